This is an optimization exercise on Yosys and OpenROAD, whose aim is small area and a short achievable clock period, not a production implementation.
RTL that was checked went through simulation tests only; none was proved equivalent to the original.
Order is by start time. A run may have started before the one above it ended, and the first run may already hold edits.
Not every run is shown, and edits may drop behaviour that the tests do not exercise.
No functional check of the RTL was part of runs 2, 8, 12, 21 and 22.
Power and IR drop assume default switching activity.

`design/flow/run.sh`:
```
#!/bin/bash
# synth_recipe.tcl (not shown) runs the flow's synth.tcl, then flattens the netlist and writes it again
# the make line also repeats each setting of config.mk as NAME=value (left out here)
make -C /OpenROAD-flow-scripts/flow DESIGN_CONFIG=/design/flow/config.mk WORK_HOME=/design/flow/orfs CLKGATE_MAP_FILE= SYNTH_SCRIPT=/design/flow/synth_recipe.tcl finish
```
`design/flow/config.mk`:
```
export PLATFORM = sky130hd
export DESIGN_NAME = adress_checker
export DESIGN_NICKNAME = adress_checker
export VERILOG_FILES = /design/flow/design.v
export SDC_FILE = /design/flow/constraint.sdc
export NUM_CORES = 4
export LEC_CHECK = 0
export CAP_MARGIN = 20
export CORE_MARGIN = 2
export CORE_UTILIZATION = 40
export SETUP_SLACK_MARGIN = 0.1
export SLEW_MARGIN = 20
```
`design/flow/constraint.sdc`:
```
create_clock -name core_clock -period 7.5 [get_ports {clk}]
set_input_delay 1.5000 -clock core_clock [delete_from_list [all_inputs] [get_ports {clk}]]
set_output_delay 1.5000 -clock core_clock [all_outputs]
set_load 0.01 [all_outputs]
```
`design/flow/design.v`:
```
`timescale 1ns / 1ps
module adress_checker(
    input clk,
    input rst,
    input [63:0] address,          
    input [63:0] size,             
    input valid,                   
    input [3:0] start,             
    input [3:0] complete,          
    output reg [1:0] dependency    
    );
reg [63:0] address_buffer [0:3];
reg [63:0] end_address_buffer [0:3];
reg [3:0] busy;
reg [3:0] clash;
reg full;
reg [1:0] free_slot;
wire [63:0] end_address;
assign end_address = address + size - 1'b1;
integer i;
always @(*) begin
    full = &busy;
    for (i = 0; i < 4; i = i + 1)
        clash[i] = busy[i] & (address <= end_address_buffer[i]) & (end_address >= address_buffer[i]);
    if (~busy[0])      free_slot = 2'd0;
    else if (~busy[1]) free_slot = 2'd1;
    else if (~busy[2]) free_slot = 2'd2;
    else               free_slot = 2'd3;
end
always @(posedge clk) begin
    if (~rst) begin
        for (i = 0; i < 4; i = i + 1) begin
            address_buffer[i] <= 0;
            end_address_buffer[i] <= 0;
        end
        busy <= 0;
        dependency <= 0;
    end
    else begin
        busy <= busy & ~complete;
        if (valid) begin
            if (full) begin
                dependency <= 2'b11;
            end
            else if (|clash) begin
                dependency <= 2'b01;
            end
            else begin
                dependency <= 2'b00;
                address_buffer[free_slot] <= address;
                end_address_buffer[free_slot] <= end_address;
                busy[free_slot] <= 1'b1;
            end
        end
    end
end
endmodule
```
==> notes.md, run 1 <==
Maxcap violations: 0
Starting Density: 40.5%
Clock transition at path regs: 0.06 ns
Reg2Reg Setup Slack: 3.21 ns
Die Area: 0.0973 mm^2
Hold Path Cell Cnt: 1
Depth of the worst register-to-register path: 15
HPWL reported at the end of detailed placement: 92,200 um
Final wirelength: 121,000 um
Crit-path most repeated cell: o21ai_4
RSZ-0062 raised after global routing: no
Max Root-Sink Buffers: 3
Leak pwr: 21.5 nW
Hold Path Origin: dependency[0]
Worst R2R Start: end_address_buffer[0][29]
Largest net degree at the start of global routing: 163
Initial antenna violation count: 2
DP Area: 0.0461 mm^2
Die Ht: 312 um
Post-synth EDFFs: 512
Kind of critical path: in -> reg
Total CTS buffers: 60
Main combinational cell family by area after synthesis: adder cells
Synth-to-Final Area Change: 28.7%
TritonCTS Sinks: 518
Via count: 32,500
Slowest CP cell: clkdlybuf4s50_1
Max VDD drop: 0.202 mV
Hold Crit Class: reg -> reg
DR WL/cell: 20.3 um
Slowest stage delay, CP: 0.48 ns
GRT Overall Usage: 24.1%
Synth area leaders: edfxtp_1 (41%), ha_1 (21%), inv_1 (8.4%), nor4_1 (6.6%), a21oi_1 (3.3%)
Post-Synthesis Cell Area: 0.0379 mm^2
Clock Latency Late Sink: 0.66 ns
Slew @ Worst Pin: 1.17 ns
Hold bufs inserted after CTS: 0
Syn_nets: 4,750
Clock Tree Root: clkbuf_16
Pre-antenna DRT Iters: 6
Vias in the first global route: 31,600
Port Buf Inserts: 136
Status: complete, no violations
Unique masters post-synth: 73
Design area: 0.0488 mm^2
Syn Area/Cell: 9.55 um^2
Reg2reg end: end_address_buffer[0][27]
DRT iter0 DRCs: 2,486
Synth Area in XOR/XNOR: 1.32%
Avg Vias per Cell: 5.46
Number of I/O pins: 141
TritonCTS clock tree: built
CTS H-tree lvls: 2
CP endpoint kind: flip-flop
Post-synthesis sequential area ratio: 40.8%
Yosys top cell by area: edfxtp_1
Synth top area share: 40.5%
Final hold violation count: 0
Critical path startpoint category: primary input
Nets: 5,424
YS warnings: 1
Post-synthesis adder-cell area fraction: 21.1%
Total gr overflow: 0
Worst hold slack: 0.485 ns
Rel. slew slack: 21.6%
DIE WIDTH: 312 um
Slew Limit Fails: 0
Remaining DRCs: 0
Yosys reg bits: 518
Crit path DAT: 7.68 ns
Post-synthesis async set-or-reset flop share: 0%
Power Density: 230 mW/mm^2
Antenna Nets Post-Route: 0
CP Max Fanout: 8
Most frequent cell after synthesis: inv_1
Simple-gate share of the synthesized area: 15.6%
Synth Instances: 3,973
Global-route wire length before repair: 183,000 um
Global placer's final weighted congestion: 0.931
Clock skew: 0.0448 ns
Setup violations, final: 0
# rows: 112
Compound-Gate Fraction of Synth Area: 10.9%
Mux cell area share after synthesis: 0.0264%
Share of cells above drive strength 1: 18.9%
Crit path time final: 7.33 ns
Required time at the worst-slack endpoint: 7.85 ns
Core Footprint: 0.0936 mm^2
Tcrit/Tclk final: 97.7%
Main flop type after synthesis: edfxtp_1
Commonest cells post-synth: inv_1 (846), ha_1 (637), edfxtp_1 (512)
Fmax: 136 MHz
WHS Endpoint: dependency[0]
==> state kept, by name, indices dropped and copies added, names as in the netlist <==
register	flops
dependency	2
address_buffer	256
end_address_buffer	256
busy	4
==> power by group <==
group	internal, mW	switching (mW)	leakage [nW]	total [mW]
logic	2.10	2.62	15.2	4.71
clock network	1.71	1.26	0.945	2.97
registers	3.46	0.0699	5.42	3.53
==> worst max-delay path by stage <==
stage / from / end
after floorplan: address[1] / address_buffer[0][0]
after global placement: address[19] / end_address_buffer[1][3]
after detailed placement: address[19] / address_buffer[1][44]
after CTS: address[16] / address_buffer[0][42]
after global routing: address[1] / end_address_buffer[0][26]
final: address[2] / end_address_buffer[0][27]
==> metal layers <==
| layer | wire (um) | vias to the layer above | GRT usage [%] | share of wire [%] |
|---|---|---|---|---|
| li1 | - | 15800 | - | - |
| met1 | 52400 | 15700 | 32.4 | 43 |
| met2 | 57700 | 849 | 41.1 | 48 |
| met3 | 7030 | 187 | 2.58 | 5.8 |
| met4 | 3640 | 2 | 7.18 | 3.0 |
| met5 | 13 | - | 0 | 0.011 |
==> layout by cell type (no fill, tap or decap), types with 8 or more instances in the layout <==
master,synthesis,final
inv_1,846,823
ha_1,637,611
buf_4,0,597
edfxtp_1,512,512
nor4_1,401,395
a21oi_1,252,235
nand2_1,166,162
nor3_1,166,162
clkdlybuf4s50_1,0,128
o21ai_0,119,102
nand4_1,100,100
a21o_1,88,87
clkbuf_16,0,69
nor2_1,71,66
nand3_1,64,60
buf_12,0,46
xnor2_1,32,27
xor2_1,25,22
o211ai_1,22,22
ha_4,0,22
clkbuf_1,146,20
o21a_1,19,19
and4_1,18,18
nand2b_1,19,18
nor2b_1,17,17
inv_2,0,17
a211oi_1,20,17
a21oi_2,1,16
a31oi_1,15,13
o21ai_1,2,12
o21bai_1,13,12
clkinv_1,0,12
a221oi_1,14,11
or3_1,10,9
or4_1,9,9
and3_1,10,9
clkinv_2,0,9
a21boi_0,9,8
and2_1,8,8
==> cell type report <==
| type | count | area, um^2 |
|---|---|---|
| fill | 8569 | 44800 |
| multi-input combinational | 2429 | 19500 |
| sequential | 518 | 15500 |
| timing repair buffer | 792 | 7060 |
| inverter | 846 | 3210 |
| clock buffer | 82 | 1620 |
| tap | 1254 | 1570 |
| clock inverter | 31 | 317 |
| antenna | 2 | 5.00 |
==> worst max-delay path, delay by kind of cell <==
family	cells	cell delay, ns
simple gates	4	0.82
fa+ha+maj	3	0.82
buf+inv	10	1.71
compound gates	13	2.80
==> logic make-up after synthesis <==
group / count (synthesis)
xor gates and xnor gates: 57
and+or+nand+nor: 1074
muxes: 1
AOI/OAI and AO/OA: 659
buffers and inverters: 1026
DFF: 518
adders and majority gates: 638
==> per-stage QoR <==
stage | setup TNS, ns | worst slack, ns | std cells | util [%] | power (mW)
2_1_floorplan | -432.29 | -0.856 | 3973 | - | 6.01
5_1_grt | 0 | 0.0297 | 5952 | 52.1 | 11.9
3_3_place_gp | -645.83 | -0.694 | 5817 | 49.3 | 7.98
6_report | 0 | 0.173 | 5954 | 52.2 | 11.2
3_5_place_dp | -698.09 | -0.747 | 5817 | 49.3 | 8.08
4_1_cts | 0 | 0.101 | 5933 | 51.4 | 11.1
==> timing repair <==
item,in CTS,in global routing
buffers inserted,3,10
setup endpoints to repair,1000,1027
gates cloned,0,9
gates resized for setup,12,88
pin swaps,5,34
==> run 2, diff against run 1 <==
==> design/flow/design.v (replaced) <==
`timescale 1ns / 1ps
module adress_checker(
    input clk,
    input rst,
    input [63:0] address,          
    input [63:0] size,             
    input valid,                   
    input [3:0] start,             
    input [3:0] complete,          
    output reg [1:0] dependency    
    );
reg [63:0] address_buffer [0:3];
reg [63:0] end_address_buffer [0:3];
reg [3:0] busy;
reg [3:0] clash;
reg full;
reg [3:0] take;
wire [63:0] end_address = address + size - 1'b1;
integer i;
always @(*) begin
    full = &busy;
    for (i = 0; i < 4; i = i + 1)
        clash[i] = busy[i] & (address <= end_address_buffer[i]) & (end_address >= address_buffer[i]);
    take[0] = ~busy[0];
    take[1] = busy[0] & ~busy[1];
    take[2] = busy[0] & busy[1] & ~busy[2];
    take[3] = busy[0] & busy[1] & busy[2] & ~busy[3];
end
always @(posedge clk) begin
    for (i = 0; i < 4; i = i + 1)
        if (~busy[i]) begin
            address_buffer[i] <= address;
            end_address_buffer[i] <= end_address;
        end
end
always @(posedge clk) begin
    if (~rst) begin
        busy <= 0;
        dependency <= 0;
    end
    else begin
        if (valid)
            dependency <= full ? 2'b11 : (|clash) ? 2'b01 : 2'b00;
        busy <= (busy & ~complete) | (take & {4{valid & ~|clash}});
    end
end
endmodule
==> run 2 against run 1 <==
Still clean on timing, DRC and antenna. Sequential power grew 24%. Clock-buffer cell count shrank 12. Non-clock buffer count shrank 419. Flip-flop and latch count is the same. Critical endpoint is now busy[2]. Largest power group unchanged.
==> notes.md, run 2 <==
Status: complete, no violations
Most common cell after layout, fill and taps aside: inv_1
Commonest cells post-synth: inv_1 (780), ha_1 (637), edfxtp_1 (512)
Total CTS buffers: 58 (-3.3%)
Psw: 4.13 mW (+4.5%)
CTS H-tree lvls: 2 (unchanged)
Commonest cells after routing, fill and taps aside: inv_1 (776), ha_1 (637), edfxtp_1 (512)
Post-synthesis sequential area ratio: 46.1% (+5.3 points)
Die Area: 0.0863 mm^2 (-11%)
Setup violations, final: 0 (unchanged)
Pint: 7.77 mW (+6.8%)
Clock transition at path regs: 0.06 ns (about the same)
Dpl ws: -0.773 ns (-0.0254 ns)
Power Density: 298 mW/mm^2 (+29%)
Critical path startpoint category: primary input
Logic pwr share: 40.1% (-1.9 points)
Yosys top cell by area: edfxtp_1
Crit path time final: 7.14 ns (-0.189 ns)
# rows: 106 (-5.4%)
Vias in the first global route: 22,700 (-28%)
Core Footprint: 0.0834 mm^2 (-11%)
Worst setup margin: 0.362 ns (+0.189 ns)
Kind of critical path: in -> reg
Synth top area share: 45.8% (+5.2 points)
Slew Limit Fails: 0 (unchanged)
Pre-antenna DRT Iters: 7 (+1)
Clock skew: 0.0252 ns (-0.0196 ns)
Biggest regs: address_buffer: 256 flops, end_address_buffer: 256 flops, busy: 4 flops
Clock Latency Late Sink: 0.64 ns (-0.02 ns)
Die Ht: 294 um (-5.8%)
Yosys reg bits: 518 (unchanged)
Number of I/O pins: 141 (unchanged)
Hold Crit Class: reg -> reg
Synth area leaders: edfxtp_1 (46%), ha_1 (24%), inv_1 (8.7%), a21o_1 (5.3%), a21oi_1 (2.8%)
Worst hold slack: 0.611 ns (+0.126 ns)
Unique masters post-synth: 66 (-9.6%)
Post-layout total power: 11.9 mW (+6.0%)
Leak pwr: 20.2 nW (-6.3%)
YS warnings: 3 (+2)
# fillers: 7,612 (-11%)
CP bufs+invs: 5 (-5)
Global placer's final weighted congestion: 0.882 (-5.2%)
Share of cells above drive strength 1: 9.84% (-9.1 points)
Largest net degree at the start of global routing: 85 (-48%)
Sequential power share: 36.9% (+5.4 points)
Rel. slew slack: 29.1% (+7.5 points)
Starting Density: 40.3% (-0.25 points)
HPWL reported at the end of detailed placement: 67,200 um (-27%)
Post-Synthesis Cell Area: 0.0336 mm^2 (-11%)
Slowest stage delay, CP: 0.48 ns (about the same)
Syn Area/Cell: 10.9 um^2 (+14%)
Net Sw Frac: 34.7% (-0.51 points)
Clock Tree Root: clkbuf_16
CP Max Fanout: 4 (-4)
Maxcap violations: 0 (unchanged)
Antenna Nets Post-Route: 0 (unchanged)
TritonCTS Sinks: 518 (unchanged)
Most frequent cell after synthesis: inv_1
Synth Instances: 3,088 (-22%)
Required time at the worst-slack endpoint: 8.05 ns (+0.20 ns)
Max Root-Sink Buffers: 3 (unchanged)
CP endpoint kind: flip-flop
Final wirelength: 88,300 um (-27%)
# diodes: 0 (-2)
DIE WIDTH: 294 um (-5.8%)
Remaining DRCs: 0 (unchanged)
DR WL/cell: 19.1 um (-5.9%)
Total gr overflow: 0 (unchanged)
Max VDD drop: 0.194 mV (-4.0%)
Nets: 4,279 (-21%)
Avg Vias per Cell: 5.10 (-6.7%)
Synth-to-Final Area Change: 19.0%
GRT Overall Usage: 20.6% (-3.5 points)
Post-synthesis async set-or-reset flop share: 0% (unchanged)
Initial antenna violation count: 3 (+1)
Crit path DAT: 7.69 ns (about the same)
Final hold violation count: 0 (unchanged)
Via count: 23,600 (-27%)
Slowest CP cell: clkdlybuf4s50_1
Syn_nets: 3,865 (-19%)
Global-route wire length before repair: 135,000 um (-26%)
Port Buf Inserts: 136 (unchanged)
RSZ-0062 raised after global routing: no
DRT iter0 DRCs: 1,652 (-34%)
Slew @ Worst Pin: 1.05 ns (-0.112 ns)
TritonCTS clock tree: built
Main flop type after synthesis: edfxtp_1
Clock power frac: 23.0% (-3.5 points)
Post-synth EDFFs: 512 (unchanged)
Fmax: 140 MHz (+2.6%)
Crit-path most repeated cell: ha_1
Tcrit/Tclk final: 95.2% (-2.5 points)
CP delay by family, top: compound AO/OA/AOI/OAI gates
run 2: cell count changes in the layout (fill, tap and decap cells not counted), sizes merged, moves of 36 or more:
cell / delta
nand2: -90
nor3: -143
o21ai: -36
buf: -411
a21o: +149
inv: -69
a21oi: -64
nor4: -388
run 2: repair_timing:
action	CTS	global route
resized for setup	2	22
setup buffers	0	5
endpoints found under the setup margin	5	5
pin swaps	0	6
hold buffers	0	0
run 2: cell families after synthesis:
| logic type | synth area share, % |
|---|---|
| adders and majority gates | 23.8 |
| AOI/OAI and AO/OA | 13.0 |
| DFF | 46.1 |
| and+or+nand+nor | 6.48 |
| muxes | 0.0298 |
| buffers and inverters | 8.96 |
| xor gates and xnor gates | 1.62 |
run 2: metal layers:
| metal | track usage (%) | vias to the layer above | share of wire, % |
|---|---|---|---|
| li1 | - | 11800 | - |
| met1 | 30.1 | 11200 | 48 |
| met2 | 32.6 | 556 | 44 |
| met3 | 2.21 | 106 | 5.5 |
| met4 | 5.16 | 0 | 2.4 |
| met5 | 0 | - | 0 |
run 2: worst reg2reg max path: stages (launching register included):
cell	delay, ns
edfxtp_1	0.36
inv_1	0.06
ha_1	0.23
a21o_1	0.16
a21o_1	0.16
a21oi_1	0.24
o21ai_0	0.31
a211oi_1	0.90
nand3_1	0.38
a2111oi_0	0.74
nor2b_1	0.21
o211ai_1	0.39
buf_4	0.18
o41ai_2	0.05
run 2: final timing paths:
path / slack [ns] / end / depth (start not counted) / startpoint
worst max-delay path: 0.36 / busy[2] / 28 / address[1]
worst min-delay path: 0.61 / busy[3] / 2 / busy[2]
worst max register to register: 3.01 / busy[0] / 13 / end_address_buffer[0][41]
worst min register to register: 0.61 / busy[3] / 2 / busy[2]
run 2: area by class of cell:
| class | instances | area (um^2) | share of cell area [%] |
|---|---|---|---|
| sequential | 518 | 15500 | 38.8 |
| multi-input combinational | 1771 | 15200 | 38.1 |
| timing repair buffer | 373 | 3150 | 7.89 |
| inverter | 780 | 2950 | 7.37 |
| clock buffer | 70 | 1520 | 3.80 |
| tap | 1080 | 1350 | 3.38 |
| clock inverter | 34 | 272 | 0.679 |
run 2: power by group through the flow:
stage	registers, mW	clock network [mW]	logic [mW]
floorplan	4.43	0	2.90
CTS	4.39	2.78	4.75
global route	4.46	2.90	5.42
detailed placement	4.45	0	4.70
finish	4.39	2.73	4.77
global placement	4.43	0	4.60
run 2: stage by stage:
stage	cells	util, %	cell area (um^2)	TNS [ns]
after floorplan	3088	-	33600	0
after global placement	4517	45.6	38000	-3.71
after detailed placement	4517	45.6	38000	-3.73
after CTS	4621	47.7	39800	0
after global routing	4626	47.9	40000	0
final	4626	47.9	40000	0
==> run 3, diff against run 2 <==
==> design/flow/design.v (replaced) <==
`timescale 1ns / 1ps
module adress_checker(
    input clk,
    input rst,
    input [63:0] address,          
    input [63:0] size,             
    input valid,                   
    input [3:0] start,             
    input [3:0] complete,          
    output reg [1:0] dependency    
    );
reg [63:0] address_buffer [0:3];
reg [63:0] end_address_buffer [0:3];
reg [3:0] busy;
reg [3:0] free;      
function le64;
    input [63:0] x;
    input [63:0] y;
    reg [63:0] g, p;
    integer k, w;
    begin
        g = y & ~x;
        p = y | ~x;
        g[0] = p[0];                       
        for (w = 32; w >= 1; w = w / 2)
            for (k = 0; k < w; k = k + 1) begin
                g[k] = g[2*k+1] | (p[2*k+1] & g[2*k]);
                p[k] = p[2*k+1] & p[2*k];
            end
        le64 = g[0];
    end
endfunction
function [63:0] addm1;
    input [63:0] x;
    input [63:0] y;
    reg [63:0] u, v, g, p;
    integer k, l, s;
    begin
        u = ~(x ^ y);
        v = {(x[62:0] | y[62:0]), 1'b0};
        g = u & v;
        p = u ^ v;
        for (l = 0; l < 6; l = l + 1) begin
            s = 1 << l;
            for (k = 63; k >= 0; k = k - 1)
                if ((k & s) != 0) begin
                    g[k] = g[k] | (p[k] & g[(k & ~(2*s-1)) + s - 1]);
                    p[k] = p[k] & p[(k & ~(2*s-1)) + s - 1];
                end
        end
        addm1 = (u ^ v) ^ {g[62:0], 1'b0};
    end
endfunction
wire [63:0] end_address = addm1(address, size);
reg [3:0] clash;
reg [3:0] take;
integer i;
always @(*) begin
    for (i = 0; i < 4; i = i + 1)
        clash[i] = busy[i] & le64(address, end_address_buffer[i]) & le64(address_buffer[i], end_address);
    take[0] = ~busy[0];
    take[1] = busy[0] & ~busy[1];
    take[2] = busy[0] & busy[1] & ~busy[2];
    take[3] = busy[0] & busy[1] & busy[2] & ~busy[3];
end
always @(posedge clk) begin
    for (i = 0; i < 4; i = i + 1) begin
        address_buffer[i] <= (address_buffer[i] & {64{busy[i]}}) | (address & {64{free[i]}});
        end_address_buffer[i] <= (end_address_buffer[i] & {64{busy[i]}}) | (end_address & {64{free[i]}});
    end
end
always @(posedge clk) begin
    if (~rst) begin
        busy <= 0;
        free <= 4'b1111;
        dependency <= 0;
    end
    else begin
        if (valid)
            dependency <= (&busy) ? 2'b11 : (|clash) ? 2'b01 : 2'b00;
        busy <= (busy & ~complete) | (take & {4{valid & ~|clash}});
        free <= ~((busy & ~complete) | (take & {4{valid & ~|clash}}));
    end
end
endmodule
--- a/design/flow/config.mk
+++ b/design/flow/config.mk
@@ -7,2 +7,3 @@
 export LEC_CHECK = 0
+export ABC_AREA = 1
 export CAP_MARGIN = 20
==> run 3 against run 2 <==
Sequential share of layout area fell by 7.9 points. Maximum frequency rose by 17%. Area after synthesis fell by 11%. Largest cell class is now multi-input combinational cells. Final area down 15%.
==> notes.md, run 3 <==
Status: complete, no violations
Required time at the worst-slack endpoint: 8.03 ns (-0.02 ns)
Postcts setup bufs: 0 (unchanged)
Nets: 4,840 (+13%)
Rel. slew slack: 23.8% (-5.3 points)
Most frequent cell after synthesis: nand2_1
PostCTS Resize Cnt: 0 (-2)
Slew Limit Fails: 0 (unchanged)
Tcrit/Tclk final: 81.3% (-14 points)
Port Buf Inserts: 136 (unchanged)
Final wirelength: 93,400 um (+5.7%)
DR WL/cell: 16.7 um (-13%)
Utilization after layout: 45.6% (-2.4 points)
Main flop type after synthesis: dfxtp_1
Kind of critical path: in -> reg
HPWL reported at the end of detailed placement: 65,100 um (-3.1%)
Global placer's final weighted congestion: 0.869 (-1.4%)
Crit path DAT: 6.63 ns (-1.06 ns)
Post-synthesis adder-cell area fraction: 5.54% (-18 points)
CTS H-tree lvls: 2 (unchanged)
Compound-Gate Fraction of Synth Area: 20.9% (+7.9 points)
Synth area leaders: dfxtp_1 (35%), nand2_1 (13%), inv_1 (9.7%), o22ai_1 (8.6%), o21ai_0 (6.1%)
# rows: 100 (-5.7%)
Share of cells above drive strength 1: 5.73% (-4.1 points)
Post-synthesis async set-or-reset flop share: 0% (unchanged)
Die Ht: 278 um (-5.4%)
Die Area: 0.0773 mm^2 (-10%)
CP delay by family, top: simple AND/OR/NAND/NOR gates
Main combinational cell family by area after synthesis: simple AND/OR/NAND/NOR gates
Antenna Nets Post-Route: 0 (unchanged)
Number of I/O pins: 141 (unchanged)
Initial antenna violation count: 1 (-2)
Critical path depth in cells: 30 (+7.1%)
Global-route wire length before repair: 147,000 um (+8.9%)
TritonCTS Sinks: 522 (+0.77%)
Post-Synthesis Cell Area: 0.0300 mm^2 (-11%)
Clock Latency Late Sink: 0.64 ns (about the same)
Mux cell area share after synthesis: 0% (-0.030 points)
Commonest cells post-synth: nand2_1 (1,045), inv_1 (775), dfxtp_1 (522)
Post-synthesis sequential area ratio: 34.8% (-11 points)
CP endpoint kind: flip-flop
Syn_nets: 4,810 (+24%)
Unique masters post-synth: 56 (-15%)
Fmax: 164 MHz (+17%)
Largest net degree at the start of global routing: 91 (+7.1%)
Slowest CP cell: clkdlybuf4s50_1
Slowest stage delay, CP: 0.68 ns (+0.20 ns)
Total gr overflow: 0 (unchanged)
Vias in the first global route: 27,300 (+21%)
RSZ-0062 raised after global routing: no
DIE WIDTH: 278 um (-5.4%)
Setup Total Neg Slack: 0 ns (unchanged)
Depth of the worst register-to-register path: 18 (+5)
GRT Overall Usage: 23.7% (+3.1 points)
Syn Area/Cell: 6.61 um^2 (-39%)
Core Footprint: 0.0744 mm^2 (-11%)
Avg Vias per Cell: 5.28 (+3.4%)
Max Root-Sink Buffers: 3 (unchanged)
Synth top area share: 34.8% (-11 points)
Critical path startpoint category: primary input
Hold bufs inserted after CTS: 0 (unchanged)
Via count: 29,500 (+25%)
Hold Path Cell Cnt: 2 (unchanged)
Final hold violation count: 0 (unchanged)
Remaining DRCs: 0 (unchanged)
DRT iter0 DRCs: 1,918 (+16%)
Starting Density: 40.3% (+0.062 points)
Power Density: 293 mW/mm^2 (-1.5%)
CP Max Fanout: 11 (+7)
Total CTS buffers: 58 (unchanged)
Commonest cells after routing, fill and taps aside: nand2_1 (1,045), inv_1 (767), dfxtp_1 (518)
Most common cell after layout, fill and taps aside: nand2_1
Post-synth EDFFs: 0 (-100%)
Slew @ Worst Pin: 1.14 ns (+0.0889 ns)
Clock transition at path regs: 0.06 ns (about the same)
Post-layout total power: 9.94 mW (-16%)
Synth Instances: 4,541 (+47%)
Leak pwr: 16.4 nW (-19%)
Synth-to-Final Area Change: 12.9%
Crit-path most repeated cell: nand2_1
Max VDD drop: 0.165 mV (-15%)
Clock Tree Root: clkbuf_16
Simple-gate share of the synthesized area: 25.7% (+19 points)
# diodes: 0 (unchanged)
Yosys reg bits: 522 (+0.77%)
YS warnings: 3 (unchanged)
Yosys top cell by area: dfxtp_1
Clock skew: 0.0303 ns (+0.00509 ns)
Hold Crit Class: reg -> reg
Maxcap violations: 0 (unchanged)
CP bufs+invs: 9 (+4)
Setup violations, final: 0 (unchanged)
Pre-antenna DRT Iters: 6 (-1)
Biggest regs: address_buffer: 256 flops, end_address_buffer: 256 flops
Synth Area in XOR/XNOR: 0.0875% (-1.5 points)
Crit path time final: 6.10 ns (-1.04 ns)
TritonCTS clock tree: built
[run 3: cell count changes in the layout (fill, tap and decap cells not counted), sizes merged, moves of 100 or more]
cell / delta
dfxtp: +516
edfxtp: -512
nand2: +1027
nand3: +293
o21ai: +295
nand4: -100
o22ai: +406
nor2: +223
buf: -214
a21o: -236
ha: -512
[run 3: final timing paths]
| check | endpoint | start | slack [ns] |
|---|---|---|---|
| setup / recovery | dependency[0] | address[32] | 1.40 |
| hold / removal | end_address_buffer[2][0] | end_address_buffer[2][0] | 0.46 |
| setup reg to reg | dependency[0] | end_address_buffer[2][35] | 4.76 |
| hold reg to reg | end_address_buffer[2][0] | end_address_buffer[2][0] | 0.46 |
[run 3: tightest hold or removal path, stage by stage (launching register included)]
cell and delay, ns:
dfxtp_1 0.33, nand2_1 0.05, o21ai_0 0.05
[run 3: cell type report]
| type | instances | area (um^2) |
|---|---|---|
| clock buffers | 84 | 1670 |
| clock inverters | 26 | 272 |
| fillers | 7775 | 40500 |
| inverters | 820 | 3100 |
| multi-input cells | 3010 | 15700 |
| flip-flops and latches | 522 | 10500 |
| well taps | 969 | 1210 |
| repair buffers | 159 | 1530 |
[run 3: power by group]
part	total (mW)	switching, mW	internal (mW)
registers	3.65	0.292	3.36
logic	3.38	2.25	1.13
clock network	2.91	1.22	1.69
total	9.94	3.76	6.18
[run 3: layer usage]
layer  vias up  GRT usage, %  share of wire, %
met5         -             0                 0
met4         0          8.04               3.1
met3       146          2.64               4.7
met2       674          40.5                47
met1     13600          31.0                45
li1      15000             -                 -
[run 3: per-stage QoR]
stage	instance area, um^2	std cells	worst slack (ns)	hold WS (ns)
after floorplan	30000	4541	2.29	0.426
after global placement	32000	5480	0.810	0.441
after detailed placement	32000	5480	0.758	0.446
final	33900	5590	1.40	0.462
after global routing	33900	5590	0.800	0.488
after CTS	33900	5590	1.41	0.465
[run 3: cell families after synthesis]
| logic type | count (synthesis) |
|---|---|
| XOR/XNOR | 3 |
| adder cells (fa/ha/maj) | 130 |
| AND/OR/NAND/NOR | 1808 |
| flip-flops | 522 |
| buffers and inverters | 1009 |
| AO/OA/AOI/OAI | 1069 |
==> run 4, diff against run 3 <==
--- a/design/flow/config.mk
+++ b/design/flow/config.mk
@@ -10,4 +10,4 @@
 export CORE_MARGIN = 2
-export CORE_UTILIZATION = 40
-export SETUP_SLACK_MARGIN = 0.1
+export CORE_UTILIZATION = 60
+export CTS_BUF_LIST = sky130_fd_sc_hd__clkbuf_4 sky130_fd_sc_hd__clkbuf_8
 export SLEW_MARGIN = 20
==> run 4 against run 3 <==
Final area is 1.1% lower. Non-clock buffer count is 1 lower. Core utilization is 23 points higher. Combinational power hardly changed. Via count is 2.8% higher. Largest cell class unchanged. Clock-buffer cell count is 63 higher. Still clean. Hold slack worse by 0.0029 ns.
==> notes.md, run 4 <==
Leak pwr: 16.5 nW (+0.52%)
Design area: 0.0335 mm^2 (-1.1%)
Met1 GRT Util: 44.6% (+14 points)
Hold Crit Class: reg -> reg
Max Root-Sink Buffers: 3 (unchanged)
Required time at the worst-slack endpoint: 8.07 ns (+0.04 ns)
Post-layout total power: 9.82 mW (-1.2%)
Placed insts: 5,173 (-5.6%)
Post-synthesis async set-or-reset flop share: 0% (unchanged)
Slowest stage delay, CP: 0.69 ns (about the same)
Clock Tree Root: clkbuf_8
CP endpoint kind: flip-flop
Port Buf Inserts: 136 (unchanged)
Die Ht: 228 um (-18%)
GRT Overall Usage: 34.2% (+10 points)
Fmax: 165 MHz (+0.87%)
TritonCTS clock tree: built
Initial antenna violation count: 1 (unchanged)
Post-synth EDFFs: 0 (unchanged)
Crit path DAT: 6.62 ns (about the same)
# fillers: 4,548 (-42%)
HPWL reported at the end of detailed placement: 62,300 um (-4.2%)
CP Max Fanout: 11 (unchanged)
YS warnings: 3 (unchanged)
Starting Density: 61.1% (+21 points)
Synth Instances: 4,541 (unchanged)
Mux cell area share after synthesis: 0% (unchanged)
Syn_nets: 4,810 (unchanged)
Total CTS buffers: 88 (+52%)
Worst setup margin: 1.45 ns (+0.0529 ns)
Largest net degree at the start of global routing: 92 (+1.1%)
Slowest CP cell: clkdlybuf4s50_1
Depth of the worst register-to-register path: 10 (-8)
Vias in the first global route: 27,900 (+2.3%)
Clock skew: 0.0168 ns (-0.0135 ns)
Unique masters post-synth: 56 (unchanged)
TritonCTS Sinks: 522 (unchanged)
Kind of critical path: in -> reg
Reg2Reg Setup Slack: 4.47 ns (-0.29 ns)
Yosys reg bits: 522 (unchanged)
Post-synthesis adder-cell area fraction: 5.54% (unchanged)
Worst Setup SP: address[32]
WHS Endpoint: end_address_buffer[1][0]
Postcts setup bufs: 0 (unchanged)
Compound-Gate Fraction of Synth Area: 20.9% (unchanged)
Nets: 4,869 (+0.60%)
Global-route wire length before repair: 145,000 um (-1.8%)
Crit path time final: 6.05 ns (-0.0529 ns)
GR Util met3: 4.63% (+2.0 points)
Dpl ws: 0.843 ns (+0.0844 ns)
Slew Limit Fails: 0 (unchanged)
Maxcap violations: 0 (unchanged)
Total gr overflow: 0 (unchanged)
Worst R2R Start: busy[3]
Commonest cells after routing, fill and taps aside: nand2_1 (1,045), inv_1 (767), dfxtp_1 (518)
Core Footprint: 0.0492 mm^2 (-34%)
Syn Area/Cell: 6.61 um^2 (unchanged)
Clock Latency Late Sink: 0.67 ns (+0.03 ns)
Critical path startpoint category: primary input
Biggest regs: address_buffer: 256 flops, end_address_buffer: 256 flops
Crit-path most repeated cell: nand2_1
Share of cells above drive strength 1: 7.06% (+1.3 points)
PostCTS Resize Cnt: 0 (unchanged)
Synth-to-Final Area Change: 11.7%
Final wirelength: 90,900 um (-2.7%)
Main flop type after synthesis: dfxtp_1
Number of I/O pins: 141 (unchanged)
Post-Synthesis Cell Area: 0.0300 mm^2 (unchanged)
Remaining DRCs: 0 (unchanged)
Most frequent cell after synthesis: nand2_1
Setup Total Neg Slack: 0 ns (unchanged)
Post-route insts no fill: 5,337 (-4.5%)
Synth top area share: 34.8% (unchanged)
Hold Path Cell Cnt: 2 (unchanged)
Synth Area in XOR/XNOR: 0.0875% (unchanged)
Slew @ Worst Pin: 1.04 ns (-0.103 ns)
Main combinational cell family by area after synthesis: simple AND/OR/NAND/NOR gates
Antenna Nets Post-Route: 0 (unchanged)
DIE WIDTH: 228 um (-18%)
CTS H-tree lvls: 3 (+1)
Power Density: 293 mW/mm^2 (-0.17%)
Commonest cells post-synth: nand2_1 (1,045), inv_1 (775), dfxtp_1 (522)
Via count: 30,300 (+2.8%)
DP Area: 0.0316 mm^2 (-1.2%)
Hold Path Origin: end_address_buffer[1][0]
Setup violations, final: 0 (unchanged)
Final hold violation count: 0 (unchanged)
Clock transition at path regs: 0.06 ns (about the same)
Pre-antenna DRT Iters: 6 (unchanged)
Global placer's final weighted congestion: 0.901 (+3.7%)
Synth area leaders: dfxtp_1 (35%), nand2_1 (13%), inv_1 (9.7%), o22ai_1 (8.6%), o21ai_0 (6.1%)
Hold bufs inserted after CTS: 0 (unchanged)
Tcrit/Tclk final: 80.6% (-0.71 points)
Simple-gate share of the synthesized area: 25.7% (unchanged)
DRT iter0 DRCs: 2,565 (+34%)
Reg2reg end: busy[0]
Most common cell after layout, fill and taps aside: nand2_1
Max VDD drop: 0.179 mV (+8.4%)
DR WL/cell: 17.0 um (+1.9%)
Post-synthesis sequential area ratio: 34.8% (unchanged)
Most Crowded Layer GR: met2
Rel. slew slack: 30.7% (+6.9 points)
RSZ-0062 raised after global routing: no
Status: complete, no violations
Yosys top cell by area: dfxtp_1
# rows: 81 (-19%)
Die Area: 0.0519 mm^2 (-33%)
M2 GR Usage: 57.2% (+17 points)
Avg Vias per Cell: 5.68 (+7.6%)
[run 4: cell counts after synthesis]
No cell type changed its count.
[run 4: cell families after synthesis]
| group | count (synthesis) |
|---|---|
| AOI/OAI and AO/OA | 1069 |
| xor gates and xnor gates | 3 |
| adders and majority gates | 130 |
| buffers and inverters | 1009 |
| DFF | 522 |
| and+or+nand+nor | 1808 |
[run 4: worst max-delay path, delay by kind of cell]
kind,cells,cell delay [ns]
simple gates,16,2.11
compound gates,3,0.53
fa+ha+maj,2,0.69
buf+inv,9,1.75
[run 4: area by class of cell]
cell class	instances	area, um^2	area share, %
clock buffers	147	1840	5.47
flip-flops and latches	522	10500	31.2
multi-input cells	3010	15700	46.7
well taps	664	831	2.48
inverters	820	3100	9.23
diodes	1	2.50	0.00746
repair buffers	158	1550	4.61
clock inverters	15	108	0.321
[run 4: how the worst max path moves through the flow]
stage                    end  cells after the start
2_1_floorplan  dependency[0]                     34
6_report       dependency[0]                     30
5_1_grt              busy[0]                     34
4_1_cts        dependency[0]                     33
3_5_place_dp   dependency[0]                     33
3_3_place_gp   dependency[0]                     33
[run 4: metrics by stage]
stage,util [%],hold slack (ns)
global placement,64.2,0.439
CTS,68.2,0.461
global route,68.3,0.479
finish,68.3,0.459
detailed placement,64.2,0.447
floorplan,-,0.426
[run 4: routing by layer]
metal  wire length (um)  vias to the layer above
li1                   -                    15100
met1              39300                    13900
met2              41800                     1078
met3               6380                      198
met4               3380                        0
met5                  0                        -
[run 4: power breakdown]
group | switching (mW) | leakage, nW | internal [mW]
clock network | 1.21 | 1.04 | 1.58
registers | 0.299 | 4.40 | 3.36
logic | 2.24 | 11.0 | 1.13
==> run 5, diff against run 4 <==
--- a/design/flow/config.mk
+++ b/design/flow/config.mk
@@ -11,3 +11,6 @@
 export CORE_UTILIZATION = 60
-export CTS_BUF_LIST = sky130_fd_sc_hd__clkbuf_4 sky130_fd_sc_hd__clkbuf_8
+export CTS_CLUSTER_DIAMETER = 100
+export CTS_CLUSTER_SIZE = 30
+export SETUP_SLACK_MARGIN = 1.5
 export SLEW_MARGIN = 20
+export TNS_END_PERCENT = 10
==> run 5 against run 4 <==
Still clean on timing, DRC and antenna. Sequential power is essentially flat. Final area is 3.0% lower. Sequential share of layout area grew 0.96 points. Hold slack gained 0.011 ns. Cell count shrank 2.0%. Setup slack improved by 0.27 ns. Wire length is 0.85% lower. Critical path type unchanged. Critical endpoint is now busy[0].
==> notes.md, run 5 <==
Status: complete, no violations
DIE WIDTH: 228 um (unchanged)
Yosys reg bits: 522 (unchanged)
Power Density: 261 mW/mm^2 (-11%)
Post-layout total power: 8.51 mW (-13%)
Hold bufs inserted after CTS: 0 (unchanged)
Rel. slew slack: 30.1% (-0.59 points)
Biggest regs: address_buffer: 256 flops, end_address_buffer: 256 flops
CP Max Fanout: 9 (-2)
TritonCTS clock tree: built
Main flop type after synthesis: dfxtp_1
Clock Latency Late Sink: 0.58 ns (-0.09 ns)
Post-synthesis async set-or-reset flop share: 0% (unchanged)
Synth-to-Final Area Change: 8.38%
Leak pwr: 16.0 nW (-3.1%)
Register area: 0.0105 mm^2 (unchanged)
Pre-antenna DRT Iters: 6 (unchanged)
Post-synthesis sequential area ratio: 34.8% (unchanged)
Via count: 29,900 (-1.3%)
Commonest cells after routing, fill and taps aside: nand2_1 (1,042), inv_1 (762), dfxtp_1 (518)
Multi-input gate area: 0.0157 mm^2 (+0.38%)
Unique masters post-synth: 56 (unchanged)
Synth top area share: 34.8% (unchanged)
Starting Density: 61.1% (unchanged)
Largest net degree at the start of global routing: 92 (unchanged)
# rows: 81 (unchanged)
Critical path startpoint category: primary input
Final wirelength: 90,100 um (-0.85%)
Syn_nets: 4,810 (unchanged)
Avg Vias per Cell: 5.72 (+0.72%)
Kind of critical path: in -> reg
Nets: 4,830 (-0.80%)
Clock skew: 0.0194 ns (+0.00260 ns)
CP delay by family, top: simple AND/OR/NAND/NOR gates
Global-route wire length before repair: 142,000 um (-2.1%)
Utilization after layout: 66.2% (-2.0 points)
CTS H-tree lvls: 1 (-2)
Synth Instances: 4,541 (unchanged)
Total gr overflow: 0 (unchanged)
Slowest CP cell: clkdlybuf4s50_1
TritonCTS Sinks: 522 (unchanged)
Clock transition at path regs: 0.12 ns (+0.06 ns)
CP bufs+invs: 7 (-2)
Share of cells above drive strength 1: 5.26% (-1.8 points)
CP endpoint kind: flip-flop
RSZ-0062 raised after global routing: no
Setup violations, final: 0 (unchanged)
Total CTS buffers: 21 (-76%)
Crit-path most repeated cell: nand2_1
Post-Synthesis Cell Area: 0.0300 mm^2 (unchanged)
Fmax: 173 MHz (+4.6%)
Tcrit/Tclk final: 77.1% (-3.6 points)
Most frequent cell after synthesis: nand2_1
Hold Crit Class: reg -> reg
Die Area: 0.0519 mm^2 (unchanged)
Number of I/O pins: 141 (unchanged)
DRT iter0 DRCs: 2,547 (-0.70%)
Global placer's final weighted congestion: 0.901 (unchanged)
Crit path time final: 5.78 ns (-0.267 ns)
Slowest stage delay, CP: 0.62 ns (-0.07 ns)
Final hold violation count: 0 (unchanged)
Required time at the worst-slack endpoint: 7.99 ns (-0.08 ns)
Die Ht: 228 um (unchanged)
# fillers: 4,634 (+1.9%)
Antenna Nets Post-Route: 0 (unchanged)
Core Footprint: 0.0492 mm^2 (unchanged)
Crit path DAT: 6.27 ns (-0.35 ns)
Initial antenna violation count: 2 (+1)
DR WL/cell: 17.2 um (+1.2%)
Synth area leaders: dfxtp_1 (35%), nand2_1 (13%), inv_1 (9.7%), o22ai_1 (8.6%), o21ai_0 (6.1%)
Maxcap violations: 0 (unchanged)
Max VDD drop: 0.199 mV (+11%)
Syn Area/Cell: 6.61 um^2 (unchanged)
GRT Overall Usage: 33.2% (-0.95 points)
Slew Limit Fails: 0 (unchanged)
Most common cell after layout, fill and taps aside: nand2_1
Vias in the first global route: 27,100 (-2.9%)
Setup Total Neg Slack: 0 ns (unchanged)
Post-synth EDFFs: 0 (unchanged)
Max Root-Sink Buffers: 3 (unchanged)
Remaining DRCs: 0 (unchanged)
Commonest cells post-synth: nand2_1 (1,045), inv_1 (775), dfxtp_1 (522)
DP Area: 0.0316 mm^2 (unchanged)
Design area: 0.0325 mm^2 (-3.0%)
Slew @ Worst Pin: 1.05 ns (+0.00890 ns)
Port Buf Inserts: 136 (unchanged)
HPWL reported at the end of detailed placement: 62,300 um (unchanged)
Clock Tree Root: clkbuf_16
Yosys top cell by area: dfxtp_1
YS warnings: 3 (unchanged)
[run 5: changes by cell type in the layout (fill, tap and decap cells not counted), sizes merged]
| cell | delta |
|---|---|
| clkdlybuf4s50 | -14 |
| dlymetal6s2s | +14 |
| inv | -3 |
| clkinv | -17 |
| buf | +26 |
| clkinvlp | +7 |
| clkbuf | -124 |
| nand2 | +1 |
| diode | +1 |
[run 5: layout make-up]
type                    instances  area share (%)
clock inverters                 2           0.142
inverters                     820            9.65
diodes                          2          0.0154
multi-input cells            3011            48.3
flip-flops and latches        522            32.1
clock buffers                  22            1.63
well taps                     664            2.55
repair buffers                185            5.55
[run 5: worst register-to-register path: stages, from the launching register on]
cell and delay (ns):
dfxtp_2 0.76, clkinv_2 0.79, buf_4 0.60, a21oi_1 0.21
nand2_1 0.08, nand2_1 0.12, inv_2 0.09, nand2_2 0.11
nand2_2 0.05, nand2_2 0.10, inv_2 0.03
[run 5: worst paths after layout]
check / startpoint / end / slack (ns) / cells past startpoint
setup / recovery: address[21] / busy[0] / 1.72 / 33
hold / removal: address_buffer[1][0] / address_buffer[1][0] / 0.47 / 2
setup reg to reg: busy[3] / busy[0] / 4.48 / 10
hold reg to reg: address_buffer[1][0] / address_buffer[1][0] / 0.47 / 2
[run 5: logic make-up after synthesis]
group | Yosys count | share of synthesized area, %
compound gates | 1069 | 20.9
xor+xnor | 3 | 0.0875
fa+ha+maj | 130 | 5.54
buf+inv | 1009 | 13.0
flops | 522 | 34.8
simple gates | 1808 | 25.7
[run 5: repair_timing]
item / in CTS / in global routing
resized for setup: 3 / 39
endpoints found under the setup margin: 6 / 9
pin swaps: 0 / 3
cloned: 0 / 1
setup buffers: 0 / 27
[run 5: per-layer routing]
layer	GRT usage, %	vias to the layer above	share of wire [%]
met5	0	-	0
met4	11.2	0	3.7
met3	2.63	167	6.7
met2	56.5	1060	46
met1	44.5	13700	44
li1	-	15000	-
[run 5: where the power goes]
| part | internal (mW) | leakage [nW] | total [mW] | switching, mW |
|---|---|---|---|---|
| logic | 1.16 | 11.3 | 3.42 | 2.26 |
| registers | 3.35 | 4.40 | 3.65 | 0.297 |
| clock network | 0.551 | 0.281 | 1.44 | 0.891 |
[run 5: metrics by stage]
step           instances  worst slack, ns  hold slack (ns)
4_1_cts             5197             1.50            0.472
3_3_place_gp        5173            0.844            0.439
2_1_floorplan       4541             2.29            0.426
6_report            5228             1.72            0.470
5_1_grt             5228             1.48            0.485
3_5_place_dp        5173            0.843            0.447
==> run 6, diff against run 5 <==
--- a/design/flow/config.mk
+++ b/design/flow/config.mk
@@ -13,3 +13,3 @@
 export CTS_CLUSTER_SIZE = 30
-export SETUP_SLACK_MARGIN = 1.5
+export SETUP_SLACK_MARGIN = 3.0
 export SLEW_MARGIN = 20
==> run 6 against run 5 <==
Still clean. Cell count up 2.9%. Setup slack better by 1.1 ns. Clock skew grew 0.0070 ns. Hold slack got worse by 0.0042 ns. Final area rose by 12%. Core utilization is 7.7 points higher.
==> notes.md, run 6 <==
Status: complete, no violations
Die Ht: 228 um (unchanged)
Global placer's final weighted congestion: 0.903 (+0.22%)
# rows: 81 (unchanged)
Vias in the first global route: 29,200 (+7.7%)
Post-Synthesis Cell Area: 0.0300 mm^2 (unchanged)
Core Footprint: 0.0492 mm^2 (unchanged)
Most common cell after layout, fill and taps aside: nand2_1
Max VDD drop: 0.176 mV (-12%)
Antenna Nets Post-Route: 0 (unchanged)
# fillers: 4,041 (-13%)
Design area: 0.0363 mm^2 (+12%)
Leak pwr: 17.1 nW (+7.3%)
Worst hold slack: 0.466 ns (-0.00417 ns)
Post-synthesis sequential area ratio: 34.8% (unchanged)
Reg2Reg Setup Slack: 4.38 ns (-0.10 ns)
Largest net degree at the start of global routing: 97 (+5.4%)
Clock skew: 0.0264 ns (+0.00704 ns)
Clock Latency Late Sink: 0.59 ns (about the same)
Clock Tree Root: clkbuf_16
Required time at the worst-slack endpoint: 8.00 ns (about the same)
Slew @ Worst Pin: 1.11 ns (+0.0658 ns)
Nets: 4,981 (+3.1%)
Hold Crit Class: reg -> reg
YS warnings: 3 (unchanged)
Pre-antenna DRT Iters: 6 (unchanged)
Rel. slew slack: 25.7% (-4.4 points)
Placed insts: 5,174 (+0.019%)
Crit path DAT: 5.22 ns (-1.05 ns)
Worst R2R Start: busy[2]
Worst setup margin: 2.78 ns (+1.06 ns)
Final hold violation count: 0 (unchanged)
Slew Limit Fails: 0 (unchanged)
Most frequent cell after synthesis: nand2_1
DIE WIDTH: 228 um (unchanged)
Initial antenna violation count: 5 (+3)
Dpl ws: 1.03 ns (+0.187 ns)
Maxcap violations: 0 (unchanged)
Starting Density: 61.1% (unchanged)
HPWL reported at the end of detailed placement: 61,300 um (-1.6%)
TritonCTS Sinks: 522 (unchanged)
Avg Vias per Cell: 5.87 (+2.6%)
Syn_nets: 4,810 (unchanged)
Depth of the worst register-to-register path: 6 (-4)
Number of I/O pins: 141 (unchanged)
Crit path time final: 4.72 ns (-1.06 ns)
Post-synthesis async set-or-reset flop share: 0% (unchanged)
Post-synth EDFFs: 0 (unchanged)
CP endpoint kind: flip-flop
Port Buf Inserts: 136 (unchanged)
Hold Path Origin: end_address_buffer[0][0]
Setup violations, final: 0 (unchanged)
CP Max Fanout: 13 (+4)
Total gr overflow: 0 (unchanged)
Synth-to-Final Area Change: 20.9%
Crit-path most repeated cell: nand2_2
Setup Total Neg Slack: 0 ns (unchanged)
Main flop type after synthesis: dfxtp_1
Yosys reg bits: 522 (unchanged)
Via count: 31,600 (+5.6%)
Unique masters post-synth: 56 (unchanged)
Clock transition at path regs: 0.11 ns (about the same)
Syn Area/Cell: 6.61 um^2 (unchanged)
Share of cells above drive strength 1: 19.5% (+14 points)
Synth Instances: 4,541 (unchanged)
GRT Overall Usage: 36.0% (+2.8 points)
Commonest cells post-synth: nand2_1 (1,045), inv_1 (775), dfxtp_1 (522)
Post-layout total power: 9.25 mW (+8.7%)
Reg2reg end: dependency[1]
Utilization after layout: 73.9% (+7.7 points)
Worst Setup SP: address[58]
Commonest cells after routing, fill and taps aside: nand2_1 (919), inv_1 (633), dfxtp_1 (518)
CTS H-tree lvls: 1 (unchanged)
Post-route insts no fill: 5,380 (+2.9%)
Critical path startpoint category: primary input
Global-route wire length before repair: 153,000 um (+8.1%)
Die Area: 0.0519 mm^2 (unchanged)
TritonCTS clock tree: built
Kind of critical path: in -> reg
Yosys top cell by area: dfxtp_1
Hold bufs inserted after CTS: 0 (unchanged)
RSZ-0062 raised after global routing: yes
DR WL/cell: 18.3 um (+6.0%)
CP Capture Point: busy[0]
Power Density: 255 mW/mm^2 (-2.6%)
Biggest regs: address_buffer: 256 flops, end_address_buffer: 256 flops
Slowest stage delay, CP: 0.45 ns (-0.17 ns)
Max Root-Sink Buffers: 3 (unchanged)
Total CTS buffers: 21 (unchanged)
Remaining DRCs: 0 (unchanged)
DP Area: 0.0322 mm^2 (+1.8%)
Tcrit/Tclk final: 62.9% (-14 points)
DRT iter0 DRCs: 3,204 (+26%)
Slowest CP cell: clkdlybuf4s50_1
Fmax: 212 MHz (+22%)
Final wirelength: 98,300 um (+9.1%)
Synth top area share: 34.8% (unchanged)
Synth area leaders: dfxtp_1 (35%), nand2_1 (13%), inv_1 (9.7%), o22ai_1 (8.6%), o21ai_0 (6.1%)
[run 6: cell counts after synthesis]
No cell type changed its count.
[run 6: worst min path at each step]
stage	end	cells after the start	slack [ns]
2_1_floorplan	end_address_buffer[0][0]	2	0.43
3_3_place_gp	end_address_buffer[1][0]	2	0.44
3_5_place_dp	end_address_buffer[0][0]	2	0.44
4_1_cts	address_buffer[0][0]	2	0.47
5_1_grt	end_address_buffer[1][0]	2	0.49
6_report	end_address_buffer[0][0]	2	0.47
[run 6: cell type report]
| type | count | area, um^2 | area share (%) |
|---|---|---|---|
| antenna | 2 | 5.00 | 0.0138 |
| clock buffer | 21 | 526 | 1.45 |
| clock inverter | 4 | 57.6 | 0.159 |
| inverter | 820 | 3310 | 9.12 |
| multi-input combinational | 3016 | 18300 | 50.4 |
| sequential | 522 | 10500 | 28.8 |
| tap | 664 | 831 | 2.29 |
| timing repair buffer | 331 | 2830 | 7.78 |
[run 6: cell families after synthesis]
| family | Yosys count | share of synthesized area, % |
|---|---|---|
| AO/OA/AOI/OAI | 1069 | 20.9 |
| XOR/XNOR | 3 | 0.0875 |
| adder cells (fa/ha/maj) | 130 | 5.54 |
| buffers and inverters | 1009 | 13.0 |
| flip-flops | 522 | 34.8 |
| AND/OR/NAND/NOR | 1808 | 25.7 |
[run 6: layer usage]
layer  track usage, %  up-vias  part of all wire [%]
met5                0        -                 0.036
met2             60.5     1281                    47
li1                 -    15300                     -
met1             46.4    14700                    41
met3             4.01      254                   6.9
met4             16.5        6                   4.8
[run 6: critical path, delay by kind of cell]
kind / cells / cell delay (ns)
buffers and inverters: 8 / 1.04
adder cells (fa/ha/maj): 2 / 0.57
AND/OR/NAND/NOR: 20 / 2.08
[run 6: what timing repair did]
action | CTS | global route
gates resized for setup | 788 | 168
setup endpoints to repair | 26 | 9
pin swaps | 217 | 103
setup buffers | 136 | 37
gates cloned | 6 | 0
[run 6: power breakdown]
group / switching [mW] / internal, mW
Clock: 0.908 / 0.554
Combinational: 2.61 / 1.53
Sequential: 0.298 / 3.35
Total: 3.82 / 5.43
==> run 7, diff against run 6 <==
==> design/flow/flow/run.sh (new file) <==
#!/bin/bash
# Standard ORFS layout, but with the half/full adder cells marked don't-use so
# that Yosys leaves adder and comparator logic to ABC.
set -e
cp standard.sh standard_sh.txt
cat >> config.mk <<'EOF'
export DONT_USE_CELLS += sky130_fd_sc_hd__ha_1 sky130_fd_sc_hd__ha_2 sky130_fd_sc_hd__ha_4 sky130_fd_sc_hd__fa_1 sky130_fd_sc_hd__fa_2 sky130_fd_sc_hd__fa_4 sky130_fd_sc_hd__fah_1 sky130_fd_sc_hd__fahcin_1 sky130_fd_sc_hd__fahcon_1
EOF
bash standard.sh > standard.log 2>&1
==> design/flow/standard.sh (new file) <==
#!/bin/bash
# synth_recipe.tcl (not shown) runs the flow's synth.tcl, then flattens the netlist and writes it again
# the make line also repeats each setting of config.mk as NAME=value (left out here)
make -C /OpenROAD-flow-scripts/flow DESIGN_CONFIG=/design/flow/config.mk WORK_HOME=/design/flow/orfs CLKGATE_MAP_FILE= SYNTH_SCRIPT=/design/flow/synth_recipe.tcl "${@:-finish}"
--- a/design/flow/config.mk
+++ b/design/flow/config.mk
@@ -16 +16,2 @@
 export TNS_END_PERCENT = 10
+export DONT_USE_CELLS += sky130_fd_sc_hd__ha_1 sky130_fd_sc_hd__ha_2 sky130_fd_sc_hd__ha_4 sky130_fd_sc_hd__fa_1 sky130_fd_sc_hd__fa_2 sky130_fd_sc_hd__fa_4 sky130_fd_sc_hd__fah_1 sky130_fd_sc_hd__fahcin_1 sky130_fd_sc_hd__fahcon_1
removed: design/flow/run.sh
==> run 7 against run 6 <==
Sequential power fell by 4%. Clock-buffer cell count grew 1. Critical path type unchanged. Via count grew 2.3%. Critical path depth is 2 higher. Flip-flop and latch count is the same. Still clean. Die area is 0.12% lower. Clock power is essentially flat. Register-to-register slack better by 0.02 ns. First-iteration DRC count shrank 7.9%.
==> notes.md, run 7 <==
Clock Tree Root: clkbuf_16
YS warnings: 3 (unchanged)
Post-synth EDFFs: 0 (unchanged)
Commonest cells after routing, fill and taps aside: nand2_1 (1,217), inv_1 (555), dfxtp_1 (518)
Synth area leaders: dfxtp_1 (35%), nand2_1 (17%), o22ai_1 (8.3%), inv_1 (7.3%), o21ai_0 (6.5%)
Power Density: 234 mW/mm^2 (-8.2%)
Synth Instances: 4,760 (+4.8%)
Crit-path most repeated cell: nand2_4
Post-Synthesis Cell Area: 0.0300 mm^2 (-0.12%)
Slowest stage delay, CP: 0.47 ns (+0.02 ns)
Worst Setup SP: size[0]
Final hold violation count: 0 (unchanged)
Kind of critical path: in -> reg
Total CTS buffers: 21 (unchanged)
Max Root-Sink Buffers: 3 (unchanged)
CP delay by family, top: simple AND/OR/NAND/NOR gates
Remaining DRCs: 0 (unchanged)
Register area: 0.0105 mm^2 (unchanged)
Reg2Reg Setup Slack: 4.40 ns (+0.02 ns)
Setup violations, final: 0 (unchanged)
Yosys reg bits: 522 (unchanged)
Post-synthesis async set-or-reset flop share: 0% (unchanged)
Worst setup margin: 2.94 ns (+0.159 ns)
Status: complete, no violations
Die Area: 0.0518 mm^2 (-0.12%)
Total gr overflow: 0 (unchanged)
CP bufs+invs: 5 (-3)
Crit path DAT: 5.03 ns (-0.19 ns)
Hold bufs inserted after CTS: 0 (unchanged)
Slew Limit Fails: 0 (unchanged)
Leak pwr: 16.6 nW (-3.2%)
Post-layout total power: 8.08 mW (-13%)
Yosys top cell by area: dfxtp_1
Share of cells above drive strength 1: 15.0% (-4.5 points)
Required time at the worst-slack endpoint: 7.97 ns (-0.03 ns)
Largest net degree at the start of global routing: 101 (+4.1%)
Main flop type after synthesis: dfxtp_1
Avg Vias per Cell: 5.81 (-1.0%)
Clock Latency Late Sink: 0.60 ns (about the same)
GRT Overall Usage: 36.1% (+0.12 points)
Most frequent cell after synthesis: nand2_1
CTS H-tree lvls: 1 (unchanged)
Final wirelength: 96,400 um (-1.9%)
Clock transition at path regs: 0.12 ns (about the same)
Global placer's final weighted congestion: 0.883 (-2.2%)
Post-synthesis sequential area ratio: 34.8% (+0.041 points)
Critical path startpoint category: primary input
Global-route wire length before repair: 150,000 um (-2.3%)
# rows: 81 (unchanged)
Slew @ Worst Pin: 1.05 ns (-0.0641 ns)
Worst hold slack: 0.478 ns (+0.0125 ns)
Max VDD drop: 0.138 mV (-21%)
Hold Crit Class: reg -> reg
Synth-to-Final Area Change: 15.2%
Crit path time final: 4.56 ns (-0.159 ns)
Tcrit/Tclk final: 60.8% (-2.1 points)
DIE WIDTH: 228 um (about the same)
Critical path depth in cells: 32 (+6.7%)
# fillers: 4,515 (+12%)
Setup Total Neg Slack: 0 ns (unchanged)
Worst R2R Start: end_address_buffer[0][3]
Port Buf Inserts: 136 (unchanged)
Syn_nets: 4,899 (+1.9%)
Biggest regs: address_buffer: 256 flops, end_address_buffer: 256 flops
Antenna Nets Post-Route: 0 (unchanged)
Fmax: 219 MHz (+3.5%)
CP Capture Point: free[1]
Commonest cells post-synth: nand2_1 (1,351), inv_1 (586), dfxtp_1 (522)
Clock skew: 0.0274 ns (+0.000927 ns)
Synth top area share: 34.8% (+0.041 points)
Dpl ws: 1.19 ns (+0.162 ns)
RSZ-0062 raised after global routing: yes
Multi-input gate area: 0.0176 mm^2 (-3.9%)
Via count: 32,300 (+2.3%)
HPWL reported at the end of detailed placement: 63,000 um (+2.8%)
Vias in the first global route: 28,700 (-1.8%)
Number of I/O pins: 141 (unchanged)
Slowest CP cell: clkdlybuf4s50_1
Rel. slew slack: 30.0% (+4.3 points)
Utilization after layout: 70.3% (-3.6 points)
Most common cell after layout, fill and taps aside: nand2_1
TritonCTS clock tree: built
Core Footprint: 0.0492 mm^2 (unchanged)
# diodes: 0 (-2)
Syn Area/Cell: 6.30 um^2 (-4.7%)
Design area: 0.0346 mm^2 (-4.8%)
Post-route insts no fill: 5,560 (+3.3%)
CP Max Fanout: 8 (-5)
Starting Density: 61.0% (-0.071 points)
Initial antenna violation count: 0 (-5)
CP endpoint kind: flip-flop
TritonCTS Sinks: 522 (unchanged)
Depth of the worst register-to-register path: 21 (+15)
Hold Path Cell Cnt: 2 (unchanged)
Nets: 5,034 (+1.1%)
DRT iter0 DRCs: 2,952 (-7.9%)
Maxcap violations: 0 (unchanged)
Pre-antenna DRT Iters: 6 (unchanged)
DP Area: 0.0314 mm^2 (-2.3%)
Unique masters post-synth: 61 (+8.9%)
DR WL/cell: 17.3 um (-5.1%)
Placed insts: 5,386 (+4.1%)
Die Ht: 228 um (about the same)
Reg2reg end: free[1]
[run 7: logic make-up after synthesis]
logic type,synth area share [%]
AND/OR/NAND/NOR,32.8
AO/OA/AOI/OAI,20.8
buffers and inverters,11.3
flip-flops,34.8
XOR/XNOR,0.259
[run 7: metal layers]
| metal | routed length [um] | track usage (%) |
|---|---|---|
| met3 | 6250 | 3.21 |
| met4 | 3180 | 13.1 |
| met5 | 0 | 0 |
| met2 | 46000 | 61.8 |
| met1 | 41000 | 47.5 |
[run 7: timing repair]
| action | CTS | global route |
|---|---|---|
| gates cloned | 7 | 2 |
| pin swaps | 110 | 84 |
| setup buffers | 98 | 43 |
| resized for setup | 398 | 192 |
| endpoints found under the setup margin | 29 | 9 |
[run 7: worst reg2reg max path, stage by stage (launching register included)]
cell,delay (ns)
dfxtp_1,0.34
nor2_1,0.14
nor3_1,0.06
a21oi_1,0.12
o31a_1,0.18
o21ai_0,0.08
o21ai_0,0.13
nand2_1,0.08
nand3b_1,0.09
nand2_1,0.10
a21oi_1,0.25
nor2_1,0.09
o21ai_0,0.41
nand2_1,0.21
nand2_1,0.12
a21oi_1,0.07
nand2_1,0.11
nand2_2,0.09
inv_4,0.09
nand3_2,0.09
nand2_1,0.07
nand2_1,0.04
[run 7: how the worst min path moves through the flow]
| stage | endpoint | start |
|---|---|---|
| 6_report | address_buffer[2][0] | address_buffer[2][0] |
| 5_1_grt | address_buffer[0][22] | address_buffer[0][22] |
| 2_1_floorplan | end_address_buffer[1][0] | end_address_buffer[1][0] |
| 3_5_place_dp | end_address_buffer[1][0] | end_address_buffer[1][0] |
| 4_1_cts | address_buffer[1][44] | address_buffer[1][44] |
| 3_3_place_gp | address_buffer[0][0] | address_buffer[0][0] |
[run 7: report_power, final]
| group | switching (mW) | internal (mW) |
|---|---|---|
| clock | 0.905 | 0.522 |
| combinational | 2.05 | 1.10 |
| sequential | 0.258 | 3.25 |
[run 7: cell type report]
cell class              instances  area share (%)
multi-input cells            3399            50.9
clock inverters                 2          0.0833
repair buffers                293            7.25
flip-flops and latches        522            30.3
inverters                     657            7.55
clock buffers                  22            1.53
repair inverters                1          0.0253
well taps                     664            2.40
==> run 8, diff against run 7 <==
--- a/design/flow/design.v
+++ b/design/flow/design.v
@@ -15,5 +15,5 @@
 reg [3:0] free;      
-function le64;
-    input [63:0] x;
-    input [63:0] y;
+function cout64;
+    input [63:0] g_in;
+    input [63:0] p_in;
     reg [63:0] g, p;
@@ -21,5 +21,4 @@
     begin
-        g = y & ~x;
-        p = y | ~x;
-        g[0] = p[0];                       
+        g = g_in;
+        p = p_in;
         for (w = 32; w >= 1; w = w / 2)
@@ -29,27 +28,64 @@
             end
-        le64 = g[0];
+        cout64 = g[0];
     end
 endfunction
-function [63:0] addm1;
+function le64;
     input [63:0] x;
     input [63:0] y;
-    reg [63:0] u, v, g, p;
-    integer k, l, s;
+    reg [63:0] g, p;
     begin
-        u = ~(x ^ y);
-        v = {(x[62:0] | y[62:0]), 1'b0};
-        g = u & v;
-        p = u ^ v;
-        for (l = 0; l < 6; l = l + 1) begin
-            s = 1 << l;
-            for (k = 63; k >= 0; k = k - 1)
-                if ((k & s) != 0) begin
-                    g[k] = g[k] | (p[k] & g[(k & ~(2*s-1)) + s - 1]);
-                    p[k] = p[k] & p[(k & ~(2*s-1)) + s - 1];
-                end
-        end
-        addm1 = (u ^ v) ^ {g[62:0], 1'b0};
+        g = y & ~x;
+        p = y | ~x;
+        g[0] = p[0];
+        le64 = cout64(g, p);
     end
 endfunction
-wire [63:0] end_address = addm1(address, size);
+wire [63:0] h = address ^ size;
+wire [63:0] u = ~h;
+wire [63:0] w = address | size;
+wire [63:0] n = address & size;
+reg [63:0] end_address;
+reg wrap;            
+always @(*) begin : adder
+    reg [63:0] v, g, p;
+    integer k, l, s;
+    v = {w[62:0], 1'b0};
+    g = u & v;
+    p = u ^ v;
+    for (l = 0; l < 6; l = l + 1) begin
+        s = 1 << l;
+        for (k = 0; k < 64; k = k + 1) if (k % (2*s) == 2*s-1) begin
+            g[k] = g[k] | (p[k] & g[k-s]);
+            p[k] = p[k] & p[k-s];
+        end
+    end
+    for (l = 4; l >= 0; l = l - 1) begin
+        s = 1 << l;
+        for (k = 0; k < 64; k = k + 1) if (k >= 3*s-1 && k % (2*s) == s-1) begin
+            g[k] = g[k] | (p[k] & g[k-s]);
+            p[k] = p[k] & p[k-s];
+        end
+    end
+    end_address = (u ^ v) ^ {g[62:0], 1'b0};
+    wrap = w[63] & g[63];
+end
+wire zero = ~|(address | size);
+function ge_end;
+    input [63:0] s;
+    input [63:0] h;
+    input [63:0] n;
+    input [63:0] w;
+    input zero;
+    input wrap;
+    reg [63:0] t, c, g, p;
+    reg co;
+    begin
+        t = ~(h ^ s);
+        c = (s & n) | (~s & w);           
+        g = {t[63:1] & c[62:0], 1'b0};
+        p = {t[63:1] | c[62:0], 1'b0};
+        co = cout64(g, p);
+        ge_end = zero | (wrap ? (co & c[63]) : (co | c[63]));
+    end
+endfunction
 reg [3:0] clash;
@@ -59,3 +95,3 @@
     for (i = 0; i < 4; i = i + 1)
-        clash[i] = busy[i] & le64(address, end_address_buffer[i]) & le64(address_buffer[i], end_address);
+        clash[i] = busy[i] & le64(address, end_address_buffer[i]) & ge_end(address_buffer[i], h, n, w, zero, wrap);
     take[0] = ~busy[0];
==> run 8 against run 7 <==
Final area up 7.4%. Largest cell class unchanged. Largest power group unchanged. Clock power up 25%. Core utilization down 4.2 points.
==> notes.md, run 8 <==
Status: complete, no violations
CTS H-tree lvls: 1 (unchanged)
TritonCTS clock tree: built
Most frequent cell after synthesis: nand2_1
Clock transition at path regs: 0.12 ns (about the same)
YS warnings: 3 (unchanged)
Rel. slew slack: 22.5% (-7.5 points)
Synth Instances: 5,641 (+19%)
Total CTS buffers: 25 (+19%)
Final hold violation count: 0 (unchanged)
Core Footprint: 0.0562 mm^2 (+14%)
Unique masters post-synth: 59 (-3.3%)
Commonest cells after routing, fill and taps aside: nand2_1 (1,642), inv_1 (781), dfxtp_1 (519)
Worst hold slack: 0.451 ns (-0.0276 ns)
Yosys reg bits: 522 (unchanged)
Clock skew: 0.0239 ns (-0.00343 ns)
Syn_nets: 5,780 (+18%)
Synth area leaders: dfxtp_1 (31%), nand2_1 (18%), inv_1 (8.9%), o22ai_1 (8.1%), nand3_1 (6.6%)
Share of cells above drive strength 1: 5.76% (-9.3 points)
RSZ-0062 raised after global routing: yes
Max VDD drop: 0.179 mV (+29%)
Sequential power share: 42.4% (-1.0 points)
Most common cell after layout, fill and taps aside: nand2_1
Clock power frac: 21.3% (+3.6 points)
Antenna Nets Post-Route: 0 (unchanged)
Via count: 37,300 (+16%)
TritonCTS Sinks: 522 (unchanged)
Pint: 5.03 mW (+3.4%)
Setup violations, final: 0 (unchanged)
Global placer's final weighted congestion: 0.925 (+4.8%)
Vias in the first global route: 34,200 (+19%)
Max Root-Sink Buffers: 3 (unchanged)
Avg Vias per Cell: 5.78 (-0.43%)
Critical path startpoint category: primary input
Slew @ Worst Pin: 1.16 ns (+0.111 ns)
Clock Latency Late Sink: 0.61 ns (about the same)
Psw: 3.34 mW (+4.0%)
Crit path DAT: 4.76 ns (-0.27 ns)
Crit path time final: 4.30 ns (-0.257 ns)
Post-synth EDFFs: 0 (unchanged)
Pre-antenna DRT Iters: 6 (unchanged)
Global-route wire length before repair: 177,000 um (+18%)
Post-Synthesis Cell Area: 0.0340 mm^2 (+13%)
Total gr overflow: 0 (unchanged)
CP Max Fanout: 6 (-2)
Commonest cells post-synth: nand2_1 (1,664), inv_1 (809), dfxtp_1 (522)
Clock Tree Root: clkbuf_16
Biggest regs: address_buffer: 256 flops, end_address_buffer: 256 flops
Net Sw Frac: 39.9% (+0.14 points)
Remaining DRCs: 0 (unchanged)
Fmax: 232 MHz (+6.0%)
Yosys top cell by area: dfxtp_1
Synth top area share: 30.7% (-4.1 points)
Number of I/O pins: 141 (unchanged)
Tcrit/Tclk final: 57.4% (-3.4 points)
DRT iter0 DRCs: 3,309 (+12%)
GRT Overall Usage: 36.8% (+0.66 points)
Final wirelength: 112,000 um (+16%)
Required time at the worst-slack endpoint: 7.96 ns (about the same)
Die Area: 0.0586 mm^2 (+13%)
HPWL reported at the end of detailed placement: 80,000 um (+27%)
Slew Limit Fails: 0 (unchanged)
Post-synthesis sequential area ratio: 30.7% (-4.1 points)
DIE WIDTH: 242 um (+6.4%)
Maxcap violations: 0 (unchanged)
CP endpoint kind: flip-flop
Kind of critical path: in -> reg
Leak pwr: 19.3 nW (+16%)
Starting Density: 60.6% (-0.47 points)
Die Ht: 242 um (+6.4%)
Initial antenna violation count: 0 (unchanged)
Main flop type after synthesis: dfxtp_1
Power Density: 226 mW/mm^2 (-3.5%)
Synth-to-Final Area Change: 9.09%
Logic pwr share: 36.2% (-2.7 points)
Setup Total Neg Slack: 0 ns (unchanged)
Hold Crit Class: reg -> reg
Port Buf Inserts: 136 (unchanged)
Largest net degree at the start of global routing: 72 (-29%)
DR WL/cell: 17.3 um (-0.25%)
Nets: 5,823 (+16%)
Post-synthesis async set-or-reset flop share: 0% (unchanged)
Syn Area/Cell: 6.03 um^2 (-4.3%)
# rows: 87 (+7.4%)
## run 8: cell count changes after synthesis, sizes merged, moves of 11 or more
cell and delta:
a21o +27, a21oi +137, buf -14, clkbuf -11, inv +194, nand2 +280
nand3 +105, nand3b +32, nor2 +17, nor4 +12, o21ai -23, o22ai +43
or2 +12, xor2 +60
## run 8: power by group through the flow
stage                     logic [mW]  registers (mW)  clock network (mW)
after global placement          2.87            3.59                   0
after global routing            3.40            3.61                1.88
after floorplan                 2.16            3.53                   0
after detailed placement        2.93            3.60                   0
final                           3.03            3.55                1.79
after CTS                       2.94            3.54                1.80
## run 8: final timing paths
kind	startpoint	end	slack (ns)	cells after the start
hold / removal	end_address_buffer[0][43]	end_address_buffer[0][43]	0.45	2
hold reg to reg	end_address_buffer[0][43]	end_address_buffer[0][43]	0.45	2
setup reg to reg	free[2]	end_address_buffer[2][34]	4.72	3
setup / recovery	address[30]	end_address_buffer[1][55]	3.20	24
## run 8: per-layer routing
layer | vias to the layer above | track usage [%] | share of wire [%]
met3 | 279 | 3.26 | 7.5
met2 | 1470 | 60.3 | 45
met1 | 16900 | 49.9 | 43
met5 | - | 0 | 0
met4 | 0 | 14.7 | 4.5
li1 | 18700 | - | -
## run 8: metrics by stage
| step | std cells | setup slack, ns | area, um^2 | total power, mW | utilization [%] |
|---|---|---|---|---|---|
| 5_1_grt | 6454 | 2.98 | 37100 | 8.89 | 66.1 |
| 2_1_floorplan | 5641 | 3.89 | 34000 | 5.69 | - |
| 6_report | 6455 | 3.20 | 37100 | 8.37 | 66.1 |
| 3_5_place_dp | 6379 | 1.88 | 35700 | 6.53 | 63.6 |
| 3_3_place_gp | 6379 | 1.99 | 35700 | 6.46 | 63.6 |
| 4_1_cts | 6421 | 3.02 | 36600 | 8.28 | 65.2 |
## run 8: cell families (layout without fill, tap and decap cells)
| kind of cell | after synthesis | count (layout) | synth area share (%) |
|---|---|---|---|
| other | 0 | 1 | 0 |
| AOI/OAI and AO/OA | 1265 | 1265 | 21.6 |
| buffers and inverters | 1011 | 1068 | 11.5 |
| xor gates and xnor gates | 72 | 72 | 1.90 |
| and+or+nand+nor | 2771 | 2771 | 34.3 |
| DFF | 522 | 522 | 30.7 |
## run 8: timing repair
action                                  in CTS  in global routing
pin swaps                                    1                  2
hold buffers                                 0                  0
gates resized for setup                     19                122
setup buffers                                1                 33
endpoints found under the hold margin        0                  0
endpoints found under the setup margin     120                127
## run 8: layout make-up
type	instances	area, um^2
Multi-Input combinational cell	4108	19800
Timing Repair Buffer	181	1730
Antenna cell	1	2.50
Inverter	846	3280
Tap cell	756	946
Clock buffer	26	639
Clock inverter	15	215
Fill cell	5499	19100
Sequential cell	522	10500
## run 8: worst max-delay path: stages
cell and delay (ns):
clkdlybuf4s50_1 0.59, clkinvlp_4 0.19, nand2_4 0.14, nand2_2 0.13, nand2_1 0.15, nand2_1 0.08
inv_1 0.08, nand2_1 0.09, nor2_1 0.18, nand4_1 0.11, nor2_1 0.15, nand2_2 0.13
nand2_4 0.17, nand2_2 0.08, nand2_2 0.11, nand2_1 0.10, nand2_1 0.08, nand2_2 0.07
o21bai_2 0.18, nand2_1 0.11, nand2_1 0.09, nand2_2 0.08, nand3_1 0.07, o21ai_0 0.08
==> run 9, diff against run 8 <==
==> design/flow/design.v: back to that of run 3 <==
--- a/design/flow/config.mk
+++ b/design/flow/config.mk
@@ -12,4 +12,4 @@
 export CTS_CLUSTER_DIAMETER = 100
-export CTS_CLUSTER_SIZE = 30
-export SETUP_SLACK_MARGIN = 3.0
+export CTS_CLUSTER_SIZE = 25
+export SETUP_SLACK_MARGIN = 4.0
 export SLEW_MARGIN = 20
==> run 9 against run 8 <==
Sequential power down 1%. Wire length fell by 9.0%. Setup slack better by 0.019 ns. Cell count down 12%. Critical path depth rose by 8. First-iteration DRC count down 9.5%. Die area down 12%. Synthesized cell count shrank 16%. Via count is 11% lower. Total power up 0.42%. Clock skew fell by 0.013 ns. Critical endpoint is now free[1].
==> notes.md, run 9 <==
Psw: 3.34 mW (+0.20%)
Global placer's final weighted congestion: 0.905 (-2.2%)
CP delay by family, top: simple AND/OR/NAND/NOR gates
Post-synth EDFFs: 0 (unchanged)
Max Root-Sink Buffers: 3 (unchanged)
DRT iter0 DRCs: 2,996 (-9.5%)
Unique masters post-synth: 61 (+3.4%)
Net Sw Frac: 39.8% (-0.089 points)
Synth area leaders: dfxtp_1 (35%), nand2_1 (17%), o22ai_1 (8.3%), inv_1 (7.3%), o21ai_0 (6.5%)
Post-synthesis sequential area ratio: 34.8% (+4.1 points)
# diodes: 0 (-1)
Via count: 33,200 (-11%)
Die Area: 0.0518 mm^2 (-12%)
Share of cells above drive strength 1: 22.4% (+17 points)
Crit-path most repeated cell: nand2_1
Commonest cells after routing, fill and taps aside: nand2_1 (1,099), inv_1 (523), dfxtp_1 (518)
Utilization after layout: 74.4% (+8.4 points)
TritonCTS Sinks: 522 (unchanged)
Max VDD drop: 0.148 mV (-17%)
Avg Vias per Cell: 5.87 (+1.5%)
CP endpoint kind: flip-flop
Crit path time final: 4.28 ns (-0.0194 ns)
Status: complete, no violations
Core Footprint: 0.0492 mm^2 (-12%)
Pre-antenna DRT Iters: 6 (unchanged)
Final wirelength: 102,000 um (-9.0%)
Commonest cells post-synth: nand2_1 (1,351), inv_1 (586), dfxtp_1 (522)
Slew Limit Fails: 0 (unchanged)
Number of I/O pins: 141 (unchanged)
Starting Density: 61.0% (+0.47 points)
Tcrit/Tclk final: 57.1% (-0.26 points)
Post-synthesis async set-or-reset flop share: 0% (unchanged)
Hold bufs inserted after CTS: 0 (unchanged)
Synth top area share: 34.8% (+4.1 points)
Power Density: 230 mW/mm^2 (+1.8%)
DIE WIDTH: 228 um (-6.0%)
Initial antenna violation count: 0 (unchanged)
CP Max Fanout: 8 (+2)
Remaining DRCs: 0 (unchanged)
Final hold violation count: 0 (unchanged)
Hold Crit Class: reg -> reg
Clock skew: 0.0111 ns (-0.0129 ns)
Vias in the first global route: 30,500 (-11%)
Port Buf Inserts: 136 (unchanged)
TritonCTS clock tree: built
Logic pwr share: 40.2% (+4.0 points)
Fmax: 233 MHz (+0.45%)
Worst hold slack: 0.465 ns (+0.0140 ns)
Total gr overflow: 0 (unchanged)
Kind of critical path: in -> reg
Biggest regs: address_buffer: 256 flops, end_address_buffer: 256 flops
Slew @ Worst Pin: 1.17 ns (+0.00963 ns)
# rows: 81 (-6.9%)
Clock transition at path regs: 0.10 ns (-0.02 ns)
Crit path DAT: 4.77 ns (about the same)
Largest net degree at the start of global routing: 96 (+33%)
YS warnings: 3 (unchanged)
Maxcap violations: 0 (unchanged)
Slowest CP cell: nand2_8
Required time at the worst-slack endpoint: 7.98 ns (+0.02 ns)
Syn Area/Cell: 6.30 um^2 (+4.5%)
GRT Overall Usage: 37.8% (+1.0 points)
Critical path startpoint category: primary input
HPWL reported at the end of detailed placement: 63,200 um (-21%)
DR WL/cell: 17.9 um (+3.7%)
Nets: 5,135 (-12%)
Global-route wire length before repair: 156,000 um (-11%)
CP bufs+invs: 4 (+1)
Slowest stage delay, CP: 0.25 ns (-0.34 ns)
Yosys reg bits: 522 (unchanged)
CTS H-tree lvls: 1 (unchanged)
Total CTS buffers: 24 (-4.0%)
Yosys top cell by area: dfxtp_1
Die Ht: 228 um (-6.0%)
Antenna Nets Post-Route: 0 (unchanged)
Syn_nets: 4,899 (-15%)
Synth Instances: 4,760 (-16%)
Setup violations, final: 0 (unchanged)
Sequential power share: 41.8% (-0.6 points)
Post-Synthesis Cell Area: 0.0300 mm^2 (-12%)
Clock Latency Late Sink: 0.60 ns (about the same)
Synth-to-Final Area Change: 22.0%
RSZ-0062 raised after global routing: yes
Rel. slew slack: 21.9% (-0.54 points)
Pint: 5.06 mW (+0.57%)
Most common cell after layout, fill and taps aside: nand2_1
Clock power frac: 18.0% (-3.3 points)
Most frequent cell after synthesis: nand2_1
Main flop type after synthesis: dfxtp_1
Clock Tree Root: clkbuf_16
Setup Total Neg Slack: 0 ns (unchanged)
Leak pwr: 17.4 nW (-9.9%)
==> run 9: logic make-up (layout without fill, tap and decap cells) <==
kind of cell,after synthesis,count (layout),share of synthesized area [%]
xor+xnor,8,8,0.259
buf+inv,847,1075,11.3
flops,522,522,34.8
simple gates,2313,2321,32.8
compound gates,1070,1070,20.8
==> run 9: area by class of cell <==
cell class                      count  area (um^2)
Timing Repair Buffer              391         3240
Clock buffer                       25          626
Sequential cell                   522        10500
Tap cell                          664          831
Multi-Input combinational cell   3399        18800
Inverter                          657         2660
Fill cell                        4007        12600
Timing Repair inverter              1         16.3
Clock inverter                      1         5.00
==> run 9: stage by stage <==
step / area [um^2] / std cells / worst slack (ns) / power (mW)
finish: 36600 / 5660 / 3.22 / 8.40
detailed placement: 31400 / 5385 / 1.31 / 6.24
global route: 36600 / 5660 / 3.01 / 8.86
global placement: 31400 / 5385 / 1.35 / 6.18
floorplan: 30000 / 4760 / 3.34 / 5.49
CTS: 35600 / 5623 / 3.29 / 8.15
==> run 9: layer usage <==
layer	up-vias	track usage, %	part of all wire, %
li1	16200	-	-
met3	252	4.16	7.0
met5	-	0	0
met4	0	18.1	4.5
met2	1345	64.8	48
met1	15500	47.4	41
==> run 9: tightest hold or removal path, stage by stage (launching register included) <==
cell and delay [ns]:
dfxtp_1 0.33, inv_1 0.05, o22ai_1 0.05
==> run 9: power groups by stage <==
stage               sequential [mW]  clock, mW  combinational [mW]
global route                   3.56       1.59                3.71
global placement               3.55          0                2.63
CTS                            3.50       1.52                3.13
finish                         3.51       1.51                3.38
floorplan                      3.50          0                2.00
detailed placement             3.56          0                2.67
==> run 9: repair_timing <==
item / 4_1_cts / 5_1_grt
pin swaps: 265 / 146
gates resized for setup: 962 / 252
setup buffers: 205 / 35
setup endpoints to repair: 213 / 34
cloned: 7 / 2
==> run 9: final timing paths <==
path                         from                   end  slack (ns)  depth (start not counted)
max                      size[23]               free[1]        3.22                         32
max reg2reg               busy[3]               busy[1]        4.38                          9
min reg2reg  address_buffer[1][5]  address_buffer[1][5]        0.46                          2
min          address_buffer[1][5]  address_buffer[1][5]        0.46                          2
==> run 10, diff against run 9 <==
==> design/flow/flow/run.sh (replaced) <==
#!/bin/bash
# Standard ORFS layout (standard.sh) with two changes:
# - the half/full adder cells are don't-use, so Yosys leaves adder and
#   comparator logic to ABC instead of extracting ha/fa cells;
# - the port buffers that buffer_ports inserts are buf_2 cells.
set -e
cat >> config.mk <<'EOF'
export DONT_USE_CELLS += sky130_fd_sc_hd__ha_1 sky130_fd_sc_hd__ha_2 sky130_fd_sc_hd__ha_4 sky130_fd_sc_hd__fa_1 sky130_fd_sc_hd__fa_2 sky130_fd_sc_hd__fa_4 sky130_fd_sc_hd__fah_1 sky130_fd_sc_hd__fahcin_1 sky130_fd_sc_hd__fahcon_1
export BUFFER_PORTS_ARGS = -buffer_cell sky130_fd_sc_hd__buf_2
EOF
bash standard.sh > standard.log 2>&1
--- a/design/flow/config.mk
+++ b/design/flow/config.mk
@@ -12,4 +12,4 @@
 export CTS_CLUSTER_DIAMETER = 100
-export CTS_CLUSTER_SIZE = 25
-export SETUP_SLACK_MARGIN = 4.0
+export CTS_CLUSTER_SIZE = 30
+export SETUP_SLACK_MARGIN = 3.0
 export SLEW_MARGIN = 20
@@ -17 +17,2 @@
 export DONT_USE_CELLS += sky130_fd_sc_hd__ha_1 sky130_fd_sc_hd__ha_2 sky130_fd_sc_hd__ha_4 sky130_fd_sc_hd__fa_1 sky130_fd_sc_hd__fa_2 sky130_fd_sc_hd__fa_4 sky130_fd_sc_hd__fah_1 sky130_fd_sc_hd__fahcin_1 sky130_fd_sc_hd__fahcon_1
+export BUFFER_PORTS_ARGS = -buffer_cell sky130_fd_sc_hd__buf_2
==> run 10 against run 9 <==
Core utilization fell by 6.2 points. Sequential share of layout area increased by 2.6 points. Die area is the same. Critical endpoint is now free[3]. Still clean. Clock skew up 0.0030 ns. Hold slack improved by 0.0028 ns.
==> notes.md, run 10 <==
Maxcap violations: 0 (unchanged)
Status: complete, no violations
Most common cell after layout, fill and taps aside: nand2_1
Synth top area share: 34.8% (unchanged)
CTS H-tree lvls: 1 (unchanged)
Clock Latency Late Sink: 0.57 ns (-0.03 ns)
Most frequent cell after synthesis: nand2_1
DR WL/cell: 17.0 um (-5.0%)
CP endpoint kind: flip-flop
Synth-to-Final Area Change: 11.8%
DRT iter0 DRCs: 2,653 (-11%)
# fillers: 4,604 (+15%)
Yosys reg bits: 522 (unchanged)
Pre-antenna DRT Iters: 5 (-1)
Post-route insts no fill: 5,509 (-2.7%)
Global placer's final weighted congestion: 0.903 (-0.22%)
Fmax: 227 MHz (-2.6%)
Clock skew: 0.0141 ns (+0.00298 ns)
Number of I/O pins: 141 (unchanged)
Total gr overflow: 0 (unchanged)
Commonest cells after routing, fill and taps aside: nand2_1 (1,246), inv_1 (561), dfxtp_1 (518)
Leak pwr: 16.2 nW (-7.0%)
Kind of critical path: in -> reg
Clock Tree Root: clkbuf_16
Synth area leaders: dfxtp_1 (35%), nand2_1 (17%), o22ai_1 (8.3%), inv_1 (7.3%), o21ai_0 (6.5%)
Vias in the first global route: 27,400 (-10%)
TritonCTS Sinks: 522 (unchanged)
Syn Area/Cell: 6.30 um^2 (unchanged)
Antenna Nets Post-Route: 0 (unchanged)
Commonest cells post-synth: nand2_1 (1,351), inv_1 (586), dfxtp_1 (522)
Placed insts: 5,383 (-0.037%)
Setup violations, final: 0 (unchanged)
Port Buf Inserts: 136 (unchanged)
YS warnings: 3 (unchanged)
Core Footprint: 0.0492 mm^2 (unchanged)
Unique masters post-synth: 61 (unchanged)
Post-synthesis async set-or-reset flop share: 0% (unchanged)
Die Area: 0.0518 mm^2 (unchanged)
Share of cells above drive strength 1: 15.2% (-7.2 points)
Clock transition at path regs: 0.11 ns (about the same)
Post-layout total power: 7.94 mW (-5.5%)
Main flop type after synthesis: dfxtp_1
Crit path time final: 4.40 ns (+0.114 ns)
Starting Density: 61.0% (unchanged)
Slew @ Worst Pin: 1.21 ns (+0.0348 ns)
Biggest regs: address_buffer: 256 flops, end_address_buffer: 256 flops
Via count: 31,700 (-4.5%)
Initial antenna violation count: 0 (unchanged)
Slew Limit Fails: 0 (unchanged)
# diodes: 0 (unchanged)
GRT Overall Usage: 34.5% (-3.3 points)
Nets: 4,983 (-3.0%)
Final wirelength: 93,900 um (-7.6%)
Critical path startpoint category: primary input
Total CTS buffers: 21 (-13%)
Hold Crit Class: reg -> reg
DIE WIDTH: 228 um (unchanged)
Tcrit/Tclk final: 58.6% (+1.5 points)
Max Root-Sink Buffers: 3 (unchanged)
Crit path DAT: 4.86 ns (+0.09 ns)
TritonCTS clock tree: built
Final hold violation count: 0 (unchanged)
Post-synthesis sequential area ratio: 34.8% (unchanged)
# rows: 81 (unchanged)
Max VDD drop: 0.134 mV (-9.8%)
Syn_nets: 4,899 (unchanged)
Synth Instances: 4,760 (unchanged)
CP Max Fanout: 12 (+4)
HPWL reported at the end of detailed placement: 62,000 um (-1.8%)
Largest net degree at the start of global routing: 91 (-5.2%)
Required time at the worst-slack endpoint: 7.96 ns (-0.02 ns)
Yosys top cell by area: dfxtp_1
Remaining DRCs: 0 (unchanged)
Setup Total Neg Slack: 0 ns (unchanged)
Rel. slew slack: 17.5% (-4.4 points)
Global-route wire length before repair: 142,000 um (-9.0%)
Die Ht: 228 um (unchanged)
Power Density: 237 mW/mm^2 (+3.1%)
RSZ-0062 raised after global routing: yes
Post-synth EDFFs: 0 (unchanged)
Post-Synthesis Cell Area: 0.0300 mm^2 (unchanged)
Avg Vias per Cell: 5.76 (-1.9%)
==> run 10: cell counts after synthesis <==
No cell type changed its count.
==> run 10: through the flow <==
| stage | instance area, um^2 | hold slack, ns | utilization (%) | setup WS [ns] |
|---|---|---|---|---|
| global route | 33500 | 0.501 | 68.2 | 2.90 |
| floorplan | 30000 | 0.426 | - | 3.33 |
| detailed placement | 30700 | 0.445 | 62.5 | 1.84 |
| CTS | 31700 | 0.471 | 64.5 | 3.00 |
| global placement | 30700 | 0.441 | 62.5 | 1.90 |
| finish | 33500 | 0.468 | 68.2 | 3.10 |
==> run 10: final cells by class <==
cell class	instances	area, um^2	share of cell area [%]
Sequential cell	522	10500	31.2
Clock buffer	21	526	1.57
Inverter	657	2660	7.94
Tap cell	664	831	2.48
Timing Repair Buffer	244	1650	4.91
Clock inverter	3	23.8	0.0709
Multi-Input combinational cell	3398	17400	51.9
==> run 10: where the power goes <==
group	leakage, nW	internal, mW	switching, mW	total [mW]
clock network	0.269	0.517	0.895	1.41
registers	4.40	3.25	0.252	3.50
logic	11.5	1.03	2.00	3.03
==> run 10: logic make-up (layout without fill, tap and decap cells) <==
family,Yosys count,count (layout),synth area share [%]
buffers and inverters,847,925,11.3
AND/OR/NAND/NOR,2313,2320,32.8
XOR/XNOR,8,8,0.259
flip-flops,522,522,34.8
AO/OA/AOI/OAI,1070,1070,20.8
==> run 10: worst paths after layout <==
path / slack (ns) / start / end / depth (start not counted)
min: 0.47 / end_address_buffer[3][0] / end_address_buffer[3][0] / 2
max: 3.10 / address[45] / free[3] / 28
min reg2reg: 0.47 / end_address_buffer[3][0] / end_address_buffer[3][0] / 2
max reg2reg: 4.41 / end_address_buffer[1][31] / busy[0] / 15
==> run 10: layer usage <==
layer	global-route usage [%]	vias to the layer above	wire [um]
met1	45.4	14700	39800
met5	0	-	0
met2	59.3	1012	44600
met3	2.89	186	5970
met4	12.1	0	3500
li1	-	15900	-
==> run 10: critical path, cell delays in order <==
cell and delay, ns:
buf_2 0.18, inv_4 0.16, nand2_1 0.11, nand2_1 0.09, nor2_1 0.05, nor2_1 0.26
nand2_2 0.14, nor3_4 0.20, buf_4 0.17, nand2_8 0.09, nand2_8 0.15, a21oi_1 0.11
nand2_1 0.08, nand2_1 0.16, nand2_4 0.16, nand2_1 0.11, nand3_1 0.11, nand2_2 0.08
nand2_1 0.07, nand2_1 0.10, a21oi_2 0.15, nand3_2 0.09, nand2_2 0.09, nand2_2 0.07
nor2_4 0.15, nand3_2 0.10, nand2_1 0.07, nand2_1 0.05
==> run 10: what timing repair did <==
item | 4_1_cts | 5_1_grt
cloned | 4 | 3
hold buffers | 0 | 0
pin swaps | 14 | 84
gates resized for setup | 67 | 347
setup endpoints to repair | 9 | 9
buffers inserted | 15 | 80
==> run 11, diff against run 10 <==
--- a/design/flow/design.v
+++ b/design/flow/design.v
@@ -44,7 +44,13 @@
             s = 1 << l;
-            for (k = 63; k >= 0; k = k - 1)
-                if ((k & s) != 0) begin
-                    g[k] = g[k] | (p[k] & g[(k & ~(2*s-1)) + s - 1]);
-                    p[k] = p[k] & p[(k & ~(2*s-1)) + s - 1];
-                end
+            for (k = 0; k < 64; k = k + 1) if (k % (2*s) == 2*s-1) begin
+                g[k] = g[k] | (p[k] & g[k-s]);
+                p[k] = p[k] & p[k-s];
+            end
+        end
+        for (l = 4; l >= 0; l = l - 1) begin
+            s = 1 << l;
+            for (k = 0; k < 64; k = k + 1) if (k >= 3*s-1 && k % (2*s) == s-1) begin
+                g[k] = g[k] | (p[k] & g[k-s]);
+                p[k] = p[k] & p[k-s];
+            end
         end
--- a/design/flow/config.mk
+++ b/design/flow/config.mk
@@ -12,3 +12,3 @@
 export CTS_CLUSTER_DIAMETER = 100
-export CTS_CLUSTER_SIZE = 30
+export CTS_CLUSTER_SIZE = 25
 export SETUP_SLACK_MARGIN = 3.0
==> run 11 against run 10 <==
Synthesized cell count is 6.4% lower. Combinational power is 2% lower. Non-clock buffer count decreased by 8. Still clean on timing, DRC and antenna. First-iteration DRC count fell by 1.2%. Global-route usage is 0.35 points lower. Area after synthesis is 5.0% lower. Sequential power hardly changed. Clock skew is essentially flat. Setup slack worse by 0.24 ns. Flip-flop and latch count did not move. Wire length is 4.7% lower.
==> notes.md, run 11 <==
Status: complete, no violations
Yosys reg bits: 522 (unchanged)
Depth of the worst register-to-register path: 20 (+5)
Post-route insts no fill: 5,144 (-6.6%)
Slew @ Worst Pin: 0.987 ns (-0.219 ns)
Vias in the first global route: 26,500 (-3.0%)
Met3 wire len: 7440 um (+25%)
Synth-to-Final Area Change: 14.3%
Final wirelength: 89,400 um (-4.7%)
Avg Vias per Cell: 5.87 (+2.0%)
Hold Crit Class: reg -> reg
Fmax: 216 MHz (-5.1%)
Reg2reg end: busy[2]
YS warnings: 3 (unchanged)
Tcrit/Tclk final: 61.8% (+3.2 points)
Biggest regs: address_buffer: 256 flops, end_address_buffer: 256 flops
Number of I/O pins: 141 (unchanged)
Hold Path Cell Cnt: 2 (unchanged)
Global placer's final weighted congestion: 0.897 (-0.69%)
Remaining DRCs: 0 (unchanged)
Main flop type after synthesis: dfxtp_1
WHS Endpoint: end_address_buffer[3][0]
DP Area: 0.0293 mm^2 (-4.8%)
DIE WIDTH: 222 um (-2.5%)
TritonCTS Sinks: 522 (unchanged)
Largest net degree at the start of global routing: 97 (+6.6%)
Syn_nets: 4,595 (-6.2%)
Pre-antenna DRT Iters: 5 (unchanged)
Rel. slew slack: 34.2% (+17 points)
Design area: 0.0326 mm^2 (-2.9%)
DR WL met2: 41,300 um (-7.4%)
Clock Tree Root: clkbuf_16
Unique masters post-synth: 52 (-15%)
Commonest cells post-synth: nand2_1 (1,262), inv_1 (590), dfxtp_1 (522)
Hold bufs inserted after CTS: 0 (unchanged)
M1 wire length: 38,400 um (-3.4%)
Initial antenna violation count: 2 (+2)
Slew Limit Fails: 0 (unchanged)
# fillers: 4,269 (-7.3%)
Core Footprint: 0.0468 mm^2 (-4.9%)
Setup violations, final: 0 (unchanged)
Worst R2R Start: end_address_buffer[0][1]
Placed insts: 5,028 (-6.6%)
Port Buf Inserts: 136 (unchanged)
Power Density: 244 mW/mm^2 (+3.2%)
Share of cells above drive strength 1: 16.7% (+1.5 points)
HPWL reported at the end of detailed placement: 58,800 um (-5.3%)
Maxcap violations: 0 (unchanged)
Crit-path most repeated cell: nand2_1
Crit path DAT: 5.15 ns (+0.29 ns)
CP Max Fanout: 10 (-2)
RSZ-0062 raised after global routing: yes
# rows: 79 (-2.5%)
Global-route wire length before repair: 137,000 um (-3.5%)
Synth Instances: 4,456 (-6.4%)
Slowest stage delay, CP: 0.30 ns (+0.04 ns)
Setup Total Neg Slack: 0 ns (unchanged)
Post-synth EDFFs: 0 (unchanged)
Nets: 4,675 (-6.2%)
Top layer in use: met5
Clock transition at path regs: 0.10 ns (about the same)
Die Ht: 222 um (-2.5%)
Starting Density: 61.0% (-0.076 points)
TritonCTS clock tree: built
Max Root-Sink Buffers: 3 (unchanged)
Post-Synthesis Cell Area: 0.0285 mm^2 (-5.0%)
Final hold violation count: 0 (unchanged)
Post-synthesis sequential area ratio: 36.7% (+1.8 points)
Crit path time final: 4.64 ns (+0.238 ns)
Clock skew: 0.0138 ns (-0.000236 ns)
Total gr overflow: 0 (unchanged)
Leak pwr: 15.6 nW (-3.7%)
Critical path startpoint category: primary input
Syn Area/Cell: 6.40 um^2 (+1.5%)
CTS H-tree lvls: 1 (unchanged)
Slowest CP cell: a21boi_0
Worst setup margin: 2.86 ns (-0.238 ns)
CP endpoint kind: flip-flop
Synth top area share: 36.7% (+1.8 points)
Synth area leaders: dfxtp_1 (37%), nand2_1 (17%), o22ai_1 (9.5%), inv_1 (7.8%), o21ai_0 (6.2%)
Antenna Nets Post-Route: 0 (unchanged)
Die Area: 0.0493 mm^2 (-4.9%)
Most common cell after layout, fill and taps aside: nand2_1
Clock Latency Late Sink: 0.59 ns (+0.02 ns)
Most frequent cell after synthesis: nand2_1
Reg2Reg Setup Slack: 3.91 ns (-0.50 ns)
Total CTS buffers: 24 (+14%)
Post-synthesis async set-or-reset flop share: 0% (unchanged)
Max VDD drop: 0.177 mV (+32%)
Commonest cells after routing, fill and taps aside: nand2_1 (1,066), inv_1 (569), dfxtp_1 (518)
Utilization after layout: 69.7% (+1.4 points)
Via count: 30,200 (-4.8%)
DRT iter0 DRCs: 2,621 (-1.2%)
Yosys top cell by area: dfxtp_1
GRT Overall Usage: 34.1% (-0.35 points)
Kind of critical path: in -> reg
Required time at the worst-slack endpoint: 8.01 ns (+0.05 ns)
Hold Path Origin: end_address_buffer[3][0]
DR WL/cell: 17.4 um (+2.0%)
Dpl ws: 1.53 ns (-0.316 ns)
run 11: changes by cell type after synthesis, moves of 20 or more:
| cell | change |
|---|---|
| nand2_1 | -89 |
| a21oi_1 | -63 |
| nor2_1 | -49 |
| nand2_2 | -47 |
| nand3_1 | -47 |
| o21ai_0 | -35 |
| o22ai_1 | +33 |
| nand4_1 | +20 |
run 11: kinds of logic after synthesis:
kind of cell           share of synthesized area, %
XOR/XNOR                                      0.364
buffers and inverters                          11.4
flip-flops                                     36.7
AO/OA/AOI/OAI                                  21.3
AND/OR/NAND/NOR                                30.3
run 11: worst max path at each step:
stage	from	end	slack, ns	cells past startpoint
6_report	address[9]	busy[2]	2.86	32
2_1_floorplan	address[15]	busy[0]	3.19	36
4_1_cts	size[18]	busy[0]	3.00	34
3_3_place_gp	address[1]	busy[0]	1.59	33
3_5_place_dp	address[1]	free[0]	1.53	33
5_1_grt	address[6]	free[3]	2.72	31
run 11: report_power, final:
group          leakage (nW)  switching [mW]  internal (mW)  total [mW]
clock network         0.312           0.901          0.598        1.50
registers              4.40           0.257           3.25        3.50
logic                  10.8            1.95           1.01        2.96
total                  15.6            3.11           4.85        7.96
run 11: area by class of cell:
| cell class | count | area (um^2) | share of cell area (%) |
|---|---|---|---|
| Clock inverter | 1 | 5.00 | 0.0154 |
| Sequential cell | 522 | 10500 | 32.1 |
| Clock buffer | 25 | 626 | 1.92 |
| Timing Repair Buffer | 236 | 1630 | 5.02 |
| Inverter | 648 | 2620 | 8.03 |
| Tap cell | 607 | 759 | 2.33 |
| Multi-Input combinational cell | 3104 | 16500 | 50.6 |
| Antenna cell | 1 | 2.50 | 0.00768 |
run 11: repair_timing:
action,CTS,global route
gates cloned,0,2
buffers inserted,35,52
gates resized for setup,173,417
pin swaps,46,158
endpoints found under the setup margin,9,9
run 11: worst max-delay path: cells and delay by family:
family / cells / cell delay (ns)
buffers and inverters: 2 / 0.20
and+or+nand+nor: 27 / 2.74
AOI/OAI and AO/OA: 3 / 0.69
run 11: per-layer routing:
| layer | GRT usage, % | up-vias |
|---|---|---|
| met5 | 0 | - |
| li1 | - | 14900 |
| met1 | 47.6 | 14000 |
| met2 | 56.4 | 1157 |
| met3 | 3.92 | 152 |
| met4 | 8.22 | 2 |
run 11: through the flow:
step                hold slack, ns  total power [mW]
detailed placement           0.445              6.07
CTS                          0.467              7.63
global placement             0.440              6.02
floorplan                    0.426              5.38
finish                       0.465              7.96
global route                 0.494              8.41
==> run 12, diff against run 11 <==
--- a/design/flow/design.v
+++ b/design/flow/design.v
@@ -15,5 +15,5 @@
 reg [3:0] free;      
-function le64;
-    input [63:0] x;
-    input [63:0] y;
+function cout64;
+    input [63:0] g_in;
+    input [63:0] p_in;
     reg [63:0] g, p;
@@ -21,5 +21,4 @@
     begin
-        g = y & ~x;
-        p = y | ~x;
-        g[0] = p[0];                       
+        g = g_in;
+        p = p_in;
         for (w = 32; w >= 1; w = w / 2)
@@ -29,33 +28,58 @@
             end
-        le64 = g[0];
+        cout64 = g[0];
     end
 endfunction
-function [63:0] addm1;
+function le64;
     input [63:0] x;
     input [63:0] y;
-    reg [63:0] u, v, g, p;
-    integer k, l, s;
+    reg [63:0] g, p;
     begin
-        u = ~(x ^ y);
-        v = {(x[62:0] | y[62:0]), 1'b0};
-        g = u & v;
-        p = u ^ v;
-        for (l = 0; l < 6; l = l + 1) begin
-            s = 1 << l;
-            for (k = 0; k < 64; k = k + 1) if (k % (2*s) == 2*s-1) begin
-                g[k] = g[k] | (p[k] & g[k-s]);
-                p[k] = p[k] & p[k-s];
-            end
-        end
-        for (l = 4; l >= 0; l = l - 1) begin
-            s = 1 << l;
-            for (k = 0; k < 64; k = k + 1) if (k >= 3*s-1 && k % (2*s) == s-1) begin
-                g[k] = g[k] | (p[k] & g[k-s]);
-                p[k] = p[k] & p[k-s];
-            end
-        end
-        addm1 = (u ^ v) ^ {g[62:0], 1'b0};
+        g = y & ~x;
+        p = y | ~x;
+        g[0] = p[0];
+        le64 = cout64(g, p);
     end
 endfunction
-wire [63:0] end_address = addm1(address, size);
+wire [63:0] h = address ^ size;
+wire [63:0] u = ~h;
+wire [63:0] w = address | size;
+wire [63:0] n = address & size;
+reg [63:0] end_address;
+reg wrap;            
+always @(*) begin : adder
+    reg [63:0] v, g, p;
+    integer k, l, s;
+    v = {w[62:0], 1'b0};
+    g = u & v;
+    p = u ^ v;
+    for (l = 0; l < 6; l = l + 1) begin
+        s = 1 << l;
+        for (k = 63; k >= 0; k = k - 1)
+            if ((k & s) != 0) begin
+                g[k] = g[k] | (p[k] & g[(k & ~(2*s-1)) + s - 1]);
+                p[k] = p[k] & p[(k & ~(2*s-1)) + s - 1];
+            end
+    end
+    end_address = (u ^ v) ^ {g[62:0], 1'b0};
+    wrap = w[63] & g[63];
+end
+wire zero = ~|(address | size);
+function ge_end;
+    input [63:0] s;
+    input [63:0] h;
+    input [63:0] n;
+    input [63:0] w;
+    input zero;
+    input wrap;
+    reg [63:0] t, c, g, p;
+    reg co;
+    begin
+        t = ~(h ^ s);
+        c = (s & n) | (~s & w);           
+        g = {t[63:1] & c[62:0], 1'b0};
+        p = {t[63:1] | c[62:0], 1'b0};
+        co = cout64(g, p);
+        ge_end = zero | (wrap ? (co & c[63]) : (co | c[63]));
+    end
+endfunction
 reg [3:0] clash;
@@ -65,3 +89,3 @@
     for (i = 0; i < 4; i = i + 1)
-        clash[i] = busy[i] & le64(address, end_address_buffer[i]) & le64(address_buffer[i], end_address);
+        clash[i] = busy[i] & le64(address, end_address_buffer[i]) & ge_end(address_buffer[i], h, n, w, zero, wrap);
     take[0] = ~busy[0];
==> run 12 against run 11 <==
Combinational power rose by 5%. Clock power rose by 28%. Synthesized cell count grew 25%. Final area grew 12%. Global-route usage increased by 2.8 points. Flip-flop and latch count stayed put. Area after synthesis up 21%. Largest cell class unchanged. Highest routed layer unchanged.
==> notes.md, run 12 <==
Status: complete, no violations
TritonCTS clock tree: built
Final wirelength: 113,000 um (+26%)
Slowest stage delay, CP: 0.31 ns (about the same)
Required time at the worst-slack endpoint: 8.02 ns (about the same)
Core Footprint: 0.0565 mm^2 (+21%)
DIE WIDTH: 243 um (+9.7%)
Max VDD drop: 0.199 mV (+13%)
Clock skew: 0.0215 ns (+0.00773 ns)
Post-Synthesis Cell Area: 0.0344 mm^2 (+21%)
Nets: 5,715 (+22%)
Critical path startpoint category: primary input
Setup violations, final: 0 (unchanged)
Die Area: 0.0592 mm^2 (+20%)
Hold bufs inserted after CTS: 0 (unchanged)
Initial antenna violation count: 4 (+2)
Vias in the first global route: 33,200 (+25%)
Crit-path most repeated cell: nand2_1
Clock Tree Root: clkbuf_16
Slew @ Worst Pin: 1.20 ns (+0.212 ns)
Die Ht: 243 um (+9.7%)
Clock Latency Late Sink: 0.63 ns (+0.04 ns)
DRT iter0 DRCs: 3,469 (+32%)
Biggest regs: address_buffer: 256 flops, end_address_buffer: 256 flops
Via count: 36,900 (+22%)
Global-route wire length before repair: 177,000 um (+29%)
Tcrit/Tclk final: 56.7% (-5.1 points)
Clock transition at path regs: 0.10 ns (about the same)
Global placer's final weighted congestion: 0.954 (+6.3%)
Synth-to-Final Area Change: 5.77%
Post-layout total power: 8.61 mW (+8.2%)
Unique masters post-synth: 66 (+27%)
Rel. slew slack: 20.1% (-14 points)
Crit path DAT: 4.77 ns (-0.38 ns)
Post-synth EDFFs: 0 (unchanged)
CP delay by family, top: simple AND/OR/NAND/NOR gates
GRT Overall Usage: 36.9% (+2.8 points)
Slowest CP cell: a21oi_1
Worst hold slack: 0.456 ns (-0.00907 ns)
Synth top area share: 30.4% (-6.3 points)
# rows: 87 (+10%)
Avg Vias per Cell: 5.81 (-1.0%)
CP bufs+invs: 2 (unchanged)
Yosys reg bits: 522 (unchanged)
Largest net degree at the start of global routing: 80 (-18%)
Cell Chain, Critical Path: buf_2 > inv_1 > nand2_2 > nand2_2 > xor2_1 > nand2_1 > nand3_1 > nor2_1 > nor2_1 > nand2_1 > a21oi_1 > nand2_1 > nand2_1 > nand2_1 > a21oi_1 > nand2_1 > nand2_2 > nand2_2 > nor2_4 > nand2_4 > nor2_1 > nor2_1
Total CTS buffers: 29 (+21%)
Commonest cells post-synth: nand2_1 (1,559), inv_1 (730), dfxtp_1 (522)
Kind of critical path: in -> reg
Starting Density: 60.9% (-0.086 points)
Utilization after layout: 64.4% (-5.3 points)
HPWL reported at the end of detailed placement: 81,700 um (+39%)
CP Max Fanout: 13 (+3)
Share of cells above drive strength 1: 9.12% (-7.6 points)
CTS H-tree lvls: 1 (unchanged)
YS warnings: 3 (unchanged)
Post-synthesis sequential area ratio: 30.4% (-6.3 points)
Power Density: 237 mW/mm^2 (-3.1%)
Slew Limit Fails: 0 (unchanged)
# fillers: 5,496 (+29%)
Synth Instances: 5,559 (+25%)
Antenna Nets Post-Route: 0 (unchanged)
Fmax: 235 MHz (+8.9%)
Main flop type after synthesis: dfxtp_1
Maxcap violations: 0 (unchanged)
Reg2Reg Setup Slack: 4.28 ns (+0.37 ns)
TritonCTS Sinks: 522 (unchanged)
Hold Crit Class: reg -> reg
Leak pwr: 18.7 nW (+20%)
RSZ-0062 raised after global routing: no
CP endpoint kind: flip-flop
Worst R2R Start: busy[3]
Commonest cells after routing, fill and taps aside: nand2_1 (1,557), inv_1 (726), dfxtp_1 (519)
Pre-antenna DRT Iters: 6 (+1)
Syn_nets: 5,698 (+24%)
Number of I/O pins: 141 (unchanged)
Final hold violation count: 0 (unchanged)
Total gr overflow: 0 (unchanged)
Setup Total Neg Slack: 0 ns (unchanged)
Most common cell after layout, fill and taps aside: nand2_1
Max Root-Sink Buffers: 3 (unchanged)
Worst setup margin: 3.25 ns (+0.381 ns)
Crit path time final: 4.25 ns (-0.381 ns)
Port Buf Inserts: 136 (unchanged)
Worst Setup SP: address[30]
Yosys top cell by area: dfxtp_1
DR WL/cell: 17.8 um (+2.3%)
Dpl ws: 2.68 ns (+1.15 ns)
Synth area leaders: dfxtp_1 (30%), nand2_1 (17%), o22ai_1 (8.3%), inv_1 (8.0%), o21ai_0 (5.3%)
Post-synthesis async set-or-reset flop share: 0% (unchanged)
Syn Area/Cell: 6.19 um^2 (-3.3%)
Remaining DRCs: 0 (unchanged)
Hold Path Origin: end_address_buffer[3][51]
Most frequent cell after synthesis: nand2_1
-- run 12: cell types whose count changed in the layout (fill, tap and decap cells not counted), sizes merged, moves of 37 or more --
cell,previous run,this run
xor2,5,100
nand2,1323,1676
nand3,281,359
inv,629,818
nor2,368,490
a21o,0,37
buf,229,145
a21oi,96,270
-- run 12: area by class of cell --
class                   instances  area (um^2)  share of cell area, %
inverters                     815         3090                   8.49
multi-input cells            4063        20200                   55.4
repair buffers                145          748                   2.06
diodes                          4         10.0                 0.0275
clock buffers                  38          800                   2.20
well taps                     756          946                   2.60
flip-flops and latches        522        10500                   28.7
clock inverters                12          173                  0.475
-- run 12: logic make-up (layout without fill, tap and decap cells) --
family,Yosys count,in the layout,synth area share [%]
AOI/OAI and AO/OA,1266,1266,21.6
buffers and inverters,974,1010,11.0
DFF,522,522,30.4
xor gates and xnor gates,111,111,2.89
and+or+nand+nor,2685,2685,34.1
other,0,4,0
adders and majority gates,1,1,0.0327
-- run 12: path summary, 6_finish.rpt --
| path | to | cells past startpoint |
|---|---|---|
| hold reg to reg | end_address_buffer[3][51] | 2 |
| setup reg to reg | dependency[0] | 9 |
| setup / recovery | dependency[0] | 22 |
| hold / removal | end_address_buffer[3][51] | 2 |
-- run 12: worst reg2reg max path, stage by stage (launching register included) --
cell	delay (ns)
dfxtp_2	0.62
inv_4	0.77
buf_4	0.83
a21oi_1	0.11
nand2_1	0.11
nand2_1	0.09
inv_2	0.14
nand2_4	0.07
nor2_1	0.31
nor2_1	0.07
-- run 12: through the flow --
stage | area (um^2) | instances
global route | 36400 | 6354
CTS | 36400 | 6351
global placement | 35400 | 6301
floorplan | 34400 | 5559
finish | 36400 | 6355
detailed placement | 35400 | 6301
-- run 12: timing repair --
action	CTS	global route
gates resized for setup	0	2
setup endpoints to repair	0	1
setup buffers	0	0
-- run 12: where the power goes --
part	total [mW]	switching [mW]	leakage [nW]	internal (mW)
clock network	1.92	1.09	0.474	0.825
logic	3.12	2.10	13.8	1.02
registers	3.57	0.279	4.40	3.29
-- run 12: per-layer routing --
metal | wire length [um] | vias to the layer above | part of all wire [%] | track usage, %
met5 | 13 | - | 0.012 | 0
met4 | 3750 | 2 | 3.3 | 12.1
met3 | 8730 | 220 | 7.7 | 3.37
met2 | 50500 | 1442 | 45 | 60.0
met1 | 50100 | 16900 | 44 | 51.6
li1 | - | 18400 | - | -
==> run 13, diff against run 12 <==
==> design/flow/design.v: back to that of run 11 <==
--- a/design/flow/config.mk
+++ b/design/flow/config.mk
@@ -13,3 +13,3 @@
 export CTS_CLUSTER_SIZE = 25
-export SETUP_SLACK_MARGIN = 3.0
+export SETUP_SLACK_MARGIN = 2.2
 export SLEW_MARGIN = 20
==> run 13 against run 12 <==
Setup slack worse by 0.79 ns. Combinational power is 16% lower. Non-clock buffer count is 8 higher. Synthesized cell count is 20% lower. Critical path type unchanged. Still clean. Critical path depth is 14 higher. Clock skew is 0.0095 ns lower. Clock-buffer cell count is 13 lower. Largest cell class unchanged. Sequential share of layout area is 6.0 points higher. Area after synthesis is 17% lower. Final area is 17% lower. Via count is 21% lower. Hold slack better by 0.011 ns.
==> notes.md, run 13 <==
Post-synthesis adder-cell area fraction: 0% (-0.033 points)
Post-synthesis async set-or-reset flop share: 0% (unchanged)
Maxcap violations: 0 (unchanged)
YS warnings: 3 (unchanged)
Main combinational cell family by area after synthesis: simple AND/OR/NAND/NOR gates
Rel. slew slack: 32.4% (+12 points)
Hold Crit Class: reg -> reg
Largest net degree at the start of global routing: 97 (+21%)
Critical path startpoint category: primary input
TritonCTS clock tree: built
Hold bufs inserted after CTS: 0 (unchanged)
Sequential power share: 46.0% (+4.5 points)
GRT Overall Usage: 33.6% (-3.3 points)
Commonest cells after routing, fill and taps aside: nand2_1 (1,251), inv_1 (581), dfxtp_1 (518)
Setup Total Neg Slack: 0 ns (unchanged)
Share of cells above drive strength 1: 8.00% (-1.1 points)
Kind of critical path: in -> reg
Clock Latency Late Sink: 0.59 ns (-0.04 ns)
Total CTS buffers: 24 (-17%)
CP Max Fanout: 13 (unchanged)
Post-synth EDFFs: 0 (unchanged)
HPWL reported at the end of detailed placement: 58,800 um (-28%)
Power Density: 253 mW/mm^2 (+6.9%)
Clock skew: 0.0121 ns (-0.00948 ns)
Post-Synthesis Cell Area: 0.0285 mm^2 (-17%)
Die Ht: 222 um (-8.8%)
CP endpoint kind: flip-flop
DR WL/cell: 16.8 um (-5.3%)
Pre-antenna DRT Iters: 6 (unchanged)
Met1 GRT Util: 47.1% (-4.5 points)
RSZ-0062 raised after global routing: yes
DRT iter0 DRCs: 2,635 (-24%)
Unique masters post-synth: 52 (-21%)
M2 GR Usage: 55.5% (-4.4 points)
Synth Instances: 4,456 (-20%)
Via count: 29,200 (-21%)
Core Footprint: 0.0468 mm^2 (-17%)
Worst setup margin: 2.45 ns (-0.795 ns)
Biggest regs: address_buffer: 256 flops, end_address_buffer: 256 flops
Crit-path most repeated cell: nand2_1
Yosys top cell by area: dfxtp_1
Slowest CP cell: nor2_2
Post-synthesis sequential area ratio: 36.7% (+6.3 points)
Initial antenna violation count: 2 (-2)
Clock power frac: 19.7% (-2.5 points)
Global placer's final weighted congestion: 0.897 (-6.0%)
Number of I/O pins: 141 (unchanged)
Syn Area/Cell: 6.40 um^2 (+3.4%)
Nets: 4,590 (-20%)
Slowest stage delay, CP: 0.20 ns (-0.11 ns)
Placed insts: 5,028 (-20%)
Net Sw Frac: 38.4% (-1.9 points)
Slew @ Worst Pin: 1.00 ns (-0.194 ns)
Yosys reg bits: 522 (unchanged)
Required time at the worst-slack endpoint: 8.03 ns (about the same)
Most Crowded Layer GR: met2
Most frequent cell after synthesis: nand2_1
Vias in the first global route: 26,000 (-22%)
Compound-Gate Fraction of Synth Area: 21.3% (-0.24 points)
Synth Area in XOR/XNOR: 0.364% (-2.5 points)
Antenna Nets Post-Route: 0 (unchanged)
CTS H-tree lvls: 1 (unchanged)
Port Buf Inserts: 136 (unchanged)
Mux cell area share after synthesis: 0% (unchanged)
Synth-to-Final Area Change: 5.47%
Synth top area share: 36.7% (+6.3 points)
Clock transition at path regs: 0.10 ns (about the same)
# rows: 79 (-9.2%)
DIE WIDTH: 222 um (-8.8%)
Slew Limit Fails: 0 (unchanged)
Commonest cells post-synth: nand2_1 (1,262), inv_1 (590), dfxtp_1 (522)
TritonCTS Sinks: 522 (unchanged)
Leak pwr: 14.8 nW (-21%)
Simple-gate share of the synthesized area: 30.3% (-3.8 points)
Max Root-Sink Buffers: 3 (unchanged)
Total gr overflow: 0 (unchanged)
Utilization after layout: 64.3% (-0.097 points)
GR Util met3: 3.82% (+0.45 points)
Crit path time final: 5.05 ns (+0.795 ns)
Psw: 2.92 mW (-16%)
Remaining DRCs: 0 (unchanged)
Status: complete, no violations
Starting Density: 61.0% (+0.086 points)
Tcrit/Tclk final: 67.3% (+11 points)
Main flop type after synthesis: dfxtp_1
Logic pwr share: 34.3% (-2.0 points)
Global-route wire length before repair: 135,000 um (-24%)
Fmax: 198 MHz (-16%)
Crit path DAT: 5.58 ns (+0.81 ns)
Setup violations, final: 0 (unchanged)
Post-route insts no fill: 5,059 (-20%)
Avg Vias per Cell: 5.78 (-0.61%)
Die Area: 0.0493 mm^2 (-17%)
Most common cell after layout, fill and taps aside: nand2_1
Max VDD drop: 0.172 mV (-14%)
Final wirelength: 85,200 um (-25%)
Dpl ws: 1.53 ns (-1.15 ns)
Syn_nets: 4,595 (-19%)
Pint: 4.68 mW (-8.9%)
Post-layout total power: 7.61 mW (-12%)
Final hold violation count: 0 (unchanged)
Clock Tree Root: clkbuf_16
Synth area leaders: dfxtp_1 (37%), nand2_1 (17%), o22ai_1 (9.5%), inv_1 (7.8%), o21ai_0 (6.2%)
## run 13: changes by cell type after synthesis, sizes merged, moves of 21 or more
| cell | delta |
|---|---|
| a21o | -37 |
| nand2 | -355 |
| xor2 | -95 |
| a21oi | -174 |
| nand3 | -78 |
| o22ai | -26 |
| nor4 | -21 |
| inv | -173 |
| nor2 | -122 |
| nand3b | -24 |
## run 13: per-stage QoR
step           hold WS (ns)  area, um^2
2_1_floorplan         0.426       28500
3_3_place_gp          0.440       29300
3_5_place_dp          0.445       29300
4_1_cts               0.467       29900
5_1_grt               0.494       30100
6_report              0.468       30100
## run 13: cell type report
class | count | area (um^2)
multi-input cells | 3102 | 14900
well taps | 607 | 759
repair buffers | 153 | 815
diodes | 1 | 2.50
flip-flops and latches | 522 | 10500
fillers | 4653 | 16700
inverters | 648 | 2470
clock inverters | 1 | 5.00
clock buffers | 25 | 626
## run 13: what timing repair did
action	4_1_cts	5_1_grt
gates resized for setup	3	33
endpoints found under the setup margin	8	9
setup buffers	0	4
pin swaps	0	4
## run 13: critical path: cells and delay by family
family / cells / cell delay, ns
buffers and inverters: 2 / 0.25
AND/OR/NAND/NOR: 34 / 3.81
## run 13: kinds of logic after synthesis
group,Yosys count
AOI/OAI and AO/OA,1026
buffers and inverters,832
DFF,522
and+or+nand+nor,2065
xor gates and xnor gates,11
## run 13: metal layers
| layer | wire (um) | vias to the layer above |
|---|---|---|
| met5 | 13 | - |
| met4 | 1930 | 2 |
| met3 | 6430 | 114 |
| met2 | 38500 | 962 |
| met1 | 38300 | 13400 |
| li1 | - | 14800 |
## run 13: power groups by stage
stage | Clock [mW] | Sequential (mW) | Combinational [mW]
after detailed placement | 0 | 3.55 | 2.52
after CTS | 1.50 | 3.49 | 2.53
after floorplan | 0 | 3.50 | 1.88
after global routing | 1.59 | 3.55 | 2.92
final | 1.50 | 3.50 | 2.61
after global placement | 0 | 3.54 | 2.48
## run 13: worst paths after layout
kind	from	endpoint	slack, ns	cells past startpoint
worst max-delay path	address[1]	busy[0]	2.45	36
worst min-delay path	end_address_buffer[3][0]	end_address_buffer[3][0]	0.47	2
worst max register to register	end_address_buffer[1][63]	busy[0]	3.63	15
worst min register to register	end_address_buffer[3][0]	end_address_buffer[3][0]	0.47	2
==> run 14, diff against run 13 <==
--- a/design/flow/design.v
+++ b/design/flow/design.v
@@ -44,13 +44,7 @@
             s = 1 << l;
-            for (k = 0; k < 64; k = k + 1) if (k % (2*s) == 2*s-1) begin
-                g[k] = g[k] | (p[k] & g[k-s]);
-                p[k] = p[k] & p[k-s];
-            end
-        end
-        for (l = 4; l >= 0; l = l - 1) begin
-            s = 1 << l;
-            for (k = 0; k < 64; k = k + 1) if (k >= 3*s-1 && k % (2*s) == s-1) begin
-                g[k] = g[k] | (p[k] & g[k-s]);
-                p[k] = p[k] & p[k-s];
-            end
+            for (k = 63; k >= 0; k = k - 1)
+                if ((k & s) != 0) begin
+                    g[k] = g[k] | (p[k] & g[(k & ~(2*s-1)) + s - 1]);
+                    p[k] = p[k] & p[(k & ~(2*s-1)) + s - 1];
+                end
         end
--- a/design/flow/config.mk
+++ b/design/flow/config.mk
@@ -13,3 +13,3 @@
 export CTS_CLUSTER_SIZE = 25
-export SETUP_SLACK_MARGIN = 2.2
+export SETUP_SLACK_MARGIN = 3.0
 export SLEW_MARGIN = 20
==> run 14 against run 13 <==
Critical path type unchanged. Clock power about the same. Setup slack better by 0.70 ns. Area after synthesis up 5.3%. Still clean. Core utilization up 3.7 points. Via count up 7.5%. Die area up 5.2%. Total power up 5.2%.
==> notes.md, run 14 <==
Initial antenna violation count: 0 (-2)
M2 GR Usage: 58.8% (+3.3 points)
Die Area: 0.0518 mm^2 (+5.2%)
Kind of critical path: in -> reg
Net Sw Frac: 39.2% (+0.84 points)
CP bufs+invs: 2 (unchanged)
Clock skew: 0.0243 ns (+0.0123 ns)
Synth Instances: 4,760 (+6.8%)
Commonest cells after routing, fill and taps aside: nand2_1 (1,253), inv_1 (563), dfxtp_1 (518)
CP endpoint kind: flip-flop
Global-route wire length before repair: 142,000 um (+4.9%)
Main combinational cell family by area after synthesis: simple AND/OR/NAND/NOR gates
Synth area leaders: dfxtp_1 (35%), nand2_1 (17%), o22ai_1 (8.3%), inv_1 (7.3%), o21ai_0 (6.5%)
Required time at the worst-slack endpoint: 7.98 ns (-0.05 ns)
RSZ-0062 raised after global routing: no
Vias in the first global route: 27,300 (+5.1%)
Crit path time final: 4.35 ns (-0.704 ns)
Met1 GRT Util: 45.2% (-1.9 points)
Unique masters post-synth: 61 (+17%)
Slew @ Worst Pin: 1.22 ns (+0.217 ns)
Leak pwr: 16.1 nW (+9.2%)
Die Ht: 228 um (+2.6%)
Commonest cells post-synth: nand2_1 (1,351), inv_1 (586), dfxtp_1 (522)
Post-Synthesis Cell Area: 0.0300 mm^2 (+5.3%)
Logic pwr share: 37.5% (+3.2 points)
Worst setup margin: 3.15 ns (+0.704 ns)
Crit path DAT: 4.83 ns (-0.75 ns)
Main flop type after synthesis: dfxtp_1
Sequential power share: 43.7% (-2.3 points)
Worst Setup SP: address[2]
Largest net degree at the start of global routing: 91 (-6.2%)
Slew Limit Fails: 0 (unchanged)
Share of cells above drive strength 1: 14.6% (+6.6 points)
TritonCTS clock tree: built
DR WL/cell: 16.9 um (+0.35%)
CP Capture Point: free[3]
Worst R2R Start: end_address_buffer[1][31]
GR Util met3: 3.15% (-0.67 points)
Max VDD drop: 0.178 mV (+3.7%)
Compound-Gate Fraction of Synth Area: 20.8% (-0.55 points)
Status: complete, no violations
Dpl ws: 1.84 ns (+0.316 ns)
Pint: 4.86 mW (+3.8%)
Most Crowded Layer GR: met2
Final hold violation count: 0 (unchanged)
HPWL reported at the end of detailed placement: 62,000 um (+5.6%)
Number of I/O pins: 141 (unchanged)
# rows: 81 (+2.5%)
Slowest CP cell: nand2_8
Power Density: 240 mW/mm^2 (-5.3%)
GRT Overall Usage: 34.3% (+0.68 points)
Avg Vias per Cell: 5.71 (-1.2%)
Clock Latency Late Sink: 0.60 ns (about the same)
Yosys reg bits: 522 (unchanged)
Synth Area in XOR/XNOR: 0.259% (-0.11 points)
Clock Tree Root: clkbuf_16
TritonCTS Sinks: 522 (unchanged)
Reg2reg end: busy[0]
CP delay by family, top: simple AND/OR/NAND/NOR gates
Clock power frac: 18.8% (-0.9 points)
Most frequent cell after synthesis: nand2_1
Slowest stage delay, CP: 0.23 ns (+0.03 ns)
Crit-path most repeated cell: nand2_2
Placed insts: 5,383 (+7.1%)
Simple-gate share of the synthesized area: 32.8% (+2.6 points)
Total CTS buffers: 24 (unchanged)
Depth of the worst register-to-register path: 15 (unchanged)
Synth-to-Final Area Change: 11.4%
Mux cell area share after synthesis: 0% (unchanged)
Post-synthesis adder-cell area fraction: 0% (unchanged)
Via count: 31,400 (+7.5%)
Global placer's final weighted congestion: 0.903 (+0.69%)
Hold bufs inserted after CTS: 0 (unchanged)
Final wirelength: 93,000 um (+9.1%)
Syn_nets: 4,899 (+6.6%)
Utilization after layout: 68.0% (+3.7 points)
Pre-antenna DRT Iters: 6 (unchanged)
# diodes: 0 (-1)
Tcrit/Tclk final: 57.9% (-9.4 points)
Clock transition at path regs: 0.10 ns (about the same)
Post-synthesis sequential area ratio: 34.8% (-1.8 points)
Syn Area/Cell: 6.30 um^2 (-1.5%)
Rel. slew slack: 16.5% (-16 points)
CTS H-tree lvls: 1 (unchanged)
CP Max Fanout: 10 (-3)
Core Footprint: 0.0492 mm^2 (+5.1%)
YS warnings: 3 (unchanged)
Setup violations, final: 0 (unchanged)
Psw: 3.14 mW (+7.5%)
Setup Total Neg Slack: 0 ns (unchanged)
Hold Crit Class: reg -> reg
Synth top area share: 34.8% (-1.8 points)
Reg2Reg Setup Slack: 4.41 ns (+0.78 ns)
DP Area: 0.0307 mm^2 (+5.0%)
Fmax: 230 MHz (+16%)
DIE WIDTH: 228 um (+2.6%)
Yosys top cell by area: dfxtp_1
Critical path startpoint category: primary input
Post-route insts no fill: 5,502 (+8.8%)
Biggest regs: address_buffer: 256 flops, end_address_buffer: 256 flops
Remaining DRCs: 0 (unchanged)
Antenna Nets Post-Route: 0 (unchanged)
Max Root-Sink Buffers: 3 (unchanged)
Post-synth EDFFs: 0 (unchanged)
Most common cell after layout, fill and taps aside: nand2_1
DRT iter0 DRCs: 2,520 (-4.4%)
Nets: 4,976 (+8.4%)
Starting Density: 61.0% (+0.076 points)
Port Buf Inserts: 136 (unchanged)
Critical path depth in cells: 31 (-14%)
Maxcap violations: 0 (unchanged)
Total gr overflow: 0 (unchanged)
Design area: 0.0334 mm^2 (+11%)
Post-synthesis async set-or-reset flop share: 0% (unchanged)
-- run 14: changes by cell type after synthesis, moves of 16 or more --
cell,before,now
a21oi_1,91,154
nand3_1,279,326
nand2_2,45,92
nand2_1,1262,1351
nor2_1,354,403
o22ai_1,431,398
nand3_2,2,20
inv_2,44,60
o21ai_0,354,389
nand4_1,44,24
-- run 14: power groups by stage --
stage / sequential, mW / clock [mW] / combinational, mW
detailed placement: 3.55 / 0 / 2.64
floorplan: 3.50 / 0 / 2.00
global route: 3.55 / 1.61 / 3.33
finish: 3.50 / 1.50 / 3.00
CTS: 3.49 / 1.52 / 2.71
global placement: 3.54 / 0 / 2.60
-- run 14: through the flow --
step	hold WS, ns	power, mW
2_1_floorplan	0.426	5.49
3_3_place_gp	0.441	6.14
3_5_place_dp	0.445	6.19
4_1_cts	0.467	7.72
5_1_grt	0.499	8.49
6_report	0.463	8.00
-- run 14: worst min-delay path by stage --
stage	start	to	slack [ns]	depth (start not counted)
floorplan	end_address_buffer[1][0]	end_address_buffer[1][0]	0.43	2
detailed placement	end_address_buffer[3][0]	end_address_buffer[3][0]	0.44	2
CTS	end_address_buffer[3][0]	end_address_buffer[3][0]	0.47	2
global route	address_buffer[0][13]	address_buffer[0][13]	0.50	2
global placement	end_address_buffer[3][0]	end_address_buffer[3][0]	0.44	2
finish	end_address_buffer[3][0]	end_address_buffer[3][0]	0.46	2
-- run 14: layout make-up --
cell class                      count  area [um^2]
Clock buffer                       26          618
Clock inverter                      1         16.3
Fill cell                        4626        15700
Inverter                          657         2660
Multi-Input combinational cell   3395        17200
Sequential cell                   522        10500
Tap cell                          664          831
Timing Repair Buffer              237         1610
-- run 14: worst reg2reg max path, delay by kind of cell, from the launching register on --
family | cells | cell delay (ns)
AO/OA/AOI/OAI | 5 | 1.59
AND/OR/NAND/NOR | 7 | 0.88
flip-flops | 1 | 0.35
buffers and inverters | 3 | 0.20
-- run 14: repair_timing --
action,CTS,global route
buffers inserted,8,80
endpoints found under the setup margin,9,9
gates cloned,2,2
hold endpoints to repair,0,0
gates resized for setup,58,313
pin swaps,9,79
-- run 14: routing by layer --
| layer | share of wire [%] | wire (um) |
|---|---|---|
| met4 | 4.0 | 3710 |
| met3 | 6.6 | 6180 |
| met1 | 42 | 39400 |
| met5 | 0 | 0 |
| met2 | 47 | 43700 |
-- run 14: cells by family after synthesis --
kind of cell	Yosys count
and+or+nand+nor	2313
AOI/OAI and AO/OA	1070
xor gates and xnor gates	8
DFF	522
buffers and inverters	847
==> run 15, diff against run 14 <==
--- a/design/flow/config.mk
+++ b/design/flow/config.mk
@@ -10,6 +10,7 @@
 export CORE_MARGIN = 2
-export CORE_UTILIZATION = 60
+export CORE_UTILIZATION = 70
 export CTS_CLUSTER_DIAMETER = 100
 export CTS_CLUSTER_SIZE = 25
-export SETUP_SLACK_MARGIN = 3.0
+export GPL_TIMING_DRIVEN = 1
+export SETUP_SLACK_MARGIN = 3.5
 export SLEW_MARGIN = 20
==> run 15 against run 14 <==
Clock skew is 0.0060 ns lower. Register-to-register slack hardly changed. First-iteration DRC count is 62% higher. Synthesized cell count stayed put. Cell count is 1.0% lower. Die area is 14% lower. Final area is 4.9% higher. Area after synthesis stayed put. Clock-buffer cell count is 1 lower. Clock power hardly changed. Largest cell class unchanged. Setup slack worse by 0.045 ns. Sequential power hardly changed. Still clean.
==> notes.md, run 15 <==
Worst R2R Start: end_address_buffer[0][3]
Clock transition at path regs: 0.10 ns (about the same)
Largest net degree at the start of global routing: 84 (-7.7%)
Max Root-Sink Buffers: 3 (unchanged)
Tcrit/Tclk final: 58.5% (+0.60 points)
Hold Crit Class: reg -> reg
TritonCTS clock tree: built
# fillers: 2,848 (-38%)
Synth-to-Final Area Change: 16.9%
Die Area: 0.0445 mm^2 (-14%)
Synth top area share: 34.8% (unchanged)
Unique masters post-synth: 61 (unchanged)
HPWL reported at the end of detailed placement: 60,400 um (-2.7%)
Initial antenna violation count: 2 (+2)
Post-Synthesis Cell Area: 0.0300 mm^2 (unchanged)
Most frequent cell after synthesis: nand2_1
Power Density: 237 mW/mm^2 (-0.98%)
Most common cell after layout, fill and taps aside: nand2_1
Vias in the first global route: 30,000 (+9.9%)
Worst Setup SP: size[10]
YS warnings: 3 (unchanged)
Final wirelength: 103,000 um (+10%)
CTS H-tree lvls: 1 (unchanged)
Yosys top cell by area: dfxtp_1
Global-route wire length before repair: 148,000 um (+4.0%)
Slowest CP cell: a21oi_4
Crit path DAT: 4.87 ns (+0.04 ns)
Main flop type after synthesis: dfxtp_1
Register area: 0.0105 mm^2 (unchanged)
DR WL/cell: 18.9 um (+12%)
DRT iter0 DRCs: 4,087 (+62%)
Nets: 5,046 (+1.4%)
Number of I/O pins: 141 (unchanged)
Required time at the worst-slack endpoint: 7.98 ns (about the same)
Pre-antenna DRT Iters: 9 (+3)
Clock Tree Root: clkbuf_16
# rows: 75 (-7.4%)
Max VDD drop: 0.207 mV (+16%)
Syn_nets: 4,899 (unchanged)
Clock Latency Late Sink: 0.59 ns (about the same)
Yosys reg bits: 522 (unchanged)
Post-synth EDFFs: 0 (unchanged)
Crit-path most repeated cell: nand2_1
Total CTS buffers: 24 (unchanged)
Multi-input gate area: 0.0183 mm^2 (+6.1%)
Avg Vias per Cell: 6.30 (+10%)
Remaining DRCs: 0 (unchanged)
Maxcap violations: 0 (unchanged)
DP Area: 0.0306 mm^2 (-0.53%)
Fmax: 228 MHz (-1.0%)
Global placer's final weighted congestion: 0.919 (+1.8%)
Biggest regs: address_buffer: 256 flops, end_address_buffer: 256 flops
Post-synthesis async set-or-reset flop share: 0% (unchanged)
Crit path time final: 4.39 ns (+0.0447 ns)
Worst hold slack: 0.469 ns (+0.00637 ns)
Synth area leaders: dfxtp_1 (35%), nand2_1 (17%), o22ai_1 (8.3%), inv_1 (7.3%), o21ai_0 (6.5%)
Setup Total Neg Slack: 0 ns (unchanged)
Hold bufs inserted after CTS: 0 (unchanged)
Slew @ Worst Pin: 0.999 ns (-0.222 ns)
Die Ht: 211 um (-7.3%)
Commonest cells post-synth: nand2_1 (1,351), inv_1 (586), dfxtp_1 (522)
Status: complete, no violations
DIE WIDTH: 211 um (-7.3%)
Share of cells above drive strength 1: 19.5% (+4.9 points)
CP endpoint kind: flip-flop
Antenna Nets Post-Route: 0 (unchanged)
GRT Overall Usage: 40.8% (+6.5 points)
Slowest stage delay, CP: 0.27 ns (+0.04 ns)
Reg2reg end: free[2]
Kind of critical path: in -> reg
Hold Path Origin: end_address_buffer[3][0]
Starting Density: 71.2% (+10 points)
Slew Limit Fails: 0 (unchanged)
# diodes: 0 (unchanged)
Design area: 0.0351 mm^2 (+4.9%)
Rel. slew slack: 33.4% (+17 points)
Synth Instances: 4,760 (unchanged)
Setup violations, final: 0 (unchanged)
Post-layout total power: 8.32 mW (+3.9%)
Port Buf Inserts: 136 (unchanged)
CP Max Fanout: 8 (-2)
TritonCTS Sinks: 522 (unchanged)
Critical path startpoint category: primary input
Total gr overflow: 0 (unchanged)
Post-synthesis sequential area ratio: 34.8% (unchanged)
RSZ-0062 raised after global routing: yes
Core Footprint: 0.0421 mm^2 (-14%)
CP Capture Point: busy[0]
Leak pwr: 16.8 nW (+4.6%)
Reg2Reg Setup Slack: 4.42 ns (about the same)
Syn Area/Cell: 6.30 um^2 (unchanged)
Via count: 34,300 (+9.2%)
Depth of the worst register-to-register path: 21 (+6)
Final hold violation count: 0 (unchanged)
Clock skew: 0.0183 ns (-0.00602 ns)
Commonest cells after routing, fill and taps aside: nand2_1 (1,154), inv_1 (549), dfxtp_1 (518)
==> run 15: cell types whose count changed in the layout (fill, tap and decap cells not counted), moves of 9 or more <==
cell	delta
buf_2	-24
buf_4	+66
buf_6	+27
clkbuf_4	-11
inv_1	-14
inv_2	+9
nand2_1	-99
nand2_2	+48
nand2_4	+56
nand3_1	-28
nand3_2	+17
nand3_4	+11
nor2_1	-29
nor2_4	+28
==> run 15: timing repair <==
action,in CTS,in global routing
gates resized for setup,353,385
cloned,7,2
endpoints found under the setup margin,13,9
buffers inserted,85,69
pin swaps,101,161
==> run 15: kinds of logic (layout without fill, tap and decap cells) <==
kind of cell              after synthesis  in the layout  share of synthesized area, %
DFF                                   522            522                          34.8
and+or+nand+nor                      2313           2321                          32.8
xor gates and xnor gates                8              8                         0.259
AOI/OAI and AO/OA                    1070           1070                          20.8
buffers and inverters                 847            986                          11.3
==> run 15: final cells by class <==
class / count / share of cell area (%)
Tap cell: 539 / 1.92
Inverter: 657 / 7.73
Timing Repair inverter: 1 / 0.0321
Multi-Input combinational cell: 3399 / 52.1
Clock buffer: 25 / 1.78
Timing Repair Buffer: 302 / 6.57
Sequential cell: 522 / 29.8
Clock inverter: 1 / 0.0143
==> run 15: critical path: cells and delay by family <==
| family | cells | cell delay (ns) |
|---|---|---|
| buffers and inverters | 4 | 0.33 |
| AND/OR/NAND/NOR | 25 | 2.61 |
| AO/OA/AOI/OAI | 2 | 0.41 |
==> run 15: power breakdown <==
part,switching [mW],leakage [nW],internal (mW)
sequential,0.267,4.40,3.25
combinational,2.18,12.1,1.12
clock,0.903,0.312,0.598
==> run 15: worst min path at each step <==
stage	slack [ns]	to	cells past startpoint
3_3_place_gp	0.44	address_buffer[3][0]	2
2_1_floorplan	0.43	end_address_buffer[1][0]	2
3_5_place_dp	0.45	end_address_buffer[3][0]	2
6_report	0.47	end_address_buffer[3][0]	2
4_1_cts	0.47	address_buffer[1][5]	2
5_1_grt	0.49	address_buffer[0][33]	2
==> run 15: stage by stage <==
| stage | utilization [%] | instances | setup WS, ns |
|---|---|---|---|
| after floorplan | - | 4760 | 3.34 |
| after global placement | 72.5 | 5257 | 1.87 |
| final | 83.2 | 5446 | 3.11 |
| after global routing | 83.2 | 5446 | 2.88 |
| after detailed placement | 72.5 | 5257 | 1.82 |
| after CTS | 78.7 | 5375 | 3.29 |
==> run 15: per-layer routing <==
| metal | wire length [um] | track usage, % | part of all wire [%] |
|---|---|---|---|
| met1 | 37900 | 50.1 | 37 |
| met2 | 47500 | 69.5 | 46 |
| met3 | 10400 | 5.75 | 10 |
| met4 | 6890 | 21.6 | 6.7 |
| met5 | 13 | 0 | 0.013 |
==> run 16, diff against run 15 <==
--- a/design/flow/config.mk
+++ b/design/flow/config.mk
@@ -10,7 +10,6 @@
 export CORE_MARGIN = 2
-export CORE_UTILIZATION = 70
+export CORE_UTILIZATION = 60
 export CTS_CLUSTER_DIAMETER = 100
 export CTS_CLUSTER_SIZE = 25
-export GPL_TIMING_DRIVEN = 1
-export SETUP_SLACK_MARGIN = 3.5
+export SETUP_SLACK_MARGIN = 3.4
 export SLEW_MARGIN = 20
==> run 16 against run 15 <==
Highest routed layer is now met4. Flip-flop and latch count stayed put. First-iteration DRC count is 36% lower. Sequential share of layout area is 0.27 points higher. Largest power group unchanged. Clock-buffer cell count is 1 higher. Non-clock buffer count is 23 lower.
==> notes.md, run 16 <==
Final wirelength: 96,200 um (-6.2%)
Starting Density: 61.0% (-10 points)
Hold Crit Class: reg -> reg
Most common cell after layout, fill and taps aside: nand2_1
Total CTS buffers: 24 (unchanged)
Rel. slew slack: 33.6% (+0.19 points)
CP endpoint kind: flip-flop
Tcrit/Tclk final: 57.5% (-1.0 points)
Yosys top cell by area: dfxtp_1
DRT iter0 DRCs: 2,630 (-36%)
DIE WIDTH: 228 um (+7.9%)
Initial antenna violation count: 0 (-2)
Die Area: 0.0518 mm^2 (+16%)
Clock power frac: 18.3% (+0.2 points)
TritonCTS clock tree: built
Yosys reg bits: 522 (unchanged)
TritonCTS Sinks: 522 (unchanged)
Worst setup margin: 3.19 ns (+0.0784 ns)
Synth top area share: 34.8% (unchanged)
Via count: 32,100 (-6.4%)
Fmax: 232 MHz (+1.8%)
Synth area leaders: dfxtp_1 (35%), nand2_1 (17%), o22ai_1 (8.3%), inv_1 (7.3%), o21ai_0 (6.5%)
Crit path DAT: 4.79 ns (-0.08 ns)
Syn Area/Cell: 6.30 um^2 (unchanged)
Post-synthesis async set-or-reset flop share: 0% (unchanged)
Share of cells above drive strength 1: 18.5% (-1.0 points)
Slowest CP cell: nand2_8
Hold bufs inserted after CTS: 0 (unchanged)
Commonest cells after routing, fill and taps aside: nand2_1 (1,180), inv_1 (555), dfxtp_1 (518)
Avg Vias per Cell: 5.79 (-8.2%)
Commonest cells post-synth: nand2_1 (1,351), inv_1 (586), dfxtp_1 (522)
Clock skew: 0.0179 ns (-0.000463 ns)
Dpl ws: 1.75 ns (-0.0679 ns)
Slew Limit Fails: 0 (unchanged)
Antenna Nets Post-Route: 0 (unchanged)
Number of I/O pins: 141 (unchanged)
Vias in the first global route: 28,000 (-6.7%)
HPWL reported at the end of detailed placement: 62,600 um (+3.6%)
Post-synthesis sequential area ratio: 34.8% (unchanged)
Unique masters post-synth: 61 (unchanged)
Nets: 5,023 (-0.46%)
Slew @ Worst Pin: 0.996 ns (-0.00288 ns)
Pre-antenna DRT Iters: 6 (-3)
Max VDD drop: 0.143 mV (-31%)
Global placer's final weighted congestion: 0.907 (-1.3%)
Max Root-Sink Buffers: 3 (unchanged)
Main flop type after synthesis: dfxtp_1
Setup violations, final: 0 (unchanged)
Critical path startpoint category: primary input
RSZ-0062 raised after global routing: yes
Crit path time final: 4.31 ns (-0.0784 ns)
CP Max Fanout: 8 (unchanged)
Power Density: 235 mW/mm^2 (-0.73%)
Post-Synthesis Cell Area: 0.0300 mm^2 (unchanged)
Largest net degree at the start of global routing: 93 (+11%)
# rows: 81 (+8.0%)
Global-route wire length before repair: 144,000 um (-2.5%)
Die Ht: 228 um (+7.9%)
Port Buf Inserts: 136 (unchanged)
Status: complete, no violations
DR WL/cell: 17.3 um (-8.0%)
CP delay by family, top: simple AND/OR/NAND/NOR gates
Logic pwr share: 38.8% (-0.9 points)
Most frequent cell after synthesis: nand2_1
Synth-to-Final Area Change: 15.8%
CTS H-tree lvls: 1 (unchanged)
Required time at the worst-slack endpoint: 7.98 ns (about the same)
GRT Overall Usage: 34.7% (-6.1 points)
Syn_nets: 4,899 (unchanged)
Post-synth EDFFs: 0 (unchanged)
Setup Total Neg Slack: 0 ns (unchanged)
Psw: 3.24 mW (-3.3%)
Kind of critical path: in -> reg
Synth Instances: 4,760 (unchanged)
Leak pwr: 16.6 nW (-1.4%)
Clock Latency Late Sink: 0.59 ns (about the same)
Remaining DRCs: 0 (unchanged)
Crit-path most repeated cell: nand2_2
YS warnings: 3 (unchanged)
Net Sw Frac: 39.5% (-0.70 points)
Sequential power share: 42.9% (+0.6 points)
Total gr overflow: 0 (unchanged)
# diodes: 0 (unchanged)
Core Footprint: 0.0492 mm^2 (+17%)
CP bufs+invs: 3 (-1)
Maxcap violations: 0 (unchanged)
Pint: 4.95 mW (-0.44%)
Slowest stage delay, CP: 0.23 ns (-0.04 ns)
Clock transition at path regs: 0.10 ns (about the same)
Clock Tree Root: clkbuf_16
Biggest regs: address_buffer: 256 flops, end_address_buffer: 256 flops
Final hold violation count: 0 (unchanged)
## run 16: worst min-delay path, stage by stage, from the launching register on
cell	delay (ns)
dfxtp_1	0.33
inv_1	0.05
o22ai_1	0.05
## run 16: through the flow
| step | std cells | cell area, um^2 | power (mW) | util (%) | hold slack, ns |
|---|---|---|---|---|---|
| final | 5549 | 34800 | 8.18 | 70.7 | 0.472 |
| after global routing | 5549 | 34800 | 8.66 | 70.7 | 0.488 |
| after CTS | 5453 | 32300 | 7.80 | 65.7 | 0.471 |
| after detailed placement | 5384 | 30700 | 6.20 | 62.5 | 0.449 |
| after global placement | 5384 | 30700 | 6.14 | 62.5 | 0.444 |
| after floorplan | 4760 | 30000 | 5.49 | - | 0.426 |
## run 16: layout make-up
class | instances | area [um^2]
Clock inverter | 1 | 5.00
Multi-Input combinational cell | 3400 | 18100
Fill cell | 4375 | 14400
Clock buffer | 26 | 629
Inverter | 657 | 2720
Tap cell | 664 | 831
Sequential cell | 522 | 10500
Timing Repair Buffer | 279 | 2000
## run 16: logic make-up (layout without fill, tap and decap cells)
kind of cell / Yosys count / after routing / synth area share, %
buffers and inverters: 847 / 963 / 11.3
xor gates and xnor gates: 8 / 8 / 0.259
and+or+nand+nor: 2313 / 2322 / 32.8
DFF: 522 / 522 / 34.8
AOI/OAI and AO/OA: 1070 / 1070 / 20.8
## run 16: timing repair
action	in CTS	in global routing
cloned	4	5
buffers inserted	38	91
resized for setup	159	491
setup endpoints to repair	9	9
pin swaps	43	137
## run 16: path summary, 6_finish.rpt
kind	start	cells past startpoint	end	slack, ns
worst max-delay path	address[25]	30	free[3]	3.19
worst min-delay path	address_buffer[1][9]	2	address_buffer[1][9]	0.47
worst max register to register	end_address_buffer[1][63]	15	busy[0]	4.37
worst min register to register	address_buffer[1][9]	2	address_buffer[1][9]	0.47
## run 16: per-layer routing
metal,wire length (um),vias up,part of all wire (%),GRT usage (%)
met5,0,-,0,0
met4,4580,0,4.8,14.6
li1,-,16000,-,-
met3,6010,241,6.2,2.65
met1,40300,14800,42,45.5
met2,45400,1107,47,59.0
## run 16: power by group through the flow
stage	Sequential (mW)	Combinational, mW	Clock (mW)
floorplan	3.50	2.00	0
global placement	3.55	2.59	0
detailed placement	3.56	2.63	0
CTS	3.50	2.79	1.51
global route	3.57	3.49	1.60
finish	3.51	3.18	1.50
==> run 17, diff against run 16 <==
--- a/design/flow/config.mk
+++ b/design/flow/config.mk
@@ -10,6 +10,6 @@
 export CORE_MARGIN = 2
-export CORE_UTILIZATION = 60
+export CORE_UTILIZATION = 50
 export CTS_CLUSTER_DIAMETER = 100
 export CTS_CLUSTER_SIZE = 25
-export SETUP_SLACK_MARGIN = 3.4
+export SETUP_SLACK_MARGIN = 3.0
 export SLEW_MARGIN = 20
==> run 17 against run 16 <==
Still clean on timing, DRC and antenna. Synthesized cell count did not move. Final area fell by 2.1%. Setup slack worse by 0.074 ns. Clock skew is 0.0018 ns lower. Sequential share of layout area up 0.65 points. Cell count grew 1.2%.
==> notes.md, run 17 <==
Maxcap violations: 0 (unchanged)
Clock skew: 0.0160 ns (-0.00183 ns)
Post-synthesis sequential area ratio: 34.8% (unchanged)
Crit path time final: 4.39 ns (+0.0739 ns)
Rel. slew slack: 17.6% (-16 points)
Placed insts: 5,494 (+2.0%)
Total CTS buffers: 25 (+4.2%)
Clock Latency Late Sink: 0.60 ns (about the same)
Die Area: 0.0620 mm^2 (+20%)
Post-synth EDFFs: 0 (unchanged)
Crit-path most repeated cell: nand2_1
Final wirelength: 97,600 um (+1.4%)
TritonCTS clock tree: built
DIE WIDTH: 249 um (+9.4%)
Setup violations, final: 0 (unchanged)
DR WL/cell: 17.4 um (+0.25%)
Worst setup margin: 3.11 ns (-0.0739 ns)
Pre-antenna DRT Iters: 6 (unchanged)
Setup Total Neg Slack: 0 ns (unchanged)
Commonest cells after routing, fill and taps aside: nand2_1 (1,222), inv_1 (563), dfxtp_1 (518)
Port Buf Inserts: 136 (unchanged)
Share of cells above drive strength 1: 16.1% (-2.4 points)
Synth Instances: 4,760 (unchanged)
Nets: 4,977 (-0.92%)
Starting Density: 50.7% (-10 points)
CP endpoint kind: flip-flop
CP delay by family, top: simple AND/OR/NAND/NOR gates
Unique masters post-synth: 61 (unchanged)
Antenna Nets Post-Route: 0 (unchanged)
Most common cell after layout, fill and taps aside: nand2_1
HPWL reported at the end of detailed placement: 65,500 um (+4.7%)
Remaining DRCs: 0 (unchanged)
Synth-to-Final Area Change: 13.4%
Sequential power share: 43.1% (+0.2 points)
Power Density: 239 mW/mm^2 (+1.6%)
CP Max Fanout: 8 (unchanged)
DRT iter0 DRCs: 2,315 (-12%)
Global placer's final weighted congestion: 0.877 (-3.3%)
Net Sw Frac: 39.8% (+0.28 points)
Kind of critical path: in -> reg
Syn_nets: 4,899 (unchanged)
RSZ-0062 raised after global routing: yes
Slew @ Worst Pin: 1.21 ns (+0.209 ns)
GRT Overall Usage: 29.7% (-5.0 points)
Clock power frac: 19.2% (+0.9 points)
Max Root-Sink Buffers: 3 (unchanged)
Design area: 0.0340 mm^2 (-2.1%)
Main flop type after synthesis: dfxtp_1
Logic pwr share: 37.7% (-1.1 points)
Post-layout total power: 8.14 mW (-0.59%)
Synth top area share: 34.8% (unchanged)
Clock transition at path regs: 0.10 ns (about the same)
Crit path DAT: 4.88 ns (+0.09 ns)
Largest net degree at the start of global routing: 93 (unchanged)
Synth area leaders: dfxtp_1 (35%), nand2_1 (17%), o22ai_1 (8.3%), inv_1 (7.3%), o21ai_0 (6.5%)
Final hold violation count: 0 (unchanged)
Yosys top cell by area: dfxtp_1
Initial antenna violation count: 0 (unchanged)
Syn Area/Cell: 6.30 um^2 (unchanged)
DP Area: 0.0309 mm^2 (+0.46%)
Fmax: 228 MHz (-1.7%)
Post-Synthesis Cell Area: 0.0300 mm^2 (unchanged)
Global-route wire length before repair: 150,000 um (+4.2%)
Worst hold slack: 0.472 ns (-0.0000360 ns)
Max VDD drop: 0.169 mV (+19%)
Critical path startpoint category: primary input
Clock Tree Root: clkbuf_16
Status: complete, no violations
Tcrit/Tclk final: 58.5% (+0.99 points)
Psw: 3.24 mW (+0.12%)
Utilization after layout: 57.5% (-13 points)
Slowest stage delay, CP: 0.23 ns (about the same)
CTS H-tree lvls: 1 (unchanged)
Hold Crit Class: reg -> reg
Total gr overflow: 0 (unchanged)
Via count: 31,100 (-3.1%)
Yosys reg bits: 522 (unchanged)
# fillers: 6,007 (+37%)
# rows: 89 (+9.9%)
Commonest cells post-synth: nand2_1 (1,351), inv_1 (586), dfxtp_1 (522)
Required time at the worst-slack endpoint: 8.00 ns (+0.02 ns)
Core Footprint: 0.0591 mm^2 (+20%)
Most frequent cell after synthesis: nand2_1
Slowest CP cell: a21oi_4
Biggest regs: address_buffer: 256 flops, end_address_buffer: 256 flops
Pint: 4.90 mW (-1.1%)
Number of I/O pins: 141 (unchanged)
YS warnings: 3 (unchanged)
# diodes: 0 (unchanged)
Post-synthesis async set-or-reset flop share: 0% (unchanged)
Dpl ws: 1.74 ns (-0.0102 ns)
Vias in the first global route: 27,400 (-2.3%)
CP bufs+invs: 4 (+1)
Slew Limit Fails: 0 (unchanged)
Avg Vias per Cell: 5.54 (-4.2%)
Leak pwr: 16.2 nW (-2.2%)
TritonCTS Sinks: 522 (unchanged)
Die Ht: 249 um (+9.4%)
Post-route insts no fill: 5,614 (+1.2%)
## run 17: cell counts after synthesis
Identical to the previous run, type by type.
## run 17: cell type report
type	instances	area (um^2)	share of cell area [%]
clock buffers	26	629	1.85
clock inverters	4	38.8	0.114
inverters	657	2680	7.87
multi-input cells	3398	17700	52.0
flip-flops and latches	522	10500	30.7
well taps	773	967	2.84
repair buffers	234	1560	4.59
## run 17: worst reg2reg max path: cells and delay by family (launching register included)
kind                   cells  cell delay, ns
flip-flops                 1            0.35
AND/OR/NAND/NOR            7            0.98
buffers and inverters      3            0.18
AO/OA/AOI/OAI              5            1.68
## run 17: kinds of logic (layout without fill, tap and decap cells)
kind of cell,after synthesis,count (layout),share of synthesized area [%]
compound gates,1070,1070,20.8
xor+xnor,8,8,0.259
buf+inv,847,921,11.3
flops,522,522,34.8
simple gates,2313,2320,32.8
## run 17: metal layers
metal | track usage (%) | vias up | routed length, um
met2 | 51.9 | 735 | 46900
li1 | - | 15800 | -
met4 | 6.04 | 0 | 2020
met5 | 0 | - | 0
met3 | 2.10 | 101 | 4560
met1 | 40.3 | 14400 | 44100
## run 17: path summary, 6_finish.rpt
check	startpoint	endpoint	slack, ns	cells after the start
worst max-delay path	address[15]	free[3]	3.11	32
worst min-delay path	address_buffer[3][32]	address_buffer[3][32]	0.47	2
worst max register to register	end_address_buffer[1][31]	busy[0]	4.22	15
worst min register to register	address_buffer[3][32]	address_buffer[3][32]	0.47	2
## run 17: what timing repair did
item                                    CTS  global route
pin swaps                                17           103
gates cloned                              4             3
gates resized for setup                 128           371
endpoints found under the setup margin    9             9
buffers inserted                         20            63
hold buffers                              0             0
## run 17: power by group through the flow
stage               sequential (mW)  combinational, mW  clock, mW
floorplan                      3.50               2.00          0
global placement               3.55               2.65          0
CTS                            3.50               2.81       1.59
detailed placement             3.56               2.67          0
global route                   3.56               3.42       1.68
finish                         3.50               3.07       1.56
==> run 18, diff against run 17 <==
--- a/design/flow/design.v
+++ b/design/flow/design.v
@@ -11,7 +11,8 @@
     );
-reg [63:0] address_buffer [0:3];
-reg [63:0] end_address_buffer [0:3];
+reg [63:0] address_buffer [0:3];       
+reg [63:0] end_plus1_buffer [0:3];     
+reg [3:0] end_plus1_top;               
 reg [3:0] busy;
 reg [3:0] free;      
-function le64;
+function lt64;
     input [63:0] x;
@@ -23,3 +24,2 @@
         p = y | ~x;
-        g[0] = p[0];                       
         for (w = 32; w >= 1; w = w / 2)
@@ -29,15 +29,13 @@
             end
-        le64 = g[0];
+        lt64 = g[0];
     end
 endfunction
-function [63:0] addm1;
+function [63:0] add64;
     input [63:0] x;
     input [63:0] y;
-    reg [63:0] u, v, g, p;
+    reg [63:0] g, p;
     integer k, l, s;
     begin
-        u = ~(x ^ y);
-        v = {(x[62:0] | y[62:0]), 1'b0};
-        g = u & v;
-        p = u ^ v;
+        g = x & y;
+        p = x ^ y;
         for (l = 0; l < 6; l = l + 1) begin
@@ -50,6 +48,7 @@
         end
-        addm1 = (u ^ v) ^ {g[62:0], 1'b0};
+        add64 = (x ^ y) ^ {g[62:0], 1'b0};
     end
 endfunction
-wire [63:0] end_address = addm1(address, size);
+wire [63:0] end_plus1 = add64(address, size);
+wire end_plus1_is_top = ~|end_plus1;
 reg [3:0] clash;
@@ -59,3 +58,5 @@
     for (i = 0; i < 4; i = i + 1)
-        clash[i] = busy[i] & le64(address, end_address_buffer[i]) & le64(address_buffer[i], end_address);
+        clash[i] = busy[i]
+                 & (end_plus1_top[i] | lt64(address, end_plus1_buffer[i]))
+                 & (end_plus1_is_top | lt64(address_buffer[i], end_plus1));
     take[0] = ~busy[0];
@@ -68,3 +69,4 @@
         address_buffer[i] <= (address_buffer[i] & {64{busy[i]}}) | (address & {64{free[i]}});
-        end_address_buffer[i] <= (end_address_buffer[i] & {64{busy[i]}}) | (end_address & {64{free[i]}});
+        end_plus1_buffer[i] <= (end_plus1_buffer[i] & {64{busy[i]}}) | (end_plus1 & {64{free[i]}});
+        end_plus1_top[i] <= (end_plus1_top[i] & busy[i]) | (end_plus1_is_top & free[i]);
     end
--- a/design/flow/config.mk
+++ b/design/flow/config.mk
@@ -10,3 +10,3 @@
 export CORE_MARGIN = 2
-export CORE_UTILIZATION = 50
+export CORE_UTILIZATION = 60
 export CTS_CLUSTER_DIAMETER = 100
==> run 18 against run 17 <==
Non-clock buffer count fell by 63. Sequential share of layout area is 3.3 points higher. Cell count shrank 8.8%. Still clean. Largest power group unchanged. Wire length decreased by 8.4%. Global-route usage increased by 4.3 points. Total power down 10%. Critical endpoint is now free[0]. Die area down 19%. Highest routed layer unchanged. Critical path type unchanged. Final area shrank 8.9%. Clock-buffer cell count did not move.
==> notes.md, run 18 <==
Most frequent cell after synthesis: nand2_1
Design area: 0.0310 mm^2 (-8.9%)
Clock transition at path regs: 0.10 ns (about the same)
# fillers: 4,641 (-23%)
Biggest regs: address_buffer: 256 flops, end_plus1_buffer: 256 flops
Clock Tree Root: clkbuf_16
Unique masters post-synth: 56 (-8.2%)
Most Crowded Layer GR: met2
Post-Synthesis Cell Area: 0.0291 mm^2 (-3.0%)
Yosys top cell by area: dfxtp_1
Remaining DRCs: 0 (unchanged)
Required time at the worst-slack endpoint: 8.00 ns (about the same)
TritonCTS clock tree: built
Via count: 29,900 (-3.9%)
DIE WIDTH: 224 um (-9.9%)
Crit-path most repeated cell: nand2_1
Synth Instances: 4,498 (-5.5%)
Met1 GRT Util: 47.1% (+6.7 points)
Kind of critical path: in -> reg
Power Density: 236 mW/mm^2 (-1.2%)
CP endpoint kind: flip-flop
Post-layout total power: 7.32 mW (-10%)
Worst R2R Start: busy[1]
Fmax: 223 MHz (-2.1%)
Nets: 4,643 (-6.7%)
Post-synthesis async set-or-reset flop share: 0% (unchanged)
Worst setup margin: 3.02 ns (-0.0947 ns)
GR Util met3: 2.80% (+0.70 points)
Die Area: 0.0503 mm^2 (-19%)
Crit path time final: 4.48 ns (+0.0947 ns)
Total CTS buffers: 25 (unchanged)
Initial antenna violation count: 0 (unchanged)
M2 GR Usage: 56.5% (+4.6 points)
Antenna Nets Post-Route: 0 (unchanged)
Global placer's final weighted congestion: 0.898 (+2.4%)
CTS H-tree lvls: 1 (unchanged)
Dpl ws: 1.98 ns (+0.236 ns)
Synth-to-Final Area Change: 6.51%
Total gr overflow: 0 (unchanged)
Slew @ Worst Pin: 1.06 ns (-0.147 ns)
Setup violations, final: 0 (unchanged)
Synth area leaders: dfxtp_1 (36%), nand2_1 (15%), o22ai_1 (9.0%), inv_1 (7.1%), o21ai_0 (6.8%)
Placed insts: 5,067 (-7.8%)
Yosys reg bits: 526 (+0.77%)
YS warnings: 3 (unchanged)
Most common cell after layout, fill and taps aside: nand2_1
Die Ht: 224 um (-9.9%)
Largest net degree at the start of global routing: 98 (+5.4%)
HPWL reported at the end of detailed placement: 59,300 um (-9.6%)
DP Area: 0.0297 mm^2 (-3.8%)
GRT Overall Usage: 34.0% (+4.3 points)
Leak pwr: 14.7 nW (-9.3%)
Syn Area/Cell: 6.47 um^2 (+2.6%)
Main flop type after synthesis: dfxtp_1
Global-route wire length before repair: 138,000 um (-7.8%)
TritonCTS Sinks: 526 (+0.77%)
Crit path DAT: 4.98 ns (+0.10 ns)
Max VDD drop: 0.209 mV (+24%)
Register area: 0.0105 mm^2 (+0.74%)
Port Buf Inserts: 136 (unchanged)
Avg Vias per Cell: 5.84 (+5.4%)
Max Root-Sink Buffers: 3 (unchanged)
Clock Latency Late Sink: 0.61 ns (about the same)
Critical path startpoint category: primary input
Hold Crit Class: reg -> reg
DRT iter0 DRCs: 2,833 (+22%)
Slowest CP cell: nand2_8
Post-synthesis sequential area ratio: 36.2% (+1.4 points)
RSZ-0062 raised after global routing: yes
Hold bufs inserted after CTS: 0 (unchanged)
Commonest cells after routing, fill and taps aside: nand2_1 (1,130), inv_1 (541), dfxtp_1 (522)
Final wirelength: 89,500 um (-8.4%)
Post-route insts no fill: 5,121 (-8.8%)
Slew Limit Fails: 0 (unchanged)
Pre-antenna DRT Iters: 5 (-1)
Maxcap violations: 0 (unchanged)
Number of I/O pins: 141 (unchanged)
Syn_nets: 4,637 (-5.3%)
Tcrit/Tclk final: 59.7% (+1.3 points)
Hold Path Origin: end_plus1_buffer[0][0]
CP Max Fanout: 11 (+3)
# diodes: 0 (unchanged)
Synth top area share: 36.2% (+1.4 points)
Status: complete, no violations
Final hold violation count: 0 (unchanged)
Share of cells above drive strength 1: 10.5% (-5.7 points)
Setup Total Neg Slack: 0 ns (unchanged)
# rows: 80 (-10%)
Commonest cells post-synth: nand2_1 (1,155), inv_1 (553), dfxtp_1 (526)
DR WL/cell: 17.5 um (+0.46%)
Core Footprint: 0.0478 mm^2 (-19%)
Worst hold slack: 0.469 ns (-0.00247 ns)
Rel. slew slack: 29.4% (+12 points)
Multi-input gate area: 0.0157 mm^2 (-11%)
Clock skew: 0.0255 ns (+0.00943 ns)
Post-synth EDFFs: 0 (unchanged)
Worst Setup SP: address[10]
Slowest stage delay, CP: 0.19 ns (-0.04 ns)
Starting Density: 60.8% (+10 points)
Vias in the first global route: 26,100 (-4.7%)
Utilization after layout: 64.8% (+7.2 points)
-- run 18: layer usage --
| metal | part of all wire (%) | up-vias | wire [um] |
|---|---|---|---|
| met3 | 6.6 | 160 | 5920 |
| met5 | 0 | - | 0 |
| met4 | 3.2 | 0 | 2870 |
| met1 | 45 | 13800 | 39800 |
| met2 | 46 | 1081 | 40800 |
| li1 | - | 14900 | - |
-- run 18: what timing repair did --
action,4_1_cts,5_1_grt
setup endpoints to repair,9,9
setup buffers,4,15
pin swaps,3,15
gates resized for setup,32,76
gates cloned,1,5
-- run 18: final cells by class --
type,count,area share [%]
clock buffers,26,2.03
inverters,620,7.64
well taps,615,2.48
flip-flops and latches,526,34.0
repair buffers,171,3.10
multi-input cells,3160,50.6
clock inverters,3,0.109
-- run 18: power breakdown --
part	switching (mW)	total (mW)	internal [mW]	leakage, nW
combinational	1.58	2.34	0.765	9.96
clock	0.947	1.56	0.612	0.326
sequential	0.215	3.42	3.20	4.43
-- run 18: path summary, 6_finish.rpt --
| path | endpoint | slack (ns) | cells past startpoint |
|---|---|---|---|
| worst max register to register | busy[0] | 4.17 | 9 |
| worst min register to register | end_plus1_buffer[0][0] | 0.47 | 2 |
| worst min-delay path | end_plus1_buffer[0][0] | 0.47 | 2 |
| worst max-delay path | free[0] | 3.02 | 31 |
-- run 18: cells by family (layout without fill, tap and decap cells) --
kind of cell,count (synthesis),count (layout),share of synthesized area [%]
AO/OA/AOI/OAI,1124,1124,22.5
flip-flops,526,526,36.2
AND/OR/NAND/NOR,2020,2026,29.6
buffers and inverters,818,820,11.4
XOR/XNOR,10,10,0.327
-- run 18: critical path: cells and delay by family --
kind,cells,cell delay (ns)
buf+inv,5,0.67
simple gates,24,2.45
compound gates,2,0.31
==> run 19, diff against run 18 <==
--- a/design/flow/config.mk
+++ b/design/flow/config.mk
@@ -13,3 +13,3 @@
 export CTS_CLUSTER_SIZE = 25
-export SETUP_SLACK_MARGIN = 3.0
+export SETUP_SLACK_MARGIN = 3.2
 export SLEW_MARGIN = 20
==> run 19 against run 18 <==
Still clean on timing, DRC and antenna. Cell count about the same. Core utilization about the same. Hold slack improved by 0.0034 ns. Setup slack improved by 0.090 ns. Flip-flop and latch count unchanged. Critical path depth unchanged. Wire length increased by 0.14%. First-iteration DRC count decreased by 3.5%. Non-clock buffer count decreased by 3. Register-to-register slack about the same. Clock-buffer cell count unchanged. Largest power group unchanged. Highest routed layer unchanged.
==> notes.md, run 19 <==
Clock Latency Late Sink: 0.61 ns (about the same)
Multi-input gate area: 0.0157 mm^2 (about the same)
Fmax: 228 MHz (+2.1%)
Synth Instances: 4,498 (unchanged)
Global-route wire length before repair: 140,000 um (+1.2%)
Reg2Reg Setup Slack: 4.16 ns (about the same)
YS warnings: 3 (unchanged)
Post-layout total power: 7.32 mW (about the same)
DR WL/cell: 17.5 um (+0.22%)
Port Buf Inserts: 136 (unchanged)
Most common cell after layout, fill and taps aside: nand2_1
Biggest regs: address_buffer: 256 flops, end_plus1_buffer: 256 flops
Post-synth EDFFs: 0 (unchanged)
Crit path time final: 4.39 ns (-0.0901 ns)
RSZ-0062 raised after global routing: yes
Vias in the first global route: 26,300 (+0.78%)
Slowest CP cell: buf_2
Max VDD drop: 0.209 mV (-0.22%)
Slowest stage delay, CP: 0.23 ns (+0.04 ns)
Worst hold slack: 0.473 ns (+0.00341 ns)
Crit path DAT: 4.89 ns (-0.09 ns)
Status: complete, no violations
Pre-antenna DRT Iters: 6 (+1)
Required time at the worst-slack endpoint: 8.00 ns (about the same)
Placed insts: 5,067 (unchanged)
Post-synthesis adder-cell area fraction: 0% (unchanged)
Nets: 4,639 (-0.086%)
Antenna Nets Post-Route: 0 (unchanged)
Syn Area/Cell: 6.47 um^2 (unchanged)
# diodes: 0 (unchanged)
Most frequent cell after synthesis: nand2_1
Hold Path Cell Cnt: 2 (unchanged)
Kind of critical path: in -> reg
Main combinational cell family by area after synthesis: simple AND/OR/NAND/NOR gates
Via count: 29,900 (-0.12%)
Global placer's final weighted congestion: 0.898 (unchanged)
Register area: 0.0105 mm^2 (unchanged)
# fillers: 4,625 (-0.34%)
Power Density: 236 mW/mm^2 (about the same)
Hold Path Origin: address_buffer[3][1]
Clock Tree Root: clkbuf_16
Main flop type after synthesis: dfxtp_1
Syn_nets: 4,637 (unchanged)
TritonCTS clock tree: built
Final hold violation count: 0 (unchanged)
Compound-Gate Fraction of Synth Area: 22.5% (unchanged)
Largest net degree at the start of global routing: 98 (unchanged)
Synth-to-Final Area Change: 6.55% (about the same)
Synth area leaders: dfxtp_1 (36%), nand2_1 (15%), o22ai_1 (9.0%), inv_1 (7.1%), o21ai_0 (6.8%)
Post-route insts no fill: 5,117 (-0.078%)
Initial antenna violation count: 0 (unchanged)
Total gr overflow: 0 (unchanged)
Yosys reg bits: 526 (unchanged)
Utilization after layout: 64.8% (about the same)
GRT Overall Usage: 34.5% (+0.51 points)
Depth of the worst register-to-register path: 10 (+1)
Mux cell area share after synthesis: 0% (unchanged)
Reg2reg end: dependency[0]
TritonCTS Sinks: 526 (unchanged)
Die Ht: 224 um (unchanged)
Simple-gate share of the synthesized area: 29.6% (unchanged)
Tcrit/Tclk final: 58.5% (-1.2 points)
Yosys top cell by area: dfxtp_1
Max Root-Sink Buffers: 3 (unchanged)
Avg Vias per Cell: 5.84 (about the same)
Synth top area share: 36.2% (unchanged)
Setup violations, final: 0 (unchanged)
Core Footprint: 0.0478 mm^2 (unchanged)
DRT iter0 DRCs: 2,734 (-3.5%)
DIE WIDTH: 224 um (unchanged)
Maxcap violations: 0 (unchanged)
Commonest cells after routing, fill and taps aside: nand2_1 (1,129), inv_1 (542), dfxtp_1 (522)
Rel. slew slack: 30.7% (+1.3 points)
# rows: 80 (unchanged)
Post-synthesis async set-or-reset flop share: 0% (unchanged)
Unique masters post-synth: 56 (unchanged)
Worst R2R Start: busy[1]
Setup Total Neg Slack: 0 ns (unchanged)
HPWL reported at the end of detailed placement: 59,300 um (unchanged)
Share of cells above drive strength 1: 10.4% (-0.10 points)
Slew Limit Fails: 0 (unchanged)
Clock skew: 0.0239 ns (-0.00152 ns)
CTS H-tree lvls: 1 (unchanged)
Synth Area in XOR/XNOR: 0.327% (unchanged)
Remaining DRCs: 0 (unchanged)
Crit-path most repeated cell: nand2_1
Final wirelength: 89,600 um (+0.14%)
Hold Crit Class: reg -> reg
Hold bufs inserted after CTS: 0 (unchanged)
Leak pwr: 14.7 nW (about the same)
Critical path startpoint category: primary input
Die Area: 0.0503 mm^2 (unchanged)
Post-Synthesis Cell Area: 0.0291 mm^2 (unchanged)
Slew @ Worst Pin: 1.04 ns (-0.0196 ns)
Commonest cells post-synth: nand2_1 (1,155), inv_1 (553), dfxtp_1 (526)
Clock transition at path regs: 0.10 ns (about the same)
Total CTS buffers: 25 (unchanged)
Post-synthesis sequential area ratio: 36.2% (unchanged)
Number of I/O pins: 141 (unchanged)
Starting Density: 60.8% (unchanged)
WHS Endpoint: address_buffer[3][1]
CP Max Fanout: 10 (-1)
CP endpoint kind: flip-flop
run 19: cell types whose count changed in the layout (fill, tap and decap cells not counted), sizes merged:
cell and delta:
buf -1, clkbuf -2, nand2 -1
run 19: per-stage QoR:
step                instance area, um^2  worst slack, ns
global route                      31000             2.89
finish                            31000             3.11
floorplan                         29100             3.36
CTS                               30900             3.20
detailed placement                29700             1.98
global placement                  29700             1.99
run 19: worst max-delay path by stage:
stage | startpoint | endpoint | slack [ns] | depth (start not counted)
6_report | address[19] | dependency[0] | 3.11 | 31
5_1_grt | address[9] | dependency[0] | 2.89 | 31
4_1_cts | address[7] | busy[0] | 3.20 | 31
3_5_place_dp | address[2] | dependency[0] | 1.98 | 31
3_3_place_gp | address[2] | dependency[0] | 1.99 | 31
2_1_floorplan | address[17] | dependency[0] | 3.36 | 29
run 19: power breakdown:
group / switching (mW) / total (mW) / internal, mW
sequential: 0.215 / 3.42 / 3.20
clock: 0.945 / 1.56 / 0.612
combinational: 1.58 / 2.34 / 0.765
run 19: logic make-up (layout without fill, tap and decap cells):
kind of cell           after synthesis  in the layout
AO/OA/AOI/OAI                     1124           1124
XOR/XNOR                            10             10
buffers and inverters              818            817
flip-flops                         526            526
AND/OR/NAND/NOR                   2020           2025
run 19: layer usage:
metal | up-vias | global-route usage [%] | wire length [um]
li1 | 14900 | - | -
met1 | 13800 | 47.8 | 40200
met2 | 1065 | 57.4 | 40800
met3 | 155 | 2.73 | 5650
met4 | 0 | 10.9 | 2860
met5 | - | 0 | 0
run 19: what timing repair did:
| item | in CTS | in global routing |
|---|---|---|
| hold endpoints to repair | 0 | 0 |
| endpoints found under the setup margin | 9 | 9 |
| resized for setup | 88 | 24 |
| cloned | 5 | 0 |
| buffers inserted | 8 | 8 |
| pin swaps | 15 | 6 |
run 19: cell type report:
type / instances / area share, %
multi-input cells: 3159 / 50.7
flip-flops and latches: 526 / 34.0
inverters: 620 / 7.66
repair buffers: 168 / 3.08
well taps: 615 / 2.48
clock buffers: 26 / 2.03
clock inverters: 3 / 0.109
run 19: critical path: cells and delay by family:
family	cells	cell delay, ns
AND/OR/NAND/NOR	27	2.75
AO/OA/AOI/OAI	1	0.10
buffers and inverters	3	0.50
==> run 20, diff against run 19 <==
--- a/design/flow/config.mk
+++ b/design/flow/config.mk
@@ -13,3 +13,3 @@
 export CTS_CLUSTER_SIZE = 25
-export SETUP_SLACK_MARGIN = 3.2
+export SETUP_SLACK_MARGIN = 3.5
 export SLEW_MARGIN = 20
==> run 20 against run 19 <==
Still clean. Final area is 8.9% higher. Clock power hardly changed. Setup slack better by 0.090 ns. Clock-buffer cell count stayed put. Critical path type unchanged. Largest power group unchanged.
==> notes.md, run 20 <==
Maxcap violations: 0 (unchanged)
YS warnings: 3 (unchanged)
Remaining DRCs: 0 (unchanged)
Worst R2R Start: busy[1]
Top layer in use: met4
Utilization after layout: 70.6% (+5.8 points)
Clock transition at path regs: 0.11 ns (about the same)
TritonCTS clock tree: built
Clock Tree Root: clkbuf_16
Main flop type after synthesis: dfxtp_1
# rows: 80 (unchanged)
Avg Vias per Cell: 5.93 (+1.6%)
# diodes: 0 (unchanged)
Synth Instances: 4,498 (unchanged)
CP delay by family, top: simple AND/OR/NAND/NOR gates
CP endpoint kind: flip-flop
Met3 wire len: 7150 um (+27%)
Hold Path Origin: end_plus1_top[1]
Synth-to-Final Area Change: 16.0%
Sequential power share: 44.7% (-2.0 points)
Largest net degree at the start of global routing: 81 (-17%)
WHS Endpoint: end_plus1_top[1]
Reg2reg end: dependency[0]
Synth top area share: 36.2% (unchanged)
CP bufs+invs: 5 (+2)
GRT Overall Usage: 35.7% (+1.2 points)
Commonest cells post-synth: nand2_1 (1,155), inv_1 (553), dfxtp_1 (526)
Unique masters post-synth: 56 (unchanged)
Slew @ Worst Pin: 1.04 ns (-0.000930 ns)
Setup Total Neg Slack: 0 ns (unchanged)
Leak pwr: 15.9 nW (+8.0%)
Power Density: 227 mW/mm^2 (-4.1%)
DR WL/cell: 18.4 um (+5.0%)
Pint: 4.75 mW (+3.6%)
Clock power frac: 20.3% (-1.0 points)
Clock skew: 0.0281 ns (+0.00412 ns)
DR WL met2: 44,100 um (+8.1%)
Via count: 31,200 (+4.4%)
RSZ-0062 raised after global routing: yes
Post-synth EDFFs: 0 (unchanged)
Depth of the worst register-to-register path: 10 (unchanged)
Max Root-Sink Buffers: 3 (unchanged)
Global placer's final weighted congestion: 0.895 (-0.35%)
Most common cell after layout, fill and taps aside: nand2_1
TritonCTS Sinks: 526 (unchanged)
Pre-antenna DRT Iters: 9 (+3)
Initial antenna violation count: 0 (unchanged)
Hold Path Cell Cnt: 2 (unchanged)
Most frequent cell after synthesis: nand2_1
DIE WIDTH: 224 um (unchanged)
Syn Area/Cell: 6.47 um^2 (unchanged)
Crit path DAT: 4.84 ns (-0.05 ns)
Hold bufs inserted after CTS: 0 (unchanged)
CP Max Fanout: 8 (-2)
Total CTS buffers: 25 (unchanged)
Critical path startpoint category: primary input
Final hold violation count: 0 (unchanged)
Die Ht: 224 um (unchanged)
Logic pwr share: 35.0% (+3.0 points)
# fillers: 4,305 (-6.9%)
Slew Limit Fails: 0 (unchanged)
Rel. slew slack: 30.8% (+0.062 points)
Post-synthesis async set-or-reset flop share: 0% (unchanged)
Biggest regs: address_buffer: 256 flops, end_plus1_buffer: 256 flops
Starting Density: 60.8% (unchanged)
HPWL reported at the end of detailed placement: 59,200 um (about the same)
Global-route wire length before repair: 144,000 um (+3.2%)
CTS H-tree lvls: 1 (unchanged)
Psw: 2.90 mW (+5.9%)
Nets: 4,779 (+3.0%)
Syn_nets: 4,637 (unchanged)
Post-synthesis sequential area ratio: 36.2% (unchanged)
Max VDD drop: 0.215 mV (+2.7%)
Commonest cells after routing, fill and taps aside: nand2_1 (1,012), inv_1 (530), dfxtp_1 (522)
Crit path time final: 4.30 ns (-0.0903 ns)
Core Footprint: 0.0478 mm^2 (unchanged)
Yosys reg bits: 526 (unchanged)
DRT iter0 DRCs: 3,049 (+12%)
Net Sw Frac: 37.9% (+0.50 points)
Vias in the first global route: 27,400 (+4.1%)
Hold Crit Class: reg -> reg
Yosys top cell by area: dfxtp_1
Setup violations, final: 0 (unchanged)
Number of I/O pins: 141 (unchanged)
Die Area: 0.0503 mm^2 (unchanged)
M1 wire length: 41,000 um (+1.8%)
Fmax: 233 MHz (+2.1%)
Status: complete, no violations
Slowest stage delay, CP: 0.27 ns (+0.04 ns)
Reg2Reg Setup Slack: 4.25 ns (+0.09 ns)
Share of cells above drive strength 1: 18.3% (+8.0 points)
Required time at the worst-slack endpoint: 8.04 ns (+0.04 ns)
Synth area leaders: dfxtp_1 (36%), nand2_1 (15%), o22ai_1 (9.0%), inv_1 (7.1%), o21ai_0 (6.8%)
Antenna Nets Post-Route: 0 (unchanged)
Kind of critical path: in -> reg
Slowest CP cell: nor3_1
Port Buf Inserts: 136 (unchanged)
Clock Latency Late Sink: 0.60 ns (about the same)
Tcrit/Tclk final: 57.3% (-1.2 points)
Final wirelength: 96,600 um (+7.8%)
Total gr overflow: 0 (unchanged)
Post-Synthesis Cell Area: 0.0291 mm^2 (unchanged)
-- run 20: how the worst max path moves through the flow --
stage	to	slack [ns]	start	cells after the start
4_1_cts	dependency[0]	3.36	address[16]	28
6_report	dependency[0]	3.20	address[40]	30
2_1_floorplan	dependency[0]	3.36	address[17]	29
3_3_place_gp	dependency[0]	1.97	address[2]	29
5_1_grt	dependency[0]	3.00	address[40]	29
3_5_place_dp	dependency[0]	1.95	address[18]	27
-- run 20: worst reg2reg max path, cell delays in order, from the launching register on --
cell,delay (ns)
dfxtp_2,0.33
buf_4,0.70
clkinv_2,0.72
buf_4,0.63
a21oi_1,0.31
nand2_2,0.10
nand2_4,0.12
nor2_8,0.05
nand2_4,0.09
nor2_4,0.05
nor2_2,0.11
-- run 20: layer usage --
layer	global-route usage, %	vias to the layer above
met1	48.4	14500
met5	0	-
met4	14.2	0
met3	3.55	238
li1	-	15200
met2	58.8	1270
-- run 20: final cells by class --
type / instances / area, um^2 / share of cell area [%]
tap: 615 / 769 / 2.28
clock inverter: 2 / 38.8 / 0.115
inverter: 620 / 2410 / 7.15
sequential: 526 / 10500 / 31.2
timing repair buffer: 296 / 2230 / 6.62
clock buffer: 26 / 629 / 1.86
multi-input combinational: 3171 / 17100 / 50.8
-- run 20: cell families after synthesis --
family          count (synthesis)  synth area share, %
compound gates               1124                 22.5
xor+xnor                       10                0.327
buf+inv                       818                 11.4
flops                         526                 36.2
simple gates                 2020                 29.6
-- run 20: power by group through the flow --
stage                     Clock, mW  Sequential, mW  Combinational, mW
after floorplan                   0            3.43               1.66
final                          1.55            3.42               2.68
after detailed placement          0            3.47               2.20
after global placement            0            3.47               2.17
after global routing           1.64            3.47               2.93
after CTS                      1.55            3.41               2.44
-- run 20: repair_timing --
item	4_1_cts	5_1_grt
gates cloned	10	7
setup buffers	75	71
hold endpoints to repair	0	0
pin swaps	103	110
resized for setup	335	222
endpoints found under the setup margin	13	13
-- run 20: through the flow --
step	setup WS, ns	instances	area (um^2)	hold slack, ns	power (mW)
after floorplan	3.36	4498	29100	0.425	5.09
after global placement	1.97	5065	29700	0.437	5.63
after detailed placement	1.95	5065	29700	0.447	5.67
after CTS	3.36	5178	32300	0.472	7.40
after global routing	3.00	5256	33800	0.488	8.04
final	3.20	5256	33800	0.473	7.65
==> run 21, diff against run 20 <==
--- a/design/flow/design.v
+++ b/design/flow/design.v
@@ -53,2 +53,3 @@
 wire end_plus1_is_top = ~|end_plus1;
+reg [3:0] early;      
 reg [3:0] clash;
@@ -57,6 +58,6 @@
 always @(*) begin
-    for (i = 0; i < 4; i = i + 1)
-        clash[i] = busy[i]
-                 & (end_plus1_top[i] | lt64(address, end_plus1_buffer[i]))
-                 & (end_plus1_is_top | lt64(address_buffer[i], end_plus1));
+    for (i = 0; i < 4; i = i + 1) begin
+        early[i] = busy[i] & (end_plus1_top[i] | lt64(address, end_plus1_buffer[i]));
+        clash[i] = early[i] & (end_plus1_is_top | lt64(address_buffer[i], end_plus1));
+    end
     take[0] = ~busy[0];
@@ -80,6 +81,6 @@
     else begin
-        if (valid)
-            dependency <= (&busy) ? 2'b11 : (|clash) ? 2'b01 : 2'b00;
-        busy <= (busy & ~complete) | (take & {4{valid & ~|clash}});
-        free <= ~((busy & ~complete) | (take & {4{valid & ~|clash}}));
+        dependency[1] <= valid ? (&busy) : dependency[1];
+        dependency[0] <= (valid & (&busy)) | (valid & |clash) | (~valid & dependency[0]);
+        busy <= (busy & ~complete) | ((take & {4{valid}}) & {4{~|clash}});
+        free <= ~((busy & ~complete) | ((take & {4{valid}}) & {4{~|clash}}));
     end
--- a/design/flow/config.mk
+++ b/design/flow/config.mk
@@ -13,3 +13,3 @@
 export CTS_CLUSTER_SIZE = 25
-export SETUP_SLACK_MARGIN = 3.5
+export SETUP_SLACK_MARGIN = 3.2
 export SLEW_MARGIN = 20
==> run 21 against run 20 <==
Wire length fell by 0.97%. Sequential power about the same. Clock power is essentially flat. Register-to-register slack about the same. Cell count is 0.68% lower. Critical endpoint is now busy[1]. Largest cell class unchanged. Largest power group unchanged.
==> notes.md, run 21 <==
Power Density: 227 mW/mm^2 (+0.30%)
Most common cell after layout, fill and taps aside: nand2_1
Global placer's final weighted congestion: 0.904 (+1.0%)
Clock Tree Root: clkbuf_16
Most frequent cell after synthesis: nand2_1
Share of cells above drive strength 1: 15.9% (-2.4 points)
Commonest cells after routing, fill and taps aside: nand2_1 (1,013), inv_1 (556), dfxtp_1 (522)
Port Buf Inserts: 136 (unchanged)
Nets: 4,743 (-0.75%)
Avg Vias per Cell: 5.93 (about the same)
Setup violations, final: 0 (unchanged)
Vias in the first global route: 26,800 (-2.0%)
Synth top area share: 36.4% (+0.21 points)
Antenna Nets Post-Route: 0 (unchanged)
Synth-to-Final Area Change: 14.4%
CP Max Fanout: 8 (unchanged)
Main flop type after synthesis: dfxtp_1
Initial antenna violation count: 0 (unchanged)
TritonCTS clock tree: built
Post-Synthesis Cell Area: 0.0289 mm^2 (-0.56%)
Slowest CP cell: nand2_8
# diodes: 0 (unchanged)
HPWL reported at the end of detailed placement: 60,400 um (+2.0%)
Largest net degree at the start of global routing: 92 (+14%)
Utilization after layout: 69.5% (-1.1 points)
Biggest regs: address_buffer: 256 flops, end_plus1_buffer: 256 flops
RSZ-0062 raised after global routing: yes
Unique masters post-synth: 54 (-3.6%)
# rows: 80 (unchanged)
Commonest cells post-synth: nand2_1 (1,153), inv_1 (576), dfxtp_1 (526)
Post-synth EDFFs: 0 (unchanged)
GRT Overall Usage: 35.5% (-0.26 points)
YS warnings: 3 (unchanged)
DRT iter0 DRCs: 3,171 (+4.0%)
Syn Area/Cell: 6.42 um^2 (-0.81%)
Critical path startpoint category: primary input
Total gr overflow: 0 (unchanged)
Total CTS buffers: 25 (unchanged)
Slew @ Worst Pin: 1.12 ns (+0.0858 ns)
Post-layout total power: 7.52 mW (-1.6%)
Global-route wire length before repair: 142,000 um (-1.6%)
Crit path DAT: 4.84 ns (about the same)
Yosys reg bits: 526 (unchanged)
Post-synthesis sequential area ratio: 36.4% (+0.21 points)
Via count: 31,000 (-0.64%)
Hold bufs inserted after CTS: 0 (unchanged)
# fillers: 4,335 (+0.70%)
Rel. slew slack: 25.1% (-5.7 points)
Maxcap violations: 0 (unchanged)
Die Ht: 224 um (-0.28%)
Max Root-Sink Buffers: 3 (unchanged)
Hold Crit Class: reg -> reg
Tcrit/Tclk final: 57.8% (+0.45 points)
TritonCTS Sinks: 526 (unchanged)
Syn_nets: 4,648 (+0.24%)
Final wirelength: 95,700 um (-0.97%)
Post-synthesis async set-or-reset flop share: 0% (unchanged)
Clock Latency Late Sink: 0.61 ns (about the same)
Leak pwr: 15.7 nW (-1.3%)
Crit-path most repeated cell: nor2_4
DIE WIDTH: 224 um (-0.28%)
Required time at the worst-slack endpoint: 8.00 ns (-0.04 ns)
Synth Instances: 4,509 (+0.24%)
Number of I/O pins: 141 (unchanged)
Remaining DRCs: 0 (unchanged)
Crit path time final: 4.33 ns (+0.0337 ns)
CTS H-tree lvls: 1 (unchanged)
Slowest stage delay, CP: 0.20 ns (-0.07 ns)
Slew Limit Fails: 0 (unchanged)
Die Area: 0.0500 mm^2 (-0.55%)
Core Footprint: 0.0476 mm^2 (-0.42%)
Kind of critical path: in -> reg
Clock skew: 0.0286 ns (+0.000487 ns)
Fmax: 231 MHz (-0.78%)
Max VDD drop: 0.250 mV (+17%)
Status: complete, no violations
CP endpoint kind: flip-flop
Yosys top cell by area: dfxtp_1
Final hold violation count: 0 (unchanged)
Starting Density: 60.7% (-0.088 points)
DR WL/cell: 18.3 um (-0.29%)
Clock transition at path regs: 0.10 ns (about the same)
Pre-antenna DRT Iters: 6 (-3)
Synth area leaders: dfxtp_1 (36%), nand2_1 (15%), o22ai_1 (9.1%), inv_1 (7.5%), o21ai_0 (6.7%)
Setup Total Neg Slack: 0 ns (unchanged)
## run 21: per-layer routing
layer  track usage [%]  vias up  part of all wire (%)
li1                  -    15100                     -
met1              49.5    14300                    43
met2              56.7     1347                    44
met3              5.29      185                   9.6
met4              10.9        0                   3.3
met5                 0        -                     0
## run 21: layout make-up
cell class / instances / area (um^2) / share of cell area [%]
tap: 615 / 769 / 2.32
clock inverter: 2 / 38.8 / 0.117
timing repair buffer: 262 / 1930 / 5.83
inverter: 627 / 2420 / 7.30
sequential: 526 / 10500 / 31.8
multi-input combinational: 3162 / 16800 / 50.7
clock buffer: 26 / 629 / 1.90
## run 21: power breakdown
part	switching [mW]	internal, mW
sequential	0.202	3.18
clock	0.953	0.612
combinational	1.69	0.882
## run 21: cell families after synthesis
| group | after synthesis | share of synthesized area [%] |
|---|---|---|
| and+or+nand+nor | 2003 | 28.9 |
| buffers and inverters | 833 | 11.5 |
| DFF | 526 | 36.4 |
| xor gates and xnor gates | 14 | 0.450 |
| AOI/OAI and AO/OA | 1133 | 22.8 |
## run 21: worst max-delay path: cells and delay by family
kind / cells / cell delay, ns
AOI/OAI and AO/OA: 1 / 0.06
buffers and inverters: 6 / 0.62
and+or+nand+nor: 24 / 2.60
## run 21: path summary, 6_finish.rpt
check / start / endpoint / slack [ns] / cells past startpoint
worst max-delay path: address[14] / busy[1] / 3.17 / 31
worst min-delay path: end_plus1_buffer[0][0] / end_plus1_buffer[0][0] / 0.47 / 2
worst max register to register: busy[1] / busy[1] / 4.25 / 9
worst min register to register: end_plus1_buffer[0][0] / end_plus1_buffer[0][0] / 0.47 / 2
## run 21: metrics by stage
stage / worst slack [ns] / hold WS [ns] / instances / cell area [um^2]
final: 3.17 / 0.468 / 5220 / 33100
after global routing: 2.97 / 0.495 / 5220 / 33100
after CTS: 3.20 / 0.469 / 5128 / 31000
after detailed placement: 1.66 / 0.446 / 5069 / 29500
after global placement: 1.68 / 0.436 / 5069 / 29500
after floorplan: 3.37 / 0.425 / 4509 / 28900
## run 21: timing repair
action,CTS,global route
setup buffers,26,85
setup endpoints to repair,13,11
hold endpoints to repair,0,0
pin swaps,24,117
gates cloned,5,7
resized for setup,125,401
==> run 22, diff against run 21 <==
--- a/design/flow/design.v
+++ b/design/flow/design.v
@@ -15,3 +15,2 @@
 reg [3:0] busy;
-reg [3:0] free;      
 function lt64;
@@ -53,3 +52,2 @@
 wire end_plus1_is_top = ~|end_plus1;
-reg [3:0] early;      
 reg [3:0] clash;
@@ -58,6 +56,6 @@
 always @(*) begin
-    for (i = 0; i < 4; i = i + 1) begin
-        early[i] = busy[i] & (end_plus1_top[i] | lt64(address, end_plus1_buffer[i]));
-        clash[i] = early[i] & (end_plus1_is_top | lt64(address_buffer[i], end_plus1));
-    end
+    for (i = 0; i < 4; i = i + 1)
+        clash[i] = busy[i]
+                 & (end_plus1_top[i] | lt64(address, end_plus1_buffer[i]))
+                 & (end_plus1_is_top | lt64(address_buffer[i], end_plus1));
     take[0] = ~busy[0];
@@ -69,5 +67,7 @@
     for (i = 0; i < 4; i = i + 1) begin
-        address_buffer[i] <= (address_buffer[i] & {64{busy[i]}}) | (address & {64{free[i]}});
-        end_plus1_buffer[i] <= (end_plus1_buffer[i] & {64{busy[i]}}) | (end_plus1 & {64{free[i]}});
-        end_plus1_top[i] <= (end_plus1_top[i] & busy[i]) | (end_plus1_is_top & free[i]);
+        if (~busy[i]) begin
+            address_buffer[i] <= address;
+            end_plus1_buffer[i] <= end_plus1;
+            end_plus1_top[i] <= end_plus1_is_top;
+        end
     end
@@ -77,3 +77,2 @@
         busy <= 0;
-        free <= 4'b1111;
         dependency <= 0;
@@ -81,6 +80,5 @@
     else begin
-        dependency[1] <= valid ? (&busy) : dependency[1];
-        dependency[0] <= (valid & (&busy)) | (valid & |clash) | (~valid & dependency[0]);
-        busy <= (busy & ~complete) | ((take & {4{valid}}) & {4{~|clash}});
-        free <= ~((busy & ~complete) | ((take & {4{valid}}) & {4{~|clash}}));
+        if (valid)
+            dependency <= (&busy) ? 2'b11 : (|clash) ? 2'b01 : 2'b00;
+        busy <= (busy & ~complete) | (take & {4{valid & ~|clash}});
     end
==> run 22 against run 21 <==
Total power fell by 3.5%. Wire length decreased by 20%. Critical path type unchanged. Die area increased by 2.0%. Combinational power shrank 24%. Global-route usage down 6.5 points. Highest routed layer unchanged. First-iteration DRC count shrank 33%. Register-to-register slack improved by 0.40 ns. Non-clock buffer count down 75. Clock power shrank 4%. Clock-buffer cell count increased by 8.
==> notes.md, run 22 <==
Setup Total Neg Slack: 0 ns (unchanged)
Number of I/O pins: 141 (unchanged)
DR WL/cell: 17.3 um (-5.7%)
Starting Density: 60.6% (-0.15 points)
Nets: 3,889 (-18%)
Total CTS buffers: 24 (-4.0%)
Net Sw Frac: 32.8% (-5.0 points)
Share of cells above drive strength 1: 17.6% (+1.7 points)
Yosys reg bits: 522 (-0.76%)
Commonest cells post-synth: nand2_1 (1,058), edfxtp_1 (516), inv_1 (440)
Yosys top cell by area: edfxtp_1
Clock Latency Late Sink: 0.59 ns (-0.02 ns)
Post-synthesis sequential area ratio: 52.9% (+16 points)
Remaining DRCs: 0 (unchanged)
Initial antenna violation count: 1 (+1)
Post-synth EDFFs: 516 (+516)
Reg2Reg Setup Slack: 4.65 ns (+0.40 ns)
GRT Overall Usage: 28.9% (-6.5 points)
Logic pwr share: 27.1% (-7.1 points)
Syn Area/Cell: 8.31 um^2 (+30%)
Required time at the worst-slack endpoint: 8.01 ns (about the same)
Hold bufs inserted after CTS: 0 (unchanged)
Crit path time final: 4.29 ns (-0.0465 ns)
DRT iter0 DRCs: 2,115 (-33%)
Rel. slew slack: 30.5% (+5.4 points)
Clock skew: 0.0187 ns (-0.00982 ns)
Placed insts: 4,332 (-15%)
CP endpoint kind: flip-flop
Fmax: 233 MHz (+1.1%)
Post-synthesis async set-or-reset flop share: 0% (unchanged)
Antenna Nets Post-Route: 0 (unchanged)
RSZ-0062 raised after global routing: yes
Psw: 2.38 mW (-16%)
Clock transition at path regs: 0.10 ns (about the same)
Unique masters post-synth: 61 (+13%)
Slowest stage delay, CP: 0.20 ns (about the same)
Slew @ Worst Pin: 1.04 ns (-0.0805 ns)
Synth area leaders: edfxtp_1 (52%), nand2_1 (13%), inv_1 (5.6%), nor2_1 (5.3%), nand3_1 (4.3%)
Setup violations, final: 0 (unchanged)
Most Crowded Layer GR: met2
CTS H-tree lvls: 1 (unchanged)
Kind of critical path: in -> reg
Hold Crit Class: reg -> reg
Max Root-Sink Buffers: 3 (unchanged)
Commonest cells after routing, fill and taps aside: nand2_1 (969), edfxtp_1 (516), inv_1 (418)
Clock Tree Root: clkbuf_16
Post-layout total power: 7.26 mW (-3.5%)
Die Ht: 226 um (+1.0%)
Synth Instances: 3,553 (-21%)
# fillers: 3,920 (-9.6%)
Critical path startpoint category: primary input
CP Max Fanout: 9 (+1)
Port Buf Inserts: 136 (unchanged)
# rows: 81 (+1.3%)
Maxcap violations: 0 (unchanged)
YS warnings: 3 (unchanged)
Vias in the first global route: 23,300 (-13%)
GR Util met3: 2.33% (-3.0 points)
Reg2reg end: busy[2]
Max VDD drop: 0.185 mV (-26%)
Biggest regs: address_buffer: 256 flops, end_plus1_buffer: 256 flops
Register area: 0.0156 mm^2 (+48%)
Final hold violation count: 0 (unchanged)
Crit path DAT: 4.80 ns (-0.04 ns)
Worst R2R Start: end_plus1_buffer[2][1]
M2 GR Usage: 48.1% (-8.7 points)
Status: complete, no violations
Post-Synthesis Cell Area: 0.0295 mm^2 (+2.1%)
Multi-input gate area: 0.0132 mm^2 (-21%)
Post-route insts no fill: 4,423 (-15%)
Global placer's final weighted congestion: 0.872 (-3.5%)
TritonCTS Sinks: 522 (-0.76%)
Power Density: 217 mW/mm^2 (-4.3%)
Via count: 25,300 (-18%)
Slew Limit Fails: 0 (unchanged)
DIE WIDTH: 226 um (+1.0%)
# diodes: 0 (unchanged)
Synth top area share: 52.5% (+16 points)
Leak pwr: 15.0 nW (-4.3%)
Worst Setup SP: address[3]
Total gr overflow: 0 (unchanged)
TritonCTS clock tree: built
Pre-antenna DRT Iters: 6 (unchanged)
HPWL reported at the end of detailed placement: 53,000 um (-12%)
Clock power frac: 20.7% (about the same)
Synth-to-Final Area Change: 13.0%
Largest net degree at the start of global routing: 77 (-16%)
CP Capture Point: busy[2]
Dpl ws: 1.91 ns (+0.251 ns)
Most frequent cell after synthesis: nand2_1
Core Footprint: 0.0487 mm^2 (+2.3%)
Tcrit/Tclk final: 57.2% (-0.62 points)
Slowest CP cell: nand2_8
Depth of the worst register-to-register path: 19 (+10)
Met1 GRT Util: 41.2% (-8.3 points)
Design area: 0.0334 mm^2 (+0.81%)
DP Area: 0.0309 mm^2 (+4.6%)
Main flop type after synthesis: edfxtp_1
Most common cell after layout, fill and taps aside: nand2_1
Hold Path Origin: dependency[1]
Die Area: 0.0510 mm^2 (+2.0%)
Pint: 4.88 mW (+4.2%)
Worst setup margin: 3.21 ns (+0.0465 ns)
Crit-path most repeated cell: nand2_1
Syn_nets: 3,692 (-21%)
Sequential power share: 52.2% (+7.2 points)
Final wirelength: 76,400 um (-20%)
Global-route wire length before repair: 116,000 um (-18%)
Avg Vias per Cell: 5.72 (-3.6%)
-- run 22: layer usage --
metal  routed length [um]  part of all wire [%]  vias to the layer above
li1                     -                     -                    12300
met5                    0                     0                        -
met2                36100                    47                      879
met4                 1680                   2.2                        0
met1                33800                    44                    12000
met3                 4860                   6.4                      102
-- run 22: cell families after synthesis --
family	count (synthesis)	share of synthesized area [%]
flops	522	52.9
compound gates	498	10.1
xor+xnor	8	0.288
simple gates	2030	30.1
buf+inv	495	6.63
-- run 22: worst min-delay path by stage --
stage / cells after the start / to / slack [ns]
floorplan: 2 / dependency[1] / 0.48
global placement: 2 / dependency[1] / 0.51
detailed placement: 2 / dependency[1] / 0.52
CTS: 2 / dependency[1] / 0.55
global route: 2 / dependency[1] / 0.58
finish: 2 / dependency[1] / 0.55
-- run 22: layout make-up --
class | instances | area share, %
flip-flops and latches | 522 | 46.8
well taps | 664 | 2.49
multi-input cells | 2545 | 39.7
inverters | 470 | 5.45
repair buffers | 187 | 3.61
clock buffers | 34 | 1.98
clock inverters | 1 | 0.0150
-- run 22: per-stage QoR --
step	hold slack [ns]	utilization, %
final	0.553	68.5
after global placement	0.508	63.4
after global routing	0.584	68.5
after detailed placement	0.525	63.4
after CTS	0.551	66.2
after floorplan	0.481	-
-- run 22: critical path, delay by kind of cell --
kind            cells  cell delay (ns)
compound gates      4             0.57
simple gates       23             2.34
buf+inv             4             0.34
-- run 22: timing repair --
| action | CTS | global route |
|---|---|---|
| pin swaps | 45 | 81 |
| buffers inserted | 22 | 25 |
| gates cloned | 5 | 4 |
| resized for setup | 129 | 251 |
| setup endpoints to repair | 9 | 5 |
-- run 22: power groups by stage --
stage / Sequential [mW] / Clock (mW) / Combinational (mW)
floorplan: 3.82 / 0 / 1.23
global placement: 3.83 / 0 / 1.67
detailed placement: 3.85 / 0 / 1.73
CTS: 3.79 / 1.52 / 1.82
global route: 3.83 / 1.61 / 2.18
finish: 3.79 / 1.50 / 1.96
==> run 23, diff against run 22 <==
--- a/design/flow/design.v
+++ b/design/flow/design.v
@@ -15,2 +15,3 @@
 reg [3:0] busy;
+reg [3:0] free;      
 function lt64;
@@ -67,7 +68,5 @@
     for (i = 0; i < 4; i = i + 1) begin
-        if (~busy[i]) begin
-            address_buffer[i] <= address;
-            end_plus1_buffer[i] <= end_plus1;
-            end_plus1_top[i] <= end_plus1_is_top;
-        end
+        address_buffer[i] <= (address_buffer[i] & {64{busy[i]}}) | (address & {64{free[i]}});
+        end_plus1_buffer[i] <= (end_plus1_buffer[i] & {64{busy[i]}}) | (end_plus1 & {64{free[i]}});
+        end_plus1_top[i] <= (end_plus1_top[i] & busy[i]) | (end_plus1_is_top & free[i]);
     end
@@ -77,2 +76,3 @@
         busy <= 0;
+        free <= 4'b1111;
         dependency <= 0;
@@ -83,2 +83,3 @@
         busy <= (busy & ~complete) | (take & {4{valid & ~|clash}});
+        free <= ~((busy & ~complete) | (take & {4{valid & ~|clash}}));
     end
--- a/design/flow/config.mk
+++ b/design/flow/config.mk
@@ -15,3 +15,3 @@
 export SLEW_MARGIN = 20
-export TNS_END_PERCENT = 10
+export TNS_END_PERCENT = 0
 export DONT_USE_CELLS += sky130_fd_sc_hd__ha_1 sky130_fd_sc_hd__ha_2 sky130_fd_sc_hd__ha_4 sky130_fd_sc_hd__fa_1 sky130_fd_sc_hd__fa_2 sky130_fd_sc_hd__fa_4 sky130_fd_sc_hd__fah_1 sky130_fd_sc_hd__fahcin_1 sky130_fd_sc_hd__fahcon_1
==> run 23 against run 22 <==
Highest routed layer unchanged. Clock power up 4%. Maximum frequency is 2.3% lower. Wire length is 17% higher.
==> notes.md, run 23 <==
Status: complete, no violations
TritonCTS clock tree: built
Yosys top cell by area: dfxtp_1
Share of cells above drive strength 1: 10.4% (-7.3 points)
# rows: 80 (-1.2%)
Most Crowded Layer GR: met2
Total gr overflow: 0 (unchanged)
Avg Vias per Cell: 5.84 (+2.0%)
Vias in the first global route: 26,300 (+13%)
Most common cell after layout, fill and taps aside: nand2_1
Design area: 0.0310 mm^2 (-7.1%)
Crit path time final: 4.39 ns (+0.103 ns)
Post-layout total power: 7.32 mW (+0.86%)
DR WL/cell: 17.5 um (+1.3%)
Die Area: 0.0503 mm^2 (-1.4%)
Slew @ Worst Pin: 1.04 ns (-0.00436 ns)
Clock skew: 0.0239 ns (+0.00521 ns)
Final wirelength: 89,600 um (+17%)
Tcrit/Tclk final: 58.5% (+1.4 points)
Max Root-Sink Buffers: 3 (unchanged)
Final hold violation count: 0 (unchanged)
Core Footprint: 0.0478 mm^2 (-1.9%)
Number of I/O pins: 141 (unchanged)
Largest net degree at the start of global routing: 98 (+27%)
Clock Tree Root: clkbuf_16
DP Area: 0.0297 mm^2 (-3.8%)
YS warnings: 3 (unchanged)
CP endpoint kind: flip-flop
Synth top area share: 36.2% (-16 points)
Global placer's final weighted congestion: 0.898 (+2.9%)
Biggest regs: address_buffer: 256 flops, end_plus1_buffer: 256 flops
Post-synthesis async set-or-reset flop share: 0% (unchanged)
M2 GR Usage: 57.4% (+9.3 points)
Synth-to-Final Area Change: 6.55%
Syn Area/Cell: 6.47 um^2 (-22%)
Setup violations, final: 0 (unchanged)
Syn_nets: 4,637 (+26%)
Synth Instances: 4,498 (+27%)
DRT iter0 DRCs: 2,734 (+29%)
Placed insts: 5,067 (+17%)
Post-route insts no fill: 5,117 (+16%)
Slew Limit Fails: 0 (unchanged)
# diodes: 0 (unchanged)
Leak pwr: 14.7 nW (-1.9%)
Max VDD drop: 0.209 mV (+13%)
Total CTS buffers: 25 (+4.2%)
RSZ-0062 raised after global routing: yes
Remaining DRCs: 0 (unchanged)
Unique masters post-synth: 56 (-8.2%)
Most frequent cell after synthesis: nand2_1
Fmax: 228 MHz (-2.3%)
Synth area leaders: dfxtp_1 (36%), nand2_1 (15%), o22ai_1 (9.0%), inv_1 (7.1%), o21ai_0 (6.8%)
Die Ht: 224 um (-0.72%)
Nets: 4,639 (+19%)
Post-synth EDFFs: 0 (-100%)
Starting Density: 60.8% (+0.24 points)
Main flop type after synthesis: dfxtp_1
Antenna Nets Post-Route: 0 (unchanged)
Crit path DAT: 4.89 ns (+0.09 ns)
Rel. slew slack: 30.7% (+0.29 points)
Met1 GRT Util: 47.8% (+6.6 points)
CP Max Fanout: 10 (+1)
Post-synthesis sequential area ratio: 36.2% (-17 points)
Global-route wire length before repair: 140,000 um (+20%)
Crit-path most repeated cell: nand2_1
DIE WIDTH: 224 um (-0.72%)
Slowest CP cell: buf_2
Commonest cells after routing, fill and taps aside: nand2_1 (1,129), inv_1 (542), dfxtp_1 (522)
Required time at the worst-slack endpoint: 8.00 ns (about the same)
Kind of critical path: in -> reg
Critical path startpoint category: primary input
Worst R2R Start: busy[1]
Maxcap violations: 0 (unchanged)
Reg2Reg Setup Slack: 4.16 ns (-0.49 ns)
CP Capture Point: dependency[0]
Depth of the worst register-to-register path: 10 (-9)
Post-Synthesis Cell Area: 0.0291 mm^2 (-1.5%)
GRT Overall Usage: 34.5% (+5.6 points)
Clock transition at path regs: 0.10 ns (about the same)
Power Density: 236 mW/mm^2 (+8.6%)
Clock Latency Late Sink: 0.61 ns (+0.02 ns)
TritonCTS Sinks: 526 (+0.77%)
GR Util met3: 2.73% (+0.40 points)
Hold Crit Class: reg -> reg
Pre-antenna DRT Iters: 6 (unchanged)
CTS H-tree lvls: 1 (unchanged)
Yosys reg bits: 526 (+0.77%)
Initial antenna violation count: 0 (-1)
Utilization after layout: 64.8% (-3.7 points)
HPWL reported at the end of detailed placement: 59,300 um (+12%)
Port Buf Inserts: 136 (unchanged)
Reg2reg end: dependency[0]
Commonest cells post-synth: nand2_1 (1,155), inv_1 (553), dfxtp_1 (526)
Via count: 29,900 (+18%)
Worst Setup SP: address[19]
Setup Total Neg Slack: 0 ns (unchanged)
Slowest stage delay, CP: 0.23 ns (+0.03 ns)
run 23: cell types whose count changed in the layout (fill, tap and decap cells not counted), moves of 19 or more:
cell      previous run  this run
dfxtp_1              6       522
buf_2              114       135
a21oi_2             24         5
nand2_1            969      1129
a21oi_1            108       159
nand2_4             61        33
nor2_1             365       402
edfxtp_1           516         0
buf_4               56        29
nand2_2            128        58
inv_1              418       542
or2_2               33        10
o22ai_1             58       420
o21ai_0            150       392
run 23: stage by stage:
stage / setup slack, ns / hold slack [ns]
detailed placement: 1.98 / 0.443
floorplan: 3.36 / 0.425
finish: 3.11 / 0.473
global route: 2.89 / 0.494
global placement: 1.99 / 0.442
CTS: 3.20 / 0.470
run 23: kinds of logic (layout without fill, tap and decap cells):
group | after synthesis | count (layout) | synth area share, %
AO/OA/AOI/OAI | 1124 | 1124 | 22.5
XOR/XNOR | 10 | 10 | 0.327
buffers and inverters | 818 | 817 | 11.4
flip-flops | 526 | 526 | 36.2
AND/OR/NAND/NOR | 2020 | 2025 | 29.6
run 23: critical path, delay by kind of cell:
family	cells	cell delay, ns
simple gates	27	2.75
buf+inv	3	0.50
compound gates	1	0.10
run 23: timing repair:
item / in CTS / in global routing
pin swaps: 15 / 6
endpoints found under the setup margin: 9 / 9
hold endpoints to repair: 0 / 0
hold buffers: 0 / 0
gates cloned: 5 / 0
gates resized for setup: 88 / 24
buffers inserted: 8 / 8
run 23: cell type report:
cell class / instances / area [um^2]
multi-input cells: 3159 / 15700
inverters: 620 / 2370
clock inverters: 3 / 33.8
clock buffers: 26 / 629
repair buffers: 168 / 956
fillers: 4625 / 16800
well taps: 615 / 769
flip-flops and latches: 526 / 10500
run 23: power breakdown:
| part | leakage (nW) | switching, mW | internal (mW) |
|---|---|---|---|
| sequential | 4.43 | 0.215 | 3.20 |
| clock | 0.326 | 0.945 | 0.612 |
| combinational | 9.96 | 1.58 | 0.765 |
| total | 14.7 | 2.74 | 4.58 |
run 23: worst min-delay path by stage:
stage	slack (ns)	start	cells past startpoint	to
final	0.47	address_buffer[3][1]	2	address_buffer[3][1]
after global routing	0.49	end_plus1_top[3]	2	end_plus1_top[3]
after CTS	0.47	end_plus1_buffer[0][0]	2	end_plus1_buffer[0][0]
after detailed placement	0.44	end_plus1_buffer[3][0]	2	end_plus1_buffer[3][0]
after global placement	0.44	end_plus1_buffer[0][0]	2	end_plus1_buffer[0][0]
after floorplan	0.43	end_plus1_buffer[0][0]	2	end_plus1_buffer[0][0]
run 23: routing by layer:
| layer | up-vias | wire, um |
|---|---|---|
| li1 | 14900 | - |
| met1 | 13800 | 40200 |
| met2 | 1065 | 40800 |
| met3 | 155 | 5650 |
| met4 | 0 | 2860 |
| met5 | - | 0 |
==> run 24, diff against run 23 <==
--- a/design/flow/config.mk
+++ b/design/flow/config.mk
@@ -13,3 +13,3 @@
 export CTS_CLUSTER_SIZE = 25
-export SETUP_SLACK_MARGIN = 3.2
+export SETUP_SLACK_MARGIN = 3.4
 export SLEW_MARGIN = 20
==> run 24 against run 23 <==
Flip-flop and latch count stayed put. Critical path depth is 1 lower. Setup slack better by 0.090 ns. Area after synthesis stayed put. Sequential power hardly changed. Total power is 4.5% higher. Core utilization is 5.8 points higher. Die area stayed put. Combinational power is 15% higher. Register-to-register slack better by 0.09 ns.
==> notes.md, run 24 <==
Core Footprint: 0.0478 mm^2 (unchanged)
Initial antenna violation count: 0 (unchanged)
Fmax: 233 MHz (+2.1%)
CP endpoint kind: flip-flop
Starting Density: 60.8% (unchanged)
Crit path DAT: 4.84 ns (-0.05 ns)
Synth area leaders: dfxtp_1 (36%), nand2_1 (15%), o22ai_1 (9.0%), inv_1 (7.1%), o21ai_0 (6.8%)
Max Root-Sink Buffers: 3 (unchanged)
Post-synthesis async set-or-reset flop share: 0% (unchanged)
Avg Vias per Cell: 5.93 (+1.6%)
Pre-antenna DRT Iters: 9 (+3)
TritonCTS Sinks: 526 (unchanged)
Via count: 31,200 (+4.4%)
# fillers: 4,305 (-6.9%)
CP delay by family, top: simple AND/OR/NAND/NOR gates
Syn_nets: 4,637 (unchanged)
Clock transition at path regs: 0.11 ns (about the same)
Slew Limit Fails: 0 (unchanged)
Clock Latency Late Sink: 0.60 ns (about the same)
Post-Synthesis Cell Area: 0.0291 mm^2 (unchanged)
Hold Crit Class: reg -> reg
Total CTS buffers: 25 (unchanged)
Crit path time final: 4.30 ns (-0.0903 ns)
GRT Overall Usage: 35.7% (+1.2 points)
Depth of the worst register-to-register path: 10 (unchanged)
Required time at the worst-slack endpoint: 8.04 ns (+0.04 ns)
Post-synth EDFFs: 0 (unchanged)
Hold Path Cell Cnt: 2 (unchanged)
Most common cell after layout, fill and taps aside: nand2_1
TritonCTS clock tree: built
Power Density: 227 mW/mm^2 (-4.1%)
DIE WIDTH: 224 um (unchanged)
# diodes: 0 (unchanged)
Commonest cells after routing, fill and taps aside: nand2_1 (1,012), inv_1 (530), dfxtp_1 (522)
Status: complete, no violations
Syn Area/Cell: 6.47 um^2 (unchanged)
CTS H-tree lvls: 1 (unchanged)
Worst setup margin: 3.20 ns (+0.0903 ns)
Reg2Reg Setup Slack: 4.25 ns (+0.09 ns)
Share of cells above drive strength 1: 18.3% (+8.0 points)
Number of I/O pins: 141 (unchanged)
Rel. slew slack: 30.8% (+0.062 points)
Die Ht: 224 um (unchanged)
Main flop type after synthesis: dfxtp_1
Clock skew: 0.0281 ns (+0.00412 ns)
Setup violations, final: 0 (unchanged)
Leak pwr: 15.9 nW (+8.0%)
Die Area: 0.0503 mm^2 (unchanged)
Global placer's final weighted congestion: 0.895 (-0.35%)
CP Max Fanout: 8 (-2)
Total gr overflow: 0 (unchanged)
Slowest CP cell: nor3_1
M2 GR Usage: 58.8% (+1.5 points)
Final wirelength: 96,600 um (+7.8%)
Maxcap violations: 0 (unchanged)
Global-route wire length before repair: 144,000 um (+3.2%)
Slew @ Worst Pin: 1.04 ns (-0.000930 ns)
GR Util met3: 3.55% (+0.82 points)
Slowest stage delay, CP: 0.27 ns (+0.04 ns)
Critical path startpoint category: primary input
Final hold violation count: 0 (unchanged)
Clock Tree Root: clkbuf_16
YS warnings: 3 (unchanged)
Max VDD drop: 0.215 mV (+2.7%)
Remaining DRCs: 0 (unchanged)
Most frequent cell after synthesis: nand2_1
DR WL/cell: 18.4 um (+5.0%)
CP bufs+invs: 5 (+2)
Setup Total Neg Slack: 0 ns (unchanged)
Synth-to-Final Area Change: 16.0%
Post-synthesis sequential area ratio: 36.2% (unchanged)
Critical path depth in cells: 30 (-3.2%)
Unique masters post-synth: 56 (unchanged)
Post-layout total power: 7.65 mW (+4.5%)
Synth Instances: 4,498 (unchanged)
Largest net degree at the start of global routing: 81 (-17%)
Multi-input gate area: 0.0171 mm^2 (+9.2%)
Biggest regs: address_buffer: 256 flops, end_plus1_buffer: 256 flops
Tcrit/Tclk final: 57.3% (-1.2 points)
Register area: 0.0105 mm^2 (unchanged)
Dpl ws: 1.95 ns (-0.0345 ns)
HPWL reported at the end of detailed placement: 59,200 um (about the same)
Port Buf Inserts: 136 (unchanged)
Synth top area share: 36.2% (unchanged)
Yosys reg bits: 526 (unchanged)
Most Crowded Layer GR: met2
Met1 GRT Util: 48.4% (+0.57 points)
Yosys top cell by area: dfxtp_1
# rows: 80 (unchanged)
Antenna Nets Post-Route: 0 (unchanged)
Nets: 4,779 (+3.0%)
DRT iter0 DRCs: 3,049 (+12%)
Vias in the first global route: 27,400 (+4.1%)
Commonest cells post-synth: nand2_1 (1,155), inv_1 (553), dfxtp_1 (526)
Kind of critical path: in -> reg
RSZ-0062 raised after global routing: yes
[run 24: path summary, 6_finish.rpt]
path                      endpoint        startpoint
hold / removal    end_plus1_top[1]  end_plus1_top[1]
hold reg to reg   end_plus1_top[1]  end_plus1_top[1]
setup / recovery     dependency[0]       address[40]
setup reg to reg     dependency[0]           busy[1]
[run 24: power by group]
part | switching (mW) | internal, mW | total (mW)
Sequential | 0.215 | 3.20 | 3.42
Clock | 0.941 | 0.612 | 1.55
Combinational | 1.74 | 0.932 | 2.68
[run 24: what timing repair did]
action | CTS | global route
gates cloned | 10 | 7
resized for setup | 335 | 222
endpoints found under the hold margin | 0 | 0
pin swaps | 103 | 110
setup buffers | 75 | 71
hold buffers | 0 | 0
setup endpoints to repair | 13 | 12
[run 24: cell type report]
class,count,area share (%)
flip-flops and latches,526,31.2
clock buffers,26,1.86
inverters,620,7.15
well taps,615,2.28
repair buffers,296,6.62
multi-input cells,3171,50.8
clock inverters,2,0.115
[run 24: cell families (layout without fill, tap and decap cells)]
family / after synthesis / count (layout) / share of synthesized area, %
xor+xnor: 10 / 10 / 0.327
simple gates: 2020 / 2037 / 29.6
buf+inv: 818 / 944 / 11.4
compound gates: 1124 / 1124 / 22.5
flops: 526 / 526 / 36.2
[run 24: per-stage QoR]
stage	util, %	instances	instance area [um^2]	hold slack [ns]
3_5_place_dp	62.1	5065	29700	0.447
3_3_place_gp	62.1	5065	29700	0.437
5_1_grt	70.6	5256	33800	0.488
2_1_floorplan	-	4498	29100	0.425
4_1_cts	67.5	5178	32300	0.472
6_report	70.6	5256	33800	0.473
[run 24: worst register-to-register path: cells and delay by family, from the launching register on]
| kind | cells | cell delay [ns] |
|---|---|---|
| and+or+nand+nor | 6 | 0.52 |
| buffers and inverters | 3 | 2.05 |
| AOI/OAI and AO/OA | 1 | 0.31 |
| DFF | 1 | 0.33 |
[run 24: per-layer routing]
layer,part of all wire [%],wire [um]
met2,46,44100
met5,0,0
met4,4.5,4340
met3,7.4,7150
met1,42,41000
==> run 25, diff against run 24 <==
--- a/design/flow/config.mk
+++ b/design/flow/config.mk
@@ -13,5 +13,5 @@
 export CTS_CLUSTER_SIZE = 25
-export SETUP_SLACK_MARGIN = 3.4
+export SETUP_SLACK_MARGIN = 3.1
 export SLEW_MARGIN = 20
-export TNS_END_PERCENT = 0
+export TNS_END_PERCENT = 10
 export DONT_USE_CELLS += sky130_fd_sc_hd__ha_1 sky130_fd_sc_hd__ha_2 sky130_fd_sc_hd__ha_4 sky130_fd_sc_hd__fa_1 sky130_fd_sc_hd__fa_2 sky130_fd_sc_hd__fa_4 sky130_fd_sc_hd__fah_1 sky130_fd_sc_hd__fahcin_1 sky130_fd_sc_hd__fahcon_1
==> run 25 against run 24 <==
Critical endpoint unchanged. Non-clock buffer count decreased by 62. Critical path type unchanged. Hold slack got worse by 0.0038 ns. First-iteration DRC count decreased by 2.8%. Clock-buffer cell count unchanged. Maximum frequency decreased by 1.1%. Largest power group unchanged. Largest cell class unchanged.
==> notes.md, run 25 <==
Met1 GRT Util: 47.6% (-0.76 points)
Kind of critical path: in -> reg
Depth of the worst register-to-register path: 10 (unchanged)
M2 GR Usage: 57.3% (-1.6 points)
Setup Total Neg Slack: 0 ns (unchanged)
Synth-to-Final Area Change: 12.0%
Number of I/O pins: 141 (unchanged)
Die Ht: 224 um (unchanged)
Required time at the worst-slack endpoint: 8.00 ns (-0.04 ns)
Worst R2R Start: busy[1]
DR WL/cell: 17.8 um (-3.0%)
Clock Tree Root: clkbuf_16
Post-route insts no fill: 5,191 (-1.2%)
Worst setup margin: 3.15 ns (-0.0494 ns)
TritonCTS Sinks: 526 (unchanged)
Clock transition at path regs: 0.10 ns (about the same)
Unique masters post-synth: 56 (unchanged)
Synth area leaders: dfxtp_1 (36%), nand2_1 (15%), o22ai_1 (9.0%), inv_1 (7.1%), o21ai_0 (6.8%)
Most Crowded Layer GR: met2
Most common cell after layout, fill and taps aside: nand2_1
Worst hold slack: 0.469 ns (-0.00380 ns)
Port Buf Inserts: 136 (unchanged)
Post-synth EDFFs: 0 (unchanged)
Yosys reg bits: 526 (unchanged)
Fmax: 230 MHz (-1.1%)
Nets: 4,713 (-1.4%)
Dpl ws: 1.98 ns (+0.0345 ns)
Setup violations, final: 0 (unchanged)
Main flop type after synthesis: dfxtp_1
# diodes: 0 (unchanged)
Share of cells above drive strength 1: 15.2% (-3.2 points)
GR Util met3: 2.85% (-0.71 points)
Starting Density: 60.8% (unchanged)
Placed insts: 5,067 (+0.039%)
Avg Vias per Cell: 5.88 (-0.85%)
Die Area: 0.0503 mm^2 (unchanged)
Global placer's final weighted congestion: 0.898 (+0.35%)
Biggest regs: address_buffer: 256 flops, end_plus1_buffer: 256 flops
Syn_nets: 4,637 (unchanged)
Crit-path most repeated cell: nand2_2
DIE WIDTH: 224 um (unchanged)
Hold Crit Class: reg -> reg
Global-route wire length before repair: 140,000 um (-3.3%)
TritonCTS clock tree: built
Slew Limit Fails: 0 (unchanged)
HPWL reported at the end of detailed placement: 59,300 um (about the same)
Slew @ Worst Pin: 1.05 ns (+0.0148 ns)
# fillers: 4,430 (+2.9%)
Clock skew: 0.0261 ns (-0.00200 ns)
Core Footprint: 0.0478 mm^2 (unchanged)
Most frequent cell after synthesis: nand2_1
Critical path depth in cells: 31 (+3.3%)
Vias in the first global route: 26,300 (-4.2%)
Synth Instances: 4,498 (unchanged)
Worst Setup SP: address[10]
Commonest cells after routing, fill and taps aside: nand2_1 (1,054), inv_1 (535), dfxtp_1 (522)
Critical path startpoint category: primary input
Final wirelength: 92,600 um (-4.2%)
Initial antenna violation count: 0 (unchanged)
Syn Area/Cell: 6.47 um^2 (unchanged)
# rows: 80 (unchanged)
Post-Synthesis Cell Area: 0.0291 mm^2 (unchanged)
Commonest cells post-synth: nand2_1 (1,155), inv_1 (553), dfxtp_1 (526)
Post-synthesis async set-or-reset flop share: 0% (unchanged)
Reg2reg end: dependency[0]
Via count: 30,500 (-2.1%)
Pre-antenna DRT Iters: 6 (-3)
Maxcap violations: 0 (unchanged)
Final hold violation count: 0 (unchanged)
GRT Overall Usage: 34.4% (-1.3 points)
Antenna Nets Post-Route: 0 (unchanged)
Crit path DAT: 4.85 ns (about the same)
Max VDD drop: 0.211 mV (-1.9%)
Slowest stage delay, CP: 0.22 ns (-0.05 ns)
CTS H-tree lvls: 1 (unchanged)
Remaining DRCs: 0 (unchanged)
CP delay by family, top: simple AND/OR/NAND/NOR gates
Clock Latency Late Sink: 0.61 ns (about the same)
Post-synthesis sequential area ratio: 36.2% (unchanged)
DRT iter0 DRCs: 2,965 (-2.8%)
Slowest CP cell: nand2_8
Synth top area share: 36.2% (unchanged)
Hold bufs inserted after CTS: 0 (unchanged)
Total CTS buffers: 25 (unchanged)
Total gr overflow: 0 (unchanged)
Power Density: 231 mW/mm^2 (+2.0%)
RSZ-0062 raised after global routing: no
Largest net degree at the start of global routing: 98 (+21%)
Crit path time final: 4.35 ns (+0.0494 ns)
Rel. slew slack: 29.8% (-0.99 points)
CP Max Fanout: 9 (+1)
YS warnings: 3 (unchanged)
Yosys top cell by area: dfxtp_1
CP bufs+invs: 3 (-2)
Reg2Reg Setup Slack: 4.16 ns (-0.09 ns)
Leak pwr: 15.4 nW (-3.3%)
Max Root-Sink Buffers: 3 (unchanged)
CP endpoint kind: flip-flop
CP Capture Point: dependency[0]
Tcrit/Tclk final: 58.0% (+0.66 points)
Status: complete, no violations
run 25: cell counts after synthesis:
No cell type changed its count.
run 25: stage by stage:
stage | power, mW | cell area, um^2 | utilization (%)
after detailed placement | 5.68 | 29700 | 62.1
after global routing | 7.93 | 32600 | 68.1
final | 7.53 | 32600 | 68.1
after floorplan | 5.09 | 29100 | -
after CTS | 7.24 | 30800 | 64.3
after global placement | 5.64 | 29700 | 62.1
run 25: kinds of logic (layout without fill, tap and decap cells):
kind of cell           count (synthesis)  count (layout)  share of synthesized area [%]
AO/OA/AOI/OAI                       1124            1124                           22.5
XOR/XNOR                              10              10                          0.327
buffers and inverters                818             883                           11.4
flip-flops                           526             526                           36.2
AND/OR/NAND/NOR                     2020            2033                           29.6
run 25: how the worst min path moves through the flow:
stage | start | endpoint | slack [ns] | depth (start not counted)
final | end_plus1_buffer[0][0] | end_plus1_buffer[0][0] | 0.47 | 2
after detailed placement | end_plus1_buffer[3][0] | end_plus1_buffer[3][0] | 0.44 | 2
after floorplan | end_plus1_buffer[0][0] | end_plus1_buffer[0][0] | 0.43 | 2
after global routing | address_buffer[3][19] | address_buffer[3][19] | 0.49 | 2
after CTS | end_plus1_buffer[0][0] | end_plus1_buffer[0][0] | 0.47 | 2
after global placement | end_plus1_buffer[0][0] | end_plus1_buffer[0][0] | 0.44 | 2
run 25: final cells by class:
type	instances	area [um^2]	area share (%)
Clock buffer	26	629	1.93
Clock inverter	3	33.8	0.104
Inverter	620	2410	7.38
Multi-Input combinational cell	3167	16700	51.1
Sequential cell	526	10500	32.3
Tap cell	615	769	2.36
Timing Repair Buffer	234	1580	4.83
run 25: timing repair:
item | 4_1_cts | 5_1_grt
endpoints found under the hold margin | 0 | 0
cloned | 4 | 9
setup buffers | 6 | 76
resized for setup | 64 | 319
endpoints found under the setup margin | 9 | 9
pin swaps | 8 | 95
run 25: layer usage:
layer,share of wire [%],vias up
li1,-,15100
met1,43,14200
met2,46,1124
met3,7.4,164
met4,3.4,0
met5,0,-
run 25: worst min-delay path, cell delays in order (launching register included):
cell,delay [ns]
dfxtp_1,0.34
nand2_1,0.04
o21ai_0,0.06
run 25: power by group:
group	switching (mW)	total, mW	internal [mW]
Combinational	1.68	2.55	0.869
Clock	0.950	1.56	0.612
Sequential	0.216	3.42	3.20
==> run 26, diff against run 25 <==
--- a/design/flow/config.mk
+++ b/design/flow/config.mk
@@ -13,3 +13,3 @@
 export CTS_CLUSTER_SIZE = 25
-export SETUP_SLACK_MARGIN = 3.1
+export SETUP_SLACK_MARGIN = 3.3
 export SLEW_MARGIN = 20
==> run 26 against run 25 <==
Hold slack better by 0.0021 ns. Global-route usage grew 0.40 points. Setup slack improved by 0.0025 ns. Non-clock buffer count down 31. Total power fell by 1.9%. Maximum frequency about the same. Critical path type unchanged. Largest cell class unchanged. Highest routed layer unchanged.
==> notes.md, run 26 <==
Critical path startpoint category: primary input
Yosys top cell by area: dfxtp_1
Total CTS buffers: 25 (unchanged)
Slowest CP cell: nor3_4
Clock Latency Late Sink: 0.61 ns (about the same)
Hold Crit Class: reg -> reg
Initial antenna violation count: 0 (unchanged)
Crit-path most repeated cell: nand2_1
Hold bufs inserted after CTS: 0 (unchanged)
Antenna Nets Post-Route: 0 (unchanged)
Synth Instances: 4,498 (unchanged)
Clock skew: 0.0249 ns (-0.00115 ns)
Maxcap violations: 0 (unchanged)
Hold Path Origin: address_buffer[3][1]
DP Area: 0.0297 mm^2 (unchanged)
Worst R2R Start: busy[1]
Most frequent cell after synthesis: nand2_1
Reg2reg end: busy[0]
Post-synthesis sequential area ratio: 36.2% (unchanged)
Starting Density: 60.8% (unchanged)
CP delay by family, top: simple AND/OR/NAND/NOR gates
Final wirelength: 90,900 um (-1.8%)
Total gr overflow: 0 (unchanged)
CP bufs+invs: 4 (+1)
Via count: 30,200 (-1.1%)
Placed insts: 5,067 (unchanged)
Tcrit/Tclk final: 58.0% (about the same)
Yosys reg bits: 526 (unchanged)
Die Area: 0.0503 mm^2 (unchanged)
Max VDD drop: 0.210 mV (-0.31%)
Slew @ Worst Pin: 1.05 ns (-0.00586 ns)
Depth of the worst register-to-register path: 9 (-1)
Status: complete, no violations
Power Density: 234 mW/mm^2 (+1.3%)
Post-route insts no fill: 5,154 (-0.71%)
Number of I/O pins: 141 (unchanged)
Biggest regs: address_buffer: 256 flops, end_plus1_buffer: 256 flops
Commonest cells after routing, fill and taps aside: nand2_1 (1,105), inv_1 (538), dfxtp_1 (522)
Clock transition at path regs: 0.10 ns (about the same)
HPWL reported at the end of detailed placement: 59,300 um (unchanged)
Unique masters post-synth: 56 (unchanged)
Synth-to-Final Area Change: 8.56%
Crit path DAT: 4.85 ns (about the same)
Leak pwr: 15.0 nW (-2.8%)
RSZ-0062 raised after global routing: yes
Kind of critical path: in -> reg
# rows: 80 (unchanged)
Setup violations, final: 0 (unchanged)
Syn_nets: 4,637 (unchanged)
Setup Total Neg Slack: 0 ns (unchanged)
Largest net degree at the start of global routing: 98 (unchanged)
Share of cells above drive strength 1: 12.2% (-2.9 points)
Slew Limit Fails: 0 (unchanged)
Global-route wire length before repair: 141,000 um (+1.0%)
Crit path time final: 4.35 ns (-0.00254 ns)
Global placer's final weighted congestion: 0.898 (unchanged)
Post-Synthesis Cell Area: 0.0291 mm^2 (unchanged)
Clock Tree Root: clkbuf_16
Pre-antenna DRT Iters: 7 (+1)
TritonCTS Sinks: 526 (unchanged)
Main flop type after synthesis: dfxtp_1
YS warnings: 3 (unchanged)
DR WL/cell: 17.6 um (-1.1%)
Synth area leaders: dfxtp_1 (36%), nand2_1 (15%), o22ai_1 (9.0%), inv_1 (7.1%), o21ai_0 (6.8%)
TritonCTS clock tree: built
Design area: 0.0316 mm^2 (-3.1%)
Fmax: 230 MHz (about the same)
GRT Overall Usage: 34.8% (+0.40 points)
Post-synth EDFFs: 0 (unchanged)
Rel. slew slack: 30.2% (+0.39 points)
Port Buf Inserts: 136 (unchanged)
Syn Area/Cell: 6.47 um^2 (unchanged)
WHS Endpoint: address_buffer[3][1]
Post-synthesis async set-or-reset flop share: 0% (unchanged)
# diodes: 0 (unchanged)
CTS H-tree lvls: 1 (unchanged)
Final hold violation count: 0 (unchanged)
Commonest cells post-synth: nand2_1 (1,155), inv_1 (553), dfxtp_1 (526)
DIE WIDTH: 224 um (unchanged)
Nets: 4,676 (-0.79%)
Vias in the first global route: 26,500 (+1.1%)
Reg2Reg Setup Slack: 4.18 ns (+0.02 ns)
Max Root-Sink Buffers: 3 (unchanged)
Post-layout total power: 7.39 mW (-1.9%)
Synth top area share: 36.2% (unchanged)
Avg Vias per Cell: 5.86 (-0.38%)
Slowest stage delay, CP: 0.29 ns (+0.07 ns)
DRT iter0 DRCs: 2,837 (-4.3%)
CP endpoint kind: flip-flop
Required time at the worst-slack endpoint: 8.00 ns (about the same)
Core Footprint: 0.0478 mm^2 (unchanged)
Remaining DRCs: 0 (unchanged)
Die Ht: 224 um (unchanged)
Hold Path Cell Cnt: 2 (unchanged)
CP Max Fanout: 10 (+1)
Most common cell after layout, fill and taps aside: nand2_1
-- run 26: cell count changes in the layout (fill, tap and decap cells not counted), sizes merged --
cell      delta
buf         -23
nand2        -6
clkbuf       -8
inv          +2
clkinv       -1
clkinvlp     -1
-- run 26: repair_timing --
action | in CTS | in global routing
pin swaps | 37 | 26
gates resized for setup | 148 | 57
buffers inserted | 25 | 26
endpoints found under the setup margin | 13 | 9
cloned | 7 | 0
-- run 26: area by class of cell --
| class | instances | area (um^2) |
|---|---|---|
| fill | 4574 | 16300 |
| multi-input combinational | 3161 | 16000 |
| sequential | 526 | 10500 |
| inverter | 620 | 2380 |
| timing repair buffer | 203 | 1250 |
| tap | 615 | 769 |
| clock buffer | 26 | 629 |
| clock inverter | 3 | 33.8 |
-- run 26: metal layers --
metal  track usage, %  part of all wire [%]  vias to the layer above
li1                 -                     -                    15000
met1             48.1                    44                    14000
met2             57.6                    46                     1039
met3             2.81                   6.5                      158
met4             11.7                   3.5                        0
met5                0                     0                        -
-- run 26: worst min-delay path, stage by stage (launching register included) --
cell and delay, ns:
dfxtp_1 0.32, inv_1 0.06, o22ai_1 0.05
-- run 26: worst max path at each step --
stage | end | depth (start not counted) | slack [ns] | start
3_5_place_dp | dependency[0] | 31 | 1.98 | address[2]
4_1_cts | free[0] | 29 | 3.28 | address[16]
3_3_place_gp | dependency[0] | 31 | 1.99 | address[2]
6_report | free[0] | 27 | 3.15 | address[16]
2_1_floorplan | dependency[0] | 29 | 3.36 | address[17]
5_1_grt | dependency[0] | 30 | 2.99 | address[7]
-- run 26: power by group --
part           switching, mW  internal [mW]
clock network          0.947          0.612
registers              0.216           3.20
logic                   1.61          0.799
total                   2.77           4.62
-- run 26: stage by stage --
step	setup slack [ns]	util (%)	hold slack [ns]
after floorplan	3.36	-	0.425
after CTS	3.28	65.2	0.470
after global placement	1.99	62.1	0.442
after detailed placement	1.98	62.1	0.443
final	3.15	66.0	0.471
after global routing	2.99	66.0	0.494
-- run 26: logic make-up (layout without fill, tap and decap cells) --
family	after synthesis	after routing	share of synthesized area, %
buf+inv	818	852	11.4
compound gates	1124	1124	22.5
xor+xnor	10	10	0.327
flops	526	526	36.2
simple gates	2020	2027	29.6
==> run 27, diff against run 26 <==
==> design/flow/flow/run.sh (replaced) <==
#!/bin/bash
# Standard ORFS layout (standard.sh) with two changes:
# - the half/full adder cells are don't-use, so Yosys leaves adder and
#   comparator logic to ABC instead of extracting ha/fa cells;
# - the port buffers that buffer_ports inserts are buf_4 cells.
set -e
cat >> config.mk <<'EOF'
export DONT_USE_CELLS += sky130_fd_sc_hd__ha_1 sky130_fd_sc_hd__ha_2 sky130_fd_sc_hd__ha_4 sky130_fd_sc_hd__fa_1 sky130_fd_sc_hd__fa_2 sky130_fd_sc_hd__fa_4 sky130_fd_sc_hd__fah_1 sky130_fd_sc_hd__fahcin_1 sky130_fd_sc_hd__fahcon_1
export BUFFER_PORTS_ARGS = -buffer_cell sky130_fd_sc_hd__buf_4
EOF
bash standard.sh > standard.log 2>&1
--- a/design/flow/config.mk
+++ b/design/flow/config.mk
@@ -13,3 +13,3 @@
 export CTS_CLUSTER_SIZE = 25
-export SETUP_SLACK_MARGIN = 3.3
+export SETUP_SLACK_MARGIN = 3.2
 export SLEW_MARGIN = 20
@@ -17,2 +17,2 @@
 export DONT_USE_CELLS += sky130_fd_sc_hd__ha_1 sky130_fd_sc_hd__ha_2 sky130_fd_sc_hd__ha_4 sky130_fd_sc_hd__fa_1 sky130_fd_sc_hd__fa_2 sky130_fd_sc_hd__fa_4 sky130_fd_sc_hd__fah_1 sky130_fd_sc_hd__fahcin_1 sky130_fd_sc_hd__fahcon_1
-export BUFFER_PORTS_ARGS = -buffer_cell sky130_fd_sc_hd__buf_2
+export BUFFER_PORTS_ARGS = -buffer_cell sky130_fd_sc_hd__buf_4
==> run 27 against run 26 <==
Flip-flop and latch count unchanged. Final area rose by 0.28%. Register-to-register slack improved by 0.27 ns. Largest power group unchanged. Clock skew shrank 0.0030 ns. Critical endpoint is now dependency[0]. Wire length down 1.3%. Still clean on timing, DRC and antenna.
==> notes.md, run 27 <==
Status: complete, no violations
Syn_nets: 4,637 (unchanged)
Starting Density: 60.8% (unchanged)
Clock Tree Root: clkbuf_16
# diodes: 0 (unchanged)
Clock Latency Late Sink: 0.60 ns (about the same)
Tcrit/Tclk final: 58.3% (+0.37 points)
YS warnings: 3 (unchanged)
Unique masters post-synth: 56 (unchanged)
GRT Overall Usage: 34.6% (-0.21 points)
Max Root-Sink Buffers: 3 (unchanged)
Synth area leaders: dfxtp_1 (36%), nand2_1 (15%), o22ai_1 (9.0%), inv_1 (7.1%), o21ai_0 (6.8%)
Setup violations, final: 0 (unchanged)
Die Area: 0.0503 mm^2 (unchanged)
Crit-path most repeated cell: nand2_1
Worst setup margin: 3.13 ns (-0.0274 ns)
Nets: 4,656 (-0.43%)
CTS H-tree lvls: 1 (unchanged)
Maxcap violations: 0 (unchanged)
Largest net degree at the start of global routing: 95 (-3.1%)
Power Density: 233 mW/mm^2 (-0.60%)
Rel. slew slack: 23.6% (-6.6 points)
Dpl ws: 1.89 ns (-0.0953 ns)
Port Buf Inserts: 136 (unchanged)
Avg Vias per Cell: 5.83 (-0.55%)
CP bufs+invs: 3 (-1)
Post-synthesis sequential area ratio: 36.2% (unchanged)
Worst Setup SP: address[4]
Post-Synthesis Cell Area: 0.0291 mm^2 (unchanged)
Post-synthesis async set-or-reset flop share: 0% (unchanged)
Main flop type after synthesis: dfxtp_1
DR WL/cell: 17.5 um (-0.89%)
Clock skew: 0.0219 ns (-0.00300 ns)
Commonest cells after routing, fill and taps aside: nand2_1 (1,109), inv_1 (540), dfxtp_1 (522)
Number of I/O pins: 141 (unchanged)
DIE WIDTH: 224 um (unchanged)
Hold Crit Class: reg -> reg
Synth Instances: 4,498 (unchanged)
Slowest CP cell: nand2_8
Kind of critical path: in -> reg
Total gr overflow: 0 (unchanged)
Hold bufs inserted after CTS: 0 (unchanged)
Vias in the first global route: 26,500 (-0.072%)
Syn Area/Cell: 6.47 um^2 (unchanged)
Global-route wire length before repair: 141,000 um (-0.39%)
DRT iter0 DRCs: 2,761 (-2.7%)
CP Max Fanout: 11 (+1)
CP delay by family, top: simple AND/OR/NAND/NOR gates
Initial antenna violation count: 0 (unchanged)
Most frequent cell after synthesis: nand2_1
Total CTS buffers: 25 (unchanged)
Crit path DAT: 4.87 ns (+0.02 ns)
Design area: 0.0317 mm^2 (+0.28%)
Post-synth EDFFs: 0 (unchanged)
Final wirelength: 89,800 um (-1.3%)
TritonCTS clock tree: built
TritonCTS Sinks: 526 (unchanged)
Critical path startpoint category: primary input
Biggest regs: address_buffer: 256 flops, end_plus1_buffer: 256 flops
Yosys reg bits: 526 (unchanged)
Remaining DRCs: 0 (unchanged)
Share of cells above drive strength 1: 11.8% (-0.47 points)
Pre-antenna DRT Iters: 6 (-1)
HPWL reported at the end of detailed placement: 59,100 um (-0.23%)
CP endpoint kind: flip-flop
Worst R2R Start: end_plus1_buffer[0][1]
RSZ-0062 raised after global routing: yes
Final hold violation count: 0 (unchanged)
Hold Path Origin: end_plus1_buffer[0][0]
Core Footprint: 0.0478 mm^2 (unchanged)
Slew @ Worst Pin: 1.15 ns (+0.0989 ns)
Most common cell after layout, fill and taps aside: nand2_1
Die Ht: 224 um (unchanged)
Via count: 29,900 (-0.95%)
Crit path time final: 4.37 ns (+0.0274 ns)
Antenna Nets Post-Route: 0 (unchanged)
Yosys top cell by area: dfxtp_1
Setup Total Neg Slack: 0 ns (unchanged)
Fmax: 229 MHz (-0.63%)
Slew Limit Fails: 0 (unchanged)
Synth-to-Final Area Change: 8.86%
Global placer's final weighted congestion: 0.908 (+1.1%)
Slowest stage delay, CP: 0.19 ns (-0.10 ns)
Synth top area share: 36.2% (unchanged)
DP Area: 0.0300 mm^2 (+1.1%)
Leak pwr: 15.0 nW (+0.10%)
# rows: 80 (unchanged)
Commonest cells post-synth: nand2_1 (1,155), inv_1 (553), dfxtp_1 (526)
Max VDD drop: 0.187 mV (-11%)
Post-layout total power: 7.37 mW (-0.33%)
Required time at the worst-slack endpoint: 8.00 ns (about the same)
Clock transition at path regs: 0.10 ns (about the same)
==> run 27: changes by cell type in the layout (fill, tap and decap cells not counted), sizes merged <==
cell	previous run	this run
clkinv	18	20
nand2	1230	1231
buf	199	182
clkinvlp	6	5
clkbuf	30	25
inv	599	598
==> run 27: per-stage QoR <==
| step | util [%] | hold WS [ns] | std cells |
|---|---|---|---|
| after floorplan | - | 0.425 | 4498 |
| after global placement | 62.8 | 0.435 | 5065 |
| after detailed placement | 62.8 | 0.444 | 5065 |
| after CTS | 65.4 | 0.467 | 5114 |
| after global routing | 66.2 | 0.490 | 5133 |
| final | 66.2 | 0.463 | 5133 |
==> run 27: area by class of cell <==
class,instances,area (um^2)
fill,4592,16200
multi-input combinational,3162,15900
sequential,526,10500
inverter,620,2390
timing repair buffer,182,1380
tap,615,769
clock buffer,25,626
clock inverter,3,37.5
==> run 27: tightest hold or removal path, delay by kind of cell, from the launching register on <==
family,cells,cell delay (ns)
AO/OA/AOI/OAI,1,0.05
AND/OR/NAND/NOR,1,0.04
flip-flops,1,0.34
==> run 27: cell families (layout without fill, tap and decap cells) <==
family | count (synthesis) | count (layout) | share of synthesized area, %
AO/OA/AOI/OAI | 1124 | 1124 | 22.5
XOR/XNOR | 10 | 10 | 0.327
buffers and inverters | 818 | 830 | 11.4
flip-flops | 526 | 526 | 36.2
AND/OR/NAND/NOR | 2020 | 2028 | 29.6
==> run 27: timing repair <==
item | CTS | global route
buffers inserted | 16 | 16
resized for setup | 100 | 73
endpoints found under the setup margin | 9 | 9
pin swaps | 20 | 25
cloned | 5 | 3
==> run 27: power breakdown <==
part,switching (mW),internal (mW)
registers,0.213,3.20
clock network,0.930,0.611
logic,1.60,0.805
total,2.75,4.62
==> run 27: worst paths after layout <==
kind,endpoint,slack (ns),cells past startpoint
worst max-delay path,dependency[0],3.13,30
worst min-delay path,end_plus1_buffer[0][0],0.46,2
worst max register to register,dependency[0],4.45,20
worst min register to register,end_plus1_buffer[0][0],0.46,2
==> run 27: layer usage <==
metal / global-route usage, % / part of all wire, %
met1: 47.5 / 45
met2: 57.5 / 46
met3: 3.06 / 6.3
met4: 11.7 / 3.4
met5: 0 / 0
==> run 28, diff against run 27 <==
==> design/flow/run.sh (new file) <==
#!/bin/bash
# synth_recipe.tcl (not shown) runs the flow's synth.tcl, then flattens the netlist and writes it again
# the make line also repeats each setting of config.mk as NAME=value (left out here)
make -C /OpenROAD-flow-scripts/flow DESIGN_CONFIG=/design/flow/config.mk WORK_HOME=/design/flow/orfs CLKGATE_MAP_FILE= SYNTH_SCRIPT=/design/flow/synth_recipe.tcl finish
--- a/design/flow/config.mk
+++ b/design/flow/config.mk
@@ -16,3 +16 @@
 export TNS_END_PERCENT = 10
-export DONT_USE_CELLS += sky130_fd_sc_hd__ha_1 sky130_fd_sc_hd__ha_2 sky130_fd_sc_hd__ha_4 sky130_fd_sc_hd__fa_1 sky130_fd_sc_hd__fa_2 sky130_fd_sc_hd__fa_4 sky130_fd_sc_hd__fah_1 sky130_fd_sc_hd__fahcin_1 sky130_fd_sc_hd__fahcon_1
-export BUFFER_PORTS_ARGS = -buffer_cell sky130_fd_sc_hd__buf_4
removed: design/flow/flow/run.sh
removed: design/flow/standard.sh
==> run 28 against run 27 <==
Critical path depth up 1. Clock skew rose by 0.0045 ns. Cell count shrank 3.3%. Combinational power increased by 9.5%. Maximum frequency down 11%. Critical endpoint is now busy[0].
==> notes.md, run 28 <==
Avg Vias per Cell: 6.01 (+3.1%)
Nets: 4,556 (-2.1%)
Clock transition at path regs: 0.11 ns (about the same)
Clock Tree Root: clkbuf_16
Yosys top cell by area: dfxtp_1
DIE WIDTH: 223 um (-0.44%)
Crit-path most repeated cell: nand2_2
Post-Synthesis Cell Area: 0.0288 mm^2 (-0.89%)
YS warnings: 3 (unchanged)
Share of cells above drive strength 1: 7.98% (-3.8 points)
Setup Total Neg Slack: 0 ns (unchanged)
DP Area: 0.0303 mm^2 (+0.86%)
Number of I/O pins: 141 (unchanged)
Critical path startpoint category: primary input
Main flop type after synthesis: dfxtp_1
Max Root-Sink Buffers: 3 (unchanged)
Dpl ws: 0.828 ns (-1.06 ns)
Crit path DAT: 5.40 ns (+0.53 ns)
Syn_nets: 4,529 (-2.3%)
Maxcap violations: 0 (unchanged)
Via count: 29,800 (-0.23%)
CP Max Fanout: 5 (-6)
Synth Instances: 4,322 (-3.9%)
TritonCTS clock tree: built
Leak pwr: 14.9 nW (-0.55%)
Post-synth EDFFs: 0 (unchanged)
Synth area leaders: dfxtp_1 (37%), nand2_1 (14%), o22ai_1 (9.7%), inv_1 (7.9%), o21ai_0 (6.1%)
Antenna Nets Post-Route: 0 (unchanged)
Slew @ Worst Pin: 1.12 ns (-0.0300 ns)
Clock Latency Late Sink: 0.59 ns (about the same)
Slowest stage delay, CP: 0.55 ns (+0.36 ns)
Slowest CP cell: fa_2
Most frequent cell after synthesis: nand2_1
Hold Crit Class: reg -> reg
Initial antenna violation count: 1 (+1)
Vias in the first global route: 26,900 (+1.4%)
Commonest cells post-synth: nand2_1 (1,043), inv_1 (604), dfxtp_1 (526)
Kind of critical path: in -> reg
CTS H-tree lvls: 1 (unchanged)
Commonest cells after routing, fill and taps aside: nand2_1 (1,001), inv_1 (593), dfxtp_1 (522)
Global-route wire length before repair: 144,000 um (+2.6%)
Port Buf Inserts: 136 (unchanged)
# rows: 80 (unchanged)
Die Ht: 223 um (-0.44%)
Synth-to-Final Area Change: 10.6%
Yosys reg bits: 526 (unchanged)
# diodes: 0 (unchanged)
Final wirelength: 92,200 um (+2.7%)
Design area: 0.0319 mm^2 (+0.70%)
Required time at the worst-slack endpoint: 8.00 ns (about the same)
Core Footprint: 0.0475 mm^2 (-0.63%)
Total CTS buffers: 25 (unchanged)
GRT Overall Usage: 36.0% (+1.4 points)
DRT iter0 DRCs: 2,830 (+2.5%)
RSZ-0062 raised after global routing: yes
HPWL reported at the end of detailed placement: 62,000 um (+4.9%)
TritonCTS Sinks: 526 (unchanged)
Crit path time final: 4.90 ns (+0.524 ns)
CP endpoint kind: flip-flop
Hold bufs inserted after CTS: 0 (unchanged)
Fmax: 204 MHz (-11%)
Die Area: 0.0498 mm^2 (-0.88%)
# fillers: 4,437 (-3.4%)
Global placer's final weighted congestion: 0.905 (-0.32%)
Slew Limit Fails: 0 (unchanged)
Post-synthesis async set-or-reset flop share: 0% (unchanged)
Final hold violation count: 0 (unchanged)
Starting Density: 60.7% (-0.16 points)
Clock skew: 0.0264 ns (+0.00452 ns)
Total gr overflow: 0 (unchanged)
Unique masters post-synth: 54 (-3.6%)
Max VDD drop: 0.176 mV (-5.9%)
Setup violations, final: 0 (unchanged)
Largest net degree at the start of global routing: 86 (-9.5%)
Synth top area share: 36.5% (+0.33 points)
Pre-antenna DRT Iters: 6 (unchanged)
Most common cell after layout, fill and taps aside: nand2_1
Post-synthesis sequential area ratio: 36.5% (+0.33 points)
Power Density: 240 mW/mm^2 (+3.2%)
Remaining DRCs: 0 (unchanged)
Syn Area/Cell: 6.67 um^2 (+3.1%)
Biggest regs: address_buffer: 256 flops, end_plus1_buffer: 256 flops
Tcrit/Tclk final: 65.3% (+7.0 points)
Rel. slew slack: 25.6% (+2.0 points)
Status: complete, no violations
Worst setup margin: 2.60 ns (-0.524 ns)
DR WL/cell: 18.6 um (+6.2%)
==> run 28: cell types whose count changed in the layout (fill, tap and decap cells not counted), sizes merged, moves of 18 or more <==
cell / previous run / this run
o22ai: 420 / 449
nand2: 1231 / 1092
o21ai: 417 / 369
nor2: 464 / 304
buf: 182 / 64
dlygate4sd2: 0 / 36
nand4: 15 / 51
clkdlybuf4s50: 0 / 60
inv: 598 / 616
ha: 0 / 62
nand3: 230 / 278
==> run 28: worst max-delay path: cells and delay by family <==
kind / cells / cell delay, ns
AO/OA/AOI/OAI: 2 / 0.33
AND/OR/NAND/NOR: 24 / 2.37
adder cells (fa/ha/maj): 2 / 0.85
buffers and inverters: 3 / 0.36
==> run 28: layout make-up <==
cell class	count	area (um^2)	share of cell area, %
Clock buffer	26	639	2.00
Sequential cell	526	10500	33.0
Clock inverter	2	38.8	0.122
Tap cell	615	769	2.41
Timing Repair Buffer	182	1530	4.79
Multi-Input combinational cell	2981	16000	50.1
Inverter	633	2400	7.52
==> run 28: path summary, 6_finish.rpt <==
kind	slack, ns	end	cells past startpoint	startpoint
max	2.60	busy[0]	31	address[23]
min	0.47	end_plus1_top[1]	2	end_plus1_top[1]
max reg2reg	4.47	free[2]	13	end_plus1_buffer[3][59]
min reg2reg	0.47	end_plus1_top[1]	2	end_plus1_top[1]
==> run 28: per-stage QoR <==
stage          std cells  hold slack, ns  util (%)  total power, mW
2_1_floorplan       4322           0.420         -             5.26
3_3_place_gp        4907           0.435      63.7             5.93
4_1_cts             4953           0.463      66.9             7.57
3_5_place_dp        4907           0.442      63.7             5.98
5_1_grt             4965           0.485      67.1             8.09
6_report            4965           0.466      67.1             7.66
==> run 28: cell families after synthesis <==
family,count (synthesis),share of synthesized area (%)
flip-flops,526,36.5
XOR/XNOR,3,0.0911
AND/OR/NAND/NOR,1827,27.1
buffers and inverters,816,11.1
AO/OA/AOI/OAI,1082,22.1
adder cells (fa/ha/maj),68,3.11
==> run 28: timing repair <==
action,CTS,global route
gates resized for setup,267,91
buffers inserted,17,12
setup endpoints to repair,137,13
gates cloned,1,0
pin swaps,52,39
hold endpoints to repair,0,0
==> run 28: per-layer routing <==
metal | global-route usage [%] | up-vias | share of wire [%]
met3 | 3.07 | 181 | 7.5
met5 | 0 | - | 0
met1 | 49.2 | 13900 | 43
met2 | 60.3 | 1179 | 46
li1 | - | 14600 | -
met4 | 11.9 | 0 | 3.4
==> run 28: where the power goes <==
group / switching (mW) / internal (mW) / total [mW] / leakage (nW)
Combinational: 1.75 / 0.891 / 2.64 / 10.1
Sequential: 0.225 / 3.24 / 3.46 / 4.44
Clock: 0.935 / 0.621 / 1.56 / 0.331

[afterwards: timing with drivers on the ports]
How much do the figures lean on ideal ports? The routed layouts below were timed once more, with nothing changed but the port constraints. Step 1, drivers: a clkbuf_16 drives clk and a buf_2 each remaining input, both assumed. Step 2 adds t to the input delays and takes it off the output delays; t is the mean of the earliest and latest rising clock arrival at the registers after step 1. Input paths then give back, and output paths get back, about the clock's delay inside the block. Three values: ideal, step 1, step 2; two values: the first two.
| run | shift t [ns] | setup slack, ns | worst hold slack (ns) | worst setup path at the end |
|---|---|---|---|---|
| run 1 | 0.709 | 0.173 / 0.214 / -0.495 | 0.485 / 0.485 / 0.485 | input to register |
| run 2 | 0.686 | 0.362 / 0.396 / -0.290 | 0.611 / 0.611 / 0.611 | input to register |
| run 3 | 0.688 | 1.400 / 1.442 / 0.754 | 0.462 / 0.462 / 0.462 | input to register |
| run 4 | 0.724 | 1.453 / 1.485 / 0.761 | 0.459 / 0.459 / 0.459 | input to register |
| run 5 | 0.633 | 1.720 / 1.739 / 1.106 | 0.470 / 0.470 / 0.470 | input to register |
| run 6 | 0.641 | 2.780 / 2.755 / 2.114 | 0.466 / 0.466 / 0.466 | input to register |
| run 7 | 0.645 | 2.939 / 2.966 / 2.322 | 0.478 / 0.478 / 0.478 | input to register |
| run 8 | 0.669 | 3.196 / 3.237 / 2.568 | 0.451 / 0.451 / 0.451 | input to register |
| run 9 | 0.662 | 3.216 / 3.250 / 2.588 | 0.465 / 0.465 / 0.465 | input to register |
| run 10 | 0.628 | 3.102 / 3.130 / 2.502 | 0.468 / 0.468 / 0.468 | input to register |
| run 11 | 0.647 | 2.865 / 2.906 / 2.258 | 0.465 / 0.465 / 0.465 | input to register |
| run 12 | 0.688 | 3.245 / 3.295 / 2.607 | 0.456 / 0.456 / 0.456 | input to register |
| run 13 | 0.647 | 2.451 / 2.494 / 1.848 | 0.468 / 0.468 / 0.468 | input to register |
| run 14 | 0.649 | 3.155 / 3.195 / 2.546 | 0.463 / 0.463 / 0.463 | input to register |
| run 15 | 0.638 | 3.110 / 3.145 / 2.507 | 0.469 / 0.469 / 0.469 | input to register |
| run 16 | 0.648 | 3.189 / 3.214 / 2.566 | 0.472 / 0.472 / 0.472 | input to register |
| run 17 | 0.656 | 3.115 / 3.154 / 2.498 | 0.472 / 0.472 / 0.472 | input to register |
| run 18 | 0.659 | 3.020 / 3.061 / 2.402 | 0.469 / 0.469 / 0.469 | input to register |
| run 19 | 0.655 | 3.110 / 3.148 / 2.492 | 0.473 / 0.473 / 0.473 | input to register |
| run 20 | 0.647 | 3.200 / 3.242 / 2.595 | 0.473 / 0.473 / 0.473 | input to register |
| run 21 | 0.660 | 3.167 / 3.199 / 2.539 | 0.468 / 0.468 / 0.468 | input to register |
| run 22 | 0.640 | 3.213 / 3.245 / 2.605 | 0.553 / 0.553 / 0.553 | input to register |
| run 23 | 0.655 | 3.110 / 3.148 / 2.492 | 0.473 / 0.473 / 0.473 | input to register |
| run 24 | 0.647 | 3.200 / 3.242 / 2.595 | 0.473 / 0.473 / 0.473 | input to register |
| run 25 | 0.656 | 3.151 / 3.183 / 2.527 | 0.469 / 0.469 / 0.469 | input to register |
| run 26 | 0.657 | 3.154 / 3.192 / 2.535 | 0.471 / 0.471 / 0.471 | input to register |
| run 27 | 0.655 | 3.126 / 3.163 / 2.508 | 0.463 / 0.463 / 0.463 | input to register |
| run 28 | 0.643 | 2.602 / 2.626 / 1.983 | 0.466 / 0.466 / 0.466 | input to register |
With both steps, setup timing fails in run 1 and run 2, where it was met with ideal ports. For run 4, which loses most, drivers alone change the setup slack by +0.032 ns; drivers and shift together by -0.692 ns.
